What follows belongs to an exercise in optimizing a design on an open flow for small area and a short achievable clock period; a production flow would make more cautious choices. At most, simulation tests tie the RTL to the original design; equivalence was not proved. The runs stand in the order in which they began. Some may have run side by side, so a run need not build on the results above it, and the first need not be the original design. Some runs may be left out. An edit can pass the tests and still lose a function that they never use. The RTL of runs 2 and 3 was laid out without a check of its function. Power is estimated from default activity; no workload was simulated.

--- run.sh ---
#!/bin/bash
# synth_recipe.tcl (not shown) runs the flow's synth.tcl, then flattens the netlist and writes it again
# the make line also repeats each setting of config.mk as NAME=value (left out here)
make -C /OpenROAD-flow-scripts/flow DESIGN_CONFIG=/design/flow/config.mk WORK_HOME=/design/flow/orfs CLKGATE_MAP_FILE= SYNTH_SCRIPT=/design/flow/synth_recipe.tcl finish
--- config.mk ---
export PLATFORM = sky130hd
export DESIGN_NAME = alu_top
export DESIGN_NICKNAME = alu_top
export VERILOG_FILES = /design/flow/design.v
export SDC_FILE = /design/flow/constraint.sdc
export NUM_CORES = 4
export LEC_CHECK = 0
export CAP_MARGIN = 20
export CORE_MARGIN = 2
export CORE_UTILIZATION = 40
export SLEW_MARGIN = 20
--- constraint.sdc ---
create_clock -name core_clock -period 30.0 [get_ports {clk}]
set_input_delay 6.0000 -clock core_clock [delete_from_list [all_inputs] [get_ports {clk}]]
set_output_delay 6.0000 -clock core_clock [all_outputs]
set_load 0.01 [all_outputs]
--- design.v ---
module alu(
    input [7:0] a_in, b_in,       
    input [3:0] command_in,       
    input oe,                     
    output reg [15:0] d_out       
    );
    always @(*) begin
        if (oe) begin
            case(command_in)
                4'b0000: d_out = a_in + b_in;            
                4'b0001: d_out = a_in - b_in;            
                4'b0010: d_out = a_in * b_in;            
                4'b0011: d_out = (b_in == 8'd0) ? 16'd0 : a_in / b_in;  
                4'b0100: d_out = a_in << 1;              
                4'b0101: d_out = a_in >> 1;              
                4'b0110: d_out = {a_in[6:0], a_in[7]};   
                4'b0111: d_out = {a_in[0], a_in[7:1]};   
                4'b1000: d_out = a_in & b_in;            
                4'b1001: d_out = a_in | b_in;            
                4'b1010: d_out = a_in ^ b_in;            
                4'b1011: d_out = ~(a_in | b_in);         
                4'b1100: d_out = ~(a_in & b_in);         
                4'b1101: d_out = ~(a_in ^ b_in);         
                4'b1110: d_out = (a_in == b_in) ? 16'd1 : 16'd0;  
                4'b1111: d_out = (a_in != b_in) ? 16'd1 : 16'd0;  
                default: d_out = 16'd0;                  
            endcase
        end else begin
            d_out = 16'd0;   
        end
    end    
endmodule
module alu_top(
    input clk,
    input [7:0] a_in, b_in,
    input [3:0] command_in,
    input oe,
    output reg [15:0] d_out
    );
    reg [7:0] a_q, b_q;
    reg [3:0] cmd_q;
    reg       oe_q;
    wire [15:0] y;
    always @(posedge clk) begin
        a_q   <= a_in;
        b_q   <= b_in;
        cmd_q <= command_in;
        oe_q  <= oe;
        d_out <= y;
    end
    alu u_alu(.a_in(a_q), .b_in(b_q), .command_in(cmd_q), .oe(oe_q), .d_out(y));
endmodule
==> flow_summary.yaml, run 1 <==
global_route:
  busiest_layer: "met2"
  use_met2_pct: 35.0
  grt_util_all_layers_pct: 22.2
  grt.met1_usage_pct: 31.7
  grtUsageMet3_pct: 2.43
  overflow: 0
  grt_pass1_vias: 9140
  grt_pass1_wl_mm: 46.8
  grt_max_degree: 40
  antenna_found_initial: 0
route:
  vias: 9698
  drc: 0
  drt-initial-drc-count: 764
  drt.antenna.violating_nets: 0
  dr.pass1.iters: 7
  wire_per_inst_um: 17.2
  wl_mm: 28.9
  vias_per_cell: 5.77
sta:
  skew_ps: 9.08
  finalSetupTns_ps: 0
  fin_ws_ps: 1750
  worst_pin_slew_ps: 838
  finalMaxSlewViolations: 0
  post-route-min-period_ps: 28250
  setup_viol: 0
  fmax_mhz: 35.4
  finalHoldViolations: 0
  hold_ws_ps: 638
  slew_headroom_pct: 44.1
  post-route-period-util_pct: 94.2
layout:
  finish.utilization_pct: 45.7
  area_delta_synth_final_pct: 12.6
  stdcell_area_um2: 11100
  nFillCells: 2391
  drive_above_1_share_pct: 10.4
  stdcell_count: 1681
  multi_input_area_um2: 8720
  n_antenna_cell: 0
  num-nets-final: 1578
  seq_area_um2: 742
clock_tree:
  path_clk_slew_ps: 60
  clock_latency_ps: 300
  htreeDepth: 2
  tritoncts: "yes"
  cts_buffers: 5
  clockBufferDepth: 2
  clock-sinks: 37
  cts_root_buf: "clkbuf_16"
floorplan:
  rows: 57
  die_area_um2: 25800
  die_w_um: 161
  io_pins: 38
  core_um2: 24200
  initial_core_util_pct: 40.6
  die_height_um: 161
critical_path:
  r2r-start: "b_q[0]"
  cp_top_family: "compound AO/OA/AOI/OAI gates"
  critPathKind: "reg2reg"
  cpMostUsedCell: "o21a_1"
  cp-start-kind: "flop"
  cp-startpoint: "b_q[0]"
  end_kind: "flop"
  reg2reg_slack_ps: 1750
  crit_arrival_ps: 28430
  max_stage_delay_ps: 640
  critPathRequiredTime_ps: 30180
  crit_fanout: 13
  cp_slowest_cell: "or4b_4"
  cp_num_buf_inv: 3
synth:
  synth_area_um2: 9820
  synth_seq_cells: 37
  yosysWarnings: 2
  ys_types: 92
  synth_top_cell_area_share_pct: 20.6
  yosysMostFrequentCell: "ha_1"
  yosysTopAreaCell: "ha_1"
  ys_seq_area_share_pct: 7.54
  ys_dominant_reg_cell: "dfxtp_1"
  synth_area_per_cell_um2: 7.49
  yosys-top-cells-area: "ha_1 (21%), fa_1 (7.7%), dfxtp_1 (7.5%), a21oi_1 (5.6%), nor2_1 (5.5%)"
  synth-async-reset-ratio_pct: 0
  yosys-top-cells-count: "ha_1 (162), nor2_1 (143), nand2_1 (121)"
  synthCells: 1312
  synth-edff-count: 0
placed_design:
  globalplace.congestion: 0.917
  dp_slack_ps: -215
  port_buffers: 37
  dpl.hpwl_mm: 22.0
  placed_area_um2: 10600
  dpl.cell_count: 1662
pwr:
  power.density_nw_per_um2: 123
  fin_total_pwr_mw: 1.36
  ir_drop_mv: 0.160
  leakage_nw: 5.08
run:
  cap_violations: 0
worst_hold_path:
  hp-class: "reg2reg"
  min_from: "oe_q"
run_status:
  status: "timing/DRC/antenna clean"
kinds of logic after synthesis:
| group | count (synthesis) | synth area share (%) |
|---|---|---|
| AND/OR/NAND/NOR | 438 | 21.3 |
| AO/OA/AOI/OAI | 390 | 26.7 |
| adder cells (fa/ha/maj) | 200 | 28.4 |
| buffers and inverters | 142 | 5.67 |
| XOR/XNOR | 62 | 5.53 |
| multiplexers | 42 | 4.78 |
| flip-flops | 37 | 7.54 |
| other | 1 | 0.0382 |
where the power goes:
group | leakage [nW] | internal [mW] | switching [mW]
logic | 4.67 | 0.588 | 0.638
registers | 0.309 | 0.0534 | 0.00382
clock network | 0.0938 | 0.0476 | 0.0245
total | 5.08 | 0.689 | 0.667
final cells by class:
| type | count | share of cell area (%) |
|---|---|---|
| sequential | 37 | 6.71 |
| clock inverter | 3 | 0.588 |
| inverter | 101 | 3.43 |
| timing repair buffer | 71 | 5.66 |
| clock buffer | 5 | 1.13 |
| multi-input combinational | 1140 | 78.8 |
| tap | 324 | 3.67 |
path summary, 6_finish.rpt:
kind,to,depth (start not counted)
min reg2reg,d_out[6],1
max reg2reg,d_out[0],134
min,d_out[6],1
max,d_out[0],134
placed cells by master (no fill, tap or decap), types with 5 or more instances in the layout:
cell	count
nand4_1	5
o21ai_1	7
clkbuf_16	5
o21ai_0	61
nand2b_1	11
clkdlybuf4s50_1	37
ha_1	162
nor3b_1	5
o211ai_1	16
dfxtp_1	36
xor2_1	20
o22ai_1	11
nor3_1	44
o21a_1	41
nor2_1	140
conb_1	8
nor4_1	6
nor2b_1	13
and3_1	8
fa_1	38
xnor2_1	42
or2_2	12
a21oi_1	103
a21o_1	20
inv_1	95
a211oi_1	12
nand3b_1	5
nand3_1	23
mux2_2	21
a31oi_1	6
a21oi_2	6
mux2i_1	16
or3_1	10
o21bai_1	15
o31ai_1	16
buf_4	34
and2_1	6
nand2_1	119
metal layers:
layer,part of all wire [%],routed length [um]
met5,0,0
met1,47,13600
met3,6.3,1820
met2,43,12500
met4,3.3,941
timing repair:
item,4_1_cts,5_1_grt
hold endpoints to repair,0,0
hold buffers,0,0
pin swaps,0,6
setup endpoints to repair,1,2
setup buffers,0,11
resized for setup,2,39
registers in the layout (all words and copies together), names as in the netlist:
register and flops:
d_out 16, a_q 8, b_q 8, cmd_q 4, oe_q 1
==> inputs of run 2 (changes only) <==
==> design.v (replaced) <==
module mul8(input [7:0] a, input [7:0] b, output [15:0] p);
  wire pp0_0 = a[0] & b[0];
  wire pp0_1 = a[1] & b[0];
  wire pp0_2 = a[2] & b[0];
  wire pp0_3 = a[3] & b[0];
  wire pp0_4 = a[4] & b[0];
  wire pp0_5 = a[5] & b[0];
  wire pp0_6 = a[6] & b[0];
  wire pp0_7 = a[7] & b[0];
  wire pp1_0 = a[0] & b[1];
  wire pp1_1 = a[1] & b[1];
  wire pp1_2 = a[2] & b[1];
  wire pp1_3 = a[3] & b[1];
  wire pp1_4 = a[4] & b[1];
  wire pp1_5 = a[5] & b[1];
  wire pp1_6 = a[6] & b[1];
  wire pp1_7 = a[7] & b[1];
  wire pp2_0 = a[0] & b[2];
  wire pp2_1 = a[1] & b[2];
  wire pp2_2 = a[2] & b[2];
  wire pp2_3 = a[3] & b[2];
  wire pp2_4 = a[4] & b[2];
  wire pp2_5 = a[5] & b[2];
  wire pp2_6 = a[6] & b[2];
  wire pp2_7 = a[7] & b[2];
  wire pp3_0 = a[0] & b[3];
  wire pp3_1 = a[1] & b[3];
  wire pp3_2 = a[2] & b[3];
  wire pp3_3 = a[3] & b[3];
  wire pp3_4 = a[4] & b[3];
  wire pp3_5 = a[5] & b[3];
  wire pp3_6 = a[6] & b[3];
  wire pp3_7 = a[7] & b[3];
  wire pp4_0 = a[0] & b[4];
  wire pp4_1 = a[1] & b[4];
  wire pp4_2 = a[2] & b[4];
  wire pp4_3 = a[3] & b[4];
  wire pp4_4 = a[4] & b[4];
  wire pp4_5 = a[5] & b[4];
  wire pp4_6 = a[6] & b[4];
  wire pp4_7 = a[7] & b[4];
  wire pp5_0 = a[0] & b[5];
  wire pp5_1 = a[1] & b[5];
  wire pp5_2 = a[2] & b[5];
  wire pp5_3 = a[3] & b[5];
  wire pp5_4 = a[4] & b[5];
  wire pp5_5 = a[5] & b[5];
  wire pp5_6 = a[6] & b[5];
  wire pp5_7 = a[7] & b[5];
  wire pp6_0 = a[0] & b[6];
  wire pp6_1 = a[1] & b[6];
  wire pp6_2 = a[2] & b[6];
  wire pp6_3 = a[3] & b[6];
  wire pp6_4 = a[4] & b[6];
  wire pp6_5 = a[5] & b[6];
  wire pp6_6 = a[6] & b[6];
  wire pp6_7 = a[7] & b[6];
  wire pp7_0 = a[0] & b[7];
  wire pp7_1 = a[1] & b[7];
  wire pp7_2 = a[2] & b[7];
  wire pp7_3 = a[3] & b[7];
  wire pp7_4 = a[4] & b[7];
  wire pp7_5 = a[5] & b[7];
  wire pp7_6 = a[6] & b[7];
  wire pp7_7 = a[7] & b[7];
  wire t1 = pp0_1 ^ pp1_0;
  wire t2 = pp0_1 & pp1_0;
  wire t3 = pp0_2 ^ pp1_1 ^ pp2_0;
  wire t4 = (pp0_2 & pp1_1) | (pp0_2 & pp2_0) | (pp1_1 & pp2_0);
  wire t5 = t2 ^ t3;
  wire t6 = t2 & t3;
  wire t7 = pp0_3 ^ pp1_2 ^ pp2_1;
  wire t8 = (pp0_3 & pp1_2) | (pp0_3 & pp2_1) | (pp1_2 & pp2_1);
  wire t9 = pp3_0 ^ t4 ^ t7;
  wire t10 = (pp3_0 & t4) | (pp3_0 & t7) | (t4 & t7);
  wire t11 = t6 ^ t9;
  wire t12 = t6 & t9;
  wire t13 = pp0_4 ^ pp1_3 ^ pp2_2;
  wire t14 = (pp0_4 & pp1_3) | (pp0_4 & pp2_2) | (pp1_3 & pp2_2);
  wire t15 = pp3_1 ^ pp4_0 ^ t8;
  wire t16 = (pp3_1 & pp4_0) | (pp3_1 & t8) | (pp4_0 & t8);
  wire t17 = t13 ^ t10 ^ t15;
  wire t18 = (t13 & t10) | (t13 & t15) | (t10 & t15);
  wire t19 = t12 ^ t17;
  wire t20 = t12 & t17;
  wire t21 = pp0_5 ^ pp1_4 ^ pp2_3;
  wire t22 = (pp0_5 & pp1_4) | (pp0_5 & pp2_3) | (pp1_4 & pp2_3);
  wire t23 = pp3_2 ^ pp4_1 ^ pp5_0;
  wire t24 = (pp3_2 & pp4_1) | (pp3_2 & pp5_0) | (pp4_1 & pp5_0);
  wire t25 = t14 ^ t21 ^ t23;
  wire t26 = (t14 & t21) | (t14 & t23) | (t21 & t23);
  wire t27 = t16 ^ t25 ^ t18;
  wire t28 = (t16 & t25) | (t16 & t18) | (t25 & t18);
  wire t29 = t20 ^ t27;
  wire t30 = t20 & t27;
  wire t31 = pp0_6 ^ pp1_5 ^ pp2_4;
  wire t32 = (pp0_6 & pp1_5) | (pp0_6 & pp2_4) | (pp1_5 & pp2_4);
  wire t33 = pp3_3 ^ pp4_2 ^ pp5_1;
  wire t34 = (pp3_3 & pp4_2) | (pp3_3 & pp5_1) | (pp4_2 & pp5_1);
  wire t35 = pp6_0 ^ t22 ^ t24;
  wire t36 = (pp6_0 & t22) | (pp6_0 & t24) | (t22 & t24);
  wire t37 = t31 ^ t33 ^ t26;
  wire t38 = (t31 & t33) | (t31 & t26) | (t33 & t26);
  wire t39 = t35 ^ t37 ^ t28;
  wire t40 = (t35 & t37) | (t35 & t28) | (t37 & t28);
  wire t41 = t30 ^ t39;
  wire t42 = t30 & t39;
  wire t43 = pp0_7 ^ pp1_6 ^ pp2_5;
  wire t44 = (pp0_7 & pp1_6) | (pp0_7 & pp2_5) | (pp1_6 & pp2_5);
  wire t45 = pp3_4 ^ pp4_3 ^ pp5_2;
  wire t46 = (pp3_4 & pp4_3) | (pp3_4 & pp5_2) | (pp4_3 & pp5_2);
  wire t47 = pp6_1 ^ pp7_0 ^ t32;
  wire t48 = (pp6_1 & pp7_0) | (pp6_1 & t32) | (pp7_0 & t32);
  wire t49 = t34 ^ t43 ^ t45;
  wire t50 = (t34 & t43) | (t34 & t45) | (t43 & t45);
  wire t51 = t36 ^ t47 ^ t49;
  wire t52 = (t36 & t47) | (t36 & t49) | (t47 & t49);
  wire t53 = t38 ^ t51 ^ t40;
  wire t54 = (t38 & t51) | (t38 & t40) | (t51 & t40);
  wire t55 = t42 ^ t53;
  wire t56 = t42 & t53;
  wire t57 = pp1_7 ^ pp2_6 ^ pp3_5;
  wire t58 = (pp1_7 & pp2_6) | (pp1_7 & pp3_5) | (pp2_6 & pp3_5);
  wire t59 = pp4_4 ^ pp5_3 ^ pp6_2;
  wire t60 = (pp4_4 & pp5_3) | (pp4_4 & pp6_2) | (pp5_3 & pp6_2);
  wire t61 = pp7_1 ^ t44 ^ t46;
  wire t62 = (pp7_1 & t44) | (pp7_1 & t46) | (t44 & t46);
  wire t63 = t57 ^ t59 ^ t48;
  wire t64 = (t57 & t59) | (t57 & t48) | (t59 & t48);
  wire t65 = t50 ^ t61 ^ t63;
  wire t66 = (t50 & t61) | (t50 & t63) | (t61 & t63);
  wire t67 = t52 ^ t65 ^ t54;
  wire t68 = (t52 & t65) | (t52 & t54) | (t65 & t54);
  wire t69 = t56 ^ t67;
  wire t70 = t56 & t67;
  wire t71 = pp2_7 ^ pp3_6 ^ pp4_5;
  wire t72 = (pp2_7 & pp3_6) | (pp2_7 & pp4_5) | (pp3_6 & pp4_5);
  wire t73 = pp5_4 ^ pp6_3 ^ pp7_2;
  wire t74 = (pp5_4 & pp6_3) | (pp5_4 & pp7_2) | (pp6_3 & pp7_2);
  wire t75 = t58 ^ t60 ^ t71;
  wire t76 = (t58 & t60) | (t58 & t71) | (t60 & t71);
  wire t77 = t73 ^ t62 ^ t75;
  wire t78 = (t73 & t62) | (t73 & t75) | (t62 & t75);
  wire t79 = t64 ^ t77 ^ t66;
  wire t80 = (t64 & t77) | (t64 & t66) | (t77 & t66);
  wire t81 = t79 ^ t68 ^ t70;
  wire t82 = (t79 & t68) | (t79 & t70) | (t68 & t70);
  wire t83 = pp3_7 ^ pp4_6 ^ pp5_5;
  wire t84 = (pp3_7 & pp4_6) | (pp3_7 & pp5_5) | (pp4_6 & pp5_5);
  wire t85 = pp6_4 ^ pp7_3 ^ t72;
  wire t86 = (pp6_4 & pp7_3) | (pp6_4 & t72) | (pp7_3 & t72);
  wire t87 = t74 ^ t83 ^ t76;
  wire t88 = (t74 & t83) | (t74 & t76) | (t83 & t76);
  wire t89 = t85 ^ t78 ^ t87;
  wire t90 = (t85 & t78) | (t85 & t87) | (t78 & t87);
  wire t91 = t89 ^ t80 ^ t82;
  wire t92 = (t89 & t80) | (t89 & t82) | (t80 & t82);
  wire t93 = pp4_7 ^ pp5_6 ^ pp6_5;
  wire t94 = (pp4_7 & pp5_6) | (pp4_7 & pp6_5) | (pp5_6 & pp6_5);
  wire t95 = pp7_4 ^ t84 ^ t93;
  wire t96 = (pp7_4 & t84) | (pp7_4 & t93) | (t84 & t93);
  wire t97 = t86 ^ t95 ^ t88;
  wire t98 = (t86 & t95) | (t86 & t88) | (t95 & t88);
  wire t99 = t90 ^ t97 ^ t92;
  wire t100 = (t90 & t97) | (t90 & t92) | (t97 & t92);
  wire t101 = pp5_7 ^ pp6_6 ^ pp7_5;
  wire t102 = (pp5_7 & pp6_6) | (pp5_7 & pp7_5) | (pp6_6 & pp7_5);
  wire t103 = t94 ^ t101 ^ t96;
  wire t104 = (t94 & t101) | (t94 & t96) | (t101 & t96);
  wire t105 = t103 ^ t98 ^ t100;
  wire t106 = (t103 & t98) | (t103 & t100) | (t98 & t100);
  wire t107 = pp6_7 ^ pp7_6 ^ t102;
  wire t108 = (pp6_7 & pp7_6) | (pp6_7 & t102) | (pp7_6 & t102);
  wire t109 = t107 ^ t104 ^ t106;
  wire t110 = (t107 & t104) | (t107 & t106) | (t104 & t106);
  wire t111 = pp7_7 ^ t108 ^ t110;
  wire t112 = (pp7_7 & t108) | (pp7_7 & t110) | (t108 & t110);
  assign p[0] = pp0_0;
  assign p[1] = t1;
  assign p[2] = t5;
  assign p[3] = t11;
  assign p[4] = t19;
  assign p[5] = t29;
  assign p[6] = t41;
  assign p[7] = t55;
  assign p[8] = t69;
  assign p[9] = t81;
  assign p[10] = t91;
  assign p[11] = t99;
  assign p[12] = t105;
  assign p[13] = t109;
  assign p[14] = t111;
  assign p[15] = t112;
endmodule
module div8(input [7:0] a, input [7:0] b, output [7:0] q);
  wire bz = ~|b;
  wire [7:0] qq;
  assign q = qq & {8{~bz}};
  wire [9:0] b3 = {2'b00, b} + {1'b0, b, 1'b0};
  wire [1:0] r1 = a[7:6];
  wire [2:0] s11 = {1'b0, r1} - {1'b0, b[1:0]};
  wire g11 = ~s11[2] & (b < 8'd4);
  wire [2:0] s12 = {1'b0, r1} - {1'b0, {b[0:0], 1'b0}};
  wire g12 = ~s12[2] & (b < 8'd2);
  wire [2:0] s13 = {1'b0, r1} - {1'b0, b3[1:0]};
  wire g13 = ~s13[2] & (b <= 8'd1);
  assign qq[7] = g12;
  assign qq[6] = g13 | (g11 & ~g12);
  wire [1:0] m1 = g13 ? s13[1:0] : g12 ? s12[1:0] : g11 ? s11[1:0] : r1;
  wire [3:0] r2 = {m1, a[5:4]};
  wire [4:0] s21 = {1'b0, r2} - {1'b0, b[3:0]};
  wire g21 = ~s21[4] & (b < 8'd16);
  wire [4:0] s22 = {1'b0, r2} - {1'b0, {b[2:0], 1'b0}};
  wire g22 = ~s22[4] & (b < 8'd8);
  wire [4:0] s23 = {1'b0, r2} - {1'b0, b3[3:0]};
  wire g23 = ~s23[4] & (b <= 8'd5);
  assign qq[5] = g22;
  assign qq[4] = g23 | (g21 & ~g22);
  wire [3:0] m2 = g23 ? s23[3:0] : g22 ? s22[3:0] : g21 ? s21[3:0] : r2;
  wire [5:0] r3 = {m2, a[3:2]};
  wire [6:0] s31 = {1'b0, r3} - {1'b0, b[5:0]};
  wire g31 = ~s31[6] & (b < 8'd64);
  wire [6:0] s32 = {1'b0, r3} - {1'b0, {b[4:0], 1'b0}};
  wire g32 = ~s32[6] & (b < 8'd32);
  wire [6:0] s33 = {1'b0, r3} - {1'b0, b3[5:0]};
  wire g33 = ~s33[6] & (b <= 8'd21);
  assign qq[3] = g32;
  assign qq[2] = g33 | (g31 & ~g32);
  wire [5:0] m3 = g33 ? s33[5:0] : g32 ? s32[5:0] : g31 ? s31[5:0] : r3;
  wire [7:0] r4 = {m3, a[1:0]};
  wire [8:0] s41 = {1'b0, r4} - {1'b0, b[7:0]};
  wire g41 = ~s41[8] & 1'b1;
  wire [8:0] s42 = {1'b0, r4} - {1'b0, {b[6:0], 1'b0}};
  wire g42 = ~s42[8] & (b < 8'd128);
  wire [8:0] s43 = {1'b0, r4} - {1'b0, b3[7:0]};
  wire g43 = ~s43[8] & (b <= 8'd85);
  assign qq[1] = g42;
  assign qq[0] = g43 | (g41 & ~g42);
endmodule
module alu(
    input [7:0] a_in, b_in,       
    input [3:0] command_in,       
    input oe,                     
    output [15:0] d_out           
    );
    wire [7:0] a = a_in;
    wire [7:0] b = b_in;
    wire [3:0] c = command_in;
    wire sub = c[0];
    wire [7:0] bb = b ^ {8{sub}};
    wire [8:0] cy;
    wire [7:0] s;
    assign cy[0] = sub;
    genvar i;
    generate
        for (i = 0; i < 8; i = i + 1) begin : g_add
            assign s[i] = a[i] ^ bb[i] ^ cy[i];
            assign cy[i+1] = (a[i] & bb[i]) | (a[i] & cy[i]) | (bb[i] & cy[i]);
        end
    endgenerate
    wire [15:0] r_addsub = sub ? {{8{~cy[8]}}, s} : {7'd0, cy[8], s};
    wire [15:0] r_mul;
    mul8 u_mul(.a(a), .b(b), .p(r_mul));
    wire [7:0] r_div;
    div8 u_div(.a(a), .b(b), .q(r_div));
    wire [7:0] x  = a ^ b;
    wire [7:0] an = a & b;
    wire [7:0] o  = a | b;
    wire eq = ~|x;
    reg [15:0] y;
    always @(*) begin
        case (c)
            4'd0, 4'd1: y = r_addsub;
            4'd2:  y = r_mul;
            4'd3:  y = {8'd0, r_div};
            4'd4:  y = {7'd0, a, 1'b0};
            4'd5:  y = {9'd0, a[7:1]};
            4'd6:  y = {8'd0, a[6:0], a[7]};
            4'd7:  y = {8'd0, a[0], a[7:1]};
            4'd8:  y = {8'd0, an};
            4'd9:  y = {8'd0, o};
            4'd10: y = {8'd0, x};
            4'd11: y = {8'hFF, ~o};
            4'd12: y = {8'hFF, ~an};
            4'd13: y = {8'hFF, ~x};
            4'd14: y = {15'd0, eq};
            default: y = {15'd0, ~eq};
        endcase
    end
    assign d_out = oe ? y : 16'd0;
endmodule
module alu_top(
    input clk,
    input [7:0] a_in, b_in,
    input [3:0] command_in,
    input oe,
    output reg [15:0] d_out
    );
    reg [7:0] a_q, b_q;
    reg [3:0] cmd_q;
    reg       oe_q;
    wire [15:0] y;
    always @(posedge clk) begin
        a_q   <= a_in;
        b_q   <= b_in;
        cmd_q <= command_in;
        oe_q  <= oe;
        d_out <= y;
    end
    alu u_alu(.a_in(a_q), .b_in(b_q), .command_in(cmd_q), .oe(oe_q), .d_out(y));
endmodule
--- a/config.mk
+++ b/config.mk
@@ -7,5 +7,5 @@
 export LEC_CHECK = 0
 export CAP_MARGIN = 20
 export CORE_MARGIN = 2
-export CORE_UTILIZATION = 40
+export CORE_UTILIZATION = 60
 export SLEW_MARGIN = 20
==> flow_summary.yaml, run 2 <==
critical_path:
  critPathRequiredTime_ps: 30250
  critPathKind: "reg2reg"
  crit_fanout: 15
  cpMostUsedCell: "ha_1"
  end_kind: "flop"
  reg2reg_to: "d_out[0]"
  reg2reg_slack_ps: 21790
  r2r-start: "b_q[1]"
  cp_slowest_cell: "dfxtp_1"
  max_stage_delay_ps: 830
  cp-start-kind: "flop"
  cp_num_buf_inv: 2
  cp_top_family: "compound AO/OA/AOI/OAI gates"
  rr_worst_depth: 26
  crit_arrival_ps: 8460
sta:
  fin_ws_ps: 21790
  setup_viol: 0
  finalSetupTns_ps: 0
  finalHoldViolations: 0
  worst_pin_slew_ps: 789
  skew_ps: 12.7
  fmax_mhz: 122
  slew_headroom_pct: 47.4
  finalMaxSlewViolations: 0
  rsz0062_at_grt: "no"
  post-route-period-util_pct: 27.4
  post-route-min-period_ps: 8210
clock_tree:
  postCtsSetupBuffers: 0
  clock-sinks: 37
  htreeDepth: 2
  cts_buffers: 5
  cts_root_buf: "clkbuf_8"
  tritoncts: "yes"
  cts_resized: 0
  path_clk_slew_ps: 80
  clock_latency_ps: 330
  hold_buffers: 0
  clockBufferDepth: 2
layout:
  num-nets-final: 910
  layout_commonest_cell: "ha_1"
  area_delta_synth_final_pct: 9.62
  largest_register_ffs: 16
  stdcell_area_um2: 6630
  final_cell_mix: "ha_1 (97), inv_1 (77), nor2_1 (76), fa_1 (64), nand2_1 (53)"
  n_antenna_cell: 0
  largest_registers: "d_out: 16 flops, a_q: 8 flops, b_q: 8 flops"
  regMostFlops: "d_out"
  finish.utilization_pct: 67.8
  drive_above_1_share_pct: 3.57
global_route:
  grt_util_all_layers_pct: 33.7
  overflow: 0
  grt_max_degree: 40
  grt_pass1_vias: 5342
  grt_pass1_wl_mm: 28.1
  antenna_found_initial: 0
run:
  cap_violations: 0
route:
  dr.pass1.iters: 5
  wire_per_inst_um: 20.3
  wl_mm: 17.5
  drt-initial-drc-count: 599
  vias_per_cell: 6.28
  vias: 5404
  drc: 0
  drt.antenna.violating_nets: 0
pwr:
  power.density_nw_per_um2: 37.3
  leakage_nw: 2.98
  ir_drop_mv: 0.0406
  fin_total_pwr_mw: 0.248
floorplan:
  die_w_um: 104
  die_area_um2: 10900
  io_pins: 38
  rows: 36
  initial_core_util_pct: 61.9
  die_height_um: 104
  core_um2: 9770
worst_hold_path:
  hp-class: "reg2reg"
  holdPathStages: 2
  min_from: "oe_q"
  holdPathEnd: "d_out[14]"
placed_design:
  port_buffers: 37
  dp_slack_ps: 21980
  globalplace.congestion: 0.997
  dpl.hpwl_mm: 13.6
  placed_area_um2: 6540
synth:
  synthCells: 698
  yosysTopAreaCell: "fa_1"
  synth-edff-count: 0
  synth_seq_cells: 37
  yosysMostFrequentCell: "ha_1"
  synth_top_cell_area_share_pct: 21.2
  yosys-top-cells-count: "ha_1 (97), inv_1 (77), nor2_1 (76)"
  ys_seq_area_share_pct: 12.2
  synth-async-reset-ratio_pct: 0
  yosysWarnings: 2
  synth_area_per_cell_um2: 8.67
  ys_types: 66
  synth_area_um2: 6050
  ys_dominant_reg_cell: "dfxtp_1"
  yosys-top-cells-area: "fa_1 (21%), ha_1 (20%), dfxtp_1 (12%), inv_1 (4.8%), nor2_1 (4.7%)"
run_status:
  status: "timing/DRC/antenna clean"
[run 2: cell count changes after synthesis, moves of 22 or more]
cell,delta
fa_1,+26
o21ai_0,-44
nor3_1,-37
clkbuf_1,-22
a21oi_1,-71
o21a_1,-34
nor2_1,-67
nand2_1,-68
xnor2_1,-28
ha_1,-65
[run 2: through the flow]
step           cells  hold WS [ps]
3_5_place_dp     853           725
6_report         861           773
2_1_floorplan    698           574
3_3_place_gp     853           850
5_1_grt          861           806
4_1_cts          861           757
[run 2: power breakdown]
part / switching [mW] / leakage (nW) / total [mW] / internal, mW
Combinational: 0.0867 / 2.62 / 0.152 / 0.0654
Sequential: 0.00539 / 0.309 / 0.0580 / 0.0526
Clock: 0.0210 / 0.0445 / 0.0374 / 0.0165
Total: 0.113 / 2.98 / 0.248 / 0.134
[run 2: cell families (layout without fill, tap and decap cells)]
family | Yosys count | in the layout | synth area share, %
multiplexers | 8 | 8 | 1.39
flip-flops | 37 | 37 | 12.2
buffers and inverters | 98 | 128 | 6.33
adder cells (fa/ha/maj) | 161 | 161 | 41.2
AND/OR/NAND/NOR | 192 | 192 | 14.5
AO/OA/AOI/OAI | 171 | 171 | 19.8
XOR/XNOR | 31 | 31 | 4.49
[run 2: cell type report]
cell class,count,area [um2]
Clock buffer,5,68.8
Clock inverter,3,21.3
Fill cell,802,3140
Inverter,77,289
Multi-Input combinational cell,563,4930
Sequential cell,37,741
Tap cell,133,166
Timing Repair Buffer,43,415
[run 2: worst max-delay path by stage]
stage	startpoint	endpoint	slack, ps	cells past startpoint
CTS	b_q[1]	d_out[0]	21940	26
global placement	b_q[1]	d_out[0]	22240	26
global route	b_q[1]	d_out[0]	21260	26
floorplan	b_q[1]	d_out[0]	23390	26
finish	b_q[1]	d_out[0]	21790	26
detailed placement	b_q[1]	d_out[0]	21980	26
[run 2: tightest hold or removal path, delay by kind of cell (launching register included)]
kind             cells  cell delay, ps
AO/OA/AOI/OAI        1             300
flip-flops           1             350
AND/OR/NAND/NOR      1              80
[run 2: metal layers]
layer / track usage, % / up-vias / part of all wire (%)
li1: - / 2481 / -
met1: 45.0 / 2573 / 42
met2: 50.6 / 308 / 43
met3: 10.2 / 42 / 11
met4: 14.5 / 0 / 3.7
met5: 0 / - / 0
==> inputs of run 3 (changes only) <==
--- a/design.v
+++ b/design.v
@@ -131,50 +131,39 @@
   wire t66 = (t50 & t61) | (t50 & t63) | (t61 & t63);
   wire t67 = t52 ^ t65 ^ t54;
   wire t68 = (t52 & t65) | (t52 & t54) | (t65 & t54);
-  wire t69 = t56 ^ t67;
-  wire t70 = t56 & t67;
-  wire t71 = pp2_7 ^ pp3_6 ^ pp4_5;
-  wire t72 = (pp2_7 & pp3_6) | (pp2_7 & pp4_5) | (pp3_6 & pp4_5);
-  wire t73 = pp5_4 ^ pp6_3 ^ pp7_2;
-  wire t74 = (pp5_4 & pp6_3) | (pp5_4 & pp7_2) | (pp6_3 & pp7_2);
-  wire t75 = t58 ^ t60 ^ t71;
-  wire t76 = (t58 & t60) | (t58 & t71) | (t60 & t71);
-  wire t77 = t73 ^ t62 ^ t75;
-  wire t78 = (t73 & t62) | (t73 & t75) | (t62 & t75);
-  wire t79 = t64 ^ t77 ^ t66;
-  wire t80 = (t64 & t77) | (t64 & t66) | (t77 & t66);
-  wire t81 = t79 ^ t68 ^ t70;
-  wire t82 = (t79 & t68) | (t79 & t70) | (t68 & t70);
-  wire t83 = pp3_7 ^ pp4_6 ^ pp5_5;
-  wire t84 = (pp3_7 & pp4_6) | (pp3_7 & pp5_5) | (pp4_6 & pp5_5);
-  wire t85 = pp6_4 ^ pp7_3 ^ t72;
-  wire t86 = (pp6_4 & pp7_3) | (pp6_4 & t72) | (pp7_3 & t72);
-  wire t87 = t74 ^ t83 ^ t76;
-  wire t88 = (t74 & t83) | (t74 & t76) | (t83 & t76);
-  wire t89 = t85 ^ t78 ^ t87;
-  wire t90 = (t85 & t78) | (t85 & t87) | (t78 & t87);
-  wire t91 = t89 ^ t80 ^ t82;
-  wire t92 = (t89 & t80) | (t89 & t82) | (t80 & t82);
-  wire t93 = pp4_7 ^ pp5_6 ^ pp6_5;
-  wire t94 = (pp4_7 & pp5_6) | (pp4_7 & pp6_5) | (pp5_6 & pp6_5);
-  wire t95 = pp7_4 ^ t84 ^ t93;
-  wire t96 = (pp7_4 & t84) | (pp7_4 & t93) | (t84 & t93);
-  wire t97 = t86 ^ t95 ^ t88;
-  wire t98 = (t86 & t95) | (t86 & t88) | (t95 & t88);
-  wire t99 = t90 ^ t97 ^ t92;
-  wire t100 = (t90 & t97) | (t90 & t92) | (t97 & t92);
-  wire t101 = pp5_7 ^ pp6_6 ^ pp7_5;
-  wire t102 = (pp5_7 & pp6_6) | (pp5_7 & pp7_5) | (pp6_6 & pp7_5);
-  wire t103 = t94 ^ t101 ^ t96;
-  wire t104 = (t94 & t101) | (t94 & t96) | (t101 & t96);
-  wire t105 = t103 ^ t98 ^ t100;
-  wire t106 = (t103 & t98) | (t103 & t100) | (t98 & t100);
-  wire t107 = pp6_7 ^ pp7_6 ^ t102;
-  wire t108 = (pp6_7 & pp7_6) | (pp6_7 & t102) | (pp7_6 & t102);
-  wire t109 = t107 ^ t104 ^ t106;
-  wire t110 = (t107 & t104) | (t107 & t106) | (t104 & t106);
-  wire t111 = pp7_7 ^ t108 ^ t110;
-  wire t112 = (pp7_7 & t108) | (pp7_7 & t110) | (t108 & t110);
+  wire t69 = pp2_7 ^ pp3_6 ^ pp4_5;
+  wire t70 = (pp2_7 & pp3_6) | (pp2_7 & pp4_5) | (pp3_6 & pp4_5);
+  wire t71 = pp5_4 ^ pp6_3 ^ pp7_2;
+  wire t72 = (pp5_4 & pp6_3) | (pp5_4 & pp7_2) | (pp6_3 & pp7_2);
+  wire t73 = t58 ^ t60 ^ t69;
+  wire t74 = (t58 & t60) | (t58 & t69) | (t60 & t69);
+  wire t75 = t71 ^ t62 ^ t73;
+  wire t76 = (t71 & t62) | (t71 & t73) | (t62 & t73);
+  wire t77 = t64 ^ t75 ^ t66;
+  wire t78 = (t64 & t75) | (t64 & t66) | (t75 & t66);
+  wire t79 = pp3_7 ^ pp4_6 ^ pp5_5;
+  wire t80 = (pp3_7 & pp4_6) | (pp3_7 & pp5_5) | (pp4_6 & pp5_5);
+  wire t81 = pp6_4 ^ pp7_3 ^ t70;
+  wire t82 = (pp6_4 & pp7_3) | (pp6_4 & t70) | (pp7_3 & t70);
+  wire t83 = t72 ^ t79 ^ t74;
+  wire t84 = (t72 & t79) | (t72 & t74) | (t79 & t74);
+  wire t85 = t81 ^ t76 ^ t83;
+  wire t86 = (t81 & t76) | (t81 & t83) | (t76 & t83);
+  wire t87 = pp4_7 ^ pp5_6 ^ pp6_5;
+  wire t88 = (pp4_7 & pp5_6) | (pp4_7 & pp6_5) | (pp5_6 & pp6_5);
+  wire t89 = pp7_4 ^ t80 ^ t87;
+  wire t90 = (pp7_4 & t80) | (pp7_4 & t87) | (t80 & t87);
+  wire t91 = t82 ^ t89 ^ t84;
+  wire t92 = (t82 & t89) | (t82 & t84) | (t89 & t84);
+  wire t93 = pp5_7 ^ pp6_6 ^ pp7_5;
+  wire t94 = (pp5_7 & pp6_6) | (pp5_7 & pp7_5) | (pp6_6 & pp7_5);
+  wire t95 = t88 ^ t93 ^ t90;
+  wire t96 = (t88 & t93) | (t88 & t90) | (t93 & t90);
+  wire t97 = pp6_7 ^ pp7_6 ^ t94;
+  wire t98 = (pp6_7 & pp7_6) | (pp6_7 & t94) | (pp7_6 & t94);
+  wire [7:0] rx = {1'b0, pp7_7, t97, t95, t86, t85, t77, t56};
+  wire [7:0] ry = {1'b0, t98, t96, t92, t91, t78, t68, t67};
+  assign p[15:8] = rx + ry;
   assign p[0] = pp0_0;
   assign p[1] = t1;
   assign p[2] = t5;
@@ -183,46 +172,52 @@
   assign p[5] = t29;
   assign p[6] = t41;
   assign p[7] = t55;
-  assign p[8] = t69;
-  assign p[9] = t81;
-  assign p[10] = t91;
-  assign p[11] = t99;
-  assign p[12] = t105;
-  assign p[13] = t109;
-  assign p[14] = t111;
-  assign p[15] = t112;
 endmodule
-module div8(input [7:0] a, input [7:0] b, output [7:0] q);
+module div8_s1(input [1:0] a, input [7:0] b, output [1:0] m);
+  wire [1:0] r1 = a;
+  wire [1:0] t3 = {b[0], b[0]};
+  wire [2:0] s11 = {1'b0, r1} - {1'b0, b[1:0]};
+  wire g11 = ~s11[2] & (b < 8'd4);
+  wire [2:0] s12 = {1'b0, r1} - {1'b0, {b[0:0], 1'b0}};
+  wire g12 = ~s12[2] & (b < 8'd2);
+  wire [2:0] s13 = {1'b0, r1} - {1'b0, t3};
+  wire g13 = ~s13[2] & (b <= 8'd1);
+  assign m = g13 ? s13[1:0] : g12 ? s12[1:0] : g11 ? s11[1:0] : r1;
+endmodule
+module div8(input [7:0] a, input [7:0] b, input [1:0] m1, output [7:0] q);
   wire bz = ~|b;
   wire [7:0] qq;
   assign q = qq & {8{~bz}};
-  wire [9:0] b3 = {2'b00, b} + {1'b0, b, 1'b0};
-  wire [1:0] r1 = a[7:6];
-  wire [2:0] s11 = {1'b0, r1} - {1'b0, b[1:0]};
+  wire [1:0] t3_1 = {b[0], b[0]};
+  wire [2:0] s11 = {1'b0, a[7:6]} - {1'b0, b[1:0]};
   wire g11 = ~s11[2] & (b < 8'd4);
-  wire [2:0] s12 = {1'b0, r1} - {1'b0, {b[0:0], 1'b0}};
+  wire [2:0] s12 = {1'b0, a[7:6]} - {1'b0, {b[0:0], 1'b0}};
   wire g12 = ~s12[2] & (b < 8'd2);
-  wire [2:0] s13 = {1'b0, r1} - {1'b0, b3[1:0]};
+  wire [2:0] s13 = {1'b0, a[7:6]} - {1'b0, t3_1};
   wire g13 = ~s13[2] & (b <= 8'd1);
   assign qq[7] = g12;
   assign qq[6] = g13 | (g11 & ~g12);
-  wire [1:0] m1 = g13 ? s13[1:0] : g12 ? s12[1:0] : g11 ? s11[1:0] : r1;
+  wire [9:0] b3 = {2'b00, b} + {1'b0, b, 1'b0};
   wire [3:0] r2 = {m1, a[5:4]};
+  wire [4:0] t3_2_w = {2'd0, b[2:0]} + {1'd0, b[2:0], 1'b0};
+  wire [3:0] t3_2 = t3_2_w[3:0];
   wire [4:0] s21 = {1'b0, r2} - {1'b0, b[3:0]};
   wire g21 = ~s21[4] & (b < 8'd16);
   wire [4:0] s22 = {1'b0, r2} - {1'b0, {b[2:0], 1'b0}};
   wire g22 = ~s22[4] & (b < 8'd8);
-  wire [4:0] s23 = {1'b0, r2} - {1'b0, b3[3:0]};
+  wire [4:0] s23 = {1'b0, r2} - {1'b0, t3_2};
   wire g23 = ~s23[4] & (b <= 8'd5);
   assign qq[5] = g22;
   assign qq[4] = g23 | (g21 & ~g22);
   wire [3:0] m2 = g23 ? s23[3:0] : g22 ? s22[3:0] : g21 ? s21[3:0] : r2;
   wire [5:0] r3 = {m2, a[3:2]};
+  wire [6:0] t3_3_w = {2'd0, b[4:0]} + {1'd0, b[4:0], 1'b0};
+  wire [5:0] t3_3 = t3_3_w[5:0];
   wire [6:0] s31 = {1'b0, r3} - {1'b0, b[5:0]};
   wire g31 = ~s31[6] & (b < 8'd64);
   wire [6:0] s32 = {1'b0, r3} - {1'b0, {b[4:0], 1'b0}};
   wire g32 = ~s32[6] & (b < 8'd32);
-  wire [6:0] s33 = {1'b0, r3} - {1'b0, b3[5:0]};
+  wire [6:0] s33 = {1'b0, r3} - {1'b0, t3_3};
   wire g33 = ~s33[6] & (b <= 8'd21);
   assign qq[3] = g32;
   assign qq[2] = g33 | (g31 & ~g32);
@@ -241,6 +236,7 @@
     input [7:0] a_in, b_in,       
     input [3:0] command_in,       
     input oe,                     
+    input [1:0] div_m1,           
     output [15:0] d_out           
     );
     wire [7:0] a = a_in;
@@ -262,7 +258,7 @@
     wire [15:0] r_mul;
     mul8 u_mul(.a(a), .b(b), .p(r_mul));
     wire [7:0] r_div;
-    div8 u_div(.a(a), .b(b), .q(r_div));
+    div8 u_div(.a(a), .b(b), .m1(div_m1), .q(r_div));
     wire [7:0] x  = a ^ b;
     wire [7:0] an = a & b;
     wire [7:0] o  = a | b;
@@ -299,13 +295,17 @@
     reg [7:0] a_q, b_q;
     reg [3:0] cmd_q;
     reg       oe_q;
+    reg [1:0] m1_q;
+    wire [1:0] m1;
     wire [15:0] y;
+    div8_s1 u_s1(.a(a_in[7:6]), .b(b_in), .m(m1));
     always @(posedge clk) begin
         a_q   <= a_in;
         b_q   <= b_in;
         cmd_q <= command_in;
         oe_q  <= oe;
+        m1_q  <= m1;
         d_out <= y;
     end
-    alu u_alu(.a_in(a_q), .b_in(b_q), .command_in(cmd_q), .oe(oe_q), .d_out(y));
+    alu u_alu(.a_in(a_q), .b_in(b_q), .command_in(cmd_q), .oe(oe_q), .div_m1(m1_q), .d_out(y));
 endmodule
==> flow_summary.yaml, run 3 <==
global_route:
  overflow: 0
  grt_pass1_wl_mm: 28.8
  grt_max_degree: 42
  antenna_found_initial: 0
  grt_util_all_layers_pct: 32.8
  grt_pass1_vias: 5687
synth:
  yosysTopAreaCell: "ha_1"
  yosysMostFrequentCell: "ha_1"
  yosys-top-cells-count: "ha_1 (105), nor2_1 (83), inv_1 (80)"
  ys_types: 62
  ys_seq_area_share_pct: 12.7
  yosys-top-cells-area: "ha_1 (21%), fa_1 (19%), dfxtp_1 (13%), nor2_1 (5.1%), inv_1 (4.9%)"
  ys_dominant_reg_cell: "dfxtp_1"
  yosysWarnings: 2
  synth_area_um2: 6160
  synth-edff-count: 0
  synth_top_cell_area_share_pct: 21.3
  synth-async-reset-ratio_pct: 0
  synth_area_per_cell_um2: 8.49
  synthCells: 726
  synth_seq_cells: 39
placed_design:
  port_buffers: 37
  dpl.hpwl_mm: 13.4
  globalplace.congestion: 0.935
  dpl.cell_count: 885
sta:
  rsz0062_at_grt: "no"
  post-route-period-util_pct: 25.3
  worst_pin_slew_ps: 785
  post-route-min-period_ps: 7600
  skew_ps: 12.8
  setup_viol: 0
  fmax_mhz: 132
  slew_headroom_pct: 47.6
  finalHoldViolations: 0
  finalMaxSlewViolations: 0
  finalSetupTns_ps: 0
clock_tree:
  cts_resized: 0
  clock_latency_ps: 310
  htreeDepth: 2
  clockBufferDepth: 2
  tritoncts: "yes"
  postCtsSetupBuffers: 0
  cts_root_buf: "clkbuf_8"
  cts_buffers: 5
  path_clk_slew_ps: 90
  clock-sinks: 39
  hold_buffers: 0
route:
  vias_per_cell: 6.20
  wire_per_inst_um: 19.0
  topRoutingLayerUsed: "met4"
  met3_length_mm: 1.39
  wl_met2_mm: 7.80
  dr.pass1.iters: 4
  wl_mm: 17.0
  drc: 0
  drt.antenna.violating_nets: 0
  drt-met1-wl_mm: 7.13
  vias: 5535
  drt-initial-drc-count: 371
layout:
  stdcell_count: 893
  multi_input_area_um2: 4980
  final_cell_mix: "ha_1 (105), nor2_1 (83), inv_1 (80), nand2_1 (61), fa_1 (59)"
  area_delta_synth_final_pct: 9.67
  largest_register_ffs: 16
  seq_area_um2: 781
  largest_registers: "d_out: 16 flops, a_q: 8 flops, b_q: 8 flops"
  regMostFlops: "d_out"
  drive_above_1_share_pct: 3.29
  nFillCells: 827
  n_antenna_cell: 0
  layout_commonest_cell: "ha_1"
  num-nets-final: 945
floorplan:
  rows: 36
  die_w_um: 105
  initial_core_util_pct: 62.5
  die_area_um2: 11100
  die_height_um: 105
  io_pins: 38
  core_um2: 9860
critical_path:
  end_kind: "flop"
  critPathKind: "in2reg"
  cp_slowest_cell: "clkdlybuf4s50_1"
  max_stage_delay_ps: 490
  cp-startpoint: "a_in[6]"
  cp-start-kind: "input port"
  path_cells: "clkdlybuf4s50_1, inv_1, ha_1, fa_1, nand2b_1, a21oi_1, o21ai_0, a22o_1"
  critPathRequiredTime_ps: 30220
  crit_fanout: 5
  crit_arrival_ps: 7820
  r2r-start: "b_q[1]"
worst_hold_path:
  min_from: "oe_q"
  hp-class: "reg2reg"
pwr:
  power.density_nw_per_um2: 38.4
  ir_drop_mv: 0.0212
  leakage_nw: 3.13
run_status:
  status: "timing/DRC/antenna clean"
run:
  cap_violations: 0
==> run 3: changes by cell type after synthesis, moves of 5 or more <==
cell / change
nor2b_1: -6
nand2_1: +8
xnor2_1: +8
ha_1: +8
a21oi_1: +11
fa_1: -5
a22oi_1: -6
nor2_1: +7
clkbuf_1: -5
clkinv_1: +5
==> run 3: cell families (layout without fill, tap and decap cells) <==
group | after synthesis | after routing | synth area share [%]
AO/OA/AOI/OAI | 175 | 175 | 19.0
XOR/XNOR | 39 | 39 | 5.54
adder cells (fa/ha/maj) | 164 | 164 | 40.5
buffers and inverters | 102 | 136 | 6.54
flip-flops | 39 | 39 | 12.7
multiplexers | 9 | 9 | 1.48
AND/OR/NAND/NOR | 198 | 198 | 14.3
==> run 3: final timing paths <==
check | end | slack, ps | cells past startpoint
max | m1_q[1] | 22400 | 8
min | d_out[0] | 570 | 3
max reg2reg | d_out[0] | 23000 | 23
min reg2reg | d_out[0] | 570 | 3
==> run 3: cell type report <==
class	instances	area share (%)
timing repair buffer	43	6.15
tap	133	2.46
clock buffer	5	1.02
sequential	39	11.6
clock inverter	3	0.370
inverter	85	4.72
multi-input combinational	585	73.7
==> run 3: power by group <==
group / switching, mW / total [mW] / internal [mW]
clock network: 0.0216 / 0.0382 / 0.0166
logic: 0.0899 / 0.161 / 0.0707
registers: 0.00493 / 0.0604 / 0.0554
==> run 3: per-stage QoR <==
step | util, % | cell area [um2] | total power [mW] | hold slack, ps | setup slack (ps)
floorplan | - | 6160 | 0.176 | 508 | 22650
global placement | 67.5 | 6660 | 0.214 | 555 | 22090
detailed placement | 67.5 | 6660 | 0.219 | 550 | 22060
CTS | 68.5 | 6750 | 0.258 | 562 | 22390
global route | 68.5 | 6760 | 0.283 | 597 | 22300
finish | 68.5 | 6760 | 0.259 | 566 | 22400
==> run 3: metal layers <==
metal	vias up	GRT usage, %
li1	2564	-
met1	2628	42.3
met2	288	54.4
met3	55	5.88
met4	0	13.3
met5	-	0
==> run 3: critical path, delay by kind of cell <==
family                     cells  cell delay [ps]
and+or+nand+nor                1              170
buffers and inverters          2              540
AOI/OAI and AO/OA              3              450
adders and majority gates      2              660
==> inputs of run 4 (changes only) <==
--- a/design.v
+++ b/design.v
@@ -174,15 +174,9 @@
   assign p[7] = t55;
 endmodule
 module div8_s1(input [1:0] a, input [7:0] b, output [1:0] m);
-  wire [1:0] r1 = a;
-  wire [1:0] t3 = {b[0], b[0]};
-  wire [2:0] s11 = {1'b0, r1} - {1'b0, b[1:0]};
-  wire g11 = ~s11[2] & (b < 8'd4);
-  wire [2:0] s12 = {1'b0, r1} - {1'b0, {b[0:0], 1'b0}};
-  wire g12 = ~s12[2] & (b < 8'd2);
-  wire [2:0] s13 = {1'b0, r1} - {1'b0, t3};
-  wire g13 = ~s13[2] & (b <= 8'd1);
-  assign m = g13 ? s13[1:0] : g12 ? s12[1:0] : g11 ? s11[1:0] : r1;
+  wire bsm = ~|b[7:2];
+  assign m[1] = a[1] & (~bsm | (~b[1] & ~b[0]) | (b[1] & b[0] & ~a[0]));
+  assign m[0] = a[0] & (~bsm | ~b[0] | (b[1] & ~a[1]));
 endmodule
 module div8(input [7:0] a, input [7:0] b, input [1:0] m1, output [7:0] q);
   wire bz = ~|b;
@@ -199,8 +193,7 @@
   assign qq[6] = g13 | (g11 & ~g12);
   wire [9:0] b3 = {2'b00, b} + {1'b0, b, 1'b0};
   wire [3:0] r2 = {m1, a[5:4]};
-  wire [4:0] t3_2_w = {2'd0, b[2:0]} + {1'd0, b[2:0], 1'b0};
-  wire [3:0] t3_2 = t3_2_w[3:0];
+  wire [3:0] t3_2 = {b[2] | (b[1] & b[0]), b[2] | (b[1] & ~b[0]), b[1] ^ b[0], b[0]};
   wire [4:0] s21 = {1'b0, r2} - {1'b0, b[3:0]};
   wire g21 = ~s21[4] & (b < 8'd16);
   wire [4:0] s22 = {1'b0, r2} - {1'b0, {b[2:0], 1'b0}};
@@ -211,13 +204,11 @@
   assign qq[4] = g23 | (g21 & ~g22);
   wire [3:0] m2 = g23 ? s23[3:0] : g22 ? s22[3:0] : g21 ? s21[3:0] : r2;
   wire [5:0] r3 = {m2, a[3:2]};
-  wire [6:0] t3_3_w = {2'd0, b[4:0]} + {1'd0, b[4:0], 1'b0};
-  wire [5:0] t3_3 = t3_3_w[5:0];
   wire [6:0] s31 = {1'b0, r3} - {1'b0, b[5:0]};
   wire g31 = ~s31[6] & (b < 8'd64);
   wire [6:0] s32 = {1'b0, r3} - {1'b0, {b[4:0], 1'b0}};
   wire g32 = ~s32[6] & (b < 8'd32);
-  wire [6:0] s33 = {1'b0, r3} - {1'b0, t3_3};
+  wire [6:0] s33 = {1'b0, r3} - {1'b0, b3[5:0]};
   wire g33 = ~s33[6] & (b <= 8'd21);
   assign qq[3] = g32;
   assign qq[2] = g33 | (g31 & ~g32);
==> flow_summary.yaml, run 4 <==
placed_design:
  globalplace.congestion: 0.943
  dpl.hpwl_mm: 14.2
  port_buffers: 37
critical_path:
  crit_arrival_ps: 1190
  critPathKind: "reg2out"
  r2r-start: "b_q[0]"
  rr_worst_depth: 22
  end_kind: "output pin"
  cp_slowest_cell: "clkdlybuf4s50_1"
  crit_fanout: 1
  cp_top_family: "buffers and inverters"
  critPathRequiredTime_ps: 24000
  cp.depth: 1
  cp-startpoint: "d_out[10]"
  cp_num_buf_inv: 1
  cp-start-kind: "flop"
  max_stage_delay_ps: 550
  path_cells: "clkdlybuf4s50_1"
synth:
  muxShareOfSynthArea_pct: 1.19
  synth_top_cell_area_share_pct: 20.5
  yosysMostFrequentCell: "ha_1"
  yosysWarnings: 2
  yosysTopAreaCell: "ha_1"
  ys_types: 75
  synth-async-reset-ratio_pct: 0
  yosys.area_share.adder_pct: 37.9
  yosys-top-cells-area: "ha_1 (20%), fa_1 (17%), dfxtp_1 (12%), nor2_1 (5.4%), inv_1 (4.3%)"
  ys_seq_area_share_pct: 12.4
  synth-edff-count: 0
  synth_seq_cells: 39
  synthSimpleGateAreaFrac_pct: 16.4
  synth_compound_area_share_pct: 21.0
  synthCells: 736
  ys_dominant_reg_cell: "dfxtp_1"
  synth_xor_area_share_pct: 4.73
  synth_area_per_cell_um2: 8.56
  synth_top_family_by_area: "adder cells"
  yosys-top-cells-count: "ha_1 (103), nor2_1 (90), inv_1 (73)"
  synth_area_um2: 6300
global_route:
  antenna_found_initial: 0
  grt_pass1_vias: 5828
  grt_pass1_wl_mm: 30.5
  grt_max_degree: 41
  overflow: 0
  grt_util_all_layers_pct: 34.9
floorplan:
  die_w_um: 106
  rows: 37
  core_um2: 10300
  initial_core_util_pct: 61.3
  die_area_um2: 11300
  die_height_um: 106
  io_pins: 38
route:
  vias_per_cell: 6.20
  drt-initial-drc-count: 515
  drt.antenna.violating_nets: 0
  dr.pass1.iters: 5
  drc: 0
  wl_mm: 18.6
  vias: 5615
  wire_per_inst_um: 20.5
sta:
  post-route-period-util_pct: 24.0
  post-route-min-period_ps: 7190
  rsz0062_at_grt: "no"
  fmax_mhz: 139
  worst_pin_slew_ps: 989
  finalMaxSlewViolations: 0
  skew_ps: 2.58
  setup_viol: 0
  finalSetupTns_ps: 0
  finalHoldViolations: 0
  hold_ws_ps: 606
  slew_headroom_pct: 34.0
clock_tree:
  tritoncts: "yes"
  htreeDepth: 2
  cts_buffers: 5
  clockBufferDepth: 2
  postCtsSetupBuffers: 0
  cts_resized: 0
  cts_root_buf: "clkbuf_8"
  hold_buffers: 0
  clock-sinks: 39
  clock_latency_ps: 320
  path_clk_slew_ps: 80
layout:
  largest_register_ffs: 16
  num-nets-final: 948
  regMostFlops: "d_out"
  area_delta_synth_final_pct: 9.69
  nFillCells: 877
  largest_registers: "d_out: 16 flops, a_q: 8 flops, b_q: 8 flops"
  final_cell_mix: "ha_1 (103), nor2_1 (90), inv_1 (73), fa_1 (55), nand2_1 (48)"
  drive_above_1_share_pct: 5.33
  layout_commonest_cell: "ha_1"
  n_antenna_cell: 0
worst_hold_path:
  min_from: "oe_q"
  hp-class: "reg2reg"
  holdPathStages: 2
pwr:
  ir_drop_mv: 0.0337
  power.density_nw_per_um2: 38.8
  leakage_nw: 3.12
run_status:
  status: "timing/DRC/antenna clean"
run:
  cap_violations: 0
-- run 4: changes by cell type in the layout (fill, tap and decap cells not counted), moves of 6 or more --
cell	change
a21oi_1	-7
inv_1	-7
a22oi_1	+6
and2_1	+7
nand2_1	-13
o21ai_0	+8
nor2_1	+7
-- run 4: per-layer routing --
layer  up-vias  wire (um)  GRT usage (%)
met4         0        811           15.2
met5         -          0              0
met1      2678       7690           45.7
met2       256       8660           56.4
li1       2620          -              -
met3        61       1410           6.56
-- run 4: cell type report --
cell class	count	area, um2	share of cell area, %
clock buffer	6	82.6	1.20
tap	136	170	2.46
inverter	77	289	4.18
timing repair buffer	45	430	6.23
multi-input combinational	600	5120	74.1
sequential	39	781	11.3
clock inverter	2	35.0	0.507
-- run 4: cells by family (layout without fill, tap and decap cells) --
kind of cell	count (synthesis)	after routing
xor+xnor	34	34
mux	7	7
simple gates	215	215
buf+inv	97	130
flops	39	39
fa+ha+maj	158	158
compound gates	186	186
-- run 4: path summary, 6_finish.rpt --
check | to | slack [ps]
worst max-delay path | d_out[10] | 22810
worst min-delay path | d_out[0] | 610
worst max register to register | d_out[0] | 23570
worst min register to register | d_out[0] | 610
-- run 4: metrics by stage --
step | util (%) | setup slack [ps] | instance area [um2] | cells | power, mW
after global routing | 67.2 | 22790 | 6910 | 905 | 0.294
after CTS | 67.2 | 22790 | 6910 | 905 | 0.267
final | 67.2 | 22810 | 6910 | 905 | 0.268
after detailed placement | 66.1 | 22730 | 6790 | 897 | 0.219
after floorplan | - | 23270 | 6300 | 736 | 0.177
after global placement | 66.1 | 22770 | 6790 | 897 | 0.215
-- run 4: where the power goes --
group / switching, mW / internal [mW]
clock: 0.0206 / 0.0269
combinational: 0.0905 / 0.0697
sequential: 0.00505 / 0.0554
total: 0.116 / 0.152
==> inputs of run 5 (changes only) <==
==> flow/run.sh (new file) <==
#!/bin/bash
# The standard layout, with plain buffers (buf_2) on the ports in place of the
# delay buffers buffer_ports picks by default.  Every tool's output goes to
# make.log here; ORFS also keeps each step's log under orfs/logs/.
set -euo pipefail
export BUFFER_PORTS_ARGS="-buffer_cell sky130_fd_sc_hd__buf_2"
bash standard.sh > make.log 2>&1
==> standard.sh (new file) <==
#!/bin/bash
# synth_recipe.tcl (not shown) runs the flow's synth.tcl, then flattens the netlist and writes it again
# the make line also repeats each setting of config.mk as NAME=value (left out here)
make -C /OpenROAD-flow-scripts/flow DESIGN_CONFIG=/design/flow/config.mk WORK_HOME=/design/flow/orfs CLKGATE_MAP_FILE= SYNTH_SCRIPT=/design/flow/synth_recipe.tcl "${@:-finish}"
removed: run.sh
==> flow_summary.yaml, run 5 <==
synth:
  yosysMostFrequentCell: "ha_1"
  synthCells: 736
  synth-edff-count: 0
  synth_seq_cells: 39
  ys_types: 75
  ys_dominant_reg_cell: "dfxtp_1"
  yosys-top-cells-area: "ha_1 (20%), fa_1 (17%), dfxtp_1 (12%), nor2_1 (5.4%), inv_1 (4.3%)"
  synth_area_um2: 6300
  yosysTopAreaCell: "ha_1"
  synth-async-reset-ratio_pct: 0
  synth_top_cell_area_share_pct: 20.5
  synth_area_per_cell_um2: 8.56
  yosysWarnings: 2
  yosys-top-cells-count: "ha_1 (103), nor2_1 (90), inv_1 (73)"
  ys_seq_area_share_pct: 12.4
sta:
  slew_headroom_pct: 33.3
  fmax_mhz: 148
  worst_pin_slew_ps: 999
  rsz0062_at_grt: "no"
  finalMaxSlewViolations: 0
  post-route-min-period_ps: 6750
  finalHoldViolations: 0
  setup_viol: 0
  post-route-period-util_pct: 22.5
  finalSetupTns_ps: 0
  skew_ps: 14.8
layout:
  largest_registers: "d_out: 16 flops, a_q: 8 flops, b_q: 8 flops"
  regMostFlops: "d_out"
  drive_above_1_share_pct: 10.1
  n_antenna_cell: 0
  layout_commonest_cell: "ha_1"
  nFillCells: 910
  largest_register_ffs: 16
  final_cell_mix: "ha_1 (103), nor2_1 (90), inv_1 (73), fa_1 (55), nand2_1 (48)"
  area_delta_synth_final_pct: 6.67
  num-nets-final: 948
  stdcell_area_um2: 6720
pwr:
  p_comb_share_pct: 59.7
  power.density_nw_per_um2: 39.4
  leakage_nw: 3.14
  power_frac_clock_pct: 17.5
  netSwitchingFraction_pct: 44.4
  switching_power_mw: 0.117
  pwr-share-seq_pct: 22.8
  ir_drop_mv: 0.0257
  cellInternalPower_mw: 0.147
route:
  wl_mm: 18.6
  dr.pass1.iters: 5
  drt-initial-drc-count: 489
  vias: 5656
  drt.antenna.violating_nets: 0
  wire_per_inst_um: 20.5
  vias_per_cell: 6.25
  drc: 0
clock_tree:
  tritoncts: "yes"
  clock_latency_ps: 320
  cts_buffers: 5
  cts_root_buf: "clkbuf_8"
  clock-sinks: 39
  path_clk_slew_ps: 90
  hold_buffers: 0
  cts_resized: 0
  postCtsSetupBuffers: 0
  htreeDepth: 2
  clockBufferDepth: 2
floorplan:
  die_area_um2: 11300
  core_um2: 10300
  initial_core_util_pct: 61.3
  rows: 37
  io_pins: 38
  die_w_um: 106
  die_height_um: 106
critical_path:
  cp_slowest_cell: "dfxtp_1"
  end_kind: "output pin"
  critPathKind: "reg2out"
  max_stage_delay_ps: 310
  cp_num_buf_inv: 1
  crit_arrival_ps: 750
  reg2reg_to: "d_out[0]"
  r2r-start: "a_q[4]"
  crit_fanout: 1
  cp-start-kind: "flop"
  reg2reg_slack_ps: 23590
  path_cells: "buf_2"
  critPathRequiredTime_ps: 24000
  cp-startpoint: "d_out[5]"
  rr_worst_depth: 21
  cp_top_family: "flip-flops"
global_route:
  grt_util_all_layers_pct: 34.0
  grt_max_degree: 41
  overflow: 0
  grt_pass1_vias: 5720
  antenna_found_initial: 0
  grt_pass1_wl_mm: 29.5
worst_hold_path:
  min_from: "oe_q"
  hp-class: "reg2reg"
  holdPathStages: 2
  holdPathEnd: "d_out[0]"
placed_design:
  dpl.hpwl_mm: 14.3
  port_buffers: 37
  globalplace.congestion: 0.972
  placed_area_um2: 6610
run:
  cap_violations: 0
run_status:
  status: "timing/DRC/antenna clean"
-- run 5: cell counts after synthesis --
No cell type changed its count.
-- run 5: cell type report --
| cell class | instances | area [um2] | share of cell area, % |
|---|---|---|---|
| timing repair buffer | 45 | 245 | 3.65 |
| clock buffer | 5 | 68.8 | 1.02 |
| multi-input combinational | 600 | 5120 | 76.2 |
| tap | 136 | 170 | 2.53 |
| clock inverter | 3 | 43.8 | 0.652 |
| inverter | 77 | 289 | 4.30 |
| sequential | 39 | 781 | 11.6 |
-- run 5: how the worst max path moves through the flow --
stage / slack, ps / end / depth (start not counted)
floorplan: 23270 / m1_q[1] / 3
global placement: 23090 / m1_q[1] / 4
detailed placement: 23100 / m1_q[1] / 4
CTS: 23230 / d_out[5] / 1
global route: 23210 / d_out[1] / 1
finish: 23250 / d_out[5] / 1
-- run 5: stage by stage --
step                      worst slack (ps)  std cells  hold WS, ps  power, mW  util, %
final                                23250        905          611      0.264     65.4
after global routing                 23210        905          622      0.288     65.4
after CTS                            23230        905          587      0.264     65.4
after detailed placement             23100        897          572      0.217     64.3
after global placement               23090        897          570      0.212     64.3
after floorplan                      23270        736          445      0.177        -
-- run 5: kinds of logic (layout without fill, tap and decap cells) --
family / Yosys count / count (layout) / share of synthesized area, %
multiplexers: 7 / 7 / 1.19
AO/OA/AOI/OAI: 186 / 186 / 21.0
flip-flops: 39 / 39 / 12.4
adder cells (fa/ha/maj): 158 / 158 / 37.9
XOR/XNOR: 34 / 34 / 4.73
AND/OR/NAND/NOR: 215 / 215 / 16.4
buffers and inverters: 97 / 130 / 6.30
-- run 5: layer usage --
metal  routed length, um  GRT usage [%]  vias to the layer above
li1                    -              -                     2624
met1                7760           44.7                     2742
met2                8670           55.1                      237
met3                1370           5.95                       53
met4                 755           14.4                        0
met5                   0              0                        -
-- run 5: power by group through the flow --
stage / Combinational (mW) / Sequential (mW) / Clock [mW]
6_report: 0.158 / 0.0604 / 0.0463
3_5_place_dp: 0.155 / 0.0615 / 0
2_1_floorplan: 0.116 / 0.0611 / 0
3_3_place_gp: 0.151 / 0.0614 / 0
4_1_cts: 0.157 / 0.0603 / 0.0474
5_1_grt: 0.178 / 0.0609 / 0.0489
==> inputs of run 6 (changes only) <==
--- a/config.mk
+++ b/config.mk
@@ -8,4 +8,6 @@
 export CAP_MARGIN = 20
 export CORE_MARGIN = 2
 export CORE_UTILIZATION = 60
+export CTS_CLUSTER_DIAMETER = 300
+export CTS_CLUSTER_SIZE = 60
 export SLEW_MARGIN = 20
==> flow_summary.yaml, run 6 <==
run_status:
  status: "timing/DRC/antenna clean"
placed_design:
  globalplace.congestion: 0.972
  dpl.hpwl_mm: 14.3
  dp_slack_ps: 23100
  port_buffers: 37
pwr:
  cellInternalPower_mw: 0.147
  leakage_nw: 3.14
  power.density_nw_per_um2: 39.4
  p_comb_share_pct: 59.7
  netSwitchingFraction_pct: 44.4
  pwr-share-seq_pct: 22.8
  power_frac_clock_pct: 17.5
  switching_power_mw: 0.117
  ir_drop_mv: 0.0257
sta:
  finalSetupTns_ps: 0
  post-route-period-util_pct: 22.5
  fmax_mhz: 148
  slew_headroom_pct: 33.3
  skew_ps: 14.8
  rsz0062_at_grt: "no"
  finalMaxSlewViolations: 0
  worst_pin_slew_ps: 999
  hold_ws_ps: 611
  fin_ws_ps: 23250
  finalHoldViolations: 0
  setup_viol: 0
  post-route-min-period_ps: 6750
clock_tree:
  clock_latency_ps: 320
  cts_buffers: 5
  tritoncts: "yes"
  htreeDepth: 2
  path_clk_slew_ps: 90
  clock-sinks: 39
  clockBufferDepth: 2
  cts_resized: 0
  cts_root_buf: "clkbuf_8"
  hold_buffers: 0
  postCtsSetupBuffers: 0
critical_path:
  cp_top_family: "flip-flops"
  crit_arrival_ps: 750
  cp_num_buf_inv: 1
  cp_slowest_cell: "dfxtp_1"
  critPathRequiredTime_ps: 24000
  critPathKind: "reg2out"
  end_kind: "output pin"
  crit_fanout: 1
  path_cells: "buf_2"
  max_stage_delay_ps: 310
  cp-start-kind: "flop"
route:
  drc: 0
  wire_per_inst_um: 20.5
  drt-initial-drc-count: 489
  wl_mm: 18.6
  drt.antenna.violating_nets: 0
  dr.pass1.iters: 5
  vias_per_cell: 6.25
  vias: 5656
synth:
  ys_types: 75
  yosysMostFrequentCell: "ha_1"
  synth_seq_cells: 39
  ys_dominant_reg_cell: "dfxtp_1"
  yosysWarnings: 2
  yosysTopAreaCell: "ha_1"
  synthCells: 736
  synth_area_per_cell_um2: 8.56
  yosys-top-cells-count: "ha_1 (103), nor2_1 (90), inv_1 (73)"
  yosys-top-cells-area: "ha_1 (20%), fa_1 (17%), dfxtp_1 (12%), nor2_1 (5.4%), inv_1 (4.3%)"
  synth-edff-count: 0
  synth_area_um2: 6300
  synth_top_cell_area_share_pct: 20.5
  ys_seq_area_share_pct: 12.4
  synth-async-reset-ratio_pct: 0
floorplan:
  initial_core_util_pct: 61.3
  rows: 37
  core_um2: 10300
  die_w_um: 106
  die_height_um: 106
  die_area_um2: 11300
  io_pins: 38
global_route:
  overflow: 0
  grt_max_degree: 41
  antenna_found_initial: 0
  grt_pass1_wl_mm: 29.5
  grt_util_all_layers_pct: 34.0
  grt_pass1_vias: 5720
layout:
  regMostFlops: "d_out"
  n_antenna_cell: 0
  largest_registers: "d_out: 16 flops, a_q: 8 flops, b_q: 8 flops"
  finish.utilization_pct: 65.4
  drive_above_1_share_pct: 10.1
  area_delta_synth_final_pct: 6.67
  largest_register_ffs: 16
  layout_commonest_cell: "ha_1"
  num-nets-final: 948
  multi_input_area_um2: 5120
  nFillCells: 910
  final_cell_mix: "ha_1 (103), nor2_1 (90), inv_1 (73), fa_1 (55), nand2_1 (48)"
  seq_area_um2: 781
run:
  cap_violations: 0
worst_hold_path:
  hp-class: "reg2reg"
run 6: cell counts after synthesis:
Identical to the previous run, type by type.
run 6: routing by layer:
metal  share of wire [%]  wire [um]  up-vias  GRT usage [%]
li1                    -          -     2624              -
met1                  42       7760     2742           44.7
met2                  47       8670      237           55.1
met3                 7.4       1370       53           5.95
met4                 4.1        755        0           14.4
met5                   0          0        -              0
run 6: power groups by stage:
| stage | registers [mW] | logic [mW] | clock network (mW) |
|---|---|---|---|
| 3_3_place_gp | 0.0614 | 0.151 | 0 |
| 4_1_cts | 0.0603 | 0.157 | 0.0474 |
| 2_1_floorplan | 0.0611 | 0.116 | 0 |
| 6_report | 0.0604 | 0.158 | 0.0463 |
| 3_5_place_dp | 0.0615 | 0.155 | 0 |
| 5_1_grt | 0.0609 | 0.178 | 0.0489 |
run 6: final timing paths:
| check | to | cells after the start | start | slack, ps |
|---|---|---|---|---|
| worst min register to register | d_out[0] | 2 | oe_q | 610 |
| worst max-delay path | d_out[5] | 1 | d_out[5] | 23250 |
| worst min-delay path | d_out[0] | 2 | oe_q | 610 |
| worst max register to register | d_out[0] | 21 | a_q[4] | 23590 |
run 6: worst register-to-register path, cell delays in order (launching register included):
cell and delay (ps):
dfxtp_1 560, inv_1 320, ha_1 390, fa_1 440, nand2b_1 170, o2bb2ai_1 190, or4_1 500, o211a_1 170
mux2_2 320, ha_1 330, o21a_1 130, o31a_1 150, o31a_1 460, nor2_1 220, a221o_1 360, o21ai_1 290
ha_1 320, a21o_1 160, a21o_1 170, a211oi_1 320, o21ai_1 130, a2bb2oi_1 180
run 6: cell type report:
class / instances / area share [%]
inverter: 77 / 4.30
clock buffer: 5 / 1.02
multi-input combinational: 600 / 76.2
tap: 136 / 2.53
timing repair buffer: 45 / 3.65
sequential: 39 / 11.6
clock inverter: 3 / 0.652
run 6: through the flow:
step	instances	total power [mW]	cell area, um2
floorplan	736	0.177	6300
global placement	897	0.212	6610
detailed placement	897	0.217	6610
CTS	905	0.264	6720
global route	905	0.288	6720
finish	905	0.264	6720
run 6: kinds of logic (layout without fill, tap and decap cells):
logic type,Yosys count,after routing,share of synthesized area (%)
compound gates,186,186,21.0
fa+ha+maj,158,158,37.9
buf+inv,97,130,6.30
simple gates,215,215,16.4
mux,7,7,1.19
xor+xnor,34,34,4.73
flops,39,39,12.4
==> inputs of run 7 (changes only) <==
--- a/design.v
+++ b/design.v
@@ -245,36 +245,35 @@
             assign cy[i+1] = (a[i] & bb[i]) | (a[i] & cy[i]) | (bb[i] & cy[i]);
         end
     endgenerate
-    wire [15:0] r_addsub = sub ? {{8{~cy[8]}}, s} : {7'd0, cy[8], s};
     wire [15:0] r_mul;
     mul8 u_mul(.a(a), .b(b), .p(r_mul));
     wire [7:0] r_div;
     div8 u_div(.a(a), .b(b), .m1(div_m1), .q(r_div));
     wire [7:0] x  = a ^ b;
     wire [7:0] an = a & b;
-    wire [7:0] o  = a | b;
+    wire [7:0] nr = ~(a | b);
     wire eq = ~|x;
-    reg [15:0] y;
-    always @(*) begin
-        case (c)
-            4'd0, 4'd1: y = r_addsub;
-            4'd2:  y = r_mul;
-            4'd3:  y = {8'd0, r_div};
-            4'd4:  y = {7'd0, a, 1'b0};
-            4'd5:  y = {9'd0, a[7:1]};
-            4'd6:  y = {8'd0, a[6:0], a[7]};
-            4'd7:  y = {8'd0, a[0], a[7:1]};
-            4'd8:  y = {8'd0, an};
-            4'd9:  y = {8'd0, o};
-            4'd10: y = {8'd0, x};
-            4'd11: y = {8'hFF, ~o};
-            4'd12: y = {8'hFF, ~an};
-            4'd13: y = {8'hFF, ~x};
-            4'd14: y = {15'd0, eq};
-            default: y = {15'd0, ~eq};
-        endcase
-    end
-    assign d_out = oe ? y : 16'd0;
+    wire [15:0] dc;
+    generate
+        for (i = 0; i < 16; i = i + 1) begin : g_dc
+            assign dc[i] = oe & (c == i);
+        end
+    endgenerate
+    wire sA  = dc[0] | dc[1];                       
+    wire sL  = dc[4] | dc[6];                       
+    wire sR  = dc[5] | dc[7];                       
+    wire tA  = dc[8] | dc[9] | dc[13];              
+    wire tX  = dc[9] | dc[10] | dc[12];             
+    wire tN  = dc[11] | dc[12] | dc[13];            
+    wire hiK = dc[11] | dc[12] | dc[13] | (dc[1] & ~cy[8]);   
+    wire [7:0] lg = (an & {8{tA}}) | (x & {8{tX}}) | (nr & {8{tN}});
+    wire [7:0] sl = {a[6:0], a[7] & dc[6]};         
+    wire [7:0] sr = {a[0] & dc[7], a[7:1]};         
+    wire [7:0] lo = (s & {8{sA}}) | (r_mul[7:0] & {8{dc[2]}}) | (r_div & {8{dc[3]}})
+                  | (sl & {8{sL}}) | (sr & {8{sR}}) | lg;
+    wire b8 = hiK | (dc[0] & cy[8]) | (dc[2] & r_mul[8]) | (dc[4] & a[7]);
+    wire [6:0] hi = {7{hiK}} | (r_mul[15:9] & {7{dc[2]}});
+    assign d_out = {hi, b8, lo[7:1], lo[0] | (dc[14] & eq) | (dc[15] & ~eq)};
 endmodule
 module alu_top(
     input clk,
--- a/config.mk
+++ b/config.mk
@@ -8,6 +8,4 @@
 export CAP_MARGIN = 20
 export CORE_MARGIN = 2
 export CORE_UTILIZATION = 60
-export CTS_CLUSTER_DIAMETER = 300
-export CTS_CLUSTER_SIZE = 60
 export SLEW_MARGIN = 20
==> flow_summary.yaml, run 7 <==
synth:
  ys_seq_area_share_pct: 13.4
  synth_xor_area_share_pct: 4.37
  synth_seq_cells: 39
  synth_compound_area_share_pct: 19.2
  synth-async-reset-ratio_pct: 0
  yosysWarnings: 1
  synth_area_um2: 5820
  synthSimpleGateAreaFrac_pct: 14.1
  yosys-top-cells-area: "ha_1 (22%), fa_1 (19%), dfxtp_1 (13%), inv_1 (5.9%), nor2_1 (4.1%)"
  yosysMostFrequentCell: "ha_1"
  synthCells: 655
  yosysTopAreaCell: "ha_1"
  ys_dominant_reg_cell: "dfxtp_1"
  muxShareOfSynthArea_pct: 0.710
  synth-edff-count: 0
  ys_types: 72
  synth_area_per_cell_um2: 8.88
  yosys.area_share.adder_pct: 41.4
  yosys-top-cells-count: "ha_1 (102), inv_1 (92), nor2_1 (64)"
  synth_top_family_by_area: "adder cells"
  synth_top_cell_area_share_pct: 21.9
critical_path:
  cp_slowest_cell: "dfxtp_1"
  path_cells: "buf_2"
  r2r-start: "a_q[4]"
  end_kind: "output pin"
  cp-start-kind: "flop"
  crit_fanout: 1
  critPathKind: "reg2out"
  cp-startpoint: "d_out[11]"
  cp_num_buf_inv: 1
  crit_arrival_ps: 750
  cp_top_family: "flip-flops"
  max_stage_delay_ps: 320
  critPathRequiredTime_ps: 24000
sta:
  post-route-min-period_ps: 6750
  finalSetupTns_ps: 0
  worst_pin_slew_ps: 904
  finalHoldViolations: 0
  rsz0062_at_grt: "no"
  fmax_mhz: 148
  finalMaxSlewViolations: 0
  setup_viol: 0
  slew_headroom_pct: 39.6
  post-route-period-util_pct: 22.5
  hold_ws_ps: 653
  skew_ps: 14.0
placed_design:
  port_buffers: 37
  globalplace.congestion: 0.889
  dpl.cell_count: 815
  placed_area_um2: 6140
  dpl.hpwl_mm: 12.3
clock_tree:
  clock-sinks: 39
  cts_buffers: 5
  hold_buffers: 0
  cts_resized: 0
  clock_latency_ps: 310
  postCtsSetupBuffers: 0
  path_clk_slew_ps: 80
  cts_root_buf: "clkbuf_8"
  htreeDepth: 2
  clockBufferDepth: 2
  tritoncts: "yes"
route:
  wire_per_inst_um: 18.8
  vias_per_cell: 6.14
  wl_mm: 15.5
  dr.pass1.iters: 6
  drt.antenna.violating_nets: 0
  drc: 0
  vias: 5044
  drt-initial-drc-count: 396
layout:
  stdcell_count: 822
  area_delta_synth_final_pct: 7.38
  largest_registers: "d_out: 16 flops, a_q: 8 flops, b_q: 8 flops"
  num-nets-final: 872
  nFillCells: 823
  drive_above_1_share_pct: 9.67
  layout_commonest_cell: "ha_1"
  largest_register_ffs: 16
  stdcell_area_um2: 6250
  regMostFlops: "d_out"
  n_antenna_cell: 0
  final_cell_mix: "ha_1 (102), inv_1 (92), nor2_1 (64), fa_1 (55), nand2_1 (44)"
global_route:
  use_met2_pct: 49.4
  grt_util_all_layers_pct: 31.5
  busiest_layer: "met2"
  grt_pass1_wl_mm: 25.1
  grtUsageMet3_pct: 6.16
  antenna_found_initial: 0
  grt.met1_usage_pct: 44.6
  grt_pass1_vias: 4918
  overflow: 0
  grt_max_degree: 20
pwr:
  leakage_nw: 3.02
  power.density_nw_per_um2: 39.7
  fin_total_pwr_mw: 0.248
  ir_drop_mv: 0.0338
run:
  cap_violations: 0
worst_hold_path:
  min_from: "oe_q"
  hp-class: "reg2reg"
floorplan:
  io_pins: 38
  die_w_um: 102
  initial_core_util_pct: 62.4
  die_height_um: 102
  rows: 35
  die_area_um2: 10500
  core_um2: 9330
run_status:
  status: "timing/DRC/antenna clean"
==> run 7: layout make-up <==
class / instances / area, um2 / share of cell area (%)
Clock buffer: 5 / 68.8 / 1.10
Clock inverter: 2 / 37.5 / 0.601
Inverter: 94 / 353 / 5.65
Multi-Input combinational cell: 513 / 4640 / 74.2
Sequential cell: 39 / 781 / 12.5
Tap cell: 129 / 161 / 2.58
Timing Repair Buffer: 40 / 208 / 3.32
==> run 7: stage by stage <==
stage / util (%) / worst slack (ps)
after floorplan: - / 23270
after global placement: 65.8 / 23070
after detailed placement: 65.8 / 23080
after CTS: 67.0 / 23250
after global routing: 67.0 / 23190
final: 67.0 / 23250
==> run 7: path summary, 6_finish.rpt <==
path               end  slack [ps]  cells past startpoint
max          d_out[11]       23250                      1
min           d_out[8]         650                      2
max reg2reg   d_out[1]       23600                     21
min reg2reg   d_out[8]         650                      2
==> run 7: where the power goes <==
group          leakage (nW)  switching [mW]  internal, mW
Clock                0.0502          0.0190        0.0243
Sequential            0.326         0.00588        0.0557
Combinational          2.65          0.0813        0.0619
Total                  3.02           0.106         0.142
==> run 7: per-layer routing <==
layer	vias to the layer above	wire length (um)
met4	0	309
met3	39	1400
li1	2347	-
met1	2419	6810
met2	239	6960
met5	-	0
==> run 7: tightest hold or removal path, stage by stage (launching register included) <==
cell	delay (ps)
dfxtp_1	350
nand2b_1	170
o31ai_1	90
==> run 7: kinds of logic (layout without fill, tap and decap cells) <==
logic type / Yosys count / in the layout
AND/OR/NAND/NOR: 172 / 172
adder cells (fa/ha/maj): 160 / 160
AO/OA/AOI/OAI: 148 / 148
buffers and inverters: 103 / 141
flip-flops: 39 / 39
XOR/XNOR: 29 / 29
multiplexers: 4 / 4
==> inputs of run 8 (changes only) <==
--- a/design.v
+++ b/design.v
@@ -191,7 +191,26 @@
   wire g13 = ~s13[2] & (b <= 8'd1);
   assign qq[7] = g12;
   assign qq[6] = g13 | (g11 & ~g12);
-  wire [9:0] b3 = {2'b00, b} + {1'b0, b, 1'b0};
+  wire [9:0] b3; wire [8:0] b3c;
+  assign b3[0] = b[0];
+  assign b3c[0] = 1'b0;
+  assign b3[1] = b[1] ^ b[0] ^ b3c[0];
+  assign b3c[1] = (b[1] & b[0]) | (b[1] & b3c[0]) | (b[0] & b3c[0]);
+  assign b3[2] = b[2] ^ b[1] ^ b3c[1];
+  assign b3c[2] = (b[2] & b[1]) | (b[2] & b3c[1]) | (b[1] & b3c[1]);
+  assign b3[3] = b[3] ^ b[2] ^ b3c[2];
+  assign b3c[3] = (b[3] & b[2]) | (b[3] & b3c[2]) | (b[2] & b3c[2]);
+  assign b3[4] = b[4] ^ b[3] ^ b3c[3];
+  assign b3c[4] = (b[4] & b[3]) | (b[4] & b3c[3]) | (b[3] & b3c[3]);
+  assign b3[5] = b[5] ^ b[4] ^ b3c[4];
+  assign b3c[5] = (b[5] & b[4]) | (b[5] & b3c[4]) | (b[4] & b3c[4]);
+  assign b3[6] = b[6] ^ b[5] ^ b3c[5];
+  assign b3c[6] = (b[6] & b[5]) | (b[6] & b3c[5]) | (b[5] & b3c[5]);
+  assign b3[7] = b[7] ^ b[6] ^ b3c[6];
+  assign b3c[7] = (b[7] & b[6]) | (b[7] & b3c[6]) | (b[6] & b3c[6]);
+  assign b3[8] = 1'b0 ^ b[7] ^ b3c[7];
+  assign b3c[8] = (1'b0 & b[7]) | (1'b0 & b3c[7]) | (b[7] & b3c[7]);
+  assign b3[9] = b3c[8];
   wire [3:0] r2 = {m1, a[5:4]};
   wire [3:0] t3_2 = {b[2] | (b[1] & b[0]), b[2] | (b[1] & ~b[0]), b[1] ^ b[0], b[0]};
   wire [4:0] s21 = {1'b0, r2} - {1'b0, b[3:0]};
==> flow_summary.yaml, run 8 <==
layout:
  num-nets-final: 847
  nFillCells: 810
  regMostFlops: "d_out"
  drive_above_1_share_pct: 11.0
  finish.utilization_pct: 66.4
  n_antenna_cell: 0
  largest_registers: "d_out: 16 flops, a_q: 8 flops, b_q: 8 flops"
  largest_register_ffs: 16
  final_cell_mix: "ha_1 (98), inv_1 (77), nor2_1 (63), fa_1 (58), nand2_1 (51)"
  layout_commonest_cell: "ha_1"
  area_delta_synth_final_pct: 7.60
floorplan:
  die_area_um2: 10300
  io_pins: 38
  core_um2: 9240
  die_height_um: 101
  initial_core_util_pct: 61.7
  rows: 35
  die_w_um: 101
synth:
  yosysTopAreaCell: "ha_1"
  synth-async-reset-ratio_pct: 0
  synth-edff-count: 0
  yosys-top-cells-area: "ha_1 (22%), fa_1 (20%), dfxtp_1 (14%), inv_1 (5.1%), nor2_1 (4.2%)"
  synth_area_um2: 5700
  ys_dominant_reg_cell: "dfxtp_1"
  synth_top_cell_area_share_pct: 21.5
  ys_types: 74
  yosysMostFrequentCell: "ha_1"
  synth_area_per_cell_um2: 9.02
  ys_seq_area_share_pct: 13.7
  yosys-top-cells-count: "ha_1 (98), inv_1 (77), nor2_1 (63)"
  synth_seq_cells: 39
  synthCells: 632
  yosysWarnings: 1
sta:
  post-route-period-util_pct: 22.5
  finalSetupTns_ps: 0
  finalHoldViolations: 0
  skew_ps: 10.7
  post-route-min-period_ps: 6760
  fmax_mhz: 148
  worst_pin_slew_ps: 793
  setup_viol: 0
  slew_headroom_pct: 46.9
  finalMaxSlewViolations: 0
  rsz0062_at_grt: "no"
pwr:
  ir_drop_mv: 0.0399
  p_comb_share_pct: 56.2
  netSwitchingFraction_pct: 42.8
  power_frac_clock_pct: 19.5
  pwr-share-seq_pct: 24.3
  leakage_nw: 3.01
  cellInternalPower_mw: 0.143
  switching_power_mw: 0.107
  power.density_nw_per_um2: 40.9
route:
  drt.antenna.violating_nets: 0
  vias_per_cell: 5.90
  vias: 4718
  wire_per_inst_um: 18.8
  drt-initial-drc-count: 461
  dr.pass1.iters: 6
  drc: 0
  wl_mm: 15.0
clock_tree:
  clockBufferDepth: 2
  cts_buffers: 5
  clock_latency_ps: 310
  htreeDepth: 2
  cts_resized: 0
  path_clk_slew_ps: 90
  cts_root_buf: "clkbuf_8"
  tritoncts: "yes"
  postCtsSetupBuffers: 0
  hold_buffers: 0
  clock-sinks: 39
run:
  cap_violations: 0
worst_hold_path:
  hp-class: "reg2reg"
  holdPathStages: 4
critical_path:
  path_cells: "buf_2"
  cp.depth: 1
  cp_num_buf_inv: 1
  cp_slowest_cell: "dfxtp_1"
  cp-start-kind: "flop"
  end_kind: "output pin"
  critPathRequiredTime_ps: 24000
  crit_fanout: 1
  rr_worst_depth: 24
  critPathKind: "reg2out"
  crit_arrival_ps: 760
  max_stage_delay_ps: 320
  cp_top_family: "flip-flops"
global_route:
  antenna_found_initial: 0
  grt_max_degree: 29
  grt_pass1_wl_mm: 24.8
  overflow: 0
  grt_util_all_layers_pct: 31.8
  grt_pass1_vias: 4700
placed_design:
  globalplace.congestion: 0.974
  port_buffers: 37
  dpl.hpwl_mm: 11.7
run_status:
  status: "timing/DRC/antenna clean"
run 8: path summary, 6_finish.rpt:
path | startpoint | to | slack (ps)
setup / recovery | d_out[15] | d_out[15] | 23240
hold / removal | a_q[6] | d_out[7] | 800
setup reg to reg | b_q[1] | d_out[0] | 23320
hold reg to reg | a_q[6] | d_out[7] | 800
run 8: area by class of cell:
type	instances	area, um2	area share, %
clock buffer	5	68.8	1.12
clock inverter	3	47.5	0.776
inverter	84	317	5.16
multi-input combinational	497	4530	73.9
sequential	39	781	12.7
tap	129	161	2.63
timing repair buffer	42	223	3.63
run 8: through the flow:
step	cell area [um2]	hold WS [ps]	cells	power, mW	worst slack [ps]
global placement	6010	781	791	0.197	23090
finish	6130	805	799	0.250	23240
detailed placement	6010	783	791	0.202	23060
floorplan	5700	600	632	0.167	23270
CTS	6130	807	799	0.252	23240
global route	6130	828	799	0.275	22980
run 8: metal layers:
| layer | part of all wire [%] | vias up | track usage [%] |
|---|---|---|---|
| met2 | 44 | 217 | 49.5 |
| li1 | - | 2239 | - |
| met1 | 43 | 2232 | 45.2 |
| met5 | 0 | - | 0 |
| met4 | 2.5 | 0 | 9.98 |
| met3 | 9.6 | 30 | 5.80 |
run 8: kinds of logic after synthesis:
kind of cell	share of synthesized area [%]
adder cells (fa/ha/maj)	42.4
multiplexers	1.89
XOR/XNOR	4.15
AND/OR/NAND/NOR	13.8
AO/OA/AOI/OAI	17.3
flip-flops	13.7
buffers and inverters	6.74
run 8: power by group through the flow:
stage,sequential [mW],combinational (mW),clock [mW]
detailed placement,0.0620,0.140,0
finish,0.0609,0.141,0.0488
global route,0.0615,0.162,0.0517
CTS,0.0608,0.141,0.0495
global placement,0.0620,0.135,0
floorplan,0.0614,0.106,0
run 8: worst min-delay path, delay by kind of cell (launching register included):
kind | cells | cell delay (ps)
AO/OA/AOI/OAI | 1 | 40
AND/OR/NAND/NOR | 3 | 240
flip-flops | 1 | 480
==> inputs of run 9 (changes only) <==
==> flow/run.sh (replaced) <==
#!/bin/bash
# The standard layout, with plain buffers (buf_2) on the ports in place of the
# delay buffers buffer_ports picks by default, and a clock tree of clkbuf_16.
# Every tool's output goes to make.log here; ORFS also keeps each step's log
# under orfs/logs/.
set -euo pipefail
export BUFFER_PORTS_ARGS="-buffer_cell sky130_fd_sc_hd__buf_2"
export CTS_ARGS="-sink_clustering_enable -repair_clock_nets -sink_clustering_size 40 -sink_clustering_max_diameter 200 -root_buf sky130_fd_sc_hd__clkbuf_16 -buf_list sky130_fd_sc_hd__clkbuf_16"
bash standard.sh > make.log 2>&1
==> flow_summary.yaml, run 9 <==
pwr:
  netSwitchingFraction_pct: 41.1
  leakage_nw: 3.04
  pwr-share-seq_pct: 22.8
  p_comb_share_pct: 52.8
  switching_power_mw: 0.110
  cellInternalPower_mw: 0.158
  power.density_nw_per_um2: 43.4
  fin_total_pwr_mw: 0.268
  ir_drop_mv: 0.0435
  power_frac_clock_pct: 24.4
route:
  wl_mm: 15.3
  drt.antenna.violating_nets: 0
  vias: 4804
  drc: 0
  drt-initial-drc-count: 396
  dr.pass1.iters: 6
  wire_per_inst_um: 19.2
  vias_per_cell: 6.01
clock_tree:
  postCtsSetupBuffers: 0
  tritoncts: "yes"
  hold_buffers: 0
  clockBufferDepth: 2
  cts_resized: 0
  cts_root_buf: "clkbuf_16"
  clock-sinks: 39
  clock_latency_ps: 290
  path_clk_slew_ps: 70
  cts_buffers: 5
  htreeDepth: 2
floorplan:
  io_pins: 38
  die_w_um: 101
  core_um2: 9240
  rows: 35
  initial_core_util_pct: 61.7
  die_area_um2: 10300
  die_height_um: 101
critical_path:
  crit_fanout: 1
  cp_num_buf_inv: 1
  cp-start-kind: "flop"
  critPathRequiredTime_ps: 24000
  path_cells: "buf_2"
  cp_slowest_cell: "dfxtp_1"
  critPathKind: "reg2out"
  cp_top_family: "flip-flops"
  max_stage_delay_ps: 310
  end_kind: "output pin"
  crit_arrival_ps: 730
synth:
  ys_seq_area_share_pct: 13.7
  synthCells: 632
  synth_top_cell_area_share_pct: 21.5
  ys_types: 74
  yosysWarnings: 1
  yosys-top-cells-count: "ha_1 (98), inv_1 (77), nor2_1 (63)"
  ys_dominant_reg_cell: "dfxtp_1"
  synth-async-reset-ratio_pct: 0
  synth_area_um2: 5700
  yosys-top-cells-area: "ha_1 (22%), fa_1 (20%), dfxtp_1 (14%), inv_1 (5.1%), nor2_1 (4.2%)"
  synth_seq_cells: 39
  synth_area_per_cell_um2: 9.02
  synth-edff-count: 0
  yosysTopAreaCell: "ha_1"
  yosysMostFrequentCell: "ha_1"
layout:
  drive_above_1_share_pct: 11.0
  final_cell_mix: "ha_1 (98), inv_1 (77), nor2_1 (63), fa_1 (58), nand2_1 (51)"
  stdcell_area_um2: 6190
  largest_registers: "d_out: 16 flops, a_q: 8 flops, b_q: 8 flops"
  largest_register_ffs: 16
  finish.utilization_pct: 67.0
  regMostFlops: "d_out"
  nFillCells: 799
  area_delta_synth_final_pct: 8.59
  stdcell_count: 799
  n_antenna_cell: 0
  num-nets-final: 847
  layout_commonest_cell: "ha_1"
sta:
  slew_headroom_pct: 47.0
  rsz0062_at_grt: "no"
  post-route-period-util_pct: 22.4
  post-route-min-period_ps: 6730
  worst_pin_slew_ps: 794
  finalMaxSlewViolations: 0
  fmax_mhz: 149
  finalSetupTns_ps: 0
  skew_ps: 6.47
  finalHoldViolations: 0
  setup_viol: 0
global_route:
  overflow: 0
  grt_pass1_wl_mm: 25.0
  antenna_found_initial: 0
  grt_pass1_vias: 4777
  grt_util_all_layers_pct: 32.2
  grt_max_degree: 29
run_status:
  status: "timing/DRC/antenna clean"
placed_design:
  placed_area_um2: 6010
  port_buffers: 37
  globalplace.congestion: 0.974
  dpl.hpwl_mm: 11.7
  dpl.cell_count: 791
run:
  cap_violations: 0
worst_hold_path:
  hp-class: "reg2reg"
==> run 9: cell counts after synthesis <==
No cell type changed its count.
==> run 9: kinds of logic (layout without fill, tap and decap cells) <==
group / Yosys count / count (layout) / share of synthesized area, %
buffers and inverters: 96 / 134 / 6.74
AND/OR/NAND/NOR: 170 / 170 / 13.8
XOR/XNOR: 27 / 27 / 4.15
adder cells (fa/ha/maj): 159 / 159 / 42.4
flip-flops: 39 / 39 / 13.7
AO/OA/AOI/OAI: 131 / 131 / 17.3
multiplexers: 10 / 10 / 1.89
==> run 9: worst paths after layout <==
path	end	from	slack, ps	cells after the start
worst min register to register	d_out[7]	a_q[6]	810	4
worst min-delay path	d_out[7]	a_q[6]	810	4
worst max-delay path	d_out[15]	d_out[15]	23270	1
worst max register to register	d_out[0]	b_q[1]	23330	24
==> run 9: routing by layer <==
layer | wire length [um] | part of all wire [%] | vias to the layer above | track usage (%)
li1 | - | - | 2246 | -
met1 | 6840 | 45 | 2292 | 45.6
met2 | 6650 | 43 | 216 | 49.7
met3 | 1250 | 8.2 | 50 | 5.24
met4 | 589 | 3.8 | 0 | 12.2
met5 | 0 | 0 | - | 0
==> run 9: final cells by class <==
class / instances / area, um2 / share of cell area (%)
multi-input cells: 497 / 4530 / 73.3
well taps: 129 / 161 / 2.61
clock inverters: 3 / 47.5 / 0.768
clock buffers: 5 / 125 / 2.02
repair buffers: 42 / 223 / 3.60
inverters: 84 / 317 / 5.12
flip-flops and latches: 39 / 781 / 12.6
==> run 9: power groups by stage <==
| stage | clock network [mW] | registers [mW] | logic [mW] |
|---|---|---|---|
| after global placement | 0 | 0.0620 | 0.135 |
| after detailed placement | 0 | 0.0620 | 0.140 |
| after global routing | 0.0684 | 0.0615 | 0.162 |
| after CTS | 0.0659 | 0.0609 | 0.142 |
| final | 0.0655 | 0.0611 | 0.142 |
| after floorplan | 0 | 0.0614 | 0.106 |
==> run 9: per-stage QoR <==
step | hold slack, ps | worst slack, ps
after floorplan | 600 | 23270
after global placement | 781 | 23090
after detailed placement | 783 | 23060
after CTS | 803 | 23270
after global routing | 821 | 22980
final | 810 | 23270
==> inputs of run 10 (changes only) <==
==> flow/run.sh (replaced) <==
#!/bin/bash
# The standard layout, with plain buffers (buf_2) on the ports in place of the
# delay buffers buffer_ports picks by default.  Every tool's output goes to
# make.log here; ORFS also keeps each step's log under orfs/logs/.
set -euo pipefail
export BUFFER_PORTS_ARGS="-buffer_cell sky130_fd_sc_hd__buf_2"
bash standard.sh > make.log 2>&1
--- a/config.mk
+++ b/config.mk
@@ -7,5 +7,5 @@
 export LEC_CHECK = 0
 export CAP_MARGIN = 20
 export CORE_MARGIN = 2
-export CORE_UTILIZATION = 60
+export CORE_UTILIZATION = 88
 export SLEW_MARGIN = 20
==> flow_summary.yaml, run 10 <==
synth:
  yosysMostFrequentCell: "ha_1"
  synthCells: 632
  yosys-top-cells-count: "ha_1 (98), inv_1 (77), nor2_1 (63)"
  yosysWarnings: 1
  synth_area_per_cell_um2: 9.02
  synth-edff-count: 0
  synth_area_um2: 5700
  yosysTopAreaCell: "ha_1"
  ys_dominant_reg_cell: "dfxtp_1"
  ys_seq_area_share_pct: 13.7
  yosys-top-cells-area: "ha_1 (22%), fa_1 (20%), dfxtp_1 (14%), inv_1 (5.1%), nor2_1 (4.2%)"
  ys_types: 74
  synth_seq_cells: 39
  synth-async-reset-ratio_pct: 0
  synth_top_cell_area_share_pct: 21.5
floorplan:
  rows: 29
  die_w_um: 84.5
  io_pins: 38
  initial_core_util_pct: 90.2
  die_height_um: 84.5
global_route:
  grt_util_all_layers_pct: 73.6
  overflow: 2
  grt_max_degree: 29
  grt_pass1_vias: 7109
  grt_pass1_wl_mm: 39.5
run_status:
  lastStage: "5_1_grt"
  error_line: "[ERROR GRT-0116] Global routing finished with congestion. Check the congestion regions in the DRC Viewer."
  status: "aborted with a tool error"
clock_tree:
  postCtsSetupBuffers: 0
  clockBufferDepth: 2
  htreeDepth: 2
  clock-sinks: 39
  hold_buffers: 0
  cts_resized: 0
  cts_root_buf: "clkbuf_8"
  cts_buffers: 5
placed_design:
  globalplace.congestion: 1.05
  dpl.hpwl_mm: 14.1
  dpl.cell_count: 737
  port_buffers: 37
  dp_slack_ps: 23070
run 10: cell counts after synthesis:
No cell type changed its count.
run 10: power groups by stage:
| stage | Sequential [mW] | Combinational [mW] | Clock, mW |
|---|---|---|---|
| after floorplan | 0.0614 | 0.106 | 0 |
| after global placement | 0.0622 | 0.132 | 0 |
| after detailed placement | 0.0625 | 0.148 | 0 |
| after CTS | 0.0614 | 0.162 | 0.0485 |
run 10: how the worst min path moves through the flow:
stage           start        end  slack [ps]  cells after the start
4_1_cts          oe_q   d_out[8]         820                      3
3_5_place_dp     oe_q  d_out[12]         810                      3
3_3_place_gp   a_q[5]   d_out[6]         760                      3
2_1_floorplan  a_q[6]   d_out[7]         600                      4
run 10: routing by layer:
metal,overflow,global-route usage [%]
met5,0,16.8
met1,0,73.4
met2,1,91.5
met4,1,72.2
met3,0,58.5
run 10: per-stage QoR:
| step | cell area [um2] | util [%] | total power [mW] |
|---|---|---|---|
| after floorplan | 5700 | - | 0.167 |
| after detailed placement | 5930 | 94.0 | 0.211 |
| after CTS | 6050 | 95.8 | 0.272 |
| after global placement | 5930 | 94.0 | 0.194 |
run 10: cell families after synthesis:
logic type / count (synthesis) / synth area share [%]
AOI/OAI and AO/OA: 131 / 17.3
muxes: 10 / 1.89
adders and majority gates: 159 / 42.4
buffers and inverters: 96 / 6.74
DFF: 39 / 13.7
and+or+nand+nor: 170 / 13.8
xor gates and xnor gates: 27 / 4.15
==> inputs of run 11 (changes only) <==
--- a/config.mk
+++ b/config.mk
@@ -7,5 +7,5 @@
 export LEC_CHECK = 0
 export CAP_MARGIN = 20
 export CORE_MARGIN = 2
-export CORE_UTILIZATION = 88
+export CORE_UTILIZATION = 75
 export SLEW_MARGIN = 20
==> flow_summary.yaml, run 11 <==
run_status:
  status: "timing/DRC/antenna clean"
worst_hold_path:
  hp-class: "reg2reg"
  min_from: "a_q[6]"
clock_tree:
  cts_buffers: 5
  postCtsSetupBuffers: 0
  path_clk_slew_ps: 100
  cts_resized: 0
  cts_root_buf: "clkbuf_8"
  tritoncts: "yes"
  clock_latency_ps: 310
  hold_buffers: 0
  clockBufferDepth: 2
  clock-sinks: 39
  htreeDepth: 2
global_route:
  antenna_found_initial: 0
  overflow: 0
  grt_util_all_layers_pct: 39.3
  grt_max_degree: 29
  grt_pass1_wl_mm: 25.8
  grt_pass1_vias: 5398
sta:
  finalSetupTns_ps: 0
  hold_ws_ps: 832
  finalMaxSlewViolations: 0
  skew_ps: 10.8
  finalHoldViolations: 0
  fin_ws_ps: 23120
  worst_pin_slew_ps: 873
  fmax_mhz: 145
  setup_viol: 0
  post-route-period-util_pct: 22.9
  rsz0062_at_grt: "no"
  post-route-min-period_ps: 6880
  slew_headroom_pct: 41.7
pwr:
  pwr-share-seq_pct: 24.0
  cellInternalPower_mw: 0.144
  switching_power_mw: 0.112
  p_comb_share_pct: 56.8
  power_frac_clock_pct: 19.2
  netSwitchingFraction_pct: 43.8
  leakage_nw: 3.00
  ir_drop_mv: 0.0364
  power.density_nw_per_um2: 42.2
layout:
  area_delta_synth_final_pct: 6.68
  largest_register_ffs: 16
  num-nets-final: 845
  nFillCells: 479
  finish.utilization_pct: 83.4
  layout_commonest_cell: "ha_1"
  final_cell_mix: "ha_1 (98), inv_1 (77), nor2_1 (63), fa_1 (58), nand2_1 (51)"
  drive_above_1_share_pct: 10.8
  regMostFlops: "d_out"
  n_antenna_cell: 0
  largest_registers: "d_out: 16 flops, a_q: 8 flops, b_q: 8 flops"
critical_path:
  path_cells: "inv_1, ha_1, xnor2_1, ha_1, o211ai_2, a221oi_4, o21bai_1, mux2_4, inv_1, ha_1, a211oi_1, nor2_1, a211o_1, o211ai_2, mux2i_1, mux2i_1, mux2_2, ha_1, a21oi_2, o21ai_1, a21o_1, a2111oi_4, a2111oi_1, a2111o_1"
  cp_top_family: "compound AO/OA/AOI/OAI gates"
  end_kind: "flop"
  max_stage_delay_ps: 900
  critPathRequiredTime_ps: 30200
  critPathKind: "reg2reg"
  cp-startpoint: "b_q[0]"
  cpMostUsedCell: "ha_1"
  cp-start-kind: "flop"
  r2r-start: "b_q[0]"
  cp_slowest_cell: "dfxtp_1"
  crit_fanout: 18
  cp_num_buf_inv: 2
  crit_arrival_ps: 7090
floorplan:
  rows: 31
  io_pins: 38
  initial_core_util_pct: 78.1
  core_um2: 7290
  die_height_um: 91.2
  die_w_um: 91.2
  die_area_um2: 8310
run:
  cap_violations: 0
synth:
  ys_dominant_reg_cell: "dfxtp_1"
  synth_area_um2: 5700
  ys_seq_area_share_pct: 13.7
  synth_top_cell_area_share_pct: 21.5
  synth_seq_cells: 39
  synth-edff-count: 0
  yosysTopAreaCell: "ha_1"
  yosys-top-cells-count: "ha_1 (98), inv_1 (77), nor2_1 (63)"
  synth-async-reset-ratio_pct: 0
  yosysMostFrequentCell: "ha_1"
  yosysWarnings: 1
  ys_types: 74
  synthCells: 632
  synth_area_per_cell_um2: 9.02
  yosys-top-cells-area: "ha_1 (22%), fa_1 (20%), dfxtp_1 (14%), inv_1 (5.1%), nor2_1 (4.2%)"
route:
  dr.pass1.iters: 9
  wl_mm: 15.5
  drt-initial-drc-count: 609
  vias: 5123
  wire_per_inst_um: 20.2
  vias_per_cell: 6.68
  drc: 0
  drt.antenna.violating_nets: 0
placed_design:
  port_buffers: 37
  globalplace.congestion: 1.01
  dpl.hpwl_mm: 11.9
  dp_slack_ps: 23080
## run 11: cell counts after synthesis
Identical to the previous run, type by type.
## run 11: path summary, 6_finish.rpt
kind | slack [ps] | cells after the start | end
setup reg to reg | 23120 | 24 | d_out[0]
setup / recovery | 23120 | 24 | d_out[0]
hold / removal | 830 | 4 | d_out[7]
hold reg to reg | 830 | 4 | d_out[7]
## run 11: kinds of logic (layout without fill, tap and decap cells)
group	after synthesis	count (layout)	share of synthesized area, %
AND/OR/NAND/NOR	170	170	13.8
adder cells (fa/ha/maj)	159	159	42.4
AO/OA/AOI/OAI	131	131	17.3
buffers and inverters	96	132	6.74
flip-flops	39	39	13.7
XOR/XNOR	27	27	4.15
multiplexers	10	10	1.89
## run 11: worst reg2reg max path: cells and delay by family, from the launching register on
family,cells,cell delay (ps)
mux,4,1020
xor+xnor,1,180
simple gates,1,120
flops,1,900
buf+inv,2,420
fa+ha+maj,4,1450
compound gates,12,2680
## run 11: stage by stage
step,instances,total power [mW],area (um2)
3_5_place_dp,759,0.204,5960
6_report,767,0.256,6080
3_3_place_gp,759,0.195,5960
2_1_floorplan,632,0.167,5700
5_1_grt,767,0.277,6080
4_1_cts,767,0.254,6080
## run 11: final cells by class
cell class              instances  area, um2  share of cell area (%)
flip-flops and latches         39        781                    12.8
repair buffers                 40        208                    3.42
well taps                      99        124                    2.04
clock inverters                 3       47.5                   0.782
clock buffers                   5       68.8                    1.13
inverters                      84        317                    5.21
multi-input cells             497       4530                    74.6
## run 11: power groups by stage
| stage | registers [mW] | logic, mW | clock network [mW] |
|---|---|---|---|
| after floorplan | 0.0614 | 0.106 | 0 |
| after global placement | 0.0623 | 0.133 | 0 |
| after detailed placement | 0.0624 | 0.142 | 0 |
| after CTS | 0.0612 | 0.143 | 0.0491 |
| after global routing | 0.0618 | 0.164 | 0.0509 |
| final | 0.0616 | 0.146 | 0.0492 |
## run 11: per-layer routing
| metal | global-route usage (%) | routed length (um) | share of wire [%] | vias to the layer above |
|---|---|---|---|---|
| met3 | 9.29 | 1890 | 12 | 107 |
| met1 | 51.1 | 5910 | 38 | 2395 |
| met5 | 0 | 0 | 0 | - |
| met2 | 62.9 | 6960 | 45 | 382 |
| li1 | - | - | - | 2239 |
| met4 | 16.7 | 741 | 4.8 | 0 |
==> inputs of run 12 (changes only) <==
--- a/design.v
+++ b/design.v
@@ -173,71 +173,49 @@
   assign p[6] = t41;
   assign p[7] = t55;
 endmodule
-module div8_s1(input [1:0] a, input [7:0] b, output [1:0] m);
+module div8_s1(input [1:0] a, input [7:0] b, output [1:0] mn);
   wire bsm = ~|b[7:2];
+  wire [1:0] m;
   assign m[1] = a[1] & (~bsm | (~b[1] & ~b[0]) | (b[1] & b[0] & ~a[0]));
   assign m[0] = a[0] & (~bsm | ~b[0] | (b[1] & ~a[1]));
+  assign mn = ~m;
 endmodule
-module div8(input [7:0] a, input [7:0] b, input [1:0] m1, output [7:0] q);
-  wire bz = ~|b;
+module div8(input [7:0] a, input [7:0] b, input [7:0] b3lo, input [1:0] m1n, output [7:0] q);
   wire [7:0] qq;
-  assign q = qq & {8{~bz}};
-  wire [1:0] t3_1 = {b[0], b[0]};
-  wire [2:0] s11 = {1'b0, a[7:6]} - {1'b0, b[1:0]};
-  wire g11 = ~s11[2] & (b < 8'd4);
-  wire [2:0] s12 = {1'b0, a[7:6]} - {1'b0, {b[0:0], 1'b0}};
-  wire g12 = ~s12[2] & (b < 8'd2);
-  wire [2:0] s13 = {1'b0, a[7:6]} - {1'b0, t3_1};
-  wire g13 = ~s13[2] & (b <= 8'd1);
+  assign q = qq;   
+  wire g11 = (a[7:6] >= b[1:0]) & (b < 8'd4);
+  wire g12 = (a[7:6] >= {b[0], 1'b0}) & (b < 8'd2);
+  wire g13 = (a[7:6] >= {b[0], b[0]}) & (b <= 8'd1);
   assign qq[7] = g12;
   assign qq[6] = g13 | (g11 & ~g12);
-  wire [9:0] b3; wire [8:0] b3c;
-  assign b3[0] = b[0];
-  assign b3c[0] = 1'b0;
-  assign b3[1] = b[1] ^ b[0] ^ b3c[0];
-  assign b3c[1] = (b[1] & b[0]) | (b[1] & b3c[0]) | (b[0] & b3c[0]);
-  assign b3[2] = b[2] ^ b[1] ^ b3c[1];
-  assign b3c[2] = (b[2] & b[1]) | (b[2] & b3c[1]) | (b[1] & b3c[1]);
-  assign b3[3] = b[3] ^ b[2] ^ b3c[2];
-  assign b3c[3] = (b[3] & b[2]) | (b[3] & b3c[2]) | (b[2] & b3c[2]);
-  assign b3[4] = b[4] ^ b[3] ^ b3c[3];
-  assign b3c[4] = (b[4] & b[3]) | (b[4] & b3c[3]) | (b[3] & b3c[3]);
-  assign b3[5] = b[5] ^ b[4] ^ b3c[4];
-  assign b3c[5] = (b[5] & b[4]) | (b[5] & b3c[4]) | (b[4] & b3c[4]);
-  assign b3[6] = b[6] ^ b[5] ^ b3c[5];
-  assign b3c[6] = (b[6] & b[5]) | (b[6] & b3c[5]) | (b[5] & b3c[5]);
-  assign b3[7] = b[7] ^ b[6] ^ b3c[6];
-  assign b3c[7] = (b[7] & b[6]) | (b[7] & b3c[6]) | (b[6] & b3c[6]);
-  assign b3[8] = 1'b0 ^ b[7] ^ b3c[7];
-  assign b3c[8] = (1'b0 & b[7]) | (1'b0 & b3c[7]) | (b[7] & b3c[7]);
-  assign b3[9] = b3c[8];
-  wire [3:0] r2 = {m1, a[5:4]};
+  wire [7:0] b3 = b3lo;   
   wire [3:0] t3_2 = {b[2] | (b[1] & b[0]), b[2] | (b[1] & ~b[0]), b[1] ^ b[0], b[0]};
-  wire [4:0] s21 = {1'b0, r2} - {1'b0, b[3:0]};
+  wire [3:0] rn2 = {m1n, ~a[5:4]};
+  wire [4:0] s21 = {1'b0, rn2} + {1'b0, b[3:0]};
   wire g21 = ~s21[4] & (b < 8'd16);
-  wire [4:0] s22 = {1'b0, r2} - {1'b0, {b[2:0], 1'b0}};
+  wire [4:0] s22 = {1'b0, rn2} + {1'b0, {b[2:0], 1'b0}};
   wire g22 = ~s22[4] & (b < 8'd8);
-  wire [4:0] s23 = {1'b0, r2} - {1'b0, t3_2};
+  wire [4:0] s23 = {1'b0, rn2} + {1'b0, t3_2};
   wire g23 = ~s23[4] & (b <= 8'd5);
   assign qq[5] = g22;
   assign qq[4] = g23 | (g21 & ~g22);
-  wire [3:0] m2 = g23 ? s23[3:0] : g22 ? s22[3:0] : g21 ? s21[3:0] : r2;
-  wire [5:0] r3 = {m2, a[3:2]};
-  wire [6:0] s31 = {1'b0, r3} - {1'b0, b[5:0]};
+  wire [3:0] mn2 = g23 ? s23[3:0] : g22 ? s22[3:0] : g21 ? s21[3:0] : rn2;
+  wire [5:0] rn3 = {mn2, ~a[3:2]};
+  wire [6:0] s31 = {1'b0, rn3} + {1'b0, b[5:0]};
   wire g31 = ~s31[6] & (b < 8'd64);
-  wire [6:0] s32 = {1'b0, r3} - {1'b0, {b[4:0], 1'b0}};
+  wire [6:0] s32 = {1'b0, rn3} + {1'b0, {b[4:0], 1'b0}};
   wire g32 = ~s32[6] & (b < 8'd32);
-  wire [6:0] s33 = {1'b0, r3} - {1'b0, b3[5:0]};
+  wire [6:0] s33 = {1'b0, rn3} + {1'b0, b3[5:0]};
   wire g33 = ~s33[6] & (b <= 8'd21);
   assign qq[3] = g32;
   assign qq[2] = g33 | (g31 & ~g32);
-  wire [5:0] m3 = g33 ? s33[5:0] : g32 ? s32[5:0] : g31 ? s31[5:0] : r3;
-  wire [7:0] r4 = {m3, a[1:0]};
-  wire [8:0] s41 = {1'b0, r4} - {1'b0, b[7:0]};
+  wire [5:0] mn3 = g33 ? s33[5:0] : g32 ? s32[5:0] : g31 ? s31[5:0] : rn3;
+  wire [7:0] rn4 = {mn3, ~a[1:0]};
+  wire [8:0] s41 = {1'b0, rn4} + {1'b0, b[7:0]};
   wire g41 = ~s41[8] & 1'b1;
-  wire [8:0] s42 = {1'b0, r4} - {1'b0, {b[6:0], 1'b0}};
+  wire [8:0] s42 = {1'b0, rn4} + {1'b0, {b[6:0], 1'b0}};
   wire g42 = ~s42[8] & (b < 8'd128);
-  wire [8:0] s43 = {1'b0, r4} - {1'b0, b3[7:0]};
+  wire [8:0] s43 = {1'b0, rn4} + {1'b0, b3[7:0]};
   wire g43 = ~s43[8] & (b <= 8'd85);
   assign qq[1] = g42;
   assign qq[0] = g43 | (g41 & ~g42);
@@ -246,13 +224,14 @@
     input [7:0] a_in, b_in,       
     input [3:0] command_in,       
     input oe,                     
-    input [1:0] div_m1,           
+    input [1:0] div_m1n,          
     output [15:0] d_out           
     );
     wire [7:0] a = a_in;
     wire [7:0] b = b_in;
     wire [3:0] c = command_in;
-    wire sub = c[0];
+    wire sub = c[0] & ~c[1];
+    wire [7:0] in1 = c[1] ? {b[6:0], 1'b0} : a;
     wire [7:0] bb = b ^ {8{sub}};
     wire [8:0] cy;
     wire [7:0] s;
@@ -260,18 +239,19 @@
     genvar i;
     generate
         for (i = 0; i < 8; i = i + 1) begin : g_add
-            assign s[i] = a[i] ^ bb[i] ^ cy[i];
-            assign cy[i+1] = (a[i] & bb[i]) | (a[i] & cy[i]) | (bb[i] & cy[i]);
+            assign s[i] = in1[i] ^ bb[i] ^ cy[i];
+            assign cy[i+1] = (in1[i] & bb[i]) | (in1[i] & cy[i]) | (bb[i] & cy[i]);
         end
     endgenerate
     wire [15:0] r_mul;
     mul8 u_mul(.a(a), .b(b), .p(r_mul));
     wire [7:0] r_div;
-    div8 u_div(.a(a), .b(b), .m1(div_m1), .q(r_div));
+    div8 u_div(.a(a), .b(b), .b3lo(s), .m1n(div_m1n), .q(r_div));
     wire [7:0] x  = a ^ b;
     wire [7:0] an = a & b;
     wire [7:0] nr = ~(a | b);
     wire eq = ~|x;
+    wire bz = ~|b;                  
     wire [15:0] dc;
     generate
         for (i = 0; i < 16; i = i + 1) begin : g_dc
@@ -288,7 +268,7 @@
     wire [7:0] lg = (an & {8{tA}}) | (x & {8{tX}}) | (nr & {8{tN}});
     wire [7:0] sl = {a[6:0], a[7] & dc[6]};         
     wire [7:0] sr = {a[0] & dc[7], a[7:1]};         
-    wire [7:0] lo = (s & {8{sA}}) | (r_mul[7:0] & {8{dc[2]}}) | (r_div & {8{dc[3]}})
+    wire [7:0] lo = (s & {8{sA}}) | (r_mul[7:0] & {8{dc[2]}}) | (r_div & {8{dc[3] & ~bz}})
                   | (sl & {8{sL}}) | (sr & {8{sR}}) | lg;
     wire b8 = hiK | (dc[0] & cy[8]) | (dc[2] & r_mul[8]) | (dc[4] & a[7]);
     wire [6:0] hi = {7{hiK}} | (r_mul[15:9] & {7{dc[2]}});
@@ -304,17 +284,17 @@
     reg [7:0] a_q, b_q;
     reg [3:0] cmd_q;
     reg       oe_q;
-    reg [1:0] m1_q;
-    wire [1:0] m1;
+    reg [1:0] m1n_q;
+    wire [1:0] m1n;
     wire [15:0] y;
-    div8_s1 u_s1(.a(a_in[7:6]), .b(b_in), .m(m1));
+    div8_s1 u_s1(.a(a_in[7:6]), .b(b_in), .mn(m1n));
     always @(posedge clk) begin
         a_q   <= a_in;
         b_q   <= b_in;
         cmd_q <= command_in;
         oe_q  <= oe;
-        m1_q  <= m1;
+        m1n_q <= m1n;
         d_out <= y;
     end
-    alu u_alu(.a_in(a_q), .b_in(b_q), .command_in(cmd_q), .oe(oe_q), .div_m1(m1_q), .d_out(y));
+    alu u_alu(.a_in(a_q), .b_in(b_q), .command_in(cmd_q), .oe(oe_q), .div_m1n(m1n_q), .d_out(y));
 endmodule
--- a/config.mk
+++ b/config.mk
@@ -7,5 +7,5 @@
 export LEC_CHECK = 0
 export CAP_MARGIN = 20
 export CORE_MARGIN = 2
-export CORE_UTILIZATION = 75
+export CORE_UTILIZATION = 60
 export SLEW_MARGIN = 20
==> flow_summary.yaml, run 12 <==
run_status:
  status: "timing/DRC/antenna clean"
critical_path:
  cp_slowest_cell: "dfxtp_1"
  crit_fanout: 1
  cp_top_family: "flip-flops"
  crit_arrival_ps: 740
  reg2reg_slack_ps: 23410
  critPathKind: "reg2out"
  critPathRequiredTime_ps: 24000
  cp_num_buf_inv: 1
  max_stage_delay_ps: 320
  rr_worst_depth: 21
  path_cells: "buf_2"
  cp-start-kind: "flop"
  cp.depth: 1
  end_kind: "output pin"
layout:
  final_cell_mix: "ha_1 (95), inv_1 (88), nor2_1 (69), fa_1 (56)"
  n_antenna_cell: 0
  seq_area_um2: 781
  largest_register_ffs: 16
  finish.utilization_pct: 66.2
  num-nets-final: 845
  multi_input_area_um2: 4440
  layout_commonest_cell: "ha_1"
  area_delta_synth_final_pct: 7.53
  stdcell_area_um2: 6050
  largest_registers: "d_out: 16 flops, a_q: 8 flops, b_q: 8 flops"
  drive_above_1_share_pct: 9.51
  regMostFlops: "d_out"
  nFillCells: 806
floorplan:
  initial_core_util_pct: 61.5
  die_height_um: 101
  die_area_um2: 10200
  rows: 35
  io_pins: 38
  core_um2: 9150
  die_w_um: 101
global_route:
  grt_pass1_wl_mm: 24.7
  busiest_layer: "met2"
  grt_pass1_vias: 4853
  grt_util_all_layers_pct: 31.5
  use_met2_pct: 55.6
  grt.met1_usage_pct: 40.3
  grtUsageMet3_pct: 2.91
  overflow: 0
  grt_max_degree: 28
  antenna_found_initial: 0
clock_tree:
  clock_latency_ps: 300
  clockBufferDepth: 2
  tritoncts: "yes"
  postCtsSetupBuffers: 0
  cts_root_buf: "clkbuf_8"
  path_clk_slew_ps: 80
  cts_resized: 0
  hold_buffers: 0
  clock-sinks: 39
  htreeDepth: 2
  cts_buffers: 5
synth:
  synth-edff-count: 0
  synth-async-reset-ratio_pct: 0
  ys_seq_area_share_pct: 13.9
  synth_area_um2: 5630
  synth_seq_cells: 39
  yosysWarnings: 1
  ys_types: 65
  synth_top_cell_area_share_pct: 21.1
  synthCells: 639
  synth_area_per_cell_um2: 8.81
  yosysTopAreaCell: "ha_1"
  yosysMostFrequentCell: "ha_1"
  yosys-top-cells-area: "ha_1 (21%), fa_1 (20%), dfxtp_1 (14%), inv_1 (5.9%), nor2_1 (4.6%)"
  yosys-top-cells-count: "ha_1 (95), inv_1 (88), nor2_1 (69)"
  ys_dominant_reg_cell: "dfxtp_1"
placed_design:
  globalplace.congestion: 0.923
  port_buffers: 37
  placed_area_um2: 5910
  dpl.hpwl_mm: 11.8
sta:
  worst_pin_slew_ps: 1030
  finalMaxSlewViolations: 0
  finalHoldViolations: 0
  hold_ws_ps: 788
  setup_viol: 0
  skew_ps: 7.07
  post-route-period-util_pct: 22.5
  rsz0062_at_grt: "no"
  slew_headroom_pct: 30.6
  finalSetupTns_ps: 0
  fmax_mhz: 148
  post-route-min-period_ps: 6740
pwr:
  fin_total_pwr_mw: 0.269
  leakage_nw: 2.98
  ir_drop_mv: 0.0311
  power.density_nw_per_um2: 44.5
route:
  vias: 4813
  wire_per_inst_um: 19.4
  drt-initial-drc-count: 379
  wl_mm: 15.2
  vias_per_cell: 6.14
  dr.pass1.iters: 5
  drc: 0
  drt.antenna.violating_nets: 0
worst_hold_path:
  hp-class: "reg2reg"
  holdPathStages: 2
run:
  cap_violations: 0
## run 12: cell types whose count changed after synthesis, sizes merged, moves of 5 or more
cell / before / now
nor2: 63 / 70
clkbuf: 4 / 9
inv: 81 / 88
o21a: 12 / 5
a21oi: 20 / 34
xnor2: 14 / 23
nor3: 10 / 4
xor2: 13 / 5
nand2: 51 / 39
## run 12: area by class of cell
class / count / share of cell area, %
multi-input cells: 495 / 73.3
flip-flops and latches: 39 / 12.9
inverters: 89 / 5.52
repair buffers: 42 / 3.68
well taps: 111 / 2.29
clock inverters: 3 / 1.18
clock buffers: 5 / 1.14
## run 12: path summary, 6_finish.rpt
path	startpoint	end
min	oe_q	d_out[9]
min reg2reg	oe_q	d_out[9]
max	d_out[1]	d_out[1]
max reg2reg	b_q[1]	d_out[0]
## run 12: through the flow
| stage | std cells | worst slack [ps] |
|---|---|---|
| 3_3_place_gp | 776 | 23280 |
| 2_1_floorplan | 639 | 23470 |
| 3_5_place_dp | 776 | 23230 |
| 4_1_cts | 784 | 23260 |
| 6_report | 784 | 23260 |
| 5_1_grt | 784 | 22920 |
## run 12: report_power, final
group,leakage [nW],switching [mW],internal (mW)
sequential,0.326,0.00564,0.0557
combinational,2.59,0.0873,0.0658
clock,0.0703,0.0211,0.0338
## run 12: kinds of logic after synthesis
group           share of synthesized area [%]
compound gates                           17.3
xor+xnor                                 4.36
fa+ha+maj                                41.0
buf+inv                                  7.31
flops                                    13.9
mux                                      1.96
simple gates                             14.2
## run 12: layer usage
metal  vias up  wire length [um]  share of wire [%]
li1       2250                 -                  -
met3        44               786                5.2
met1      2333              6380                 42
met2       186              7580                 50
met5         -                 0                  0
met4         0               477                3.1
==> inputs of run 13 (changes only) <==
==> flow/run.sh (replaced) <==
#!/bin/bash
# The standard layout, with plain buffers (buf_2) on the ports in place of the
# delay buffers buffer_ports picks by default, and a clock tree built from
# clkbuf_16 without sink clustering.  Every tool's output goes to make.log
# here; ORFS also keeps each step's log under orfs/logs/.
set -euo pipefail
export BUFFER_PORTS_ARGS="-buffer_cell sky130_fd_sc_hd__buf_2"
export CTS_ARGS="-repair_clock_nets -root_buf sky130_fd_sc_hd__clkbuf_16 -buf_list sky130_fd_sc_hd__clkbuf_16"
bash standard.sh > make.log 2>&1
==> flow_summary.yaml, run 13 <==
layout:
  regMostFlops: "d_out"
  largest_register_ffs: 16
  largest_registers: "d_out: 16 flops, a_q: 8 flops, b_q: 8 flops"
  nFillCells: 800
  multi_input_area_um2: 4440
  num-nets-final: 845
  drive_above_1_share_pct: 9.51
  finish.utilization_pct: 66.8
  final_cell_mix: "ha_1 (95), inv_1 (88), nor2_1 (69), fa_1 (56)"
  area_delta_synth_final_pct: 8.53
  layout_commonest_cell: "ha_1"
  seq_area_um2: 781
  n_antenna_cell: 0
route:
  drc: 0
  drt-initial-drc-count: 353
  vias_per_cell: 6.16
  vias: 4828
  wire_per_inst_um: 19.4
  drt.antenna.violating_nets: 0
  wl_mm: 15.2
  dr.pass1.iters: 5
critical_path:
  end_kind: "output pin"
  crit_arrival_ps: 720
  path_cells: "buf_2"
  critPathKind: "reg2out"
  cp-start-kind: "flop"
  crit_fanout: 1
  cp_slowest_cell: "dfxtp_1"
  cp_num_buf_inv: 1
  critPathRequiredTime_ps: 24000
  max_stage_delay_ps: 310
  cp_top_family: "flip-flops"
clock_tree:
  tritoncts: "yes"
  hold_buffers: 0
  path_clk_slew_ps: 60
  clockBufferDepth: 2
  cts_buffers: 5
  clock-sinks: 39
  postCtsSetupBuffers: 0
  cts_resized: 0
  htreeDepth: 2
  clock_latency_ps: 290
  cts_root_buf: "clkbuf_16"
floorplan:
  initial_core_util_pct: 61.5
  die_w_um: 101
  core_um2: 9150
  rows: 35
  io_pins: 38
  die_area_um2: 10200
  die_height_um: 101
synth:
  synth-async-reset-ratio_pct: 0
  synth_area_per_cell_um2: 8.81
  ys_seq_area_share_pct: 13.9
  ys_dominant_reg_cell: "dfxtp_1"
  synthCells: 639
  synth_area_um2: 5630
  synth_seq_cells: 39
  synth_top_cell_area_share_pct: 21.1
  yosysTopAreaCell: "ha_1"
  yosysMostFrequentCell: "ha_1"
  ys_types: 65
  synth-edff-count: 0
  yosysWarnings: 1
  yosys-top-cells-count: "ha_1 (95), inv_1 (88), nor2_1 (69)"
  yosys-top-cells-area: "ha_1 (21%), fa_1 (20%), dfxtp_1 (14%), inv_1 (5.9%), nor2_1 (4.6%)"
sta:
  worst_pin_slew_ps: 1030
  rsz0062_at_grt: "no"
  finalMaxSlewViolations: 0
  fmax_mhz: 149
  finalSetupTns_ps: 0
  skew_ps: 3.69
  post-route-period-util_pct: 22.4
  finalHoldViolations: 0
  setup_viol: 0
  slew_headroom_pct: 30.8
  post-route-min-period_ps: 6720
placed_design:
  port_buffers: 37
  dpl.hpwl_mm: 11.8
  globalplace.congestion: 0.923
global_route:
  antenna_found_initial: 0
  grt_pass1_wl_mm: 24.6
  grt_max_degree: 28
  overflow: 0
  grt_util_all_layers_pct: 31.4
  grt_pass1_vias: 4872
worst_hold_path:
  hp-class: "reg2reg"
pwr:
  power.density_nw_per_um2: 46.9
  ir_drop_mv: 0.0312
  leakage_nw: 3.01
run:
  cap_violations: 0
run_status:
  status: "timing/DRC/antenna clean"
==> run 13: cell counts after synthesis <==
Identical to the previous run, type by type.
==> run 13: routing by layer <==
metal  vias to the layer above  part of all wire, %  track usage [%]  routed length (um)
met2                       173                   49             55.1                7450
met5                         -                    0                0                   0
met1                      2346                   43             40.0                6500
met3                        54                  4.6             3.54                 697
li1                       2255                    -                -                   -
met4                         0                  3.7             11.1                 563
==> run 13: cells by family after synthesis <==
group / synth area share [%]
flip-flops: 13.9
buffers and inverters: 7.31
adder cells (fa/ha/maj): 41.0
AND/OR/NAND/NOR: 14.2
XOR/XNOR: 4.36
AO/OA/AOI/OAI: 17.3
multiplexers: 1.96
==> run 13: final timing paths <==
path / depth (start not counted) / slack (ps) / start / endpoint
worst max register to register: 21 / 23380 / b_q[1] / d_out[0]
worst min-delay path: 2 / 790 / oe_q / d_out[9]
worst max-delay path: 1 / 23280 / d_out[1] / d_out[1]
worst min register to register: 2 / 790 / oe_q / d_out[9]
==> run 13: area by class of cell <==
type	instances	share of cell area [%]
Inverter	89	5.47
Timing Repair Buffer	42	3.64
Multi-Input combinational cell	495	72.6
Tap cell	111	2.27
Clock buffer	5	2.05
Sequential cell	39	12.8
Clock inverter	3	1.17
==> run 13: worst register-to-register path: stages, from the launching register on <==
cell and delay (ps):
dfxtp_1 300, buf_4 220, inv_1 520, ha_1 390
fa_1 440, a21o_1 190, a211o_1 310, or3_1 440
o22a_1 330, ha_1 260, a211oi_1 310, o21ai_0 170
a211oi_2 740, nor2_1 250, a221o_1 370, o22ai_1 260
ha_1 310, nor2b_1 130, o21ai_0 140, nand3_1 90
o31a_1 320, o31ai_1 60
==> run 13: stage by stage <==
step           cell area (um2)  hold slack [ps]  std cells  total power, mW  worst slack, ps
2_1_floorplan             5630              634        639            0.174            23470
3_3_place_gp              5910              776        776            0.211            23280
3_5_place_dp              5910              774        776            0.215            23230
4_1_cts                   6110              788        784            0.287            23280
5_1_grt                   6110              848        784            0.310            22920
6_report                  6110              786        784            0.287            23280
==> run 13: power breakdown <==
part	internal, mW	switching, mW
clock network	0.0483	0.0236
logic	0.0659	0.0874
registers	0.0558	0.00566
total	0.170	0.117
==> inputs of run 14 (changes only) <==
==> flow/run.sh (replaced) <==
#!/bin/bash
# The standard layout, with plain buffers (buf_2) on the ports in place of the
# delay buffers buffer_ports picks by default, and no dummy loads added to the
# clock tree.  Every tool's output goes to make.log here; ORFS also keeps each
# step's log under orfs/logs/.
set -euo pipefail
export BUFFER_PORTS_ARGS="-buffer_cell sky130_fd_sc_hd__buf_2"
export CTS_ARGS="-sink_clustering_enable -repair_clock_nets -dont_use_dummy_load"
bash standard.sh > make.log 2>&1
==> flow_summary.yaml, run 14 <==
pwr:
  ir_drop_mv: 0.0309
  leakage_nw: 2.95
  switching_power_mw: 0.111
  p_comb_share_pct: 61.7
  power.density_nw_per_um2: 41.3
  power_frac_clock_pct: 13.4
  netSwitchingFraction_pct: 44.8
  cellInternalPower_mw: 0.136
  pwr-share-seq_pct: 24.8
clock_tree:
  clock-sinks: 39
  tritoncts: "yes"
  clock_latency_ps: 300
  postCtsSetupBuffers: 0
  clockBufferDepth: 2
  hold_buffers: 0
  htreeDepth: 2
  path_clk_slew_ps: 70
  cts_resized: 0
  cts_root_buf: "clkbuf_8"
  cts_buffers: 5
sta:
  post-route-period-util_pct: 22.4
  post-route-min-period_ps: 6720
  finalHoldViolations: 0
  worst_pin_slew_ps: 1020
  fmax_mhz: 149
  setup_viol: 0
  rsz0062_at_grt: "no"
  finalMaxSlewViolations: 0
  skew_ps: 27.0
  slew_headroom_pct: 31.4
  finalSetupTns_ps: 0
  fin_ws_ps: 23280
layout:
  seq_area_um2: 781
  area_delta_synth_final_pct: 6.27
  multi_input_area_um2: 4440
  largest_registers: "d_out: 16 flops, a_q: 8 flops, b_q: 8 flops"
  regMostFlops: "d_out"
  num-nets-final: 845
  drive_above_1_share_pct: 9.10
  nFillCells: 813
  layout_commonest_cell: "ha_1"
  finish.utilization_pct: 65.4
  n_antenna_cell: 0
  largest_register_ffs: 16
  final_cell_mix: "ha_1 (95), inv_1 (88), nor2_1 (69), fa_1 (56)"
synth:
  synth_area_per_cell_um2: 8.81
  synth_compound_area_share_pct: 17.3
  synth-async-reset-ratio_pct: 0
  ys_dominant_reg_cell: "dfxtp_1"
  synth_area_um2: 5630
  synthSimpleGateAreaFrac_pct: 14.2
  synth_top_cell_area_share_pct: 21.1
  synth_seq_cells: 39
  synthCells: 639
  ys_types: 65
  synth-edff-count: 0
  ys_seq_area_share_pct: 13.9
  synth_top_family_by_area: "adder cells"
  yosysTopAreaCell: "ha_1"
  yosys.area_share.adder_pct: 41.0
  yosys-top-cells-area: "ha_1 (21%), fa_1 (20%), dfxtp_1 (14%), inv_1 (5.9%), nor2_1 (4.6%)"
  synth_xor_area_share_pct: 4.36
  yosysWarnings: 1
  muxShareOfSynthArea_pct: 1.96
  yosysMostFrequentCell: "ha_1"
  yosys-top-cells-count: "ha_1 (95), inv_1 (88), nor2_1 (69)"
critical_path:
  critPathRequiredTime_ps: 24000
  critPathKind: "reg2out"
  end_kind: "output pin"
  cp_top_family: "flip-flops"
  cp.depth: 1
  cp-start-kind: "flop"
  path_cells: "buf_2"
  max_stage_delay_ps: 310
  cp_slowest_cell: "dfxtp_1"
  crit_fanout: 1
  cp_num_buf_inv: 1
  rr_worst_depth: 21
  r2r-start: "b_q[1]"
  reg2reg_slack_ps: 23310
  crit_arrival_ps: 720
  reg2reg_to: "d_out[0]"
route:
  drt.antenna.violating_nets: 0
  drc: 0
  wire_per_inst_um: 19.4
  dr.pass1.iters: 5
  vias: 4808
  vias_per_cell: 6.16
  drt-initial-drc-count: 397
  wl_mm: 15.2
worst_hold_path:
  hp-class: "reg2reg"
  min_from: "oe_q"
  holdPathStages: 2
  holdPathEnd: "d_out[9]"
floorplan:
  rows: 35
  initial_core_util_pct: 61.5
  die_w_um: 101
  core_um2: 9150
  io_pins: 38
  die_height_um: 101
  die_area_um2: 10200
placed_design:
  port_buffers: 37
  dpl.hpwl_mm: 11.8
  globalplace.congestion: 0.923
  dp_slack_ps: 23230
global_route:
  grt_util_all_layers_pct: 31.3
  grt_max_degree: 28
  antenna_found_initial: 0
  grt_pass1_wl_mm: 24.5
  overflow: 0
  grt_pass1_vias: 4848
run_status:
  status: "timing/DRC/antenna clean"
run:
  cap_violations: 0
## run 14: cell counts after synthesis
No cell type changed its count.
## run 14: logic make-up after synthesis
logic type,after synthesis
XOR/XNOR,28
adder cells (fa/ha/maj),151
multiplexers,11
flip-flops,39
buffers and inverters,105
AND/OR/NAND/NOR,164
AO/OA/AOI/OAI,141
## run 14: area by class of cell
class | instances | share of cell area, %
multi-input cells | 495 | 74.2
flip-flops and latches | 39 | 13.0
inverters | 89 | 5.58
repair buffers | 42 | 3.72
well taps | 111 | 2.32
clock buffers | 5 | 1.15
## run 14: stage by stage
stage	hold WS [ps]	area [um2]	power [mW]	instances
after global placement	776	5910	0.211	776
final	785	5980	0.247	781
after global routing	847	5980	0.271	781
after detailed placement	774	5910	0.215	776
after CTS	792	5980	0.248	781
after floorplan	634	5630	0.174	639
## run 14: how the worst max path moves through the flow
stage	slack, ps	to	start
2_1_floorplan	23470	m1n_q[0]	b_in[5]
3_3_place_gp	23280	m1n_q[1]	b_in[5]
3_5_place_dp	23230	m1n_q[0]	b_in[5]
4_1_cts	23270	d_out[5]	d_out[5]
5_1_grt	22890	d_out[0]	b_q[1]
6_report	23280	d_out[5]	d_out[5]
## run 14: power groups by stage
stage | Sequential (mW) | Combinational (mW) | Clock, mW
5_1_grt | 0.0618 | 0.174 | 0.0351
4_1_cts | 0.0612 | 0.153 | 0.0335
6_report | 0.0614 | 0.153 | 0.0332
3_3_place_gp | 0.0624 | 0.148 | 0
3_5_place_dp | 0.0624 | 0.153 | 0
2_1_floorplan | 0.0616 | 0.112 | 0
## run 14: tightest hold or removal path, cell delays in order (launching register included)
cell,delay (ps)
dfxtp_1,430
o21ai_1,230
nand2_1,100
## run 14: routing by layer
| metal | GRT usage (%) | vias up | routed length [um] |
|---|---|---|---|
| met4 | 10.2 | 0 | 442 |
| met1 | 39.8 | 2344 | 6250 |
| met2 | 55.4 | 172 | 7560 |
| li1 | - | 2247 | - |
| met3 | 3.33 | 45 | 935 |
| met5 | 0 | - | 0 |
==> inputs of run 15 (changes only) <==
==> flow/run.sh (replaced) <==
#!/bin/bash
# The standard layout, with plain buffers (buf_2) on the ports in place of the
# delay buffers buffer_ports picks by default, and timing repair asked to
# leave 23.3 ns of setup slack at the design's 30 ns clock (the SDC is
# unchanged).  Every tool's output goes to make.log here; ORFS also keeps
# each step's log under orfs/logs/.
set -euo pipefail
export BUFFER_PORTS_ARGS="-buffer_cell sky130_fd_sc_hd__buf_2"
export SETUP_SLACK_MARGIN=23.3
bash standard.sh > make.log 2>&1
==> flow_summary.yaml, run 15 <==
pwr:
  netSwitchingFraction_pct: 42.3
  switching_power_mw: 0.115
  power_frac_clock_pct: 20.3
  power.density_nw_per_um2: 44.3
  leakage_nw: 3.00
  p_comb_share_pct: 56.9
  ir_drop_mv: 0.0311
  pwr-share-seq_pct: 22.7
  cellInternalPower_mw: 0.156
critical_path:
  path_cells: "buf_2"
  max_stage_delay_ps: 320
  cp_top_family: "flip-flops"
  reg2reg_slack_ps: 23660
  cp_num_buf_inv: 1
  cp-startpoint: "d_out[5]"
  r2r-start: "b_q[1]"
  critPathRequiredTime_ps: 24000
  crit_fanout: 1
  critPathKind: "reg2out"
  end_kind: "output pin"
  cp_slowest_cell: "dfxtp_1"
  crit_arrival_ps: 740
  cp-start-kind: "flop"
synth:
  yosysMostFrequentCell: "ha_1"
  synth-edff-count: 0
  synth_seq_cells: 39
  muxShareOfSynthArea_pct: 1.96
  ys_seq_area_share_pct: 13.9
  yosys.area_share.adder_pct: 41.0
  synth_compound_area_share_pct: 17.3
  yosys-top-cells-count: "ha_1 (95), inv_1 (88), nor2_1 (69)"
  yosys-top-cells-area: "ha_1 (21%), fa_1 (20%), dfxtp_1 (14%), inv_1 (5.9%), nor2_1 (4.6%)"
  synth_top_family_by_area: "adder cells"
  synth_area_per_cell_um2: 8.81
  synth-async-reset-ratio_pct: 0
  synth_xor_area_share_pct: 4.36
  synth_top_cell_area_share_pct: 21.1
  ys_types: 65
  ys_dominant_reg_cell: "dfxtp_1"
  yosysTopAreaCell: "ha_1"
  synth_area_um2: 5630
  yosysWarnings: 1
  synthCells: 639
  synthSimpleGateAreaFrac_pct: 14.2
clock_tree:
  clock-sinks: 39
  cts_root_buf: "clkbuf_8"
  clockBufferDepth: 2
  hold_buffers: 0
  tritoncts: "yes"
  cts_buffers: 5
  htreeDepth: 2
  clock_latency_ps: 300
  path_clk_slew_ps: 80
floorplan:
  die_w_um: 101
  die_area_um2: 10200
  initial_core_util_pct: 61.5
  io_pins: 38
  core_um2: 9150
  die_height_um: 101
  rows: 35
sta:
  finalHoldViolations: 0
  finalSetupTns_ps: 0
  finalMaxSlewViolations: 0
  post-route-min-period_ps: 6740
  post-route-period-util_pct: 22.5
  worst_pin_slew_ps: 1040
  fmax_mhz: 148
  setup_viol: 0
  slew_headroom_pct: 30.5
  skew_ps: 5.83
  rsz0062_at_grt: "yes"
route:
  vias_per_cell: 6.13
  dr.pass1.iters: 6
  vias: 4826
  drt-initial-drc-count: 360
  wire_per_inst_um: 19.4
  wl_mm: 15.2
  drt.antenna.violating_nets: 0
  drc: 0
layout:
  final_cell_mix: "ha_1 (95), inv_1 (87), nor2_1 (69), fa_1 (56), nand2_1 (39)"
  n_antenna_cell: 0
  layout_commonest_cell: "ha_1"
  area_delta_synth_final_pct: 8.71
  regMostFlops: "d_out"
  stdcell_area_um2: 6120
  largest_registers: "d_out: 16 flops, a_q: 8 flops, b_q: 8 flops"
  drive_above_1_share_pct: 10.8
  largest_register_ffs: 16
  num-nets-final: 848
global_route:
  overflow: 0
  grt_max_degree: 28
  antenna_found_initial: 0
  grt_pass1_vias: 4853
  grt_util_all_layers_pct: 31.5
  grt_pass1_wl_mm: 24.7
run:
  cap_violations: 0
run_status:
  status: "timing/DRC/antenna clean"
placed_design:
  placed_area_um2: 5910
  dpl.hpwl_mm: 11.8
  port_buffers: 37
  globalplace.congestion: 0.923
worst_hold_path:
  hp-class: "reg2reg"
  min_from: "oe_q"
run 15: per-layer routing:
layer	global-route usage, %	vias up	wire (um)
li1	-	2258	-
met1	40.3	2333	6330
met2	55.6	191	7570
met3	2.91	44	847
met4	11.0	0	492
met5	0	-	0
run 15: repair_timing:
action / 4_1_cts / 5_1_grt
gates resized for setup: 0 / 11
endpoints found under the setup margin: 16 / 18
pin swaps: 0 / 1
buffers inserted: 0 / 3
run 15: area by class of cell:
| type | instances | area (um2) |
|---|---|---|
| Tap cell | 111 | 139 |
| Inverter | 89 | 338 |
| Fill cell | 799 | 3030 |
| Clock buffer | 5 | 68.8 |
| Multi-Input combinational cell | 495 | 4450 |
| Clock inverter | 3 | 71.3 |
| Sequential cell | 39 | 786 |
| Timing Repair Buffer | 45 | 270 |
run 15: worst paths after layout:
kind	endpoint	depth (start not counted)
max	d_out[5]	1
min	d_out[9]	2
max reg2reg	d_out[0]	21
min reg2reg	d_out[9]	2
run 15: power by group through the flow:
stage	Combinational [mW]	Clock, mW	Sequential (mW)
final	0.154	0.0552	0.0617
after global routing	0.176	0.0575	0.0620
after CTS	0.154	0.0559	0.0612
after detailed placement	0.153	0	0.0624
after global placement	0.148	0	0.0624
after floorplan	0.112	0	0.0616
run 15: kinds of logic after synthesis:
logic type      Yosys count
compound gates          141
xor+xnor                 28
fa+ha+maj               151
buf+inv                 105
flops                    39
mux                      11
simple gates            164
run 15: stage by stage:
| stage | total power [mW] | std cells | util (%) | hold WS [ps] | setup WS, ps |
|---|---|---|---|---|---|
| final | 0.271 | 787 | 66.9 | 786 | 23260 |
| after global placement | 0.211 | 776 | 64.6 | 776 | 23280 |
| after floorplan | 0.174 | 639 | - | 634 | 23470 |
| after global routing | 0.296 | 787 | 66.9 | 857 | 23240 |
| after CTS | 0.271 | 784 | 66.2 | 796 | 23260 |
| after detailed placement | 0.215 | 776 | 64.6 | 774 | 23230 |
==> inputs of run 16 (changes only) <==
==> flow/run.sh (replaced) <==
#!/bin/bash
# The standard layout, with plain buffers (buf_2) on the ports in place of the
# delay buffers buffer_ports picks by default, and timing repair asked to
# leave 23.6 ns of setup slack at the design's 30 ns clock (the SDC is
# unchanged).  Every tool's output goes to make.log here; ORFS also keeps
# each step's log under orfs/logs/.
set -euo pipefail
export BUFFER_PORTS_ARGS="-buffer_cell sky130_fd_sc_hd__buf_2"
export SETUP_SLACK_MARGIN=23.6
bash standard.sh > make.log 2>&1
==> flow_summary.yaml, run 16 <==
clock_tree:
  cts_buffers: 5
  clockBufferDepth: 2
  path_clk_slew_ps: 90
  tritoncts: "yes"
  cts_root_buf: "clkbuf_8"
  hold_buffers: 0
  clock-sinks: 39
  htreeDepth: 2
  clock_latency_ps: 300
synth:
  synth-edff-count: 0
  synthCells: 639
  synth_top_cell_area_share_pct: 21.1
  synth_seq_cells: 39
  ys_types: 65
  synth-async-reset-ratio_pct: 0
  yosysWarnings: 1
  yosysMostFrequentCell: "ha_1"
  ys_dominant_reg_cell: "dfxtp_1"
  yosysTopAreaCell: "ha_1"
  yosys-top-cells-area: "ha_1 (21%), fa_1 (20%), dfxtp_1 (14%), inv_1 (5.9%), nor2_1 (4.6%)"
  yosys-top-cells-count: "ha_1 (95), inv_1 (88), nor2_1 (69)"
  synth_area_per_cell_um2: 8.81
  ys_seq_area_share_pct: 13.9
  synth_area_um2: 5630
critical_path:
  reg2reg_to: "d_out[0]"
  crit_fanout: 1
  critPathRequiredTime_ps: 24000
  cp.depth: 1
  r2r-start: "b_q[0]"
  critPathKind: "reg2out"
  cp_top_family: "flip-flops"
  cp_num_buf_inv: 1
  reg2reg_slack_ps: 23890
  path_cells: "buf_2"
  rr_worst_depth: 23
  cp-startpoint: "d_out[0]"
  end_kind: "output pin"
  crit_path_end: "d_out[0]"
  cp-start-kind: "flop"
  max_stage_delay_ps: 320
  cp_slowest_cell: "dfxtp_1"
  crit_arrival_ps: 740
sta:
  fmax_mhz: 148
  worst_pin_slew_ps: 1010
  skew_ps: 5.79
  setup_viol: 0
  finalSetupTns_ps: 0
  rsz0062_at_grt: "yes"
  fin_ws_ps: 23260
  finalMaxSlewViolations: 0
  post-route-min-period_ps: 6740
  finalHoldViolations: 0
  post-route-period-util_pct: 22.5
  slew_headroom_pct: 32.3
layout:
  finish.utilization_pct: 67.7
  num-nets-final: 853
  regMostFlops: "d_out"
  area_delta_synth_final_pct: 10.1
  n_antenna_cell: 0
  layout_commonest_cell: "ha_1"
  final_cell_mix: "ha_1 (95), inv_1 (87), nor2_1 (69), fa_1 (56), nand2_1 (39)"
  largest_register_ffs: 16
  largest_registers: "d_out: 16 flops, a_q: 8 flops, b_q: 8 flops"
  drive_above_1_share_pct: 12.2
  stdcell_area_um2: 6200
  stdcell_count: 792
pwr:
  cellInternalPower_mw: 0.158
  netSwitchingFraction_pct: 42.7
  leakage_nw: 3.03
  ir_drop_mv: 0.0297
  switching_power_mw: 0.118
  pwr-share-seq_pct: 22.6
  power_frac_clock_pct: 20.0
  p_comb_share_pct: 57.4
  power.density_nw_per_um2: 44.4
placed_design:
  placed_area_um2: 5920
  port_buffers: 37
  dpl.cell_count: 775
  dp_slack_ps: 23340
  dpl.hpwl_mm: 12.0
  globalplace.congestion: 0.965
global_route:
  grt_max_degree: 28
  grt_pass1_wl_mm: 25.2
  antenna_found_initial: 0
  overflow: 0
  grt_pass1_vias: 5058
  grt_util_all_layers_pct: 32.2
route:
  drt.antenna.violating_nets: 0
  dr.pass1.iters: 5
  drc: 0
  vias: 4901
  wl_mm: 15.5
  drt-initial-drc-count: 337
  vias_per_cell: 6.19
  wire_per_inst_um: 19.6
run:
  cap_violations: 0
floorplan:
  io_pins: 38
  die_w_um: 101
  die_area_um2: 10200
  core_um2: 9150
  die_height_um: 101
  initial_core_util_pct: 61.5
  rows: 35
run_status:
  status: "timing/DRC/antenna clean"
worst_hold_path:
  hp-class: "reg2reg"
## run 16: power groups by stage
stage	logic [mW]	clock network, mW	registers (mW)
after floorplan	0.112	0	0.0616
after global placement	0.149	0	0.0628
after detailed placement	0.155	0	0.0628
after CTS	0.156	0.0557	0.0616
after global routing	0.179	0.0581	0.0628
final	0.158	0.0551	0.0623
## run 16: worst min path at each step
stage,slack (ps),startpoint,end,cells past startpoint
global placement,770,oe_q,d_out[9],2
global route,860,a_q[2],d_out[1],3
floorplan,630,oe_q,d_out[9],2
CTS,810,a_q[2],d_out[1],3
finish,820,a_q[2],d_out[1],3
detailed placement,790,a_q[2],d_out[1],3
## run 16: kinds of logic after synthesis
logic type,Yosys count,synth area share (%)
compound gates,141,17.3
mux,11,1.96
flops,39,13.9
simple gates,164,14.2
fa+ha+maj,151,41.0
xor+xnor,28,4.36
buf+inv,105,7.31
## run 16: timing repair
action	4_1_cts	5_1_grt
endpoints found under the setup margin	18	18
resized for setup	1	16
pin swaps	0	1
buffers inserted	0	9
## run 16: cell type report
cell class	count	area [um2]
inverters	89	338
flip-flops and latches	39	788
fillers	802	2950
clock inverters	3	71.3
clock buffers	5	68.8
well taps	111	139
multi-input cells	495	4470
repair buffers	50	320
## run 16: layer usage
metal | global-route usage (%) | share of wire, % | up-vias
met3 | 5.69 | 6.1 | 61
li1 | - | - | 2268
met5 | 0 | 0 | -
met1 | 39.4 | 40 | 2364
met4 | 15.5 | 4.6 | 0
met2 | 54.9 | 49 | 208
## run 16: per-stage QoR
step                      power, mW  hold WS, ps
final                         0.275          823
after global routing          0.300          865
after CTS                     0.273          807
after detailed placement      0.217          786
after global placement        0.212          769
after floorplan               0.174          634

==> re-timing with driven ports <==
How much do the figures lean on ideal ports? The routed layouts below were timed once more, with nothing changed but the port constraints.
Step 1 assumes that a clkbuf_16 drives the clock port and a buf_2 every other input.
Step 2, shift: input delay + t, output delay - t, t = (earliest + latest rising clock arrival at the registers) / 2. This alone moves slack from input paths to output paths.
Slacks: ideal ports / drivers / drivers and shift; pairs: ideal ports / drivers.
run	t (ns)	slack for setup (ns)	hold WS [ns]
run 1	0.338	1.747 / 1.747 / 1.747	0.638 / 0.638 / 0.638
run 2	0.360	21.787 / 21.787 / 21.787	0.773 / 0.773 / 0.773
run 3	0.344	22.398 / 22.412 / 22.068	0.566 / 0.566 / 0.566
run 4	0.356	22.814 / 22.776 / 22.750	0.606 / 0.606 / 0.606
run 5	0.351	23.246 / 23.211 / 23.089	0.611 / 0.611 / 0.611
run 6	0.351	23.246 / 23.211 / 23.089	0.611 / 0.611 / 0.611
run 7	0.337	23.252 / 23.218 / 23.095	0.653 / 0.653 / 0.653
run 8	0.345	23.245 / 23.209 / 23.081	0.805 / 0.805 / 0.805
run 9	0.330	23.273 / 23.235 / 23.080	0.810 / 0.810 / 0.810
run 11	0.338	23.118 / 23.118 / 23.090	0.832 / 0.832 / 0.832
run 12	0.332	23.264 / 23.228 / 23.204	0.788 / 0.788 / 0.788
run 13	0.328	23.281 / 23.239 / 23.213	0.786 / 0.786 / 0.786
run 14	0.325	23.278 / 23.242 / 23.226	0.785 / 0.785 / 0.785
run 15	0.335	23.264 / 23.226 / 23.204	0.786 / 0.786 / 0.786
run 16	0.334	23.257 / 23.222 / 23.341	0.823 / 0.823 / 0.823
After both steps setup and hold are still met in every run listed. The setup slack of run 3, which loses most, moves by +0.014 ns with the drivers and by -0.330 ns with both steps.
